This is an optimization exercise on Yosys and OpenROAD, whose aim is a short achievable clock period and few clock cycles, not a production implementation.
At most, simulation tests tie the RTL to the original design; equivalence was not proved.
The runs stand in the order in which they began. Some may have run side by side, so a run need not build on the results above it, and the first need not be the original design.
Not every run is shown, and edits may drop behaviour that the tests do not exercise.
For runs 2 to 8, 11, 12, 14 and 16, only the layout was checked, not whether the RTL still works.
Power and IR drop assume default switching activity.

[flow/design.v]
`timescale 1ns / 1ps
module MultiCPU(
    input clk,
    input reset,
    input [31:0] Data_in,
    output mem_w,
    output [2:0] RAMCtrl,
    output [31:0] Data_out,
    output [31:0] Addr_out
    );
    localparam NL = 128;
    integer i;
    reg  [31:0] pcF;
    reg  [10:0] fa;                  
    reg         vD;
    reg  [31:0] irD, pcD, pnD;
    reg  [1:0]  ctrD;
    reg         vE;
    reg  [4:0]  rdE;
    reg  [31:0] opA, opB, immE, tgtE, dataE, pnE, fallE;
    reg         fA, fB;
    reg         oAdd, oSub, oAnd, oOr, oXor, oNor, oSlt, oSltu, oSll, oSr, oImm, sraE;
    reg         ldE, stE;
    reg  [2:0]  ctlE;
    reg         bEq, bNe, bGez, bAlw, bJr;
    reg  [6:0]  pidxE;
    reg  [1:0]  ctrE;
    reg  [4:0]  rdW;
    reg  [31:0] resW;
    reg  [32*32-1:0] rf;             
    reg  [NL-1:0]    cval;
    reg  [32*NL-1:0] cdat;
    reg  [4*NL-1:0]  ctag;
    reg  [NL-1:0]    cctl;           
    reg  [2*NL-1:0]  cctr;           
    reg  [11*NL-1:0] ctgt;           
    wire [6:0]  ix    = pcF[7:1];
    wire        hitC  = cval[ix] && (ctag[ix*4 +: 4] == pcF[11:8]);
    wire        memE  = ldE | stE;
    wire        byp   = !memE && (fa == pcF[11:1]);
    wire        avail = hitC | byp;
    wire [31:0] instF = hitC ? cdat[ix*32 +: 32] : Data_in;
    wire        ptF   = hitC & cctl[ix] & cctr[ix*2+1];
    wire [31:0] pc2F  = pcF + 32'd2;
    wire [31:0] pnF   = ptF ? {pcF[31:12], ctgt[ix*11 +: 11], 1'b0} : pc2F;
    wire [6:0]  fix   = fa[6:0];
    wire        fpres = cval[fix] && (ctag[fix*4 +: 4] == fa[10:7]);
    wire        fillEn = !memE && !fpres;
    wire [5:0]  dop   = Data_in[31:26];
    wire        dBr   = (dop == 6'h04) | (dop == 6'h05) | (dop == 6'h01);
    wire        dJ    = (dop == 6'h02) | (dop == 6'h03);
    wire        dJr   = (dop == 6'h00) && (Data_in[5:1] == 5'b00100);
    wire        pdCtl = dBr | dJ | dJr;
    wire [1:0]  pdCtr = dJ ? 2'b11 : dBr ? (Data_in[15] ? 2'b10 : 2'b01) : 2'b00;
    wire [10:0] pdTgt = dJ ? Data_in[10:0] : (fa + 11'd1 + Data_in[10:0]);
    wire [5:0]  op  = irD[31:26];
    wire [5:0]  fn  = irD[5:0];
    wire [4:0]  rs  = irD[25:21];
    wire [4:0]  rt  = irD[20:16];
    wire [4:0]  rd  = irD[15:11];
    wire [4:0]  sa  = irD[10:6];
    wire [15:0] imm = irD[15:0];
    wire [31:0] simm = {{16{imm[15]}}, imm};
    wire isR    = (op == 6'h00);
    wire isJr   = isR && (fn[5:1] == 5'b00100);      
    wire isJalr = isR && (fn == 6'h09);
    wire isSh   = isR && ((fn == 6'h00) || (fn == 6'h02) || (fn == 6'h03));
    wire isRalu = isR && !isJr;
    wire isIalu = (op == 6'h08) || (op == 6'h0A) || (op == 6'h0B) ||
                  (op == 6'h0C) || (op == 6'h0D) || (op == 6'h0E);
    wire isLui  = (op == 6'h0F);
    wire isLd   = (op[5:3] == 3'b100);
    wire isSt   = (op[5:3] == 3'b101);
    wire isBeq  = (op == 6'h04);
    wire isBne  = (op == 6'h05);
    wire isBgez = (op == 6'h01);
    wire isJ    = (op == 6'h02);
    wire isJal  = (op == 6'h03);
    wire isBr   = isBeq | isBne | isBgez;
    wire [4:0] dst = isRalu ? rd :
                     (isIalu | isLui | isLd) ? rt :
                     (isJal | isJalr | isBgez) ? 5'd31 : 5'd0;
    wire [31:0] rfA = rf[rs*32 +: 32];
    wire [31:0] rfB = rf[rt*32 +: 32];
    wire [31:0] rsV = (rdW != 5'd0 && rdW == rs) ? resW : rfA;
    wire [31:0] rtV = (rdW != 5'd0 && rdW == rt) ? resW : rfB;
    wire hitEs = (rdE != 5'd0) && (rdE == rs);
    wire hitEt = (rdE != 5'd0) && (rdE == rt);
    wire stall = vD && (isLd | isSt | isJr) && (hitEs || (isJr && hitEt));
    wire [31:0] agu  = rsV + (isJr ? rtV : simm);
    wire [31:0] pc2D = pcD + 32'd2;
    wire [31:0] btgt = {pcD[31:1], 1'b1} + {simm[30:0], 1'b1};
    wire [31:0] jtgt = {pc2D[31:27], irD[25:0], 1'b0};
    wire [31:0] tgtD = (isJ | isJal) ? jtgt : isBr ? btgt : agu;
    reg  [2:0] ctlD;
    always @(*) begin
        case (op[2:0])
            3'b011: ctlD = 3'b000;       
            3'b010: ctlD = 3'b001;       
            3'b001: ctlD = 3'b111;       
            3'b000: ctlD = 3'b110;       
            3'b101: ctlD = 3'b101;       
            3'b100: ctlD = 3'b100;       
            default: ctlD = 3'b000;
        endcase
    end
    reg dAdd, dSub, dAnd, dOr, dXor, dNor, dSlt, dSltu, dSll, dSr, dSra;
    always @(*) begin
        {dAdd, dSub, dAnd, dOr, dXor, dNor, dSlt, dSltu, dSll, dSr, dSra} = 11'b0;
        if (isRalu) begin
            case (fn)
                6'h22: dSub = 1'b1;
                6'h24: dAnd = 1'b1;
                6'h25: dOr  = 1'b1;
                6'h26: dXor = 1'b1;
                6'h27: dNor = 1'b1;
                6'h2A: dSlt = 1'b1;
                6'h2B: dSltu = 1'b1;
                6'h04, 6'h00: dSll = 1'b1;
                6'h06, 6'h02: dSr = 1'b1;
                6'h07, 6'h03: begin dSr = 1'b1; dSra = 1'b1; end
                default: dAdd = 1'b1;
            endcase
        end else if (isIalu) begin
            case (op)
                6'h0A: dSlt = 1'b1;
                6'h0B: dSltu = 1'b1;
                6'h0C: dAnd = 1'b1;
                6'h0D: dOr  = 1'b1;
                6'h0E: dXor = 1'b1;
                default: dAdd = 1'b1;
            endcase
        end
    end
    wire [31:0] A = fA ? resW : opA;
    wire [31:0] B = fB ? resW : opB;
    wire [31:0] sumAB = A + B;
    wire [32:0] difAB = {1'b0, A} - {1'b0, B};
    wire        ltu   = difAB[32];
    wire        lts   = (A[31] ^ B[31]) ? A[31] : difAB[31];
    wire        big   = |B[31:5];
    wire [31:0] shl   = big ? 32'd0 : (A << B[4:0]);
    wire        fill  = sraE & A[31];
    wire [63:0] srw   = {{32{fill}}, A} >> B[4:0];
    wire [31:0] shr   = big ? {32{fill}} : srw[31:0];
    wire [31:0] aluR  = ({32{oAdd}} & sumAB) | ({32{oSub}} & difAB[31:0]) |
                        ({32{oAnd}} & (A & B)) | ({32{oOr}} & (A | B)) |
                        ({32{oXor}} & (A ^ B)) | ({32{oNor}} & ~(A | B)) |
                        {31'd0, (oSlt & lts) | (oSltu & ltu)} |
                        ({32{oSll}} & shl) | ({32{oSr}} & shr) |
                        ({32{oImm}} & immE);
    wire [31:0] resE  = ldE ? Data_in : aluR;
    wire        eqAB  = (A == B);
    wire        taken = bAlw | (bEq & eqAB) | (bNe & ~eqAB) | (bGez & ~A[31]);
    wire        eqT   = (tgtE == pnE);
    wire        eqF   = (fallE == pnE);
    wire        misp  = vE & (taken ? ~eqT : ~eqF);
    wire [31:0] redir = taken ? tgtE : fallE;
    wire        updEn = bEq | bNe | bGez | bJr;
    wire [1:0]  updCtr = bJr ? 2'b11 :
                         taken ? ((ctrE == 2'b11) ? 2'b11 : ctrE + 2'd1) :
                                 ((ctrE == 2'b00) ? 2'b00 : ctrE - 2'd1);
    assign Addr_out = memE ? tgtE : {20'd0, fa, 1'b0};
    assign RAMCtrl  = memE ? ctlE : 3'b000;
    assign mem_w    = stE;
    assign Data_out = dataE;
    wire goE = vD && !stall && !misp;
    always @(posedge clk or posedge reset) begin
        if (reset) begin
            pcF <= 32'd0;
            fa  <= 11'd0;
            vD  <= 1'b0;
            vE  <= 1'b0;
            rdE <= 5'd0;
            ldE <= 1'b0;
            stE <= 1'b0;
            bEq <= 1'b0; bNe <= 1'b0; bGez <= 1'b0; bAlw <= 1'b0; bJr <= 1'b0;
            rdW <= 5'd0;
            cval <= {NL{1'b0}};
            rf  <= {32*32{1'b0}};
        end else begin
            if (misp) begin
                vD  <= 1'b0;
                pcF <= redir;
            end else if (!stall) begin
                vD  <= avail;
                if (avail) pcF <= pnF;
            end
            if (misp)
                fa <= redir[11:1];
            else if (!hitC && !byp)
                fa <= pcF[11:1];
            else if (!memE && ((fa - pcF[11:1]) < 11'd64))
                fa <= fa + 11'd1;
            if (fillEn) cval[fix] <= 1'b1;
            vE  <= goE;
            rdE <= goE ? dst : 5'd0;
            ldE <= goE & isLd;
            stE <= goE & isSt;
            bEq <= goE & isBeq;
            bNe <= goE & isBne;
            bGez <= goE & isBgez;
            bAlw <= goE & (isJ | isJal | isJr);
            bJr <= goE & isJr;
            rdW <= rdE;
            for (i = 1; i < 32; i = i + 1)
                if (rdW == i) rf[i*32 +: 32] <= resW;
        end
    end
    always @(posedge clk) begin
        if (!stall) begin
            irD  <= instF;
            pcD  <= pcF;
            pnD  <= pnF;
            ctrD <= hitC ? cctr[ix*2 +: 2] : pdCtr;
        end
        opA   <= rsV;
        opB   <= isSh ? {27'd0, sa} : isIalu ? simm : rtV;
        fA    <= hitEs;
        fB    <= hitEt && !(isSh | isIalu);
        immE  <= isLui ? {imm, 16'd0} : pc2D;
        oImm  <= isLui | isJal | isJalr | isBgez;
        oAdd  <= dAdd; oSub <= dSub; oAnd <= dAnd; oOr <= dOr; oXor <= dXor; oNor <= dNor;
        oSlt  <= dSlt; oSltu <= dSltu; oSll <= dSll; oSr <= dSr; sraE <= dSra;
        tgtE  <= tgtD;
        dataE <= hitEt ? resE : rtV;
        ctlE  <= ctlD;
        pnE   <= pnD;
        fallE <= pc2D;
        pidxE <= pcD[7:1];
        ctrE  <= ctrD;
        resW  <= resE;
        for (i = 0; i < NL; i = i + 1) begin
            if (fillEn && fix == i) begin
                cdat[i*32 +: 32] <= Data_in;
                ctag[i*4 +: 4]   <= fa[10:7];
                cctl[i]          <= pdCtl;
                cctr[i*2 +: 2]   <= pdCtr;
                ctgt[i*11 +: 11] <= pdTgt;
            end else if (updEn && pidxE == i) begin
                cctr[i*2 +: 2]   <= updCtr;
                if (bJr) ctgt[i*11 +: 11] <= tgtE[11:1];
            end
        end
    end
endmodule
[flow/run.sh]
#!/bin/bash
# synth_recipe.tcl (not shown) runs the flow's synth.tcl, then flattens the netlist and writes it again
# the make line also repeats each setting of config.mk as NAME=value (left out here)
make -C /OpenROAD-flow-scripts/flow DESIGN_CONFIG=/design/flow/config.mk WORK_HOME=/design/flow/orfs CLKGATE_MAP_FILE= SYNTH_SCRIPT=/design/flow/synth_recipe.tcl finish
[flow/config.mk]
export PLATFORM = sky130hd
export DESIGN_NAME = MultiCPU
export DESIGN_NICKNAME = MultiCPU
export VERILOG_FILES = /design/flow/design.v
export SDC_FILE = /design/flow/constraint.sdc
export NUM_CORES = 8
export LEC_CHECK = 0
export CAP_MARGIN = 30
export CORE_MARGIN = 2
export CORE_UTILIZATION = 40
export SLEW_MARGIN = 30
[flow/constraint.sdc]
create_clock -name core_clock -period 13.0 [get_ports {clk}]
set_input_delay 2.6000 -clock core_clock [delete_from_list [all_inputs] [get_ports {clk}]]
set_output_delay 2.6000 -clock core_clock [all_outputs]
set_load 0.01 [all_outputs]
==> results of run 1 <==
## stage by stage
step                util (%)  TNS (ns)
floorplan                  -  -7002.13
global placement        41.8         0
detailed placement      41.9         0
CTS                     44.8         0
global route            44.9         0
finish                  44.9         0
## layer usage
layer  share of wire [%]  vias to the layer above
li1                    -                    80497
met1                  39                   110185
met2                  47                    10465
met3                 9.5                     2125
met4                 4.2                       42
met5               0.049                        -
## kinds of logic (layout without fill, tap and decap cells)
kind of cell | Yosys count | count (layout) | synth area share (%)
flops | 7973 | 7973 | 63.9
mux | 6025 | 6025 | 27.1
buf+inv | 2082 | 2651 | 2.38
compound gates | 1724 | 1724 | 3.05
simple gates | 1691 | 1691 | 2.22
xor+xnor | 266 | 266 | 0.646
fa+ha+maj | 202 | 202 | 0.711
other cells | 0 | 46 | 0
## registers in the layout, summed over array words and instances, names as in the netlist, 32 cells and up, named ones only
signal,cells
cctl,128
cctr,256
cdat,4096
ctag,512
ctgt,1408
cval,128
dataE,32
fallE,32
immE,32
irD,32
opA,32
opB,32
pcD,32
pcF,32
pnD,32
pnE,32
resW,32
rf,992
tgtE,32
## power by group
group	leakage [µW]	switching, µW	total, µW	internal [µW]
registers	0.0774	1630	31900	30300
logic	0.0514	20000	32800	12800
clock network	0.0130	10200	23600	13500
total	0.142	31800	88400	56600
## worst max-delay path: stages, from the launching register on
cell,delay [ns]
dfrtp_4,0.92
buf_12,0.66
mux4_2,0.61
mux4_2,0.51
nand2_1,0.11
a21oi_1,0.08
a31oi_1,0.54
o221ai_1,0.30
xor2_1,0.21
a211oi_2,0.08
buf_4,0.19
nand2b_1,0.17
buf_4,0.32
nor3_4,0.73
nand2_1,0.69
inv_2,0.69
buf_4,0.64
## worst max-delay path by stage
stage / slack (ns) / cells after the start / end / from
2_1_floorplan: -5.92 / 1 / bAlw / reset
5_1_grt: 4.54 / 16 / cdat[1434] / fa[0]
4_1_cts: 4.56 / 15 / cdat[430] / fa[0]
6_report: 4.82 / 16 / cdat[1434] / fa[0]
3_5_place_dp: 4.73 / 15 / cdat[445] / fa[0]
3_3_place_gp: 4.67 / 15 / cdat[458] / fa[0]
## synthesized netlist by cell type (all sizes together), types with 70 or more instances
cell / number
nor3: 70
inv: 310
a21oi: 436
nand3: 164
ha: 194
clkbuf: 1183
nor2: 493
dfxtp: 293
mux2: 2560
xnor2: 161
xor2: 105
nor2b: 75
a22oi: 104
mux4: 2741
edfxtp: 6498
dfrtp: 1182
o21ai: 448
a22o: 91
a21o: 181
mux2i: 724
nand2: 541
buf: 585
## cell type report
type / count / area share [%]
Inverter: 314 / 0.328
Tap cell: 11900 / 3.69
Multi-Input combinational cell: 9908 / 30.4
Antenna cell: 46 / 0.0285
Sequential cell: 7973 / 57.2
Timing Repair Buffer: 832 / 1.82
Clock inverter: 419 / 0.894
Clock buffer: 1086 / 5.65
==> flow_metrics.py, run 1 <==
metrics = {
    "status": {
        "status": "complete, no violations",
    },
    "logic_synthesis": {
        "syn_avg_cell_area_um2": 18.1,
        "ys_types": 95,
        "yosysWarnings": 1,
        "ys_async_sr_fraction_pct": 14.8,
        "netlist.area_leader.share_pct": 54.1,
        "synthCells": 19963,
        "syn_area_mm2": 0.361,
        "synth-seq-cells": 7973,
        "post_synth_main_area_contributors": "edfxtp_1, mux4_2, dfrtp_1, mux2_2, mux2i_1",
        "synth_top_area_cell": "edfxtp_1",
        "ys_seq_area_share_pct": 63.9,
        "synth_flop_cell": "edfxtp_1",
        "synth_edf_count": 6498,
    },
    "worst_setup_path": {
        "reg2reg_to": "cdat[1434]",
        "cp.arrival_ns": 8.82,
        "start_kind": "flop",
        "cp-end-kind": "flop",
        "worstPathRequired_ns": 13.64,
        "cp_max_fo": 95,
        "timing.rr.start": "fa[0]",
        "critical_path_class": "flop to flop",
        "r2r_slack_ns": 4.82,
        "worst_r2r_path_depth": 16,
    },
    "timing": {
        "relSlewSlack_pct": 21.2,
        "finalClockSkew_ns": 0.211,
        "timing.hold.ws_ns": 0.339,
        "timing.final.ws_setup_ns": 4.82,
        "final_max_slew_viol_count": 0,
        "finalHoldViolations": 0,
        "setup_violations": 0,
        "tightest_slew_ns": 1.18,
        "finalCritPeriodShare_pct": 63.0,
        "grt_setup_unrepaired": "no",
        "period_needed_ns": 8.18,
        "fmax_mhz": 122,
    },
    "grt": {
        "grt_usage_pct": 25.7,
        "grt_pass1_wl_mm": 1650,
        "grt_pass1_vias": 201895,
        "overflow": 0,
        "use_met2_pct": 41.0,
        "grt_max_degree": 159,
        "busiest_layer": "met2",
        "antenna_found_initial": 103,
        "met3_usage_pct": 5.75,
        "use_met1_pct": 34.7,
    },
    "finish": {
        "finalNetCount": 20111,
        "final_cell_mix": "edfxtp_1, mux4_2, mux2_2, dfrtp_1, clkbuf_16",
        "multi_input_area_mm2": 0.123,
        "fill_cells": 76970,
        "final_area_mm2": 0.403,
        "seq_area_mm2": 0.231,
        "fin_cells": 32478,
        "drive_gt1_share_pct": 36.8,
        "syn_to_final_growth_pct": 11.8,
        "final_common_cell": "edfxtp_1",
    },
    "pwr": {
        "total_power_uw": 88400,
        "cellLeakagePower_uw": 0.142,
        "power.density_mw_per_mm2": 219,
        "ir_drop_mv": 0.454,
    },
    "floorplanning": {
        "core.rowCount": 348,
        "initial_core_util_pct": 40.2,
        "io_pins": 102,
        "dieHeight_um": 954,
        "die-area_mm2": 0.910,
        "die_width_um": 954,
        "core_area_mm2": 0.899,
    },
    "run": {
        "cap_violations": 0,
    },
    "drt": {
        "vias": 203314,
        "via_per_inst": 6.26,
        "antenna_left": 0,
        "avgRoutedWirePerCell_um": 36.8,
        "firstDrtPassIters": 8,
        "drtIter0Drc": 27993,
        "wirelength_mm": 1190,
        "drc": 0,
    },
    "placement": {
        "placed_area_mm2": 0.377,
        "preCtsSetupSlack_ns": 4.73,
        "placed_cells": 30914,
        "portBuffers": 101,
        "hpwl_mm": 738,
        "globalplace.congestion": 0.949,
    },
    "clocking": {
        "clock-sinks": 7973,
        "clk_path_buf_depth": 5,
        "cts_buffers": 848,
        "cts_setup_buffers": 0,
        "cts_tree": "built",
        "cts_hold_buf": 0,
        "clk_latency_ns": 1.20,
        "cts_resized": 0,
        "cts.reportedPaths.clkPinSlew_ns": 0.06,
        "cts_max_level": 6,
        "cts_root_buf": "clkbuf_16",
    },
    "min_path": {
        "worstHoldStart": "pnD[2]",
        "worst_hold_path_type": "flop to flop",
        "hold_end": "pnE[2]",
        "hold_depth": 0,
    },
}
Testbench counts, summed over its fixed seeds: cycles 36,785.
==> run 2, diff against run 1 <==
--- a/flow/design.v
+++ b/flow/design.v
@@ -36,7 +36,7 @@
     reg  [11*NL-1:0] ctgt;           
     wire [6:0]  ix    = pcF[7:1];
     wire        hitC  = cval[ix] && (ctag[ix*4 +: 4] == pcF[11:8]);
-    wire        memE  = ldE | stE;
+    reg         memE;                
     wire        byp   = !memE && (fa == pcF[11:1]);
     wire        avail = hitC | byp;
     wire [31:0] instF = hitC ? cdat[ix*32 +: 32] : Data_in;
@@ -46,13 +46,20 @@
     wire [6:0]  fix   = fa[6:0];
     wire        fpres = cval[fix] && (ctag[fix*4 +: 4] == fa[10:7]);
     wire        fillEn = !memE && !fpres;
+    reg         fv;
+    reg  [10:0] fad;
+    reg  [31:0] fdat;
+    wire [5:0]  fop   = fdat[31:26];
+    wire        fBr   = (fop == 6'h04) | (fop == 6'h05) | (fop == 6'h01);
+    wire        fJ    = (fop == 6'h02) | (fop == 6'h03);
+    wire        fJr   = (fop == 6'h00) && (fdat[5:1] == 5'b00100);
+    wire        pdCtl = fBr | fJ | fJr;
+    wire [1:0]  pdCtr = fJ ? 2'b11 : fBr ? (fdat[15] ? 2'b10 : 2'b01) : 2'b00;
+    wire [10:0] pdTgt = fJ ? fdat[10:0] : (fad + 11'd1 + fdat[10:0]);
     wire [5:0]  dop   = Data_in[31:26];
     wire        dBr   = (dop == 6'h04) | (dop == 6'h05) | (dop == 6'h01);
     wire        dJ    = (dop == 6'h02) | (dop == 6'h03);
-    wire        dJr   = (dop == 6'h00) && (Data_in[5:1] == 5'b00100);
-    wire        pdCtl = dBr | dJ | dJr;
-    wire [1:0]  pdCtr = dJ ? 2'b11 : dBr ? (Data_in[15] ? 2'b10 : 2'b01) : 2'b00;
-    wire [10:0] pdTgt = dJ ? Data_in[10:0] : (fa + 11'd1 + Data_in[10:0]);
+    wire [1:0]  bpCtr = dJ ? 2'b11 : dBr ? (Data_in[15] ? 2'b10 : 2'b01) : 2'b00;
     wire [5:0]  op  = irD[31:26];
     wire [5:0]  fn  = irD[5:0];
     wire [4:0]  rs  = irD[25:21];
@@ -156,12 +163,18 @@
     wire        eqF   = (fallE == pnE);
     wire        misp  = vE & (taken ? ~eqT : ~eqF);
     wire [31:0] redir = taken ? tgtE : fallE;
+    wire        fok   = taken ? (tgtE == pcF) : (fallE == pcF);
+    wire        rdr   = misp & ~fok;
     wire        updEn = bEq | bNe | bGez | bJr;
     wire [1:0]  updCtr = bJr ? 2'b11 :
                          taken ? ((ctrE == 2'b11) ? 2'b11 : ctrE + 2'd1) :
                                  ((ctrE == 2'b00) ? 2'b00 : ctrE - 2'd1);
-    assign Addr_out = memE ? tgtE : {20'd0, fa, 1'b0};
-    assign RAMCtrl  = memE ? ctlE : 3'b000;
+    wire [10:0] fan = (!hitC && !byp) ? pcF[11:1] :
+                      (!memE && ((fa - pcF[11:1]) < 11'd64)) ? fa + 11'd1 : fa;
+    wire        selMem = vD && !stall && (isLd | isSt);
+    reg  [31:0] aout;
+    assign Addr_out = aout;
+    assign RAMCtrl  = ctlE;
     assign mem_w    = stE;
     assign Data_out = dataE;
     wire goE = vD && !stall && !misp;
@@ -169,6 +182,10 @@
         if (reset) begin
             pcF <= 32'd0;
             fa  <= 11'd0;
+            memE <= 1'b0;
+            aout <= 32'd0;
+            ctlE <= 3'b000;
+            fv  <= 1'b0;
             vD  <= 1'b0;
             vE  <= 1'b0;
             rdE <= 5'd0;
@@ -179,20 +196,19 @@
             cval <= {NL{1'b0}};
             rf  <= {32*32{1'b0}};
         end else begin
-            if (misp) begin
+            if (rdr) begin
                 vD  <= 1'b0;
                 pcF <= redir;
-            end else if (!stall) begin
+            end else if (!stall || misp) begin
                 vD  <= avail;
                 if (avail) pcF <= pnF;
             end
-            if (misp)
-                fa <= redir[11:1];
-            else if (!hitC && !byp)
-                fa <= pcF[11:1];
-            else if (!memE && ((fa - pcF[11:1]) < 11'd64))
-                fa <= fa + 11'd1;
-            if (fillEn) cval[fix] <= 1'b1;
+            fa   <= fan;
+            memE <= selMem;
+            aout <= selMem ? tgtD : {20'd0, fan, 1'b0};
+            ctlE <= selMem ? ctlD : 3'b000;
+            fv <= fillEn;
+            if (fv) cval[fad[6:0]] <= 1'b1;
             vE  <= goE;
             rdE <= goE ? dst : 5'd0;
             ldE <= goE & isLd;
@@ -208,11 +224,11 @@
         end
     end
     always @(posedge clk) begin
-        if (!stall) begin
+        if (!stall || misp) begin
             irD  <= instF;
             pcD  <= pcF;
             pnD  <= pnF;
-            ctrD <= hitC ? cctr[ix*2 +: 2] : pdCtr;
+            ctrD <= hitC ? cctr[ix*2 +: 2] : bpCtr;
         end
         opA   <= rsV;
         opB   <= isSh ? {27'd0, sa} : isIalu ? simm : rtV;
@@ -224,16 +240,17 @@
         oSlt  <= dSlt; oSltu <= dSltu; oSll <= dSll; oSr <= dSr; sraE <= dSra;
         tgtE  <= tgtD;
         dataE <= hitEt ? resE : rtV;
-        ctlE  <= ctlD;
         pnE   <= pnD;
         fallE <= pc2D;
         pidxE <= pcD[7:1];
         ctrE  <= ctrD;
         resW  <= resE;
+        fad   <= fa;
+        fdat  <= Data_in;
         for (i = 0; i < NL; i = i + 1) begin
-            if (fillEn && fix == i) begin
-                cdat[i*32 +: 32] <= Data_in;
-                ctag[i*4 +: 4]   <= fa[10:7];
+            if (fv && fad[6:0] == i) begin
+                cdat[i*32 +: 32] <= fdat;
+                ctag[i*4 +: 4]   <= fad[10:7];
                 cctl[i]          <= pdCtl;
                 cctr[i*2 +: 2]   <= pdCtr;
                 ctgt[i*11 +: 11] <= pdTgt;
==> flow/flow/run.sh (new file) <==
#!/bin/bash
set -euo pipefail
cd "$(dirname "$0")/.."
MARGIN=$(cat flow/setup_margin.txt)
bash standard.sh SETUP_SLACK_MARGIN=$MARGIN finish > flow_make.log 2>&1
==> flow/flow/setup_margin.txt (new file) <==
8.5
==> flow/standard.sh (new file) <==
#!/bin/bash
# synth_recipe.tcl (not shown) runs the flow's synth.tcl, then flattens the netlist and writes it again
# the make line also repeats each setting of config.mk as NAME=value (left out here)
make -C /OpenROAD-flow-scripts/flow DESIGN_CONFIG=/design/flow/config.mk WORK_HOME=/design/flow/orfs CLKGATE_MAP_FILE= SYNTH_SCRIPT=/design/flow/synth_recipe.tcl "${@:-finish}"
removed: flow/run.sh
==> run 2 against run 1 <==
Via count grew 8.0%. Design area grew 3.8%. Critical path depth increased by 6. Sequential power hardly changed. Cell count increased by 7.3%. Sequential share of layout area down 1.6 points. Worst hold slack worse by 0.026 ns. Clock-buffer cell count rose by 6. Synthesized area down 0.28%. Utilization rose by 1.8 points. Maximum frequency rose by 52%. Critical endpoint is now aout[31]. Largest cell class unchanged. Highest routed layer unchanged.
==> flow_metrics.py, run 2 <==
metrics = {
    "timing": {
        "setup_violations": 0,
        "final_max_slew_viol_count": 0,
        "finalClockSkew_ns": 0.125,
        "finalCritPeriodShare_pct": 41.3,
        "relSlewSlack_pct": 22.1,
        "tns_ns": 0,
        "tightest_slew_ns": 1.14,
        "fmax_mhz": 186,
        "grt_setup_unrepaired": "yes",
        "period_needed_ns": 5.37,
        "finalHoldViolations": 0,
    },
    "drt": {
        "wirelength_mm": 1250,
        "antenna_left": 0,
        "via_per_inst": 6.30,
        "firstDrtPassIters": 10,
        "drtIter0Drc": 33905,
        "drc": 0,
        "avgRoutedWirePerCell_um": 35.8,
        "vias": 219550,
    },
    "logic_synthesis": {
        "post_synth_main_area_contributors": "edfxtp_1, mux4_2, dfrtp_1, mux2_2, o21ai_0",
        "synthCells": 21791,
        "syn_area_mm2": 0.360,
        "ys_seq_area_share_pct": 64.5,
        "ys_types": 99,
        "syn_avg_cell_area_um2": 16.5,
        "yosys.cell_count.top_type": "edfxtp_1",
        "ys_async_sr_fraction_pct": 15.1,
        "ys_top_cells_by_count": "edfxtp_1, mux4_2, nand2_1",
        "synth_flop_cell": "edfxtp_1",
        "synth_edf_count": 6498,
        "synth-seq-cells": 8050,
        "yosysWarnings": 1,
        "synth_top_area_cell": "edfxtp_1",
        "netlist.area_leader.share_pct": 54.2,
    },
    "finish": {
        "largest_reg_flops": 4096,
        "regMostFlops": "cdat",
        "final_common_cell": "edfxtp_1",
        "drive_gt1_share_pct": 33.3,
        "largestRegisters": "cdat x4096, ctgt x1408, rf x992",
        "finalNetCount": 22430,
        "final_cell_mix": "edfxtp_1, mux4_2, nand2_1, o21ai_0, dfrtp_1",
        "syn_to_final_growth_pct": 16.3,
        "fin_cells": 34849,
    },
    "placement": {
        "hpwl_mm": 721,
        "placed_cells": 32623,
        "portBuffers": 101,
        "globalplace.congestion": 0.956,
    },
    "worst_setup_path": {
        "critical_path_class": "flop to flop",
        "cp.arrival_ns": 6.46,
        "worstPathRequired_ns": 14.09,
        "cp_max_fo": 7,
        "cp-end-kind": "flop",
        "start_kind": "flop",
    },
    "floorplanning": {
        "core.rowCount": 348,
        "initial_core_util_pct": 40.1,
        "die-area_mm2": 0.907,
        "die_width_um": 953,
        "core_area_mm2": 0.897,
        "io_pins": 102,
        "dieHeight_um": 953,
    },
    "pwr": {
        "power.switching_uw": 33100,
        "seq_power_share_pct": 34.4,
        "swShare_pct": 36.0,
        "cellLeakagePower_uw": 0.149,
        "power.density_mw_per_mm2": 219,
        "p_comb_share_pct": 39.6,
        "p_clk_share_pct": 26.0,
        "internal_power_uw": 58800,
        "ir_drop_mv": 0.179,
    },
    "grt": {
        "grt_usage_pct": 26.5,
        "grt_pass1_wl_mm": 1710,
        "antenna_found_initial": 100,
        "overflow": 0,
        "grt_pass1_vias": 209717,
        "grt_max_degree": 165,
    },
    "run": {
        "cap_violations": 0,
    },
    "clocking": {
        "cts.reportedPaths.clkPinSlew_ns": 0.06,
        "clk_latency_ns": 1.24,
        "cts_hold_buf": 0,
        "clock-sinks": 8050,
        "cts_max_level": 6,
        "cts_buffers": 829,
        "cts_tree": "built",
        "clk_path_buf_depth": 4,
        "cts_root_buf": "clkbuf_16",
    },
    "status": {
        "status": "complete, no violations",
    },
    "min_path": {
        "worst_hold_path_type": "flop to flop",
    },
}
run 2: cells by family after synthesis:
group / count (synthesis) / synth area share [%]
XOR/XNOR: 275 / 0.669
AND/OR/NAND/NOR: 3245 / 3.74
buffers and inverters: 2313 / 2.59
multiplexers: 4367 / 22.4
adder cells (fa/ha/maj): 203 / 0.717
flip-flops: 8050 / 64.5
AO/OA/AOI/OAI: 3338 / 5.33
run 2: layout make-up:
class                   instances  area (µm²)
diodes                         43         108
clock buffers                1092       22300
clock inverters               450        4600
fillers                     75165      479000
inverters                     325        1340
multi-input cells           11440      124000
flip-flops and latches       8050      233000
well taps                   11900       14900
repair buffers               1547       18600
repair inverters                2        13.8
run 2: critical path, cell delays in order (launching register included):
cell and delay, ns:
edfxtp_1 0.42, buf_6 0.15, buf_16 0.15, buf_16 0.14, nor2b_4 0.17, buf_12 0.18
buf_12 0.16, a22o_1 0.23, mux4_2 0.49, mux2i_4 0.29, a21oi_2 0.13, mux2_4 0.29
ha_4 0.32, nand3_4 0.10, o21ai_2 0.13, a21o_1 0.21, nand2_2 0.14, o41a_1 0.43
a211oi_4 0.38, a311o_1 0.24, xor2_1 0.15, o21ai_1 0.08, and2_1 0.19
run 2: metal layers:
metal,part of all wire [%],wire length [µm],GRT usage [%]
met1,39,484000,37.5
met2,45,562000,40.7
met3,12,143000,5.91
met5,0.041,506,0.162
met4,4.6,57100,9.44
run 2: stage by stage:
step / instance area, µm² / hold WS (ns) / util (%) / setup WS, ns / power [µW]
global placement: 375000 / 0.324 / 41.8 / 5.10 / 61800
finish: 419000 / 0.314 / 46.7 / 7.63 / 91800
global route: 419000 / 0.321 / 46.6 / 7.61 / 94400
floorplan: 360000 / 0.323 / - / -6.44 / 51000
detailed placement: 375000 / 0.327 / 41.8 / 5.31 / 62100
CTS: 415000 / 0.312 / 46.2 / 7.69 / 90300
run 2: timing repair:
| item | in CTS | in global routing |
|---|---|---|
| gates cloned | 123 | 26 |
| buffers inserted | 334 | 144 |
| gates resized for setup | 1463 | 406 |
| pin swaps | 162 | 200 |
| setup endpoints to repair | 1207 | 1345 |
run 2: path summary, 6_finish.rpt:
kind                               from        to  slack (ns)  cells after the start
worst max-delay path            irD[17]  aout[31]        7.63                     22
worst min-delay path            pnD[30]   pnE[30]        0.31                      0
worst max register to register  irD[17]  aout[31]        7.63                     22
worst min register to register  pnD[30]   pnE[30]        0.31                      0
max in group asynchronous         reset   rf[773]        8.91                      5
min in group asynchronous         reset       stE        1.75                      2
run 2: power groups by stage:
stage | logic, µW | clock network [µW] | registers [µW]
floorplan | 19800 | 0 | 31200
global placement | 29700 | 0 | 32100
detailed placement | 30000 | 0 | 32100
CTS | 34700 | 24100 | 31500
global route | 37700 | 25100 | 31700
finish | 36400 | 23900 | 31600
==> run 3, diff against run 2 <==
==> flow/design.v (replaced) <==
`timescale 1ns / 1ps
module CpuAlu(
    input  [31:0] A,
    input  [31:0] B,
    input  [31:0] imm,           
    input         oAdd, oSub, oAnd, oOr, oXor, oNor, oSlt, oSltu, oSll, oSr, oSra, oImm,
    output [31:0] res,
    output        lt             
    );
    wire [31:0] sum  = A + B;
    wire [32:0] dif  = {1'b0, A} - {1'b0, B};
    wire        ltu  = dif[32];
    wire        lts  = (A[31] ^ B[31]) ? A[31] : dif[31];
    wire        big  = |B[31:5];
    wire [31:0] shl  = big ? 32'd0 : (A << B[4:0]);
    wire        fill = oSra & A[31];
    wire [63:0] srw  = {{32{fill}}, A} >> B[4:0];
    wire [31:0] shr  = big ? {32{fill}} : srw[31:0];
    assign lt  = oSlt ? lts : ltu;
    assign res = ({32{oAdd}} & sum) | ({32{oSub}} & dif[31:0]) |
                 ({32{oAnd}} & (A & B)) | ({32{oOr}} & (A | B)) |
                 ({32{oXor}} & (A ^ B)) | ({32{oNor}} & ~(A | B)) |
                 {31'd0, (oSlt & lts) | (oSltu & ltu)} |
                 ({32{oSll}} & shl) | ({32{oSr}} & shr) |
                 ({32{oImm}} & imm);
endmodule
`timescale 1ns / 1ps
module CpuRd(
    input  [32*32-1:0] rf,       
    input  [4:0]       r,
    input  [4:0]       rdW0,
    input  [31:0]      resW0,
    input  [4:0]       rdW1,
    input  [31:0]      resW1,
    output [31:0]      v
    );
    assign v = (rdW1 != 5'd0 && rdW1 == r) ? resW1 :
               (rdW0 != 5'd0 && rdW0 == r) ? resW0 : rf[r*32 +: 32];
endmodule
`timescale 1ns / 1ps
module CpuDec(
    input  [31:0] ir,
    output [4:0]  rs,
    output [4:0]  rt,
    output [4:0]  dst,           
    output        usesRs,
    output        usesRt,
    output        isLd,
    output        isSt,
    output        isJr,          
    output        isJ,           
    output        isBeq,
    output        isBne,
    output        isBgez,
    output        isBr,          
    output        isCtl,         
    output        isSh,          
    output        isIalu,
    output        isLui,
    output        oImm,          
    output [31:0] simm,
    output [2:0]  ctl,           
    output [5:0]  fk,            
    output        oAdd, oSub, oAnd, oOr, oXor, oNor, oSlt, oSltu, oSll, oSr, oSra
    );
    wire [5:0] op = ir[31:26];
    wire [5:0] fn = ir[5:0];
    assign rs   = ir[25:21];
    assign rt   = ir[20:16];
    assign simm = {{16{ir[15]}}, ir[15:0]};
    wire isR    = (op == 6'h00);
    assign isJr   = isR && (fn[5:1] == 5'b00100);
    wire   isJalr = isR && (fn == 6'h09);
    assign isSh   = isR && ((fn == 6'h00) || (fn == 6'h02) || (fn == 6'h03));
    wire   isRalu = isR && !isJr;
    assign isIalu = (op == 6'h08) || (op == 6'h0A) || (op == 6'h0B) ||
                    (op == 6'h0C) || (op == 6'h0D) || (op == 6'h0E);
    assign isLui  = (op == 6'h0F);
    assign isLd   = (op[5:3] == 3'b100);
    assign isSt   = (op[5:3] == 3'b101);
    assign isBeq  = (op == 6'h04);
    assign isBne  = (op == 6'h05);
    assign isBgez = (op == 6'h01);
    wire   isJ0   = (op == 6'h02);
    wire   isJal  = (op == 6'h03);
    assign isJ    = isJ0 | isJal;
    assign isBr   = isBeq | isBne | isBgez;
    assign isCtl  = isBr | isJ | isJr;
    assign oImm   = isLui | isJal | isJalr | isBgez;
    assign dst = isRalu ? ir[15:11] :
                 (isIalu | isLui | isLd) ? rt :
                 (isJal | isJalr | isBgez) ? 5'd31 : 5'd0;
    assign usesRs = !(isLui | isJ);
    assign usesRt = (isRalu && !isSh) | isBeq | isBne | isSt | isJr;
    reg [2:0] c;
    always @(*) begin
        case (op[2:0])
            3'b011: c = 3'b000;      
            3'b010: c = 3'b001;      
            3'b001: c = 3'b111;      
            3'b000: c = 3'b110;      
            3'b101: c = 3'b101;      
            3'b100: c = 3'b100;      
            default: c = 3'b000;
        endcase
    end
    assign ctl = c;
    reg a, s, n, o, x, nr, lt, ltu, sl, sr, sra;
    always @(*) begin
        {a, s, n, o, x, nr, lt, ltu, sl, sr, sra} = 11'b0;
        if (isRalu) begin
            case (fn)
                6'h22: s = 1'b1;
                6'h24: n = 1'b1;
                6'h25: o = 1'b1;
                6'h26: x = 1'b1;
                6'h27: nr = 1'b1;
                6'h2A: lt = 1'b1;
                6'h2B: ltu = 1'b1;
                6'h04, 6'h00: sl = 1'b1;
                6'h06, 6'h02: sr = 1'b1;
                6'h07, 6'h03: begin sr = 1'b1; sra = 1'b1; end
                default: a = 1'b1;
            endcase
        end else if (isIalu) begin
            case (op)
                6'h0A: lt = 1'b1;
                6'h0B: ltu = 1'b1;
                6'h0C: n = 1'b1;
                6'h0D: o = 1'b1;
                6'h0E: x = 1'b1;
                default: a = 1'b1;
            endcase
        end
    end
    assign fk = {s | x, a & isIalu, n, isSh, o, lt | ltu};
    assign {oAdd, oSub, oAnd, oOr, oXor, oNor, oSlt, oSltu, oSll, oSr, oSra} =
           {a, s, n, o, x, nr, lt, ltu, sl, sr, sra};
endmodule
`timescale 1ns / 1ps
module MultiCPU(
    input clk,
    input reset,
    input [31:0] Data_in,
    output mem_w,
    output [2:0] RAMCtrl,
    output [31:0] Data_out,
    output [31:0] Addr_out
    );
    localparam LB = 5;               
    localparam NB = 1 << LB;         
    localparam TW = 10 - LB;         
    localparam LIM = 40;             
    integer i;
    reg  [31:0] pcF;
    reg  [10:0] fa;                  
    reg         memE;                
    reg  [31:0] aout;
    reg  [2:0]  ctlE;
    reg         v0, v1;
    reg  [31:0] ir0, ir1, pc0, pc1, pn0, pn1;
    reg  [1:0]  ct0, ct1;
    reg  [4:0]  rdE0, rdE1;
    reg  [31:0] opA0, opB0, imE0, opA1, opB1, imE1;
    reg         fA0w0, fA0w1, fB0w0, fB0w1, fA1w0, fA1w1, fB1w0, fB1w1;
    reg  [11:0] fnE0, fnE1;          
    reg         ldE0, ldE1, stE;
    reg  [31:0] dataE;
    reg         bEq, bNe, bGez, bAlw, bJr, cslot;
    reg  [31:0] tgtE, fallE, pnE;
    reg  [LB:0] pidxE;
    reg  [1:0]  ctrE;
    reg         fusE;
    reg  [5:0]  kE;
    reg  [31:0] kq;
    reg  [4:0]  rdW0, rdW1;
    reg  [31:0] resW0, resW1;
    reg  [32*32-1:0] rf;             
    reg  [NB-1:0]    cv0, cv1;
    reg  [TW*NB-1:0] cg0, cg1;       
    reg  [32*NB-1:0] cd0, cd1;
    reg  [NB-1:0]    ck0, ck1;       
    reg  [2*NB-1:0]  cc0, cc1;       
    reg  [11*NB-1:0] ct0b, ct1b;     
    reg         fv;
    reg  [10:0] fad;
    reg  [31:0] fdat;
    wire [10:0] iF   = pcF[11:1];
    wire [LB-1:0] x1 = iF[LB:1];
    wire [LB-1:0] x0 = iF[LB:1] + iF[0];
    wire [10:0] iF2  = pc2F[11:1];
    wire [31:0] pc2F = pcF + 32'd2;
    wire [31:0] pc4F = pcF + 32'd4;
    wire        rv0 = cv0[x0];
    wire [TW-1:0] rg0 = cg0[x0*TW +: TW];
    wire [31:0] rd0 = cd0[x0*32 +: 32];
    wire        rk0 = ck0[x0];
    wire [1:0]  rc0 = cc0[x0*2 +: 2];
    wire [10:0] rt0 = ct0b[x0*11 +: 11];
    wire        rv1 = cv1[x1];
    wire [TW-1:0] rg1 = cg1[x1*TW +: TW];
    wire [31:0] rd1 = cd1[x1*32 +: 32];
    wire        rk1 = ck1[x1];
    wire [1:0]  rc1 = cc1[x1*2 +: 2];
    wire [10:0] rt1 = ct1b[x1*11 +: 11];
    wire        sw   = iF[0];
    wire        ev0  = sw ? rv1 : rv0;
    wire [TW-1:0] eg0 = sw ? rg1 : rg0;
    wire [31:0] ed0  = sw ? rd1 : rd0;
    wire        ek0  = sw ? rk1 : rk0;
    wire [1:0]  ec0  = sw ? rc1 : rc0;
    wire [10:0] et0  = sw ? rt1 : rt0;
    wire        ev1  = sw ? rv0 : rv1;
    wire [TW-1:0] eg1 = sw ? rg0 : rg1;
    wire [31:0] ed1  = sw ? rd0 : rd1;
    wire        ek1  = sw ? rk0 : rk1;
    wire [1:0]  ec1  = sw ? rc0 : rc1;
    wire [10:0] et1  = sw ? rt0 : rt1;
    wire        hit0 = ev0 && (eg0 == iF[10:LB+1]);
    wire        hit1 = ev1 && (eg1 == iF2[10:LB+1]);
    wire        byp  = !memE && (fa == iF);
    wire        fv0  = hit0 | byp;
    wire [31:0] fi0  = hit0 ? ed0 : Data_in;
    wire        pt0  = hit0 & ek0 & ec0[1];
    wire        fv1  = fv0 & !pt0 & hit1;
    wire        pt1  = ek1 & ec1[1];
    wire [31:0] pnF0 = pt0 ? {pcF[31:12], et0, 1'b0} : pc2F;
    wire [31:0] pnF1 = pt1 ? {pc2F[31:12], et1, 1'b0} : pc4F;
    wire [5:0]  dop   = Data_in[31:26];
    wire        dBr   = (dop == 6'h04) | (dop == 6'h05) | (dop == 6'h01);
    wire        dJ    = (dop == 6'h02) | (dop == 6'h03);
    wire [1:0]  bpCtr = dJ ? 2'b11 : dBr ? (Data_in[15] ? 2'b10 : 2'b01) : 2'b00;
    wire [1:0]  fc0   = hit0 ? ec0 : bpCtr;
    wire        fpres = fa[0] ? (cv1[fa[LB:1]] && (cg1[fa[LB:1]*TW +: TW] == fa[10:LB+1]))
                              : (cv0[fa[LB:1]] && (cg0[fa[LB:1]*TW +: TW] == fa[10:LB+1]));
    wire        fillEn = !memE && !fpres;
    wire [5:0]  fop   = fdat[31:26];
    wire        fBr   = (fop == 6'h04) | (fop == 6'h05) | (fop == 6'h01);
    wire        fJ    = (fop == 6'h02) | (fop == 6'h03);
    wire        fJr   = (fop == 6'h00) && (fdat[5:1] == 5'b00100);
    wire        pdCtl = fBr | fJ | fJr;
    wire [1:0]  pdCtr = fJ ? 2'b11 : fBr ? (fdat[15] ? 2'b10 : 2'b01) : 2'b00;
    wire [10:0] pdTgt = fJ ? fdat[10:0] : (fad + 11'd1 + fdat[10:0]);
    wire [4:0]  rsa, rta, dsa, rsb, rtb, dsb;
    wire        uRsa, uRta, ldA, stA, jrA, jA, beqA, bneA, bgzA, brA, ctA, shA, iaA, luA, imA;
    wire        uRsb, uRtb, ldB, stB, jrB, jB, beqB, bneB, bgzB, brB, ctB, shB, iaB, luB, imB;
    wire [31:0] simA, simB;
    wire [2:0]  mcA, mcB;
    wire [10:0] fnA, fnB;
    wire [5:0]  fkA, fkB;
    CpuDec decA(.ir(ir0), .rs(rsa), .rt(rta), .dst(dsa), .usesRs(uRsa), .usesRt(uRta),
                .isLd(ldA), .isSt(stA), .isJr(jrA), .isJ(jA), .isBeq(beqA), .isBne(bneA),
                .isBgez(bgzA), .isBr(brA), .isCtl(ctA), .isSh(shA), .isIalu(iaA), .isLui(luA),
                .oImm(imA), .simm(simA), .ctl(mcA), .fk(fkA),
                .oAdd(fnA[10]), .oSub(fnA[9]), .oAnd(fnA[8]), .oOr(fnA[7]), .oXor(fnA[6]),
                .oNor(fnA[5]), .oSlt(fnA[4]), .oSltu(fnA[3]), .oSll(fnA[2]), .oSr(fnA[1]),
                .oSra(fnA[0]));
    CpuDec decB(.ir(ir1), .rs(rsb), .rt(rtb), .dst(dsb), .usesRs(uRsb), .usesRt(uRtb),
                .isLd(ldB), .isSt(stB), .isJr(jrB), .isJ(jB), .isBeq(beqB), .isBne(bneB),
                .isBgez(bgzB), .isBr(brB), .isCtl(ctB), .isSh(shB), .isIalu(iaB), .isLui(luB),
                .oImm(imB), .simm(simB), .ctl(mcB), .fk(fkB),
                .oAdd(fnB[10]), .oSub(fnB[9]), .oAnd(fnB[8]), .oOr(fnB[7]), .oXor(fnB[6]),
                .oNor(fnB[5]), .oSlt(fnB[4]), .oSltu(fnB[3]), .oSll(fnB[2]), .oSr(fnB[1]),
                .oSra(fnB[0]));
    wire [31:0] rsVa, rtVa, rsVb, rtVb;
    CpuRd rpa(.rf(rf), .r(rsa), .rdW0(rdW0), .resW0(resW0), .rdW1(rdW1), .resW1(resW1), .v(rsVa));
    CpuRd rpb(.rf(rf), .r(rta), .rdW0(rdW0), .resW0(resW0), .rdW1(rdW1), .resW1(resW1), .v(rtVa));
    CpuRd rpc(.rf(rf), .r(rsb), .rdW0(rdW0), .resW0(resW0), .rdW1(rdW1), .resW1(resW1), .v(rsVb));
    CpuRd rpd(.rf(rf), .r(rtb), .rdW0(rdW0), .resW0(resW0), .rdW1(rdW1), .resW1(resW1), .v(rtVb));
    wire hE0sa = (rdE0 != 5'd0) && (rdE0 == rsa);
    wire hE1sa = (rdE1 != 5'd0) && (rdE1 == rsa);
    wire hE0ta = (rdE0 != 5'd0) && (rdE0 == rta);
    wire hE1ta = (rdE1 != 5'd0) && (rdE1 == rta);
    wire hE0sb = (rdE0 != 5'd0) && (rdE0 == rsb);
    wire hE1sb = (rdE1 != 5'd0) && (rdE1 == rsb);
    wire hE0tb = (rdE0 != 5'd0) && (rdE0 == rtb);
    wire hE1tb = (rdE1 != 5'd0) && (rdE1 == rtb);
    wire agiA = (stA | ldA | jrA) && (hE0sa || hE1sa || (jrA && (hE0ta || hE1ta)));
    wire agiB = (stB | ldB | jrB) && (hE0sb || hE1sb || (jrB && (hE0tb || hE1tb)));
    wire memA = ldA | stA;
    wire memB = ldB | stB;
    wire rawBA = (dsa != 5'd0) && ((uRsb && rsb == dsa) || (uRtb && rtb == dsa));
    wire fuseB = (beqB | bneB) && (dsa != 5'd0) && (|fkA) &&
                 ((rsb == dsa && rtb == 5'd0) || (rtb == dsa && rsb == 5'd0));
    wire iss0 = v0 && !agiA;
    wire iss1 = iss0 && v1 && !agiB && (!rawBA || fuseB) && !(memA && memB) && !(ctA && ctB) && !(ctA && stB);
    wire [31:0] aguA  = rsVa + (jrA ? rtVa : simA);
    wire [31:0] aguB  = rsVb + (jrB ? rtVb : simB);
    wire [31:0] pc2a  = pc0 + 32'd2;
    wire [31:0] pc2b  = pc1 + 32'd2;
    wire [31:0] btgA  = {pc0[31:1], 1'b1} + {simA[30:0], 1'b1};
    wire [31:0] btgB  = {pc1[31:1], 1'b1} + {simB[30:0], 1'b1};
    wire [31:0] tgtA  = jA ? {pc2a[31:27], ir0[25:0], 1'b0} : brA ? btgA : aguA;
    wire [31:0] tgtB  = jB ? {pc2b[31:27], ir1[25:0], 1'b0} : brB ? btgB : aguB;
    wire [31:0] A0 = fA0w1 ? resW1 : fA0w0 ? resW0 : opA0;
    wire [31:0] B0 = fB0w1 ? resW1 : fB0w0 ? resW0 : opB0;
    wire [31:0] A1 = fA1w1 ? resW1 : fA1w0 ? resW0 : opA1;
    wire [31:0] B1 = fB1w1 ? resW1 : fB1w0 ? resW0 : opB1;
    wire [31:0] alu0, alu1;
    wire        lt0, lt1;
    CpuAlu alA(.A(A0), .B(B0), .imm(imE0),
               .oAdd(fnE0[11]), .oSub(fnE0[10]), .oAnd(fnE0[9]), .oOr(fnE0[8]), .oXor(fnE0[7]),
               .oNor(fnE0[6]), .oSlt(fnE0[5]), .oSltu(fnE0[4]), .oSll(fnE0[3]), .oSr(fnE0[2]),
               .oSra(fnE0[1]), .oImm(fnE0[0]), .res(alu0), .lt(lt0));
    CpuAlu alB(.A(A1), .B(B1), .imm(imE1),
               .oAdd(fnE1[11]), .oSub(fnE1[10]), .oAnd(fnE1[9]), .oOr(fnE1[8]), .oXor(fnE1[7]),
               .oNor(fnE1[6]), .oSlt(fnE1[5]), .oSltu(fnE1[4]), .oSll(fnE1[3]), .oSr(fnE1[2]),
               .oSra(fnE1[1]), .oImm(fnE1[0]), .res(alu1), .lt(lt1));
    wire [31:0] resE0 = ldE0 ? Data_in : alu0;
    wire [31:0] resE1 = ldE1 ? Data_in : alu1;
    wire        condF = (kE[5] & (A0 == B0)) | (kE[4] & (A0 == kq)) |
                        (kE[3] & ((A0 & B0) == 32'd0)) | (kE[2] & ((A0 & kq) == 32'd0)) |
                        (kE[1] & ((A0 | B0) == 32'd0)) | (kE[0] & ~lt0);
    wire        eqC   = fusE ? condF : cslot ? (A1 == B1) : (A0 == B0);
    wire        sgC   = cslot ? A1[31] : A0[31];
    wire        taken = bAlw | (bEq & eqC) | (bNe & ~eqC) | (bGez & ~sgC);
    wire        vC    = bEq | bNe | bGez | bAlw;
    wire        eqT   = (tgtE == pnE);
    wire        eqF   = (fallE == pnE);
    wire        misp  = vC & (taken ? ~eqT : ~eqF);
    wire [31:0] redir = taken ? tgtE : fallE;
    wire        kill1 = misp & ~cslot;
    reg         updEn, updJr;
    reg  [1:0]  updCtr;
    reg  [LB:0] updIdx;
    reg  [10:0] updTgt;
    wire keep2  = v0 && !iss0 && v1;         
    wire keepS0 = v0 && !iss0 && !v1;        
    wire shift1 = iss0 && !iss1 && v1;       
    wire r1     = keepS0 | shift1;
    wire r0     = !keep2 && !r1;
    wire take2  = r0 && fv1;                 
    wire take1  = (r0 || r1) && fv0;         
    wire [10:0] fan = (!hit0 && !byp) ? iF :
                      (!memE && ((fa - iF) < LIM)) ? fa + 11'd1 : fa;
    wire        selMem = (iss0 && memA) || (iss1 && memB);
    wire        mA     = memA;               
    wire        selCtl = (iss0 && ctA) || (iss1 && ctB);
    wire        cA     = iss0 && ctA;        
    wire        go0    = iss0 && !misp;
    wire        go1    = iss1 && !misp;
    wire        goC    = selCtl && !misp;
    wire [4:0]  sdR    = mA ? rta : rtb;
    wire [31:0] sdV    = mA ? rtVa : rtVb;
    always @(posedge clk or posedge reset) begin
        if (reset) begin
            pcF  <= 32'd0;
            fa   <= 11'd0;
            fv   <= 1'b0;
            memE <= 1'b0;
            aout <= 32'd0;
            ctlE <= 3'b000;
            v0   <= 1'b0;
            v1   <= 1'b0;
            rdE0 <= 5'd0;
            rdE1 <= 5'd0;
            ldE0 <= 1'b0;
            ldE1 <= 1'b0;
            stE  <= 1'b0;
            bEq <= 1'b0; bNe <= 1'b0; bGez <= 1'b0; bAlw <= 1'b0; bJr <= 1'b0;
            updEn <= 1'b0;
            rdW0 <= 5'd0;
            rdW1 <= 5'd0;
            cv0  <= {NB{1'b0}};
            cv1  <= {NB{1'b0}};
            rf   <= {32*32{1'b0}};
        end else begin
            if (misp) begin
                pcF <= redir;
                v0  <= 1'b0;
                v1  <= 1'b0;
            end else begin
                if (take2) pcF <= pnF1;
                else if (take1) pcF <= pnF0;
                v0 <= keep2 | r1 | fv0;
                v1 <= keep2 | (r1 ? fv0 : fv1);
            end
            fa   <= fan;
            memE <= selMem;
            aout <= selMem ? (mA ? aguA : aguB) : {20'd0, fan, 1'b0};
            ctlE <= selMem ? (mA ? mcA : mcB) : 3'b000;
            fv   <= fillEn;
            if (fv) begin
                if (fad[0]) cv1[fad[LB:1]] <= 1'b1;
                else        cv0[fad[LB:1]] <= 1'b1;
            end
            rdE0 <= go0 ? dsa : 5'd0;
            rdE1 <= go1 ? dsb : 5'd0;
            ldE0 <= go0 & ldA;
            ldE1 <= go1 & ldB;
            stE  <= (go0 & stA) | (go1 & stB);
            bEq  <= goC & (cA ? beqA : beqB);
            bNe  <= goC & (cA ? bneA : bneB);
            bGez <= goC & (cA ? bgzA : bgzB);
            bAlw <= goC & (cA ? (jA | jrA) : (jB | jrB));
            bJr  <= goC & (cA ? jrA : jrB);
            updEn <= bEq | bNe | bGez | bJr;
            rdW0 <= rdE0;
            rdW1 <= kill1 ? 5'd0 : rdE1;
            for (i = 1; i < 32; i = i + 1) begin
                if (rdW1 == i)      rf[i*32 +: 32] <= resW1;
                else if (rdW0 == i) rf[i*32 +: 32] <= resW0;
            end
        end
    end
    always @(posedge clk) begin
        if (r0) begin
            ir0 <= fi0;  pc0 <= pcF;  pn0 <= pnF0; ct0 <= fc0;
            ir1 <= ed1;  pc1 <= pc2F; pn1 <= pnF1; ct1 <= ec1;
        end else if (r1) begin
            if (shift1) begin
                ir0 <= ir1; pc0 <= pc1; pn0 <= pn1; ct0 <= ct1;
            end
            ir1 <= fi0;  pc1 <= pcF;  pn1 <= pnF0; ct1 <= fc0;
        end
        opA0 <= rsVa;
        opB0 <= shA ? {27'd0, ir0[10:6]} : iaA ? simA : rtVa;
        imE0 <= luA ? {ir0[15:0], 16'd0} : pc2a;
        fA0w1 <= hE1sa;
        fA0w0 <= hE0sa && !hE1sa;
        fB0w1 <= hE1ta && !(shA | iaA);
        fB0w0 <= hE0ta && !hE1ta && !(shA | iaA);
        fnE0 <= {fnA, imA};
        opA1 <= rsVb;
        opB1 <= shB ? {27'd0, ir1[10:6]} : iaB ? simB : rtVb;
        imE1 <= luB ? {ir1[15:0], 16'd0} : pc2b;
        fA1w1 <= hE1sb;
        fA1w0 <= hE0sb && !hE1sb;
        fB1w1 <= hE1tb && !(shB | iaB);
        fB1w0 <= hE0tb && !hE1tb && !(shB | iaB);
        fnE1 <= {fnB, imB};
        dataE <= (rdE1 != 5'd0 && rdE1 == sdR) ? resE1 :
                 (rdE0 != 5'd0 && rdE0 == sdR) ? resE0 : sdV;
        cslot <= !cA;
        fusE  <= !cA && fuseB;
        kE    <= fkA;
        kq    <= fkA[4] ? (32'd0 - simA) : fnA[2] ? (32'hFFFFFFFF >> ir0[10:6]) : (32'hFFFFFFFF << ir0[10:6]);
        tgtE  <= cA ? tgtA : tgtB;
        fallE <= cA ? pc2a : pc2b;
        pnE   <= cA ? pn0 : pn1;
        pidxE <= cA ? pc0[LB+1:1] : pc1[LB+1:1];
        ctrE  <= cA ? ct0 : ct1;
        resW0 <= resE0;
        resW1 <= resE1;
        updJr  <= bJr;
        updCtr <= bJr ? 2'b11 :
                  taken ? ((ctrE == 2'b11) ? 2'b11 : ctrE + 2'd1) :
                          ((ctrE == 2'b00) ? 2'b00 : ctrE - 2'd1);
        updIdx <= pidxE;
        updTgt <= tgtE[11:1];
        fad  <= fa;
        fdat <= Data_in;
        for (i = 0; i < NB; i = i + 1) begin
            if (fv && fad[0] == 1'b0 && fad[LB:1] == i) begin
                cd0[i*32 +: 32] <= fdat;
                cg0[i*TW +: TW] <= fad[10:LB+1];
                ck0[i]          <= pdCtl;
                cc0[i*2 +: 2]   <= pdCtr;
                ct0b[i*11 +: 11] <= pdTgt;
            end else if (updEn && updIdx[0] == 1'b0 && updIdx[LB:1] == i) begin
                cc0[i*2 +: 2]   <= updCtr;
                if (updJr) ct0b[i*11 +: 11] <= updTgt;
            end
            if (fv && fad[0] == 1'b1 && fad[LB:1] == i) begin
                cd1[i*32 +: 32] <= fdat;
                cg1[i*TW +: TW] <= fad[10:LB+1];
                ck1[i]          <= pdCtl;
                cc1[i*2 +: 2]   <= pdCtr;
                ct1b[i*11 +: 11] <= pdTgt;
            end else if (updEn && updIdx[0] == 1'b1 && updIdx[LB:1] == i) begin
                cc1[i*2 +: 2]   <= updCtr;
                if (updJr) ct1b[i*11 +: 11] <= updTgt;
            end
        end
    end
    assign Addr_out = aout;
    assign RAMCtrl  = ctlE;
    assign mem_w    = stE;
    assign Data_out = dataE;
endmodule
==> run 3 against run 2 <==
Register-to-register slack got worse by 0.75 ns. Design area decreased by 18%. Critical path depth increased by 9. Total power decreased by 10%. Sequential share of layout area decreased by 13 points. Synthesized area decreased by 21%. Sequential power decreased by 32%. Via count increased by 2.3%. Clock-buffer cell count decreased by 319. Global-route usage increased by 8.2 points. First-iteration DRC count increased by 7.4%. Highest routed layer unchanged.
==> flow_metrics.py, run 3 <==
metrics = {
    "clocking": {
        "cts_root_buf": "clkbuf_16",
        "cts_max_level": 6,
        "clk_path_buf_depth": 4,
        "cts_tree": "built",
        "cts_buffers": 586,
        "cts.reportedPaths.clkPinSlew_ns": 0.06,
        "clk_latency_ns": 1.23,
        "clock-sinks": 5174,
    },
    "logic_synthesis": {
        "syn_avg_cell_area_um2": 12.1,
        "synth_top_area_cell": "edfxtp_1",
        "synthSimpleGateAreaFrac_pct": 8.36,
        "synth_top_family_by_area": "multiplexers",
        "synth_flop_cell": "edfxtp_1",
        "synthMuxAreaShare_pct": 24.0,
        "netlist.area_leader.share_pct": 36.4,
        "ys_types": 112,
        "ys_async_sr_fraction_pct": 22.6,
        "ys_top_cells_by_count": "edfxtp_1, nand2_1, o21ai_0",
        "post_synth_main_area_contributors": "edfxtp_1, mux4_2, dfrtp_1, mux2i_1, nand2_1",
        "synth_compound_area_share_pct": 10.3,
        "synth_xor_area_share_pct": 1.53,
        "ys_seq_area_share_pct": 50.5,
        "yosysWarnings": 2,
        "syn_area_mm2": 0.285,
        "synth_edf_count": 3460,
        "yosys.cell_count.top_type": "edfxtp_1",
        "synthCells": 23491,
        "synth-seq-cells": 5174,
        "synth_fa_ha_area_share_pct": 1.77,
    },
    "pwr": {
        "total_power_uw": 82200,
        "cellLeakagePower_uw": 0.129,
        "ir_drop_mv": 0.230,
        "power.density_mw_per_mm2": 240,
    },
    "worst_setup_path": {
        "cp_max_fo": 7,
        "crit_path_frequent_cell": "a21oi_2",
        "cp-end-kind": "flop",
        "critical_path_class": "flop to flop",
        "path_buf_inv": 8,
        "cp.arrival_ns": 7.24,
        "start_kind": "flop",
        "r2r_slack_ns": 6.87,
        "critPathMaxStageDelay_ns": 0.37,
        "cp_slowest_cell": "dfxtp_4",
        "crit_family": "compound AO/OA/AOI/OAI gates",
        "worstPathRequired_ns": 14.11,
    },
    "grt": {
        "grt_pass1_wl_mm": 1740,
        "antenna_found_initial": 133,
        "grt_pass1_vias": 209103,
        "grt_max_degree": 134,
        "grt_usage_pct": 34.7,
        "overflow": 0,
    },
    "finish": {
        "largestRegisters": "cd0 x1024, cd1 x1024, rf x992",
        "finalNetCount": 24295,
        "final_common_cell": "edfxtp_1",
        "syn_to_final_growth_pct": 19.9,
        "final_area_mm2": 0.342,
        "drive_gt1_share_pct": 27.9,
        "final_cell_mix": "edfxtp_1, nand2_1, mux4_2, o21ai_0, mux2i_1",
    },
    "min_path": {
        "worst_hold_path_type": "flop to flop",
    },
    "drt": {
        "via_per_inst": 6.62,
        "wirelength_mm": 1300,
        "avgRoutedWirePerCell_um": 38.4,
        "firstDrtPassIters": 9,
        "antenna_left": 0,
        "drtIter0Drc": 36419,
        "vias": 224497,
        "drc": 0,
    },
    "timing": {
        "grt_setup_unrepaired": "yes",
        "timing.final.ws_setup_ns": 6.87,
        "finalClockSkew_ns": 0.229,
        "setup_violations": 0,
        "relSlewSlack_pct": 11.7,
        "fmax_mhz": 163,
        "finalCritPeriodShare_pct": 47.1,
        "tightest_slew_ns": 1.32,
        "finalHoldViolations": 0,
        "period_needed_ns": 6.13,
        "final_max_slew_viol_count": 0,
    },
    "status": {
        "status": "complete, no violations",
    },
    "run": {
        "cap_violations": 0,
    },
    "placement": {
        "portBuffers": 101,
        "placed_area_mm2": 0.298,
        "globalplace.congestion": 1.07,
        "hpwl_mm": 802,
        "preCtsSetupSlack_ns": 4.02,
    },
    "floorplanning": {
        "dieHeight_um": 848,
        "io_pins": 102,
        "die-area_mm2": 0.720,
        "initial_core_util_pct": 40.1,
        "die_width_um": 848,
        "core.rowCount": 310,
        "core_area_mm2": 0.712,
    },
}
-- run 3: final timing paths --
kind,startpoint,endpoint,cells after the start
max,fA0w0,pcF[2],31
min,pidxE[1],updIdx[1],0
max reg2reg,fA0w0,pcF[2],31
min reg2reg,pidxE[1],updIdx[1],0
max in group asynchronous,reset,rf[771],4
min in group asynchronous,reset,rf[98],2
-- run 3: kinds of logic (layout without fill, tap and decap cells) --
logic type / count (synthesis) / count (layout)
compound gates: 5022 / 5022
simple gates: 5716 / 5726
mux: 4076 / 4076
buf+inv: 2609 / 3437
other cells: 0 / 89
flops: 5174 / 5174
xor+xnor: 497 / 497
fa+ha+maj: 397 / 397
-- run 3: per-stage QoR --
step | setup TNS [ns] | utilization (%) | hold slack, ns | instances
CTS | 0 | 46.9 | 0.332 | 33494
global placement | 0 | 41.8 | 0.315 | 31762
detailed placement | 0 | 41.9 | 0.312 | 31778
global route | 0 | 48.0 | 0.346 | 33856
finish | 0 | 48.0 | 0.331 | 33934
floorplan | -6668.41 | - | 0.310 | 23491
-- run 3: layout make-up --
cell class	count	area (µm²)
multi-input combinational	15718	141000
fill	62191	370000
clock buffer	773	16100
tap	9516	11900
timing repair inverter	1	8.76
timing repair buffer	1968	23600
clock inverter	279	2860
sequential	5174	144000
inverter	416	1680
antenna	89	223
-- run 3: layer usage --
metal	vias to the layer above	GRT usage (%)	wire length [µm]
met3	4215	12.1	175000
met5	-	0.126	643
met1	113577	44.5	470000
met2	16999	49.5	543000
li1	89640	-	-
met4	66	23.4	112000
-- run 3: report_power, final --
group          internal [µW]  switching (µW)
clock network           9550            7230
registers              19900            1480
logic                  16900           27200
total                  46300           35900
-- run 3: what timing repair did --
item	in CTS	in global routing
setup endpoints to repair	945	648
cloned	131	35
hold buffers	0	0
buffers inserted	533	310
pin swaps	277	501
resized for setup	1911	1004
endpoints found under the hold margin	0	0
==> run 4, diff against run 3 <==
--- a/flow/design.v
+++ b/flow/design.v
@@ -1,4 +1,36 @@
 `timescale 1ns / 1ps
+module CpuAdd #(parameter W = 32) (
+    input  [W-1:0] a,
+    input  [W-1:0] b,
+    input          cin,
+    output [W-1:0] s,
+    output         cout
+    );
+    localparam L = $clog2(W);
+    wire [W-1:0] p0 = a ^ b;
+    wire [W-1:0] g0 = a & b;
+    wire [(L+1)*W-1:0] G, P;
+    assign G[W-1:0] = {g0[W-1:1], g0[0] | (p0[0] & cin)};
+    assign P[W-1:0] = p0;
+    genvar k, i;
+    generate
+        for (k = 0; k < L; k = k + 1) begin : lvl
+            for (i = 0; i < W; i = i + 1) begin : bt
+                if (i >= (1 << k)) begin : comb
+                    assign G[(k+1)*W + i] = G[k*W + i] | (P[k*W + i] & G[k*W + i - (1 << k)]);
+                    assign P[(k+1)*W + i] = P[k*W + i] & P[k*W + i - (1 << k)];
+                end else begin : ps
+                    assign G[(k+1)*W + i] = G[k*W + i];
+                    assign P[(k+1)*W + i] = P[k*W + i];
+                end
+            end
+        end
+    endgenerate
+    wire [W-1:0] c = {G[L*W +: W-1], cin};      
+    assign s    = p0 ^ c;
+    assign cout = G[L*W + W-1];
+endmodule
+`timescale 1ns / 1ps
 module CpuAlu(
     input  [31:0] A,
     input  [31:0] B,
@@ -7,9 +39,11 @@
     output [31:0] res,
     output        lt             
     );
-    wire [31:0] sum  = A + B;
-    wire [32:0] dif  = {1'b0, A} - {1'b0, B};
-    wire        ltu  = dif[32];
+    wire [31:0] sum, dif;
+    wire        cs, cd;
+    CpuAdd #(32) addS(.a(A), .b(B),  .cin(1'b0), .s(sum), .cout(cs));
+    CpuAdd #(32) addD(.a(A), .b(~B), .cin(1'b1), .s(dif), .cout(cd));
+    wire        ltu  = ~cd;
     wire        lts  = (A[31] ^ B[31]) ? A[31] : dif[31];
     wire        big  = |B[31:5];
     wire [31:0] shl  = big ? 32'd0 : (A << B[4:0]);
@@ -17,7 +51,7 @@
     wire [63:0] srw  = {{32{fill}}, A} >> B[4:0];
     wire [31:0] shr  = big ? {32{fill}} : srw[31:0];
     assign lt  = oSlt ? lts : ltu;
-    assign res = ({32{oAdd}} & sum) | ({32{oSub}} & dif[31:0]) |
+    assign res = ({32{oAdd}} & sum) | ({32{oSub}} & dif) |
                  ({32{oAnd}} & (A & B)) | ({32{oOr}} & (A | B)) |
                  ({32{oXor}} & (A ^ B)) | ({32{oNor}} & ~(A | B)) |
                  {31'd0, (oSlt & lts) | (oSltu & ltu)} |
@@ -189,8 +223,10 @@
     wire [LB-1:0] x1 = iF[LB:1];
     wire [LB-1:0] x0 = iF[LB:1] + iF[0];
     wire [10:0] iF2  = pc2F[11:1];
-    wire [31:0] pc2F = pcF + 32'd2;
-    wire [31:0] pc4F = pcF + 32'd4;
+    wire [31:0] pc2F, pc4F;
+    wire        cF2, cF4;
+    CpuAdd #(32) incF2(.a(pcF), .b(32'd2), .cin(1'b0), .s(pc2F), .cout(cF2));
+    CpuAdd #(32) incF4(.a(pcF), .b(32'd4), .cin(1'b0), .s(pc4F), .cout(cF4));
     wire        rv0 = cv0[x0];
     wire [TW-1:0] rg0 = cg0[x0*TW +: TW];
     wire [31:0] rd0 = cd0[x0*32 +: 32];
@@ -284,12 +320,14 @@
                  ((rsb == dsa && rtb == 5'd0) || (rtb == dsa && rsb == 5'd0));
     wire iss0 = v0 && !agiA;
     wire iss1 = iss0 && v1 && !agiB && (!rawBA || fuseB) && !(memA && memB) && !(ctA && ctB) && !(ctA && stB);
-    wire [31:0] aguA  = rsVa + (jrA ? rtVa : simA);
-    wire [31:0] aguB  = rsVb + (jrB ? rtVb : simB);
-    wire [31:0] pc2a  = pc0 + 32'd2;
-    wire [31:0] pc2b  = pc1 + 32'd2;
-    wire [31:0] btgA  = {pc0[31:1], 1'b1} + {simA[30:0], 1'b1};
-    wire [31:0] btgB  = {pc1[31:1], 1'b1} + {simB[30:0], 1'b1};
+    wire [31:0] aguA, aguB, pc2a, pc2b, btgA, btgB;
+    wire        c1, c2, c3, c4, c5, c6;
+    CpuAdd #(32) agA(.a(rsVa), .b(jrA ? rtVa : simA), .cin(1'b0), .s(aguA), .cout(c1));
+    CpuAdd #(32) agB(.a(rsVb), .b(jrB ? rtVb : simB), .cin(1'b0), .s(aguB), .cout(c2));
+    CpuAdd #(32) inA(.a(pc0), .b(32'd2), .cin(1'b0), .s(pc2a), .cout(c3));
+    CpuAdd #(32) inB(.a(pc1), .b(32'd2), .cin(1'b0), .s(pc2b), .cout(c4));
+    CpuAdd #(32) btA(.a({pc0[31:1], 1'b1}), .b({simA[30:0], 1'b1}), .cin(1'b0), .s(btgA), .cout(c5));
+    CpuAdd #(32) btB(.a({pc1[31:1], 1'b1}), .b({simB[30:0], 1'b1}), .cin(1'b0), .s(btgB), .cout(c6));
     wire [31:0] tgtA  = jA ? {pc2a[31:27], ir0[25:0], 1'b0} : brA ? btgA : aguA;
     wire [31:0] tgtB  = jB ? {pc2b[31:27], ir1[25:0], 1'b0} : brB ? btgB : aguB;
     wire [31:0] A0 = fA0w1 ? resW1 : fA0w0 ? resW0 : opA0;
--- a/flow/config.mk
+++ b/flow/config.mk
@@ -7,5 +7,6 @@
 export LEC_CHECK = 0
 export CAP_MARGIN = 30
 export CORE_MARGIN = 2
-export CORE_UTILIZATION = 40
+export CORE_UTILIZATION = 55
+export PLACE_DENSITY = 0.65
 export SLEW_MARGIN = 30
==> run 4 against run 3 <==
Highest routed layer unchanged. Clock power barely moved. Clock-buffer cell count fell by 20. Largest cell class unchanged. Worst hold slack got worse by 0.00052 ns. Via count rose by 1.1%. Critical path depth rose by 2.
==> flow_metrics.py, run 4 <==
metrics = {
    "floorplanning": {
        "dieHeight_um": 723,
        "core_area_mm2": 0.516,
        "die-area_mm2": 0.523,
        "io_pins": 102,
        "die_width_um": 723,
        "initial_core_util_pct": 55.1,
        "core.rowCount": 264,
    },
    "drt": {
        "drc": 0,
        "drtIter0Drc": 38866,
        "firstDrtPassIters": 11,
        "avgRoutedWirePerCell_um": 43.1,
        "wirelength_mm": 1320,
        "vias": 227051,
        "antenna_left": 0,
        "via_per_inst": 7.40,
    },
    "timing": {
        "timing.hold.ws_ns": 0.330,
        "tightest_slew_ns": 1.22,
        "finalClockSkew_ns": 0.126,
        "period_needed_ns": 6.58,
        "finalHoldViolations": 0,
        "setup_violations": 0,
        "grt_setup_unrepaired": "yes",
        "final_max_slew_viol_count": 0,
        "fmax_mhz": 152,
        "relSlewSlack_pct": 16.6,
        "finalCritPeriodShare_pct": 50.6,
    },
    "pwr": {
        "p_clk_share_pct": 21.0,
        "p_comb_share_pct": 51.3,
        "internal_power_uw": 45100,
        "power.switching_uw": 33100,
        "ir_drop_mv": 0.286,
        "swShare_pct": 42.3,
        "power.density_mw_per_mm2": 233,
        "cellLeakagePower_uw": 0.130,
        "total_power_uw": 78300,
        "seq_power_share_pct": 27.7,
    },
    "logic_synthesis": {
        "synth_top_area_cell": "edfxtp_1",
        "yosys.cell_count.top_type": "edfxtp_1",
        "synth_flop_cell": "edfxtp_1",
        "synth_edf_count": 3460,
        "ys_types": 103,
        "ys_top_cells_by_count": "edfxtp_1, nand2_1, mux4_2",
        "yosysWarnings": 2,
        "synth-seq-cells": 5174,
        "syn_avg_cell_area_um2": 12.4,
        "post_synth_main_area_contributors": "edfxtp_1, mux4_2, dfrtp_1, mux2i_1, dfxtp_1",
        "ys_seq_area_share_pct": 50.6,
        "netlist.area_leader.share_pct": 36.5,
        "syn_area_mm2": 0.284,
        "ys_async_sr_fraction_pct": 22.6,
        "synthCells": 22937,
    },
    "placement": {
        "globalplace.congestion": 1.06,
        "placed_cells": 28552,
        "hpwl_mm": 772,
        "placed_area_mm2": 0.294,
        "portBuffers": 101,
    },
    "clocking": {
        "clk_latency_ns": 1.17,
        "cts_tree": "built",
        "cts_max_level": 6,
        "cts_buffers": 565,
        "clk_path_buf_depth": 4,
        "cts.reportedPaths.clkPinSlew_ns": 0.07,
        "clock-sinks": 5174,
        "cts_root_buf": "clkbuf_16",
    },
    "worst_setup_path": {
        "critPathMaxStageDelay_ns": 0.47,
        "cp.arrival_ns": 7.62,
        "start_kind": "flop",
        "cp-end-kind": "flop",
        "cp_slowest_cell": "o31ai_4",
        "critical_path_class": "flop to flop",
        "worstPathRequired_ns": 14.04,
        "cp_max_fo": 7,
    },
    "status": {
        "status": "complete, no violations",
    },
    "finish": {
        "finalNetCount": 23616,
        "drive_gt1_share_pct": 28.4,
        "final_area_mm2": 0.337,
        "final_cell_mix": "edfxtp_1, nand2_1, mux4_2, o21ai_0, mux2i_1",
        "seq_area_mm2": 0.144,
        "syn_to_final_growth_pct": 18.3,
        "final_common_cell": "edfxtp_1",
        "fill_cells": 37823,
        "fin_cells": 30689,
        "largestRegisters": "cd0 x1024, cd1 x1024, rf x992",
        "utilization_pct": 65.3,
        "multi_input_area_mm2": 0.140,
    },
    "grt": {
        "grt_usage_pct": 49.8,
        "grt_pass1_wl_mm": 1790,
        "antenna_found_initial": 136,
        "overflow": 0,
        "grt_max_degree": 153,
        "grt_pass1_vias": 212571,
    },
    "run": {
        "cap_violations": 0,
    },
    "min_path": {
        "worst_hold_path_type": "flop to flop",
    },
}
## run 4: layout make-up
cell class / count / area share (%)
Sequential cell: 5174 / 42.9
Multi-Input combinational cell: 15195 / 41.4
Timing Repair Buffer: 1831 / 6.97
Clock buffer: 753 / 4.63
Tap cell: 6916 / 2.57
Clock inverter: 273 / 0.911
Inverter: 416 / 0.497
Antenna cell: 129 / 0.0959
Timing Repair inverter: 2 / 0.00409
## run 4: worst paths after layout
check	startpoint	end	slack (ns)	cells after the start
hold / removal	pidxE[0]	updIdx[0]	0.33	0
hold reg to reg	pidxE[0]	updIdx[0]	0.33	0
setup / recovery	fA0w0	pcF[8]	6.42	33
setup reg to reg	fA0w0	pcF[8]	6.42	33
max in group asynchronous	reset	rf[443]	8.84	5
min in group asynchronous	reset	rf[803]	1.98	3
## run 4: per-layer routing
layer	routed length, µm	part of all wire (%)	vias to the layer above	GRT usage [%]
met3	196000	15	5835	19.9
met1	432000	33	113232	60.3
met2	550000	42	20220	70.2
li1	-	-	87679	-
met5	2030	0.15	-	1.47
met4	143000	11	85	40.9
## run 4: power by group through the flow
stage	combinational, µW	clock, µW	sequential, µW
2_1_floorplan	19700	0	20900
3_3_place_gp	30100	0	21900
3_5_place_dp	30500	0	22000
4_1_cts	37400	16400	21500
5_1_grt	40800	17100	21700
6_report	40200	16500	21700
## run 4: what timing repair did
action	4_1_cts	5_1_grt
gates resized for setup	2043	600
gates cloned	191	16
hold buffers	0	0
pin swaps	377	271
hold endpoints to repair	0	0
endpoints found under the setup margin	853	760
buffers inserted	614	154
## run 4: cells by family (layout without fill, tap and decap cells)
kind of cell / after synthesis / after routing / synth area share [%]
buffers and inverters: 2577 / 3275 / 3.50
AO/OA/AOI/OAI: 4803 / 4804 / 9.83
other: 0 / 129 / 0
adder cells (fa/ha/maj): 397 / 397 / 1.77
multiplexers: 4226 / 4226 / 25.0
XOR/XNOR: 513 / 513 / 1.58
AND/OR/NAND/NOR: 5247 / 5255 / 7.69
flip-flops: 5174 / 5174 / 50.6
## run 4: worst max-delay path: cells and delay by family (launching register included)
| family | cells | cell delay [ns] |
|---|---|---|
| compound gates | 12 | 2.46 |
| simple gates | 6 | 0.88 |
| mux | 2 | 0.32 |
| fa+ha+maj | 2 | 0.64 |
| buf+inv | 11 | 1.84 |
| flops | 1 | 0.38 |
## run 4: through the flow
step	setup WS [ns]	TNS [ns]
4_1_cts	6.72	0
3_5_place_dp	3.91	0
5_1_grt	6.38	0
2_1_floorplan	-5.71	-6668.41
6_report	6.42	0
3_3_place_gp	3.65	0
==> run 5, diff against run 4 <==
==> flow/design.v (replaced) <==
`timescale 1ns / 1ps
module CpuAdd #(parameter W = 32) (
    input  [W-1:0] a,
    input  [W-1:0] b,
    input          cin,
    output [W-1:0] s,
    output         cout
    );
    localparam L = $clog2(W);
    wire [W-1:0] p0 = a ^ b;
    wire [W-1:0] g0 = a & b;
    wire [(L+1)*W-1:0] G, P;
    assign G[W-1:0] = {g0[W-1:1], g0[0] | (p0[0] & cin)};
    assign P[W-1:0] = p0;
    genvar k, i;
    generate
        for (k = 0; k < L; k = k + 1) begin : lvl
            for (i = 0; i < W; i = i + 1) begin : bt
                if (i >= (1 << k)) begin : comb
                    assign G[(k+1)*W + i] = G[k*W + i] | (P[k*W + i] & G[k*W + i - (1 << k)]);
                    assign P[(k+1)*W + i] = P[k*W + i] & P[k*W + i - (1 << k)];
                end else begin : ps
                    assign G[(k+1)*W + i] = G[k*W + i];
                    assign P[(k+1)*W + i] = P[k*W + i];
                end
            end
        end
    endgenerate
    wire [W-1:0] c = {G[L*W +: W-1], cin};      
    assign s    = p0 ^ c;
    assign cout = G[L*W + W-1];
endmodule
`timescale 1ns / 1ps
module CpuAlu(
    input  [31:0] A,
    input  [31:0] B,
    input  [31:0] imm,           
    input  [4:0]  sh,            
    input         big,           
    input         oAdd, oSub, oAnd, oOr, oXor, oNor, oSlt, oSltu, oSll, oSr, oSra, oImm,
    output [31:0] res,
    output [31:0] sum
    );
    wire [31:0] dif;
    wire        cs, cd;
    CpuAdd #(32) addS(.a(A), .b(B),  .cin(1'b0), .s(sum), .cout(cs));
    CpuAdd #(32) addD(.a(A), .b(~B), .cin(1'b1), .s(dif), .cout(cd));
    wire        ltu  = ~cd;
    wire        lts  = (A[31] ^ B[31]) ? A[31] : dif[31];
    wire [31:0] shl  = big ? 32'd0 : (A << sh);
    wire        fill = oSra & A[31];
    wire [63:0] srw  = {{32{fill}}, A} >> sh;
    wire [31:0] shr  = big ? {32{fill}} : srw[31:0];
    assign res = ({32{oAdd}} & sum) | ({32{oSub}} & dif) |
                 ({32{oAnd}} & (A & B)) | ({32{oOr}} & (A | B)) |
                 ({32{oXor}} & (A ^ B)) | ({32{oNor}} & ~(A | B)) |
                 {31'd0, (oSlt & lts) | (oSltu & ltu)} |
                 ({32{oSll}} & shl) | ({32{oSr}} & shr) |
                 ({32{oImm}} & imm);
endmodule
`timescale 1ns / 1ps
module CpuRd(
    input  [32*32-1:0] rf,       
    input  [4:0]       r,
    input  [31:1]      oh,       
    input  [4:0]       rdW0,
    input  [31:0]      resW0,
    input  [4:0]       rdW1,
    input  [31:0]      resW1,
    output [31:0]      v
    );
    reg [31:0] acc;
    integer k;
    always @(*) begin
        acc = 32'd0;
        for (k = 1; k < 32; k = k + 1)
            acc = acc | ({32{oh[k]}} & rf[k*32 +: 32]);
    end
    wire w1 = (rdW1 != 5'd0) && (rdW1 == r);
    wire w0 = (rdW0 != 5'd0) && (rdW0 == r) && !w1;
    assign v = ({32{w1}} & resW1) | ({32{w0}} & resW0) | ({32{!w1 && !w0}} & acc);
endmodule
`timescale 1ns / 1ps
module CpuDec(
    input  [31:0] ir,
    output [4:0]  rs,
    output [4:0]  rt,
    output [4:0]  dst,           
    output        usesRs,
    output        usesRt,
    output        isLd,
    output        isSt,
    output        isJr,          
    output        isJ,           
    output        isBeq,
    output        isBne,
    output        isBgez,
    output        isBr,          
    output        isCtl,         
    output        isSh,          
    output        isIalu,
    output        isLui,
    output        oImm,          
    output [31:0] simm,
    output [2:0]  ctl,           
    output [5:0]  fk,            
    output        oAdd, oSub, oAnd, oOr, oXor, oNor, oSlt, oSltu, oSll, oSr, oSra
    );
    wire [5:0] op = ir[31:26];
    wire [5:0] fn = ir[5:0];
    assign rs   = ir[25:21];
    assign rt   = ir[20:16];
    assign simm = {{16{ir[15]}}, ir[15:0]};
    wire isR    = (op == 6'h00);
    assign isJr   = isR && (fn[5:1] == 5'b00100);
    wire   isJalr = isR && (fn == 6'h09);
    assign isSh   = isR && ((fn == 6'h00) || (fn == 6'h02) || (fn == 6'h03));
    wire   isRalu = isR && !isJr;
    assign isIalu = (op == 6'h08) || (op == 6'h0A) || (op == 6'h0B) ||
                    (op == 6'h0C) || (op == 6'h0D) || (op == 6'h0E);
    assign isLui  = (op == 6'h0F);
    assign isLd   = (op[5:3] == 3'b100);
    assign isSt   = (op[5:3] == 3'b101);
    assign isBeq  = (op == 6'h04);
    assign isBne  = (op == 6'h05);
    assign isBgez = (op == 6'h01);
    wire   isJ0   = (op == 6'h02);
    wire   isJal  = (op == 6'h03);
    assign isJ    = isJ0 | isJal;
    assign isBr   = isBeq | isBne | isBgez;
    assign isCtl  = isBr | isJ | isJr;
    assign oImm   = isLui | isJal | isJalr | isBgez;
    assign dst = isRalu ? ir[15:11] :
                 (isIalu | isLui | isLd) ? rt :
                 (isJal | isJalr | isBgez) ? 5'd31 : 5'd0;
    assign usesRs = !(isLui | isJ);
    assign usesRt = (isRalu && !isSh) | isBeq | isBne | isSt | isJr;
    reg [2:0] c;
    always @(*) begin
        case (op[2:0])
            3'b011: c = 3'b000;      
            3'b010: c = 3'b001;      
            3'b001: c = 3'b111;      
            3'b000: c = 3'b110;      
            3'b101: c = 3'b101;      
            3'b100: c = 3'b100;      
            default: c = 3'b000;
        endcase
    end
    assign ctl = c;
    reg a, s, n, o, x, nr, lt, ltu, sl, sr, sra;
    always @(*) begin
        {a, s, n, o, x, nr, lt, ltu, sl, sr, sra} = 11'b0;
        if (isRalu) begin
            case (fn)
                6'h22: s = 1'b1;
                6'h24: n = 1'b1;
                6'h25: o = 1'b1;
                6'h26: x = 1'b1;
                6'h27: nr = 1'b1;
                6'h2A: lt = 1'b1;
                6'h2B: ltu = 1'b1;
                6'h04, 6'h00: sl = 1'b1;
                6'h06, 6'h02: sr = 1'b1;
                6'h07, 6'h03: begin sr = 1'b1; sra = 1'b1; end
                default: a = 1'b1;
            endcase
        end else if (isIalu) begin
            case (op)
                6'h0A: lt = 1'b1;
                6'h0B: ltu = 1'b1;
                6'h0C: n = 1'b1;
                6'h0D: o = 1'b1;
                6'h0E: x = 1'b1;
                default: a = 1'b1;
            endcase
        end
    end
    assign fk = {s | x, a & isIalu, n, isSh, o, 1'b0};
    assign {oAdd, oSub, oAnd, oOr, oXor, oNor, oSlt, oSltu, oSll, oSr, oSra} =
           {a, s, n, o, x, nr, lt, ltu, sl, sr, sra};
endmodule
`timescale 1ns / 1ps
module MultiCPU(
    input clk,
    input reset,
    input [31:0] Data_in,
    output mem_w,
    output [2:0] RAMCtrl,
    output [31:0] Data_out,
    output [31:0] Addr_out
    );
    localparam LB = 5;               
    localparam NB = 1 << LB;         
    localparam TW = 10 - LB;         
    localparam LIM = 40;             
    integer i, e;
    reg  [31:0] pcF;
    reg  [10:0] fa;                  
    reg         mpend;
    reg  [31:0] mpc;
    reg         memE;                
    reg  [31:0] aout;
    reg  [2:0]  ctlE;
    reg         v0, v1;
    reg  [31:0] ir0, ir1, pc0, pc1, pn0, pn1;
    reg  [31:1] os0, ot0, os1, ot1;   
    reg  [4:0]  rdE0, rdE1;
    reg  [31:0] opA0, opB0, imE0, opA1, opB1, imE1;
    reg         fA0w0, fA0w1, fB0w0, fB0w1, fA1w0, fA1w1, fB1w0, fB1w1;
    reg         fA0r, fB0r, fA1r, fB1r;   
    reg  [4:0]  shE0, shE1;          
    reg         bgE0, bgE1;
    reg         fS0w0, fS0w1, fS1w0, fS1w1;
    reg  [11:0] fnE0, fnE1;          
    reg         ldE0, ldE1, stE0, stE1;
    reg  [31:0] opD0, opD1;          
    reg         fD0w0, fD0w1, fD1w0, fD1w1;
    reg  [2:0]  ctlS;                
    reg         stW;                 
    reg  [31:0] dataW;
    reg         jrw;
    reg  [31:0] jrX, jrY;
    reg         bEq, bNe, bGez, bAlw, bJr, cslot;
    reg         bSh;                 
    reg         bNv;                 
    reg         vE1;                 
    reg         nc;                  
    reg  [31:0] tgtE, fallE, pnE;
    reg  [10:0] pidxE;               
    reg         fusE;
    reg  [5:0]  kE;
    reg  [31:0] kq;
    reg  [4:0]  rdW0, rdW1;
    reg  [31:0] resW0, resW1;
    reg  [32*32-1:0] rf;             
    reg         rstq;
    reg  [NB-1:0]    cv0, cv1;
    reg  [TW*NB-1:0] cg0, cg1;       
    reg  [32*NB-1:0] cd0, cd1;
    localparam NE = 8;
    reg  [NE-1:0]    bv;
    reg  [11*NE-1:0] bpc, btg;
    reg  [11*NE-1:0] bpm;            
    reg  [2*NE-1:0]  bct;
    reg  [2:0]       brr;            
    reg         fv;
    reg  [10:0] fad;
    reg  [31:0] fdat;
    wire [10:0] iF   = pcF[11:1];
    wire [LB-1:0] x1 = iF[LB:1];
    wire [LB-1:0] x0 = iF[LB:1] + iF[0];
    wire [31:0] pc2F = pcF + 32'd2;
    wire [31:0] pc4F = pcF + 32'd4;
    wire [TW-1:0] tg2 = iF[10:LB+1] + {{(TW-1){1'b0}}, &iF[LB:0]};   
    wire        rv0 = cv0[x0];
    wire [TW-1:0] rg0 = cg0[x0*TW +: TW];
    wire [31:0] rd0 = cd0[x0*32 +: 32];
    wire        rv1 = cv1[x1];
    wire [TW-1:0] rg1 = cg1[x1*TW +: TW];
    wire [31:0] rd1 = cd1[x1*32 +: 32];
    wire        sw   = iF[0];
    wire        ev0  = sw ? rv1 : rv0;
    wire [TW-1:0] eg0 = sw ? rg1 : rg0;
    wire [31:0] ed0  = sw ? rd1 : rd0;
    wire        ev1  = sw ? rv0 : rv1;
    wire [TW-1:0] eg1 = sw ? rg0 : rg1;
    wire [31:0] ed1  = sw ? rd0 : rd1;
    wire        hit0 = ev0 && (eg0 == iF[10:LB+1]);
    wire        hit1 = ev1 && (eg1 == tg2);
    wire        byp  = !memE && (fa == iF);
    wire        fv0  = (hit0 | byp) & !mpend;
    wire [31:0] fi0  = byp ? Data_in : ed0;
    reg  [31:1] ofs0, oft0, ofs1, oft1;
    always @(*) begin
        for (e = 1; e < 32; e = e + 1) begin
            ofs0[e] = (fi0[25:21] == e);
            oft0[e] = (fi0[20:16] == e);
            ofs1[e] = (ed1[25:21] == e);
            oft1[e] = (ed1[20:16] == e);
        end
    end
    reg         pt0, pt1;
    reg  [10:0] et0, et1;
    always @(*) begin
        pt0 = 1'b0; pt1 = 1'b0; et0 = 11'd0; et1 = 11'd0;
        for (e = 0; e < NE; e = e + 1) begin
            if (bv[e] && bpc[e*11 +: 11] == iF) begin
                pt0 = pt0 | bct[e*2+1];
                et0 = et0 | btg[e*11 +: 11];
            end
            if (bv[e] && bpm[e*11 +: 11] == iF) begin
                pt1 = pt1 | bct[e*2+1];
                et1 = et1 | btg[e*11 +: 11];
            end
        end
    end
    wire        fv1  = fv0 & !pt0 & hit1 & !byp;
    wire [31:0] pnF0 = pt0 ? {pcF[31:12], et0, 1'b0} : pc2F;
    wire [31:0] pnF1 = pt1 ? {pc2F[31:12], et1, 1'b0} : pc4F;
    wire        fpres = fa[0] ? (cv1[fa[LB:1]] && (cg1[fa[LB:1]*TW +: TW] == fa[10:LB+1]))
                              : (cv0[fa[LB:1]] && (cg0[fa[LB:1]*TW +: TW] == fa[10:LB+1]));
    wire        fillEn = !memE && !fpres;
    wire [4:0]  rsa, rta, dsa, rsb, rtb, dsb;
    wire        uRsa, uRta, ldA, stA, jrA, jA, beqA, bneA, bgzA, brA, ctA, shA, iaA, luA, imA;
    wire        uRsb, uRtb, ldB, stB, jrB, jB, beqB, bneB, bgzB, brB, ctB, shB, iaB, luB, imB;
    wire [31:0] simA, simB;
    wire [2:0]  mcA, mcB;
    wire [10:0] fnA, fnB;
    wire [5:0]  fkA, fkB;
    CpuDec decA(.ir(ir0), .rs(rsa), .rt(rta), .dst(dsa), .usesRs(uRsa), .usesRt(uRta),
                .isLd(ldA), .isSt(stA), .isJr(jrA), .isJ(jA), .isBeq(beqA), .isBne(bneA),
                .isBgez(bgzA), .isBr(brA), .isCtl(ctA), .isSh(shA), .isIalu(iaA), .isLui(luA),
                .oImm(imA), .simm(simA), .ctl(mcA), .fk(fkA),
                .oAdd(fnA[10]), .oSub(fnA[9]), .oAnd(fnA[8]), .oOr(fnA[7]), .oXor(fnA[6]),
                .oNor(fnA[5]), .oSlt(fnA[4]), .oSltu(fnA[3]), .oSll(fnA[2]), .oSr(fnA[1]),
                .oSra(fnA[0]));
    CpuDec decB(.ir(ir1), .rs(rsb), .rt(rtb), .dst(dsb), .usesRs(uRsb), .usesRt(uRtb),
                .isLd(ldB), .isSt(stB), .isJr(jrB), .isJ(jB), .isBeq(beqB), .isBne(bneB),
                .isBgez(bgzB), .isBr(brB), .isCtl(ctB), .isSh(shB), .isIalu(iaB), .isLui(luB),
                .oImm(imB), .simm(simB), .ctl(mcB), .fk(fkB),
                .oAdd(fnB[10]), .oSub(fnB[9]), .oAnd(fnB[8]), .oOr(fnB[7]), .oXor(fnB[6]),
                .oNor(fnB[5]), .oSlt(fnB[4]), .oSltu(fnB[3]), .oSll(fnB[2]), .oSr(fnB[1]),
                .oSra(fnB[0]));
    wire [31:0] rsVa, rtVa, rsVb, rtVb;
    CpuRd rpa(.rf(rf), .r(rsa), .oh(os0), .rdW0(rdW0), .resW0(resW0), .rdW1(rdW1), .resW1(resW1), .v(rsVa));
    CpuRd rpb(.rf(rf), .r(rta), .oh(ot0), .rdW0(rdW0), .resW0(resW0), .rdW1(rdW1), .resW1(resW1), .v(rtVa));
    CpuRd rpc(.rf(rf), .r(rsb), .oh(os1), .rdW0(rdW0), .resW0(resW0), .rdW1(rdW1), .resW1(resW1), .v(rsVb));
    CpuRd rpd(.rf(rf), .r(rtb), .oh(ot1), .rdW0(rdW0), .resW0(resW0), .rdW1(rdW1), .resW1(resW1), .v(rtVb));
    wire hE0sa = (rdE0 != 5'd0) && (rdE0 == rsa);
    wire hE1sa = (rdE1 != 5'd0) && (rdE1 == rsa);
    wire hE0ta = (rdE0 != 5'd0) && (rdE0 == rta);
    wire hE1ta = (rdE1 != 5'd0) && (rdE1 == rta);
    wire hE0sb = (rdE0 != 5'd0) && (rdE0 == rsb);
    wire hE1sb = (rdE1 != 5'd0) && (rdE1 == rsb);
    wire hE0tb = (rdE0 != 5'd0) && (rdE0 == rtb);
    wire hE1tb = (rdE1 != 5'd0) && (rdE1 == rtb);
    wire stInE = stE0 | stE1;
    wire agiA = ((ldA | jrA) && (hE0sa || hE1sa || (jrA && (hE0ta || hE1ta)))) || (ldA && stInE);
    wire agiB = ((ldB | jrB) && (hE0sb || hE1sb || (jrB && (hE0tb || hE1tb)))) || (ldB && stInE);
    wire slowA = jrA && (rta != 5'd0);       
    wire slowB = jrB && (rtb != 5'd0);
    wire memA = ldA | stA;
    wire memB = ldB | stB;
    wire vsA = (fnA[2] | fnA[1]) & !shA;     
    wire vsB = (fnB[2] | fnB[1]) & !shB;
    wire rawBA = (dsa != 5'd0) && ((uRsb && rsb == dsa) || (uRtb && rtb == dsa));
    wire fuseB = (beqB | bneB) && (dsa != 5'd0) && (|fkA) &&
                 ((rsb == dsa && rtb == 5'd0) || (rtb == dsa && rsb == 5'd0));
    wire iss0 = v0 && !agiA && !(slowA && !jrw);
    wire iss1 = iss0 && v1 && !agiB && !slowB && (!rawBA || fuseB) &&
                !(memA && memB && !(ldA && stB)) && !(ctA && ctB);
    wire [31:0] pc2a, pc2b, btgA, btgB, jrS;
    wire [11:0] ldAdA, ldAdB;
    wire        c1, c2, c3, c4, c5, c6, c7;
    CpuAdd #(12) agA(.a(rsVa[11:0]), .b(simA[11:0]), .cin(1'b0), .s(ldAdA), .cout(c1));
    CpuAdd #(12) agB(.a(rsVb[11:0]), .b(simB[11:0]), .cin(1'b0), .s(ldAdB), .cout(c2));
    CpuAdd #(32) agJ(.a(jrX), .b(jrY), .cin(1'b0), .s(jrS), .cout(c7));
    CpuAdd #(32) inA(.a(pc0), .b(32'd2), .cin(1'b0), .s(pc2a), .cout(c3));
    CpuAdd #(32) inB(.a(pc1), .b(32'd2), .cin(1'b0), .s(pc2b), .cout(c4));
    CpuAdd #(32) btA(.a({pc0[31:1], 1'b1}), .b({simA[30:0], 1'b1}), .cin(1'b0), .s(btgA), .cout(c5));
    CpuAdd #(32) btB(.a({pc1[31:1], 1'b1}), .b({simB[30:0], 1'b1}), .cin(1'b0), .s(btgB), .cout(c6));
    wire [31:0] tgtA  = jA ? {pc2a[31:27], ir0[25:0], 1'b0} : brA ? btgA : jrw ? jrS : rsVa;
    wire [31:0] tgtB  = jB ? {pc2b[31:27], ir1[25:0], 1'b0} : brB ? btgB : rsVb;
    wire [31:0] A0 = ({32{fA0w1}} & resW1) | ({32{fA0w0}} & resW0) | ({32{fA0r}} & opA0);
    wire [31:0] B0 = ({32{fB0w1}} & resW1) | ({32{fB0w0}} & resW0) | ({32{fB0r}} & opB0);
    wire [31:0] A1 = ({32{fA1w1}} & resW1) | ({32{fA1w0}} & resW0) | ({32{fA1r}} & opA1);
    wire [31:0] B1 = ({32{fB1w1}} & resW1) | ({32{fB1w0}} & resW0) | ({32{fB1r}} & opB1);
    wire [31:0] alu0, alu1, sum0, sum1;
    wire [4:0]  sh0 = fS0w1 ? resW1[4:0] : fS0w0 ? resW0[4:0] : shE0;
    wire [4:0]  sh1 = fS1w1 ? resW1[4:0] : fS1w0 ? resW0[4:0] : shE1;
    wire        bg0 = fS0w1 ? |resW1[31:5] : fS0w0 ? |resW0[31:5] : bgE0;
    wire        bg1 = fS1w1 ? |resW1[31:5] : fS1w0 ? |resW0[31:5] : bgE1;
    CpuAlu alA(.A(A0), .B(B0), .imm(imE0), .sh(sh0), .big(bg0),
               .oAdd(fnE0[11]), .oSub(fnE0[10]), .oAnd(fnE0[9]), .oOr(fnE0[8]), .oXor(fnE0[7]),
               .oNor(fnE0[6]), .oSlt(fnE0[5]), .oSltu(fnE0[4]), .oSll(fnE0[3]), .oSr(fnE0[2]),
               .oSra(fnE0[1]), .oImm(fnE0[0]), .res(alu0), .sum(sum0));
    CpuAlu alB(.A(A1), .B(B1), .imm(imE1), .sh(sh1), .big(bg1),
               .oAdd(fnE1[11]), .oSub(fnE1[10]), .oAnd(fnE1[9]), .oOr(fnE1[8]), .oXor(fnE1[7]),
               .oNor(fnE1[6]), .oSlt(fnE1[5]), .oSltu(fnE1[4]), .oSll(fnE1[3]), .oSr(fnE1[2]),
               .oSra(fnE1[1]), .oImm(fnE1[0]), .res(alu1), .sum(sum1));
    wire [31:0] resE0 = ldE0 ? Data_in : alu0;
    wire [31:0] resE1 = ldE1 ? Data_in : alu1;
    wire [31:0] D0    = fD0w1 ? resW1 : fD0w0 ? resW0 : opD0;
    wire [31:0] D1    = fD1w1 ? resW1 : fD1w0 ? resW0 : opD1;
    wire        condF = (kE[5] & (A0 == B0)) | (kE[4] & (A0 == kq)) |
                        (kE[3] & ((A0 & B0) == 32'd0)) | (kE[2] & ((A0 & kq) == 32'd0)) |
                        (kE[1] & ((A0 | B0) == 32'd0));
    wire        eqC   = fusE ? condF : cslot ? (A1 == B1) : (A0 == B0);
    wire        sgC   = cslot ? A1[31] : A0[31];
    wire        taken = bAlw | (bEq & eqC) | (bNe & ~eqC) | (bGez & ~sgC);
    wire        vC    = bEq | bNe | bGez | bAlw | bNv;
    wire        eqT   = (tgtE == pnE);
    wire        eqF   = (fallE == pnE);
    wire        shAct = bSh & eqF & (cslot | ~vE1);
    wire        misp  = vC & (taken ? (~eqT & ~shAct) : ~eqF);
    wire        shTk  = shAct & taken;
    wire        null0 = shTk | nc;                    
    wire [31:0] redir = taken ? tgtE : fallE;
    wire        kill1 = misp & ~cslot;
    reg         updEn, updAlw, updTk;
    reg  [10:0] updIdx, updTgt;
    reg  [NE-1:0] um;
    reg  [1:0]  uct;
    always @(*) begin
        uct = 2'b00;
        for (e = 0; e < NE; e = e + 1) begin
            um[e] = bv[e] && (bpc[e*11 +: 11] == updIdx);
            if (um[e]) uct = uct | bct[e*2 +: 2];
        end
    end
    wire        uhit = |um;
    wire [1:0]  unew = updAlw ? 2'b11 :
                       updTk ? ((uct == 2'b11) ? 2'b11 : uct + 2'd1) :
                               ((uct == 2'b00) ? 2'b00 : uct - 2'd1);
    wire keep2  = v0 && !iss0 && v1;         
    wire keepS0 = v0 && !iss0 && !v1;        
    wire shift1 = iss0 && !iss1 && v1;       
    wire r1     = keepS0 | shift1;
    wire r0     = !keep2 && !r1;
    wire e0     = r0 || r1;
    wire e1     = r0 && !byp && !pt0;
    wire [31:0] pcSpec = e1 ? pnF1 : e0 ? pnF0 : pcF;
    wire mev    = !mpend && ((e0 && !(hit0 | byp)) || (e1 && !hit1));
    wire [31:0] pcFix  = (hit0 | byp) ? pc2F : pcF;
    wire [10:0] fan = mpend ? fa :
                      (!hit0 && !byp) ? iF :
                      (e1 && !hit1) ? pc2F[11:1] :
                      (!memE && ((fa - iF) < LIM)) ? fa + 11'd1 : fa;
    wire        selLd  = (iss0 && ldA) || (iss1 && ldB);
    wire        selCtl = (iss0 && ctA) || (iss1 && ctB);
    wire        cA     = iss0 && ctA;        
    wire        go0    = iss0 && !misp && !null0;
    wire        go1    = iss1 && !misp;
    wire        goC    = selCtl && !misp && !(cA && null0);
    always @(posedge clk or posedge reset) begin
        if (reset) begin
            pcF  <= 32'd0;
            fa   <= 11'd0;
            fv   <= 1'b0;
            mpend <= 1'b0;
            mpc  <= 32'd0;
            memE <= 1'b0;
            aout <= 32'd0;
            ctlE <= 3'b000;
            stW  <= 1'b0;
            jrw  <= 1'b0;
            v0   <= 1'b0;
            v1   <= 1'b0;
            rdE0 <= 5'd0;
            rdE1 <= 5'd0;
            ldE0 <= 1'b0;
            ldE1 <= 1'b0;
            stE0 <= 1'b0;
            stE1 <= 1'b0;
            bEq <= 1'b0; bNe <= 1'b0; bGez <= 1'b0; bAlw <= 1'b0; bJr <= 1'b0;
            bNv <= 1'b0; vE1 <= 1'b0; nc <= 1'b0;
            updEn <= 1'b0;
            bv    <= {NE{1'b0}};
            brr   <= 3'd0;
            rdW0 <= 5'd0;
            rdW1 <= 5'd0;
            cv0  <= {NB{1'b0}};
            cv1  <= {NB{1'b0}};
        end else begin
            if (misp) begin
                pcF <= redir;
                v0  <= 1'b0;
                v1  <= 1'b0;
            end else begin
                pcF <= mpend ? mpc : pcSpec;
                v0 <= keep2 | r1 | fv0;
                v1 <= keep2 | (r1 ? fv0 : fv1);
            end
            mpend <= !misp && mev;
            mpc   <= pcFix;
            fa   <= fan;
            memE <= stInE | selLd;
            aout <= stE0 ? sum0 : stE1 ? sum1 :
                    selLd ? {20'd0, (iss0 && ldA) ? ldAdA : ldAdB} : {20'd0, fan, 1'b0};
            ctlE <= stInE ? ctlS : selLd ? ((iss0 && ldA) ? mcA : mcB) : 3'b000;
            stW  <= stE0 | (stE1 & ~kill1);
            jrw  <= !misp && v0 && slowA && !agiA && !jrw;
            fv   <= fillEn;
            if (fv) begin
                if (fad[0]) cv1[fad[LB:1]] <= 1'b1;
                else        cv0[fad[LB:1]] <= 1'b1;
            end
            rdE0 <= go0 ? dsa : 5'd0;
            rdE1 <= go1 ? dsb : 5'd0;
            ldE0 <= go0 & ldA;
            ldE1 <= go1 & ldB;
            stE0 <= go0 & stA;
            stE1 <= go1 & stB;
            bEq  <= goC & (cA ? beqA : beqB);
            bNe  <= goC & (cA ? bneA : bneB);
            bGez <= goC & (cA ? bgzA : bgzB);
            bAlw <= goC & (cA ? (jA | jrA) : (jB | jrB));
            bJr  <= goC & (cA ? jrA : jrB);
            bNv  <= iss0 && !misp && cA && null0;
            vE1  <= go1;
            nc   <= !misp && null0 && !iss0;
            updEn <= (bEq | bNe | bGez | bAlw) & ~shAct;
            if (updEn && !uhit && updTk) begin
                bv[brr] <= 1'b1;
                brr <= brr + 3'd1;
            end
            rdW0 <= rdE0;
            rdW1 <= kill1 ? 5'd0 : rdE1;
        end
    end
    always @(posedge clk) begin
        rstq <= reset;
        if (rstq)
            rf <= {32*32{1'b0}};
        else
            for (i = 1; i < 32; i = i + 1) begin
                if (rdW1 == i)      rf[i*32 +: 32] <= resW1;
                else if (rdW0 == i) rf[i*32 +: 32] <= resW0;
            end
    end
    always @(posedge clk) begin
        if (r0) begin
            ir0 <= fi0;  pc0 <= pcF;  pn0 <= pnF0; os0 <= ofs0; ot0 <= oft0;
            ir1 <= ed1;  pc1 <= pc2F; pn1 <= pnF1; os1 <= ofs1; ot1 <= oft1;
        end else if (r1) begin
            if (shift1) begin
                ir0 <= ir1; pc0 <= pc1; pn0 <= pn1; os0 <= os1; ot0 <= ot1;
            end
            ir1 <= fi0;  pc1 <= pcF;  pn1 <= pnF0; os1 <= ofs0; ot1 <= oft0;
        end
        opA0 <= rsVa;
        opB0 <= shA ? {27'd0, ir0[10:6]} : (iaA | stA) ? simA : rtVa;
        opD0 <= rtVa;
        fD0w1 <= hE1ta;
        fD0w0 <= hE0ta && !hE1ta;
        imE0 <= luA ? {ir0[15:0], 16'd0} : pc2a;
        fA0w1 <= hE1sa;
        fA0w0 <= hE0sa && !hE1sa;
        fA0r  <= !hE0sa && !hE1sa;
        fB0w1 <= hE1ta && !(shA | iaA | stA);
        fB0w0 <= hE0ta && !hE1ta && !(shA | iaA | stA);
        fB0r  <= !(hE0ta || hE1ta) || (shA | iaA | stA);
        shE0  <= shA ? ir0[10:6] : rtVa[4:0];
        bgE0  <= !shA && (|rtVa[31:5]);
        fS0w1 <= hE1ta && vsA;
        fS0w0 <= hE0ta && !hE1ta && vsA;
        fnE0 <= {fnA, imA};
        opA1 <= rsVb;
        opB1 <= shB ? {27'd0, ir1[10:6]} : (iaB | stB) ? simB : rtVb;
        opD1 <= rtVb;
        fD1w1 <= hE1tb;
        fD1w0 <= hE0tb && !hE1tb;
        ctlS <= (iss0 && stA) ? mcA : mcB;
        if (v0 && slowA && !jrw) begin
            jrX <= rsVa;
            jrY <= rtVa;
        end
        imE1 <= luB ? {ir1[15:0], 16'd0} : pc2b;
        fA1w1 <= hE1sb;
        fA1w0 <= hE0sb && !hE1sb;
        fA1r  <= !hE0sb && !hE1sb;
        fB1w1 <= hE1tb && !(shB | iaB | stB);
        fB1w0 <= hE0tb && !hE1tb && !(shB | iaB | stB);
        fB1r  <= !(hE0tb || hE1tb) || (shB | iaB | stB);
        shE1  <= shB ? ir1[10:6] : rtVb[4:0];
        bgE1  <= !shB && (|rtVb[31:5]);
        fS1w1 <= hE1tb && vsB;
        fS1w0 <= hE0tb && !hE1tb && vsB;
        fnE1 <= {fnB, imB};
        dataW <= stE0 ? D0 : D1;
        cslot <= !cA;
        fusE  <= !cA && fuseB && !null0;
        bSh   <= cA ? (brA && ir0[15:0] == 16'd1) : (brB && ir1[15:0] == 16'd1);
        kE    <= fkA;
        kq    <= fkA[4] ? (32'd0 - simA) : fnA[2] ? (32'hFFFFFFFF >> ir0[10:6]) : (32'hFFFFFFFF << ir0[10:6]);
        tgtE  <= cA ? tgtA : tgtB;
        fallE <= cA ? pc2a : pc2b;
        pnE   <= cA ? pn0 : pn1;
        pidxE <= cA ? pc0[11:1] : pc1[11:1];
        resW0 <= resE0;
        resW1 <= resE1;
        for (i = 0; i < NE; i = i + 1) begin
            if (updEn && uhit && um[i]) begin
                bct[i*2 +: 2] <= unew;
                if (updTk) btg[i*11 +: 11] <= updTgt;
            end else if (updEn && !uhit && updTk && brr == i) begin
                bpc[i*11 +: 11] <= updIdx;
                bpm[i*11 +: 11] <= updIdx - 11'd1;
                btg[i*11 +: 11] <= updTgt;
                bct[i*2 +: 2]   <= updAlw ? 2'b11 : 2'b10;
            end
        end
        updAlw <= bAlw;
        updTk  <= taken;
        updIdx <= pidxE;
        updTgt <= tgtE[11:1];
        fad  <= fa;
        fdat <= Data_in;
        for (i = 0; i < NB; i = i + 1) begin
            if (fv && fad[0] == 1'b0 && fad[LB:1] == i) begin
                cd0[i*32 +: 32] <= fdat;
                cg0[i*TW +: TW] <= fad[10:LB+1];
            end
            if (fv && fad[0] == 1'b1 && fad[LB:1] == i) begin
                cd1[i*32 +: 32] <= fdat;
                cg1[i*TW +: TW] <= fad[10:LB+1];
            end
        end
    end
    assign Addr_out = aout;
    assign RAMCtrl  = ctlE;
    assign mem_w    = stW;
    assign Data_out = dataW;
endmodule
==> flow/flow/setup_margin.txt (replaced) <==
8.0
--- a/flow/config.mk
+++ b/flow/config.mk
@@ -6,7 +6,10 @@
 export NUM_CORES = 8
 export LEC_CHECK = 0
 export CAP_MARGIN = 30
+export CELL_PAD_IN_SITES_DETAIL_PLACEMENT = 1
+export CELL_PAD_IN_SITES_GLOBAL_PLACEMENT = 1
 export CORE_MARGIN = 2
-export CORE_UTILIZATION = 55
-export PLACE_DENSITY = 0.65
+export CORE_UTILIZATION = 40
 export SLEW_MARGIN = 30
+export SYNTH_HIERARCHICAL = 1
+export SYNTH_MINIMUM_KEEP_SIZE = 0
==> run 5 against run 4 <==
Still clean on timing, DRC and antenna. Utilization fell by 19 points. Synthesized cell count rose by 0.15%. Sequential cell count fell by 304. Combinational power fell by 21%. Worst hold slack got worse by 0.0077 ns. Routed wire length rose by 5.5%. Design area fell by 10%. Clock skew fell by 0.047 ns. First-iteration DRC count fell by 0.29%. Via count rose by 0.23%. Critical path depth fell by 18. Worst setup slack improved by 1.1 ns. Highest routed layer unchanged.
==> flow_metrics.py, run 5 <==
metrics = {
    "pwr": {
        "cellLeakagePower_uw": 0.110,
        "seq_power_share_pct": 29.9,
        "swShare_pct": 44.9,
        "internal_power_uw": 37800,
        "p_comb_share_pct": 46.3,
        "power.switching_uw": 30800,
        "p_clk_share_pct": 23.8,
        "ir_drop_mv": 0.241,
        "total_power_uw": 68500,
        "power.density_mw_per_mm2": 227,
    },
    "drt": {
        "antenna_left": 0,
        "vias": 227580,
        "firstDrtPassIters": 17,
        "drtIter0Drc": 38752,
        "drc": 0,
        "wirelength_mm": 1400,
        "avgRoutedWirePerCell_um": 43.4,
        "via_per_inst": 7.07,
    },
    "worst_setup_path": {
        "worstPathRequired_ns": 14.01,
        "cp.arrival_ns": 6.45,
        "cp_slowest_cell": "nand4_1",
        "cp_max_fo": 32,
        "start_kind": "flop",
        "crit_path_frequent_cell": "a222oi_1",
        "path_cells": "buf_6 -> a222oi_1 -> nand4_1 -> nor4_4 -> o31ai_1 -> buf_4 -> ha_4 -> nand2_1 -> nand4b_1 -> o21ai_0 -> a211oi_1 -> o311ai_2 -> a222oi_1 -> nor2_1 -> a221o_1",
        "cp-end-kind": "flop",
        "critical_path_class": "flop to flop",
        "critPathMaxStageDelay_ns": 0.82,
        "path_buf_inv": 2,
        "crit_family": "compound AO/OA/AOI/OAI gates",
    },
    "finish": {
        "final_common_cell": "edfxtp_1",
        "syn_to_final_growth_pct": 15.3,
        "fill_cells": 67480,
        "drive_gt1_share_pct": 17.9,
        "largestRegisters": "cd0 x1024, cd1 x1024, rf x992",
        "final_cell_mix": "edfxtp_1, nor2_1, nand2_1, dfxtp_1, mux2i_1",
        "final_area_mm2": 0.301,
        "finalNetCount": 23578,
    },
    "logic_synthesis": {
        "yosysWarnings": 9,
        "syn_avg_cell_area_um2": 11.4,
        "synthCells": 22972,
        "syn_area_mm2": 0.261,
    },
    "placement": {
        "globalplace.congestion": 1.03,
        "portBuffers": 101,
        "hpwl_mm": 908,
        "placed_area_mm2": 0.274,
    },
    "floorplanning": {
        "core.rowCount": 296,
        "dieHeight_um": 812,
        "core_area_mm2": 0.650,
        "io_pins": 102,
        "die-area_mm2": 0.660,
        "initial_core_util_pct": 40.2,
        "die_width_um": 812,
    },
    "timing": {
        "period_needed_ns": 5.45,
        "setup_violations": 0,
        "final_max_slew_viol_count": 0,
        "finalCritPeriodShare_pct": 41.9,
        "finalClockSkew_ns": 0.0784,
        "finalHoldViolations": 0,
        "tightest_slew_ns": 1.27,
        "tns_ns": 0,
        "grt_setup_unrepaired": "yes",
        "relSlewSlack_pct": 14.8,
        "fmax_mhz": 184,
    },
    "grt": {
        "grt_max_degree": 192,
        "antenna_found_initial": 165,
        "grt_usage_pct": 40.6,
        "grt_pass1_vias": 216875,
        "overflow": 0,
        "grt_pass1_wl_mm": 1870,
    },
    "clocking": {
        "cts_max_level": 6,
        "clk_latency_ns": 1.16,
        "cts.reportedPaths.clkPinSlew_ns": 0.06,
        "cts_root_buf": "clkbuf_16",
        "cts_buffers": 564,
        "clk_path_buf_depth": 4,
        "clock-sinks": 4870,
        "cts_tree": "built",
    },
    "min_path": {
        "worst_hold_path_type": "flop to flop",
    },
    "status": {
        "status": "complete, no violations",
    },
    "run": {
        "cap_violations": 0,
    },
}
==> run 5: layout make-up <==
class	count	area, µm²	area share, %
Clock buffer	760	15600	5.17
Timing Repair Buffer	1406	13700	4.55
Tap cell	8642	10800	3.59
Antenna cell	126	315	0.105
Clock inverter	250	2880	0.955
Inverter	416	1670	0.554
Multi-Input combinational cell	15704	127000	42.2
Sequential cell	4870	129000	42.9
Timing Repair inverter	1	5.00	0.00166
==> run 5: final timing paths <==
check | start | endpoint | slack, ns | cells after the start
min | pidxE[6] | updIdx[6] | 0.32 | 0
min reg2reg | pidxE[6] | updIdx[6] | 0.32 | 0
max reg2reg | os0[25] | aout[9] | 7.55 | 15
min in group asynchronous | reset | aout[27] | 1.88 | 2
max in group asynchronous | reset | pcF[2] | 8.71 | 5
max | os0[25] | aout[9] | 7.55 | 15
==> run 5: layer usage <==
layer	track usage, %	up-vias	share of wire [%]
met3	14.1	4217	12
met4	25.8	85	7.9
met5	0.920	-	0.10
met2	56.7	16075	41
li1	-	89726	-
met1	53.4	117477	39
==> run 5: stage by stage <==
stage	std cells	setup slack, ns	util, %	hold WS, ns
final	32175	7.55	46.3	0.323
after global routing	32067	7.73	46.3	0.328
after CTS	31874	7.87	45.7	0.318
after detailed placement	30666	5.75	42.2	0.314
after global placement	30646	5.89	42.1	0.311
after floorplan	23047	7.48	-	0.310
==> run 5: power by group through the flow <==
stage / combinational, µW / sequential, µW / clock (µW)
floorplan: 16700 / 19600 / 0
global placement: 27900 / 20800 / 0
detailed placement: 28200 / 20800 / 0
CTS: 29700 / 20400 / 16400
global route: 32200 / 20500 / 16900
finish: 31700 / 20500 / 16300
==> run 5: timing repair <==
| item | 4_1_cts | 5_1_grt |
|---|---|---|
| setup buffers | 173 | 153 |
| hold buffers | 0 | 0 |
| setup endpoints to repair | 600 | 296 |
| gates cloned | 25 | 10 |
| resized for setup | 526 | 418 |
| pin swaps | 170 | 198 |
==> run 6, diff against run 5 <==
--- a/flow/design.v
+++ b/flow/design.v
@@ -1,68 +1,69 @@
 `timescale 1ns / 1ps
-module CpuAdd #(parameter W = 32) (
-    input  [W-1:0] a,
-    input  [W-1:0] b,
-    input          cin,
-    output [W-1:0] s,
-    output         cout
+module CpuInc(
+    input  [31:0] pc,
+    output [31:0] p2,
+    output [31:0] p4
     );
-    localparam L = $clog2(W);
-    wire [W-1:0] p0 = a ^ b;
-    wire [W-1:0] g0 = a & b;
-    wire [(L+1)*W-1:0] G, P;
-    assign G[W-1:0] = {g0[W-1:1], g0[0] | (p0[0] & cin)};
-    assign P[W-1:0] = p0;
-    genvar k, i;
-    generate
-        for (k = 0; k < L; k = k + 1) begin : lvl
-            for (i = 0; i < W; i = i + 1) begin : bt
-                if (i >= (1 << k)) begin : comb
-                    assign G[(k+1)*W + i] = G[k*W + i] | (P[k*W + i] & G[k*W + i - (1 << k)]);
-                    assign P[(k+1)*W + i] = P[k*W + i] & P[k*W + i - (1 << k)];
-                end else begin : ps
-                    assign G[(k+1)*W + i] = G[k*W + i];
-                    assign P[(k+1)*W + i] = P[k*W + i];
-                end
-            end
-        end
-    endgenerate
-    wire [W-1:0] c = {G[L*W +: W-1], cin};      
-    assign s    = p0 ^ c;
-    assign cout = G[L*W + W-1];
+    assign p2 = pc + 32'd2;
+    assign p4 = pc + 32'd4;
 endmodule
 `timescale 1ns / 1ps
-module CpuAlu(
-    input  [31:0] A,
-    input  [31:0] B,
+module CpuExe(
+    input  [31:0] opA,           
+    input  [31:0] opB,
+    input  [31:0] resW0,         
+    input  [31:0] resW1,
+    input         fAw1, fAw0, fAr,   
+    input         fBw1, fBw0, fBr,
+    input  [4:0]  shE,           
+    input         bgE,
+    input         fSw1, fSw0,    
     input  [31:0] imm,           
-    input  [4:0]  sh,            
-    input         big,           
     input         oAdd, oSub, oAnd, oOr, oXor, oNor, oSlt, oSltu, oSll, oSr, oSra, oImm,
+    input         ld,            
+    input  [31:0] Data_in,
+    input  [5:0]  k,             
+    input  [31:0] kq,
     output [31:0] res,
-    output [31:0] sum
+    output [31:0] resR,          
+    output [31:0] resS,
+    output [31:0] sum,           
+    output        eq,            
+    output        sgn,           
+    output        condF          
     );
-    wire [31:0] dif;
-    wire        cs, cd;
-    CpuAdd #(32) addS(.a(A), .b(B),  .cin(1'b0), .s(sum), .cout(cs));
-    CpuAdd #(32) addD(.a(A), .b(~B), .cin(1'b1), .s(dif), .cout(cd));
-    wire        ltu  = ~cd;
+    wire [31:0] A = fAw1 ? resW1 : fAw0 ? resW0 : opA;
+    wire [31:0] B = fBw1 ? resW1 : fBw0 ? resW0 : opB;
+    wire [4:0]  sh  = fSw1 ? resW1[4:0] : fSw0 ? resW0[4:0] : shE;
+    wire        big = fSw1 ? |resW1[31:5] : fSw0 ? |resW0[31:5] : bgE;
+    assign sum = A + B;
+    wire [32:0] dif = {1'b0, A} - {1'b0, B};
+    wire        ltu  = dif[32];
     wire        lts  = (A[31] ^ B[31]) ? A[31] : dif[31];
     wire [31:0] shl  = big ? 32'd0 : (A << sh);
     wire        fill = oSra & A[31];
     wire [63:0] srw  = {{32{fill}}, A} >> sh;
     wire [31:0] shr  = big ? {32{fill}} : srw[31:0];
-    assign res = ({32{oAdd}} & sum) | ({32{oSub}} & dif) |
-                 ({32{oAnd}} & (A & B)) | ({32{oOr}} & (A | B)) |
-                 ({32{oXor}} & (A ^ B)) | ({32{oNor}} & ~(A | B)) |
-                 {31'd0, (oSlt & lts) | (oSltu & ltu)} |
-                 ({32{oSll}} & shl) | ({32{oSr}} & shr) |
-                 ({32{oImm}} & imm);
+    wire [31:0] alu = ({32{oAdd}} & sum) | ({32{oSub}} & dif[31:0]) |
+                      ({32{oAnd}} & (A & B)) | ({32{oOr}} & (A | B)) |
+                      ({32{oXor}} & (A ^ B)) | ({32{oNor}} & ~(A | B)) |
+                      {31'd0, (oSlt & lts) | (oSltu & ltu)} |
+                      ({32{oSll}} & shl) | ({32{oSr}} & shr) |
+                      ({32{oImm}} & imm);
+    assign res  = alu | ({32{ld}} & Data_in);
+    assign resR = alu | ({32{ld}} & Data_in);
+    assign resS = alu | ({32{ld}} & Data_in);
+    assign eq    = (A == B);
+    assign sgn   = A[31];
+    assign condF = (k[5] & (A == B)) | (k[4] & (A == kq)) |
+                   (k[3] & ((A & B) == 32'd0)) | (k[2] & ((A & kq) == 32'd0)) |
+                   (k[1] & ((A | B) == 32'd0));
 endmodule
 `timescale 1ns / 1ps
 module CpuRd(
     input  [32*32-1:0] rf,       
     input  [4:0]       r,
-    input  [31:1]      oh,       
+    input  [31:1]      oh,
     input  [4:0]       rdW0,
     input  [31:0]      resW0,
     input  [4:0]       rdW1,
@@ -78,7 +79,34 @@
     end
     wire w1 = (rdW1 != 5'd0) && (rdW1 == r);
     wire w0 = (rdW0 != 5'd0) && (rdW0 == r) && !w1;
-    assign v = ({32{w1}} & resW1) | ({32{w0}} & resW0) | ({32{!w1 && !w0}} & acc);
+    assign v = w1 ? resW1 : w0 ? resW0 : acc;
+endmodule
+module CpuAgu(
+    input  [32*32-1:0] rf,
+    input  [4:0]       r,
+    input  [31:1]      oh,
+    input  [4:0]       rdW0,
+    input  [31:0]      resW0,
+    input  [4:0]       rdW1,
+    input  [31:0]      resW1,
+    input  [11:0]      off,
+    output [31:0]      v,
+    output [11:0]      ad
+    );
+    reg [31:0] acc;
+    integer k;
+    always @(*) begin
+        acc = 32'd0;
+        for (k = 1; k < 32; k = k + 1)
+            acc = acc | ({32{oh[k]}} & rf[k*32 +: 32]);
+    end
+    wire w1 = (rdW1 != 5'd0) && (rdW1 == r);
+    wire w0 = (rdW0 != 5'd0) && (rdW0 == r) && !w1;
+    assign v  = w1 ? resW1 : w0 ? resW0 : acc;
+    wire [11:0] ad1 = resW1[11:0] + off;
+    wire [11:0] ad0 = resW0[11:0] + off;
+    wire [11:0] adr = acc[11:0] + off;
+    assign ad = w1 ? ad1 : w0 ? ad0 : adr;
 endmodule
 `timescale 1ns / 1ps
 module CpuDec(
@@ -222,9 +250,9 @@
     reg         jrw;
     reg  [31:0] jrX, jrY;
     reg         bEq, bNe, bGez, bAlw, bJr, cslot;
-    reg         bSh;                 
     reg         bNv;                 
     reg         vE1;                 
+    reg         tZ, tN, mZ, mN, sZ, sN, skE;
     reg         nc;                  
     reg  [31:0] tgtE, fallE, pnE;
     reg  [10:0] pidxE;               
@@ -233,7 +261,11 @@
     reg  [31:0] kq;
     reg  [4:0]  rdW0, rdW1;
     reg  [31:0] resW0, resW1;
+    reg  [4:0]  rdR0, rdR1, rdS0, rdS1;
+    reg  [31:0] resR0, resR1, resS0, resS1;
+    wire [31:0] resER0, resER1, resES0, resES1;
     reg  [32*32-1:0] rf;             
+    reg  [32*32-1:0] rg;
     reg         rstq;
     reg  [NB-1:0]    cv0, cv1;
     reg  [TW*NB-1:0] cg0, cg1;       
@@ -250,8 +282,8 @@
     wire [10:0] iF   = pcF[11:1];
     wire [LB-1:0] x1 = iF[LB:1];
     wire [LB-1:0] x0 = iF[LB:1] + iF[0];
-    wire [31:0] pc2F = pcF + 32'd2;
-    wire [31:0] pc4F = pcF + 32'd4;
+    wire [31:0] pc2F, pc4F;
+    CpuInc incF(.pc(pcF), .p2(pc2F), .p4(pc4F));
     wire [TW-1:0] tg2 = iF[10:LB+1] + {{(TW-1){1'b0}}, &iF[LB:0]};   
     wire        rv0 = cv0[x0];
     wire [TW-1:0] rg0 = cg0[x0*TW +: TW];
@@ -323,10 +355,13 @@
                 .oNor(fnB[5]), .oSlt(fnB[4]), .oSltu(fnB[3]), .oSll(fnB[2]), .oSr(fnB[1]),
                 .oSra(fnB[0]));
     wire [31:0] rsVa, rtVa, rsVb, rtVb;
-    CpuRd rpa(.rf(rf), .r(rsa), .oh(os0), .rdW0(rdW0), .resW0(resW0), .rdW1(rdW1), .resW1(resW1), .v(rsVa));
+    wire [11:0] ldAdA, ldAdB;
+    CpuAgu rpa(.rf(rf), .r(rsa), .oh(os0), .rdW0(rdW0), .resW0(resW0), .rdW1(rdW1), .resW1(resW1),
+               .off(simA[11:0]), .v(rsVa), .ad(ldAdA));
     CpuRd rpb(.rf(rf), .r(rta), .oh(ot0), .rdW0(rdW0), .resW0(resW0), .rdW1(rdW1), .resW1(resW1), .v(rtVa));
-    CpuRd rpc(.rf(rf), .r(rsb), .oh(os1), .rdW0(rdW0), .resW0(resW0), .rdW1(rdW1), .resW1(resW1), .v(rsVb));
-    CpuRd rpd(.rf(rf), .r(rtb), .oh(ot1), .rdW0(rdW0), .resW0(resW0), .rdW1(rdW1), .resW1(resW1), .v(rtVb));
+    CpuAgu rpc(.rf(rg), .r(rsb), .oh(os1), .rdW0(rdW0), .resW0(resW0), .rdW1(rdW1), .resW1(resW1),
+               .off(simB[11:0]), .v(rsVb), .ad(ldAdB));
+    CpuRd rpd(.rf(rg), .r(rtb), .oh(ot1), .rdW0(rdW0), .resW0(resW0), .rdW1(rdW1), .resW1(resW1), .v(rtVb));
     wire hE0sa = (rdE0 != 5'd0) && (rdE0 == rsa);
     wire hE1sa = (rdE1 != 5'd0) && (rdE1 == rsa);
     wire hE0ta = (rdE0 != 5'd0) && (rdE0 == rta);
@@ -350,51 +385,38 @@
     wire iss0 = v0 && !agiA && !(slowA && !jrw);
     wire iss1 = iss0 && v1 && !agiB && !slowB && (!rawBA || fuseB) &&
                 !(memA && memB && !(ldA && stB)) && !(ctA && ctB);
-    wire [31:0] pc2a, pc2b, btgA, btgB, jrS;
-    wire [11:0] ldAdA, ldAdB;
-    wire        c1, c2, c3, c4, c5, c6, c7;
-    CpuAdd #(12) agA(.a(rsVa[11:0]), .b(simA[11:0]), .cin(1'b0), .s(ldAdA), .cout(c1));
-    CpuAdd #(12) agB(.a(rsVb[11:0]), .b(simB[11:0]), .cin(1'b0), .s(ldAdB), .cout(c2));
-    CpuAdd #(32) agJ(.a(jrX), .b(jrY), .cin(1'b0), .s(jrS), .cout(c7));
-    CpuAdd #(32) inA(.a(pc0), .b(32'd2), .cin(1'b0), .s(pc2a), .cout(c3));
-    CpuAdd #(32) inB(.a(pc1), .b(32'd2), .cin(1'b0), .s(pc2b), .cout(c4));
-    CpuAdd #(32) btA(.a({pc0[31:1], 1'b1}), .b({simA[30:0], 1'b1}), .cin(1'b0), .s(btgA), .cout(c5));
-    CpuAdd #(32) btB(.a({pc1[31:1], 1'b1}), .b({simB[30:0], 1'b1}), .cin(1'b0), .s(btgB), .cout(c6));
+    wire [31:0] jrS  = jrX + jrY;
+    wire [31:0] pc2a = pc0 + 32'd2;
+    wire [31:0] pc2b = pc1 + 32'd2;
+    wire [31:0] btgA = {pc0[31:1], 1'b1} + {simA[30:0], 1'b1};    
+    wire [31:0] btgB = {pc1[31:1], 1'b1} + {simB[30:0], 1'b1};
     wire [31:0] tgtA  = jA ? {pc2a[31:27], ir0[25:0], 1'b0} : brA ? btgA : jrw ? jrS : rsVa;
     wire [31:0] tgtB  = jB ? {pc2b[31:27], ir1[25:0], 1'b0} : brB ? btgB : rsVb;
-    wire [31:0] A0 = ({32{fA0w1}} & resW1) | ({32{fA0w0}} & resW0) | ({32{fA0r}} & opA0);
-    wire [31:0] B0 = ({32{fB0w1}} & resW1) | ({32{fB0w0}} & resW0) | ({32{fB0r}} & opB0);
-    wire [31:0] A1 = ({32{fA1w1}} & resW1) | ({32{fA1w0}} & resW0) | ({32{fA1r}} & opA1);
-    wire [31:0] B1 = ({32{fB1w1}} & resW1) | ({32{fB1w0}} & resW0) | ({32{fB1r}} & opB1);
-    wire [31:0] alu0, alu1, sum0, sum1;
-    wire [4:0]  sh0 = fS0w1 ? resW1[4:0] : fS0w0 ? resW0[4:0] : shE0;
-    wire [4:0]  sh1 = fS1w1 ? resW1[4:0] : fS1w0 ? resW0[4:0] : shE1;
-    wire        bg0 = fS0w1 ? |resW1[31:5] : fS0w0 ? |resW0[31:5] : bgE0;
-    wire        bg1 = fS1w1 ? |resW1[31:5] : fS1w0 ? |resW0[31:5] : bgE1;
-    CpuAlu alA(.A(A0), .B(B0), .imm(imE0), .sh(sh0), .big(bg0),
+    wire [31:0] resE0, resE1, sum0, sum1;
+    wire        eq0, eq1, sg0, sg1, condF, cf1;
+    CpuExe ex0(.opA(opA0), .opB(opB0), .resW0(resW0), .resW1(resW1),
+               .fAw1(fA0w1), .fAw0(fA0w0), .fAr(fA0r), .fBw1(fB0w1), .fBw0(fB0w0), .fBr(fB0r),
+               .shE(shE0), .bgE(bgE0), .fSw1(fS0w1), .fSw0(fS0w0), .imm(imE0),
                .oAdd(fnE0[11]), .oSub(fnE0[10]), .oAnd(fnE0[9]), .oOr(fnE0[8]), .oXor(fnE0[7]),
                .oNor(fnE0[6]), .oSlt(fnE0[5]), .oSltu(fnE0[4]), .oSll(fnE0[3]), .oSr(fnE0[2]),
-               .oSra(fnE0[1]), .oImm(fnE0[0]), .res(alu0), .sum(sum0));
-    CpuAlu alB(.A(A1), .B(B1), .imm(imE1), .sh(sh1), .big(bg1),
+               .oSra(fnE0[1]), .oImm(fnE0[0]), .ld(ldE0), .Data_in(Data_in), .k(kE), .kq(kq),
+               .res(resE0), .resR(resER0), .resS(resES0), .sum(sum0), .eq(eq0), .sgn(sg0), .condF(condF));
+    CpuExe ex1(.opA(opA1), .opB(opB1), .resW0(resW0), .resW1(resW1),
+               .fAw1(fA1w1), .fAw0(fA1w0), .fAr(fA1r), .fBw1(fB1w1), .fBw0(fB1w0), .fBr(fB1r),
+               .shE(shE1), .bgE(bgE1), .fSw1(fS1w1), .fSw0(fS1w0), .imm(imE1),
                .oAdd(fnE1[11]), .oSub(fnE1[10]), .oAnd(fnE1[9]), .oOr(fnE1[8]), .oXor(fnE1[7]),
                .oNor(fnE1[6]), .oSlt(fnE1[5]), .oSltu(fnE1[4]), .oSll(fnE1[3]), .oSr(fnE1[2]),
-               .oSra(fnE1[1]), .oImm(fnE1[0]), .res(alu1), .sum(sum1));
-    wire [31:0] resE0 = ldE0 ? Data_in : alu0;
-    wire [31:0] resE1 = ldE1 ? Data_in : alu1;
+               .oSra(fnE1[1]), .oImm(fnE1[0]), .ld(ldE1), .Data_in(Data_in), .k(6'd0), .kq(32'd0),
+               .res(resE1), .resR(resER1), .resS(resES1), .sum(sum1), .eq(eq1), .sgn(sg1), .condF(cf1));
     wire [31:0] D0    = fD0w1 ? resW1 : fD0w0 ? resW0 : opD0;
     wire [31:0] D1    = fD1w1 ? resW1 : fD1w0 ? resW0 : opD1;
-    wire        condF = (kE[5] & (A0 == B0)) | (kE[4] & (A0 == kq)) |
-                        (kE[3] & ((A0 & B0) == 32'd0)) | (kE[2] & ((A0 & kq) == 32'd0)) |
-                        (kE[1] & ((A0 | B0) == 32'd0));
-    wire        eqC   = fusE ? condF : cslot ? (A1 == B1) : (A0 == B0);
-    wire        sgC   = cslot ? A1[31] : A0[31];
-    wire        taken = bAlw | (bEq & eqC) | (bNe & ~eqC) | (bGez & ~sgC);
-    wire        vC    = bEq | bNe | bGez | bAlw | bNv;
-    wire        eqT   = (tgtE == pnE);
-    wire        eqF   = (fallE == pnE);
-    wire        shAct = bSh & eqF & (cslot | ~vE1);
-    wire        misp  = vC & (taken ? (~eqT & ~shAct) : ~eqF);
-    wire        shTk  = shAct & taken;
+    wire        eqC   = fusE ? condF : cslot ? eq1 : eq0;
+    wire        sgC   = cslot ? sg1 : sg0;
+    wire        cnd   = bGez ? ~sgC : eqC;
+    wire        taken = cnd ? tZ : tN;
+    wire        misp  = bJr ? (tgtE != pnE) : cnd ? mZ : mN;
+    wire        shTk  = cnd ? sZ : sN;
+    wire        shAct = skE;
     wire        null0 = shTk | nc;                    
     wire [31:0] redir = taken ? tgtE : fallE;
     wire        kill1 = misp & ~cslot;
@@ -413,6 +435,18 @@
     wire [1:0]  unew = updAlw ? 2'b11 :
                        updTk ? ((uct == 2'b11) ? 2'b11 : uct + 2'd1) :
                                ((uct == 2'b00) ? 2'b00 : uct - 2'd1);
+    wire [31:0] tgtD  = cA ? tgtA : tgtB;
+    wire [31:0] pnD   = cA ? pn0 : pn1;
+    wire [31:0] fallD = cA ? pc2a : pc2b;
+    wire [31:0] tgtDn = cA ? (jA ? {pc2a[31:27], ir0[25:0], 1'b0} : btgA) :
+                             (jB ? {pc2b[31:27], ir1[25:0], 1'b0} : btgB);
+    wire        eqTd  = (tgtDn == pnD);
+    wire        eqFd  = (fallD == pnD);
+    wire        tZd   = cA ? (jA | jrA | beqA | bgzA) : (jB | jrB | beqB | bgzB);
+    wire        tNd   = cA ? (jA | jrA | bneA) : (jB | jrB | bneB);
+    wire        bShD  = cA ? (brA && ir0[15:0] == 16'd1) : (brB && ir1[15:0] == 16'd1);
+    wire        shD   = bShD & eqFd & (!cA | !iss1);
+    wire        bnvD  = iss0 && !misp && cA && null0;
     wire keep2  = v0 && !iss0 && v1;         
     wire keepS0 = v0 && !iss0 && !v1;        
     wire shift1 = iss0 && !iss1 && v1;       
@@ -428,6 +462,7 @@
                       (e1 && !hit1) ? pc2F[11:1] :
                       (!memE && ((fa - iF) < LIM)) ? fa + 11'd1 : fa;
     wire        selLd  = (iss0 && ldA) || (iss1 && ldB);
+    wire        ldSp   = ((v0 && ldA) || (v1 && ldB)) && !stInE;
     wire        selCtl = (iss0 && ctA) || (iss1 && ctB);
     wire        cA     = iss0 && ctA;        
     wire        go0    = iss0 && !misp && !null0;
@@ -460,6 +495,10 @@
             brr   <= 3'd0;
             rdW0 <= 5'd0;
             rdW1 <= 5'd0;
+            rdR0 <= 5'd0;
+            rdR1 <= 5'd0;
+            rdS0 <= 5'd0;
+            rdS1 <= 5'd0;
             cv0  <= {NB{1'b0}};
             cv1  <= {NB{1'b0}};
         end else begin
@@ -475,10 +514,10 @@
             mpend <= !misp && mev;
             mpc   <= pcFix;
             fa   <= fan;
-            memE <= stInE | selLd;
-            aout <= stE0 ? sum0 : stE1 ? sum1 :
-                    selLd ? {20'd0, (iss0 && ldA) ? ldAdA : ldAdB} : {20'd0, fan, 1'b0};
-            ctlE <= stInE ? ctlS : selLd ? ((iss0 && ldA) ? mcA : mcB) : 3'b000;
+            memE <= stInE | ldSp;
+            aout <= ldSp ? {20'd0, (v0 && ldA) ? ldAdA : ldAdB} :
+                    stE0 ? sum0 : stE1 ? sum1 : {20'd0, fan, 1'b0};
+            ctlE <= ldSp ? ((v0 && ldA) ? mcA : mcB) : stInE ? ctlS : 3'b000;
             stW  <= stE0 | (stE1 & ~kill1);
             jrw  <= !misp && v0 && slowA && !agiA && !jrw;
             fv   <= fillEn;
@@ -507,16 +546,23 @@
             end
             rdW0 <= rdE0;
             rdW1 <= kill1 ? 5'd0 : rdE1;
+            rdR0 <= rdE0;
+            rdR1 <= kill1 ? 5'd0 : rdE1;
+            rdS0 <= rdE0;
+            rdS1 <= kill1 ? 5'd0 : rdE1;
         end
     end
     always @(posedge clk) begin
         rstq <= reset;
-        if (rstq)
+        if (rstq) begin
             rf <= {32*32{1'b0}};
-        else
+            rg <= {32*32{1'b0}};
+        end else
             for (i = 1; i < 32; i = i + 1) begin
-                if (rdW1 == i)      rf[i*32 +: 32] <= resW1;
-                else if (rdW0 == i) rf[i*32 +: 32] <= resW0;
+                if (rdR1 == i)      rf[i*32 +: 32] <= resR1;
+                else if (rdR0 == i) rf[i*32 +: 32] <= resR0;
+                if (rdS1 == i)      rg[i*32 +: 32] <= resS1;
+                else if (rdS0 == i) rg[i*32 +: 32] <= resS0;
             end
     end
     always @(posedge clk) begin
@@ -571,7 +617,13 @@
         dataW <= stE0 ? D0 : D1;
         cslot <= !cA;
         fusE  <= !cA && fuseB && !null0;
-        bSh   <= cA ? (brA && ir0[15:0] == 16'd1) : (brB && ir1[15:0] == 16'd1);
+        tZ <= goC & (cA ? (jA | jrA | beqA | bgzA) : (jB | jrB | beqB | bgzB));
+        tN <= goC & (cA ? (jA | jrA | bneA) : (jB | jrB | bneB));
+        mZ <= bnvD ? ~eqFd : goC & (tZd ? ~eqTd & ~shD : ~eqFd);
+        mN <= bnvD ? ~eqFd : goC & (tNd ? ~eqTd & ~shD : ~eqFd);
+        sZ <= goC & shD & tZd;
+        sN <= goC & shD & tNd;
+        skE <= goC & shD;
         kE    <= fkA;
         kq    <= fkA[4] ? (32'd0 - simA) : fnA[2] ? (32'hFFFFFFFF >> ir0[10:6]) : (32'hFFFFFFFF << ir0[10:6]);
         tgtE  <= cA ? tgtA : tgtB;
@@ -580,6 +632,10 @@
         pidxE <= cA ? pc0[11:1] : pc1[11:1];
         resW0 <= resE0;
         resW1 <= resE1;
+        resR0 <= resER0;
+        resR1 <= resER1;
+        resS0 <= resES0;
+        resS1 <= resES1;
         for (i = 0; i < NE; i = i + 1) begin
             if (updEn && uhit && um[i]) begin
                 bct[i*2 +: 2] <= unew;
==> flow/flow/setup_margin.txt (replaced) <==
8.3
--- a/flow/config.mk
+++ b/flow/config.mk
@@ -10,6 +10,7 @@
 export CELL_PAD_IN_SITES_GLOBAL_PLACEMENT = 1
 export CORE_MARGIN = 2
 export CORE_UTILIZATION = 40
+export PLACE_DENSITY = 0.55
 export SLEW_MARGIN = 30
 export SYNTH_HIERARCHICAL = 1
 export SYNTH_MINIMUM_KEEP_SIZE = 0
==> run 6 against run 5 <==
Register-to-register slack better by 0.36 ns. Utilization rose by 0.50 points. Critical path type unchanged. Non-clock buffer count grew 502. Sequential cell count up 1121. Sequential share of layout area shrank 0.47 points. Synthesized cell count is 22% higher.
==> flow_metrics.py, run 6 <==
metrics = {
    "timing": {
        "tightest_slew_ns": 1.32,
        "finalHoldViolations": 0,
        "grt_setup_unrepaired": "yes",
        "finalClockSkew_ns": 0.100,
        "final_max_slew_viol_count": 0,
        "finalCritPeriodShare_pct": 39.2,
        "tns_ns": 0,
        "period_needed_ns": 5.09,
        "timing.hold.ws_ns": 0.327,
        "relSlewSlack_pct": 11.7,
        "fmax_mhz": 196,
        "setup_violations": 0,
    },
    "pwr": {
        "seq_power_share_pct": 29.7,
        "ir_drop_mv": 0.175,
        "swShare_pct": 44.3,
        "power.density_mw_per_mm2": 229,
        "p_comb_share_pct": 45.8,
        "cellLeakagePower_uw": 0.132,
        "internal_power_uw": 45600,
        "p_clk_share_pct": 24.5,
        "total_power_uw": 81800,
        "power.switching_uw": 36300,
    },
    "placement": {
        "portBuffers": 101,
        "placed_area_mm2": 0.321,
        "globalplace.congestion": 1.03,
        "hpwl_mm": 1170,
    },
    "logic_synthesis": {
        "yosysWarnings": 10,
        "synthCells": 27957,
        "syn_area_mm2": 0.306,
        "syn_avg_cell_area_um2": 11.0,
    },
    "floorplanning": {
        "die_width_um": 879,
        "die-area_mm2": 0.773,
        "initial_core_util_pct": 40.1,
        "core.rowCount": 321,
        "dieHeight_um": 879,
        "io_pins": 102,
        "core_area_mm2": 0.764,
    },
    "worst_setup_path": {
        "cp.arrival_ns": 6.18,
        "critPathLaunch": "fB0w0",
        "critical_path_class": "flop to flop",
        "critPathMaxStageDelay_ns": 0.64,
        "cp_max_fo": 8,
        "worst_r2r_path_depth": 20,
        "timing.rr.start": "fB0w0",
        "reg2reg_to": "pcF[20]",
        "r2r_slack_ns": 7.91,
        "start_kind": "flop",
        "path_cells": "buf_12 -> buf_12 -> mux2i_1 -> o21a_1 -> ha_4 -> nand4_1 -> or4_4 -> nor4_4 -> a41oi_2 -> nand3_2 -> a21oi_4 -> o21ai_4 -> mux2i_2 -> a21oi_4 -> buf_12 -> nor3_4 -> buf_6 -> buf_12 -> a31oi_1 -> a22o_1",
        "cp_slowest_cell": "or4_4",
        "worstPathRequired_ns": 14.09,
        "crit_path_frequent_cell": "buf_12",
        "cp-end-kind": "flop",
    },
    "finish": {
        "fill_cells": 79628,
        "utilization_pct": 46.9,
        "finalNetCount": 28159,
        "syn_to_final_growth_pct": 16.8,
        "final_area_mm2": 0.358,
        "largestRegisters": "cd0 x1024, cd1 x1024",
        "final_cell_mix": "edfxtp_1, nor2_1, mux2i_1, dfxtp_1, a211oi_1",
        "drive_gt1_share_pct": 17.9,
        "final_common_cell": "edfxtp_1",
    },
    "drt": {
        "antenna_left": 0,
        "avgRoutedWirePerCell_um": 47.7,
        "drtIter0Drc": 40289,
        "via_per_inst": 7.05,
        "drc": 0,
        "firstDrtPassIters": 13,
        "vias": 275008,
        "wirelength_mm": 1860,
    },
    "clocking": {
        "cts_root_buf": "clkbuf_16",
        "cts_hold_buf": 0,
        "cts.reportedPaths.clkPinSlew_ns": 0.06,
        "cts_tree": "built",
        "clk_path_buf_depth": 4,
        "clk_latency_ns": 1.25,
        "cts_buffers": 688,
        "cts_max_level": 6,
        "clock-sinks": 5991,
    },
    "grt": {
        "grt_usage_pct": 46.1,
        "grt_pass1_vias": 262118,
        "overflow": 0,
        "grt_pass1_wl_mm": 2440,
        "grt_max_degree": 186,
        "antenna_found_initial": 264,
    },
    "min_path": {
        "worst_hold_path_type": "flop to flop",
        "hold_depth": 0,
        "worstHoldStart": "pidxE[8]",
        "hold_end": "updIdx[8]",
    },
    "run": {
        "cap_violations": 0,
    },
    "status": {
        "status": "complete, no violations",
    },
}
[run 6: timing repair]
action	in CTS	in global routing
cloned	55	26
buffers inserted	372	142
resized for setup	1136	330
setup endpoints to repair	832	510
pin swaps	175	135
[run 6: metrics by stage]
step                setup WS [ns]  instances
finish                       7.91      39001
global route                 7.94      38808
CTS                          8.05      38308
detailed placement           5.61      36617
global placement             5.65      36589
floorplan                    7.49      27957
[run 6: metal layers]
metal  part of all wire, %  global-route usage (%)  wire, µm  up-vias
li1                      -                       -         -   107000
met1                    36                    55.0    677000   142125
met2                    43                    67.7    797000    19119
met3                   9.9                    12.6    185000     6682
met4                    11                    42.0    202000       82
met5                 0.038                   0.418       706        -
[run 6: worst max path at each step]
stage | endpoint | cells after the start
after floorplan | aout[0] | 1
after global placement | os0[18] | 13
after detailed placement | os0[29] | 13
after CTS | resS1[31] | 19
after global routing | resW0[31] | 22
final | pcF[20] | 20
[run 6: final cells by class]
class,count,area [µm²],area share (%)
Antenna cell,515,1290,0.360
Clock buffer,968,19500,5.46
Clock inverter,296,3100,0.866
Inverter,441,1740,0.487
Multi-Input combinational cell,18708,148000,41.4
Sequential cell,5991,152000,42.4
Tap cell,10174,12700,3.56
Timing Repair Buffer,1908,19700,5.51
[run 6: worst max-delay path, delay by kind of cell, from the launching register on]
family / cells / cell delay [ns]
AOI/OAI and AO/OA: 7 / 1.44
adders and majority gates: 1 / 0.22
buffers and inverters: 5 / 0.84
DFF: 1 / 0.44
muxes: 2 / 0.48
and+or+nand+nor: 5 / 1.49
[run 6: power groups by stage]
| stage | registers, µW | clock network [µW] | logic, µW |
|---|---|---|---|
| 2_1_floorplan | 23200 | 0 | 17200 |
| 3_3_place_gp | 24800 | 0 | 30800 |
| 3_5_place_dp | 24800 | 0 | 31100 |
| 4_1_cts | 24200 | 20100 | 34600 |
| 5_1_grt | 24300 | 20800 | 37600 |
| 6_report | 24300 | 20100 | 37400 |
==> run 7, diff against run 6 <==
--- a/flow/config.mk
+++ b/flow/config.mk
@@ -10,7 +10,7 @@
 export CELL_PAD_IN_SITES_GLOBAL_PLACEMENT = 1
 export CORE_MARGIN = 2
 export CORE_UTILIZATION = 40
-export PLACE_DENSITY = 0.55
+export MIN_ROUTING_LAYER = met2
 export SLEW_MARGIN = 30
 export SYNTH_HIERARCHICAL = 1
 export SYNTH_MINIMUM_KEEP_SIZE = 0
==> run 7 against run 6 <==
Synthesized cell count did not move. The flow now stops in global routing. Synthesized area did not move.
==> flow_metrics.py, run 7 <==
metrics = {
    "floorplanning": {
        "io_pins": 102,
        "dieHeight_um": 879,
        "die_width_um": 879,
        "core.rowCount": 321,
        "initial_core_util_pct": 40.1,
    },
    "clocking": {
        "clk_path_buf_depth": 4,
        "cts_max_level": 6,
        "cts_buffers": 681,
        "cts_root_buf": "clkbuf_16",
        "cts_hold_buf": 0,
    },
    "status": {
        "lastStage": "global routing",
        "error_line": "[ERROR GRT-0116] Global routing finished with congestion. Check the congestion regions in the DRC Viewer.",
        "status": "aborted with a tool error",
    },
    "grt": {
        "grt_pass1_vias": 405476,
        "grt_pass1_wl_mm": 2650,
        "overflow": 58,
        "grt_usage_pct": 73.8,
        "grt_max_degree": 180,
    },
    "logic_synthesis": {
        "syn_area_mm2": 0.306,
        "yosysWarnings": 10,
        "synthCells": 27957,
        "syn_avg_cell_area_um2": 11.0,
    },
    "placement": {
        "globalplace.congestion": 1.17,
        "hpwl_mm": 1220,
        "portBuffers": 101,
    },
}
==> run 7: power by group through the flow <==
| stage | clock, µW | combinational (µW) | sequential [µW] |
|---|---|---|---|
| CTS | 20100 | 35600 | 24300 |
| detailed placement | 0 | 31700 | 24900 |
| global placement | 0 | 31400 | 24900 |
| floorplan | 0 | 17200 | 23200 |
==> run 7: stage by stage <==
stage          instances  area, µm²  util [%]  hold slack, ns  worst slack [ns]
2_1_floorplan      27957     306000         -           0.310              7.49
3_3_place_gp       36641     320000      41.9           0.314              5.42
3_5_place_dp       36676     321000      42.1           0.315              5.45
4_1_cts            38325     354000      46.4           0.311              7.96
==> run 7: what timing repair did <==
item | 4_1_cts
buffers inserted | 324
gates cloned | 72
endpoints found under the setup margin | 844
pin swaps | 183
gates resized for setup | 1216
==> run 7: worst max-delay path by stage <==
stage | start | endpoint | depth (start not counted)
3_5_place_dp | pcF[2] | os1[27] | 14
4_1_cts | fA0w0 | pcF[22] | 24
2_1_floorplan | reset | aout[0] | 1
3_3_place_gp | pcF[2] | os0[23] | 15
==> run 7: metal layers <==
layer	global-route usage (%)	GRT overflow
met5	57.4	4
met4	55.9	27
met3	81.2	25
met2	78.3	2
met1	-	-
==> run 8, diff against run 7 <==
--- a/flow/design.v
+++ b/flow/design.v
@@ -7,12 +7,45 @@
     assign p2 = pc + 32'd2;
     assign p4 = pc + 32'd4;
 endmodule
+module CpuAdd #(parameter W = 32) (
+    input  [W-1:0] a,
+    input  [W-1:0] b,
+    input          cin,
+    output [W-1:0] s,
+    output         cout
+    );
+    localparam L = $clog2(W);
+    wire [W-1:0] p0 = a ^ b;
+    wire [W-1:0] g0 = a & b;
+    wire [(L+1)*W-1:0] G, P;
+    assign G[W-1:0] = {g0[W-1:1], g0[0] | (p0[0] & cin)};
+    assign P[W-1:0] = p0;
+    genvar k, i;
+    generate
+        for (k = 0; k < L; k = k + 1) begin : lvl
+            for (i = 0; i < W; i = i + 1) begin : bt
+                if (i >= (1 << k)) begin : comb
+                    assign G[(k+1)*W + i] = G[k*W + i] | (P[k*W + i] & G[k*W + i - (1 << k)]);
+                    assign P[(k+1)*W + i] = P[k*W + i] & P[k*W + i - (1 << k)];
+                end else begin : ps
+                    assign G[(k+1)*W + i] = G[k*W + i];
+                    assign P[(k+1)*W + i] = P[k*W + i];
+                end
+            end
+        end
+    endgenerate
+    wire [W-1:0] c = {G[L*W +: W-1], cin};      
+    assign s    = p0 ^ c;
+    assign cout = G[L*W + W-1];
+endmodule
 `timescale 1ns / 1ps
 module CpuExe(
     input  [31:0] opA,           
     input  [31:0] opB,
     input  [31:0] resW0,         
     input  [31:0] resW1,
+    input  [31:0] cW0,           
+    input  [31:0] cW1,
     input         fAw1, fAw0, fAr,   
     input         fBw1, fBw0, fBr,
     input  [4:0]  shE,           
@@ -36,15 +69,17 @@
     wire [31:0] B = fBw1 ? resW1 : fBw0 ? resW0 : opB;
     wire [4:0]  sh  = fSw1 ? resW1[4:0] : fSw0 ? resW0[4:0] : shE;
     wire        big = fSw1 ? |resW1[31:5] : fSw0 ? |resW0[31:5] : bgE;
-    assign sum = A + B;
-    wire [32:0] dif = {1'b0, A} - {1'b0, B};
-    wire        ltu  = dif[32];
+    wire [31:0] dif;
+    wire        cs, cd;
+    CpuAdd #(32) adS(.a(A), .b(B),  .cin(1'b0), .s(sum), .cout(cs));
+    CpuAdd #(32) adD(.a(A), .b(~B), .cin(1'b1), .s(dif), .cout(cd));
+    wire        ltu  = ~cd;
     wire        lts  = (A[31] ^ B[31]) ? A[31] : dif[31];
     wire [31:0] shl  = big ? 32'd0 : (A << sh);
     wire        fill = oSra & A[31];
     wire [63:0] srw  = {{32{fill}}, A} >> sh;
     wire [31:0] shr  = big ? {32{fill}} : srw[31:0];
-    wire [31:0] alu = ({32{oAdd}} & sum) | ({32{oSub}} & dif[31:0]) |
+    wire [31:0] alu = ({32{oAdd}} & sum) | ({32{oSub}} & dif) |
                       ({32{oAnd}} & (A & B)) | ({32{oOr}} & (A | B)) |
                       ({32{oXor}} & (A ^ B)) | ({32{oNor}} & ~(A | B)) |
                       {31'd0, (oSlt & lts) | (oSltu & ltu)} |
@@ -53,11 +88,22 @@
     assign res  = alu | ({32{ld}} & Data_in);
     assign resR = alu | ({32{ld}} & Data_in);
     assign resS = alu | ({32{ld}} & Data_in);
-    assign eq    = (A == B);
-    assign sgn   = A[31];
-    assign condF = (k[5] & (A == B)) | (k[4] & (A == kq)) |
-                   (k[3] & ((A & B) == 32'd0)) | (k[2] & ((A & kq) == 32'd0)) |
-                   (k[1] & ((A | B) == 32'd0));
+    wire e_rr = (opA == opB), e_r0 = (opA == cW0), e_r1 = (opA == cW1);
+    wire e_0r = (cW0 == opB), e_1r = (cW1 == opB), e_01 = (cW0 == cW1);
+    assign eq = (fAr  & ((fBr & e_rr) | (fBw0 & e_r0) | (fBw1 & e_r1))) |
+                (fAw0 & ((fBr & e_0r) | fBw0 | (fBw1 & e_01))) |
+                (fAw1 & ((fBr & e_1r) | (fBw0 & e_01) | fBw1));
+    assign sgn = A[31];
+    wire kq_r = (opA == kq), kq_0 = (cW0 == kq), kq_1 = (cW1 == kq);
+    wire eqK  = (fAr & kq_r) | (fAw0 & kq_0) | (fAw1 & kq_1);
+    wire an_r = ((opA & opB) == 32'd0), an_0 = ((cW0 & opB) == 32'd0), an_1 = ((cW1 & opB) == 32'd0);
+    wire zAB  = (fAr & an_r) | (fAw0 & an_0) | (fAw1 & an_1);
+    wire ak_r = ((opA & kq) == 32'd0), ak_0 = ((cW0 & kq) == 32'd0), ak_1 = ((cW1 & kq) == 32'd0);
+    wire zAK  = (fAr & ak_r) | (fAw0 & ak_0) | (fAw1 & ak_1);
+    wire z_r  = (opA == 32'd0), z_0 = (cW0 == 32'd0), z_1 = (cW1 == 32'd0), zb_r = (opB == 32'd0);
+    wire zA   = (fAr & z_r) | (fAw0 & z_0) | (fAw1 & z_1);
+    wire zB   = (fBr & zb_r) | (fBw0 & z_0) | (fBw1 & z_1);
+    assign condF = (k[5] & eq) | (k[4] & eqK) | (k[3] & zAB) | (k[2] & zAK) | (k[1] & zA & zB);
 endmodule
 `timescale 1ns / 1ps
 module CpuRd(
@@ -103,9 +149,11 @@
     wire w1 = (rdW1 != 5'd0) && (rdW1 == r);
     wire w0 = (rdW0 != 5'd0) && (rdW0 == r) && !w1;
     assign v  = w1 ? resW1 : w0 ? resW0 : acc;
-    wire [11:0] ad1 = resW1[11:0] + off;
-    wire [11:0] ad0 = resW0[11:0] + off;
-    wire [11:0] adr = acc[11:0] + off;
+    wire [11:0] ad1, ad0, adr;
+    wire        c1, c0, cr;
+    CpuAdd #(12) a1(.a(resW1[11:0]), .b(off), .cin(1'b0), .s(ad1), .cout(c1));
+    CpuAdd #(12) a0(.a(resW0[11:0]), .b(off), .cin(1'b0), .s(ad0), .cout(c0));
+    CpuAdd #(12) ar(.a(acc[11:0]),   .b(off), .cin(1'b0), .s(adr), .cout(cr));
     assign ad = w1 ? ad1 : w0 ? ad0 : adr;
 endmodule
 `timescale 1ns / 1ps
@@ -204,7 +252,7 @@
             endcase
         end
     end
-    assign fk = {s | x, a & isIalu, n, isSh, o, 1'b0};
+    assign fk = {s | x, a & isIalu, n & isIalu, isSh, o, 1'b0};
     assign {oAdd, oSub, oAnd, oOr, oXor, oNor, oSlt, oSltu, oSll, oSr, oSra} =
            {a, s, n, o, x, nr, lt, ltu, sl, sr, sra};
 endmodule
@@ -394,14 +442,14 @@
     wire [31:0] tgtB  = jB ? {pc2b[31:27], ir1[25:0], 1'b0} : brB ? btgB : rsVb;
     wire [31:0] resE0, resE1, sum0, sum1;
     wire        eq0, eq1, sg0, sg1, condF, cf1;
-    CpuExe ex0(.opA(opA0), .opB(opB0), .resW0(resW0), .resW1(resW1),
+    CpuExe ex0(.opA(opA0), .opB(opB0), .resW0(resW0), .resW1(resW1), .cW0(resS0), .cW1(resS1),
                .fAw1(fA0w1), .fAw0(fA0w0), .fAr(fA0r), .fBw1(fB0w1), .fBw0(fB0w0), .fBr(fB0r),
                .shE(shE0), .bgE(bgE0), .fSw1(fS0w1), .fSw0(fS0w0), .imm(imE0),
                .oAdd(fnE0[11]), .oSub(fnE0[10]), .oAnd(fnE0[9]), .oOr(fnE0[8]), .oXor(fnE0[7]),
                .oNor(fnE0[6]), .oSlt(fnE0[5]), .oSltu(fnE0[4]), .oSll(fnE0[3]), .oSr(fnE0[2]),
                .oSra(fnE0[1]), .oImm(fnE0[0]), .ld(ldE0), .Data_in(Data_in), .k(kE), .kq(kq),
                .res(resE0), .resR(resER0), .resS(resES0), .sum(sum0), .eq(eq0), .sgn(sg0), .condF(condF));
-    CpuExe ex1(.opA(opA1), .opB(opB1), .resW0(resW0), .resW1(resW1),
+    CpuExe ex1(.opA(opA1), .opB(opB1), .resW0(resW0), .resW1(resW1), .cW0(resR0), .cW1(resR1),
                .fAw1(fA1w1), .fAw0(fA1w0), .fAr(fA1r), .fBw1(fB1w1), .fBw0(fB1w0), .fBr(fB1r),
                .shE(shE1), .bgE(bgE1), .fSw1(fS1w1), .fSw0(fS1w0), .imm(imE1),
                .oAdd(fnE1[11]), .oSub(fnE1[10]), .oAnd(fnE1[9]), .oOr(fnE1[8]), .oXor(fnE1[7]),
--- a/flow/config.mk
+++ b/flow/config.mk
@@ -10,7 +10,7 @@
 export CELL_PAD_IN_SITES_GLOBAL_PLACEMENT = 1
 export CORE_MARGIN = 2
 export CORE_UTILIZATION = 40
-export MIN_ROUTING_LAYER = met2
+export PLACE_DENSITY = 0.55
 export SLEW_MARGIN = 30
 export SYNTH_HIERARCHICAL = 1
 export SYNTH_MINIMUM_KEEP_SIZE = 0
==> run 8 against run 7 <==
Now clean on timing, DRC and antenna. Synthesized cell count increased by 4.1%. Synthesized area up 3.8%.
==> flow_metrics.py, run 8 <==
metrics = {
    "finish": {
        "largestRegisters": "cd0 x1024, cd1 x1024",
        "final_common_cell": "edfxtp_1",
        "final_cell_mix": "edfxtp_1, mux2i_1, nor2_1, dfxtp_1, a211oi_1",
        "finalNetCount": 29859,
        "drive_gt1_share_pct": 19.1,
        "syn_to_final_growth_pct": 18.1,
        "utilization_pct": 47.4,
    },
    "grt": {
        "grt_usage_pct": 46.5,
        "antenna_found_initial": 288,
        "grt_max_degree": 207,
        "overflow": 0,
        "grt_pass1_wl_mm": 2550,
        "grt_pass1_vias": 274710,
    },
    "status": {
        "status": "complete, no violations",
    },
    "timing": {
        "fmax_mhz": 198,
        "setup_violations": 0,
        "period_needed_ns": 5.04,
        "final_max_slew_viol_count": 0,
        "finalCritPeriodShare_pct": 38.8,
        "relSlewSlack_pct": 11.0,
        "finalClockSkew_ns": 0.125,
        "finalHoldViolations": 0,
        "tightest_slew_ns": 1.34,
        "tns_ns": 0,
        "timing.final.ws_setup_ns": 7.96,
        "grt_setup_unrepaired": "yes",
    },
    "min_path": {
        "hold_depth": 0,
        "worst_hold_path_type": "flop to flop",
        "worstHoldStart": "pidxE[9]",
        "hold_end": "updIdx[9]",
    },
    "logic_synthesis": {
        "syn_avg_cell_area_um2": 10.9,
        "yosysWarnings": 10,
        "syn_area_mm2": 0.318,
        "synthCells": 29100,
    },
    "floorplanning": {
        "die_width_um": 895,
        "initial_core_util_pct": 40.1,
        "core_area_mm2": 0.793,
        "core.rowCount": 327,
        "die-area_mm2": 0.802,
        "io_pins": 102,
        "dieHeight_um": 895,
    },
    "clocking": {
        "clock-sinks": 5995,
        "cts.reportedPaths.clkPinSlew_ns": 0.07,
        "clk_latency_ns": 1.23,
        "clk_path_buf_depth": 4,
        "cts_root_buf": "clkbuf_16",
        "cts_max_level": 6,
        "cts_tree": "built",
        "cts_buffers": 695,
        "cts_hold_buf": 0,
    },
    "worst_setup_path": {
        "cp_max_fo": 34,
        "timing.rr.start": "resR1[20]",
        "cp.arrival_ns": 6.02,
        "worstPathRequired_ns": 13.98,
        "critical_path_class": "flop to flop",
        "reg2reg_to": "pcF[19]",
        "r2r_slack_ns": 7.96,
        "cp-end-kind": "flop",
        "worst_r2r_path_depth": 18,
        "critPathLaunch": "resR1[20]",
        "start_kind": "flop",
    },
    "pwr": {
        "power.density_mw_per_mm2": 229,
        "total_power_uw": 85900,
        "ir_drop_mv": 0.197,
        "cellLeakagePower_uw": 0.142,
    },
    "drt": {
        "vias": 288863,
        "wirelength_mm": 1950,
        "drc": 0,
        "firstDrtPassIters": 10,
        "drtIter0Drc": 41546,
        "avgRoutedWirePerCell_um": 48.1,
        "via_per_inst": 7.13,
        "antenna_left": 0,
    },
    "placement": {
        "preCtsSetupSlack_ns": 5.63,
        "portBuffers": 101,
        "globalplace.congestion": 1.07,
        "hpwl_mm": 1260,
    },
    "run": {
        "cap_violations": 0,
    },
}
-- run 8: worst max-delay path by stage --
| stage | end | depth (start not counted) | slack [ns] |
|---|---|---|---|
| floorplan | aout[0] | 1 | 7.49 |
| global placement | aout[9] | 15 | 5.20 |
| detailed placement | pcF[25] | 15 | 5.63 |
| CTS | resS0[27] | 19 | 8.09 |
| global route | resR0[20] | 20 | 8.05 |
| finish | pcF[19] | 18 | 7.96 |
-- run 8: metrics by stage --
step / hold slack [ns] / area [µm²] / cells
floorplan: 0.310 / 319000 / 29104
global placement: 0.313 / 333000 / 38199
detailed placement: 0.313 / 334000 / 38233
CTS: 0.307 / 368000 / 39883
global route: 0.323 / 375000 / 40307
finish: 0.312 / 375000 / 40523
-- run 8: layout make-up --
| cell class | count | area, µm² |
|---|---|---|
| fillers | 82239 | 417000 |
| multi-input cells | 19968 | 162000 |
| flip-flops and latches | 5995 | 152000 |
| repair buffers | 2056 | 21800 |
| clock buffers | 936 | 19400 |
| well taps | 10528 | 13200 |
| clock inverters | 333 | 4380 |
| inverters | 350 | 1430 |
| diodes | 356 | 891 |
| repair inverters | 1 | 8.76 |
-- run 8: routing by layer --
layer / vias to the layer above / wire [µm] / global-route usage (%)
li1: 112012 / - / -
met1: 148517 / 710000 / 55.7
met2: 20974 / 820000 / 67.6
met3: 7262 / 211000 / 14.1
met4: 98 / 209000 / 41.0
met5: - / 1150 / 0
-- run 8: repair_timing --
action,4_1_cts,5_1_grt
setup endpoints to repair,891,530
gates cloned,51,35
setup buffers,330,228
pin swaps,187,262
resized for setup,1346,704
-- run 8: critical path: stages (launching register included) --
cell and delay (ns):
dfxtp_1 0.45, buf_6 0.38, xor2_1 0.16, nor4_1 0.20, nand4_1 0.19, nor2_2 0.21, a221oi_2 0.10, o211ai_1 0.90
mux2i_1 0.18, nor2_1 0.23, a21oi_4 0.10, o21ai_4 0.30, buf_6 0.14, buf_6 0.11, mux2i_4 0.24, buf_12 0.18
buf_12 0.20, mux2i_1 0.43, a221oi_2 0.13
-- run 8: power breakdown --
part | leakage [µW] | internal (µW) | switching (µW) | total (µW)
clock | 0.0115 | 11800 | 9010 | 20800
combinational | 0.0769 | 13000 | 27000 | 40000
sequential | 0.0531 | 22300 | 2750 | 25000
total | 0.142 | 47100 | 38700 | 85900
==> run 9, diff against run 8 <==
--- a/flow/design.v
+++ b/flow/design.v
@@ -14,7 +14,7 @@
     output [W-1:0] s,
     output         cout
     );
-    localparam L = $clog2(W);
+    localparam L = (W <= 2) ? 1 : (W <= 4) ? 2 : (W <= 8) ? 3 : (W <= 16) ? 4 : (W <= 32) ? 5 : 6;
     wire [W-1:0] p0 = a ^ b;
     wire [W-1:0] g0 = a & b;
     wire [(L+1)*W-1:0] G, P;
@@ -38,6 +38,23 @@
     assign s    = p0 ^ c;
     assign cout = G[L*W + W-1];
 endmodule
+module CpuAddN(
+    input  [31:0] a,
+    input  [31:0] b,
+    output [31:0] s
+    );
+    assign s = a + b;
+endmodule
+module CpuSubN(
+    input  [31:0] a,
+    input  [31:0] b,
+    output [31:0] d,
+    output        lo
+    );
+    wire [32:0] t = {1'b0, a} - {1'b0, b};
+    assign d  = t[31:0];
+    assign lo = t[32];
+endmodule
 `timescale 1ns / 1ps
 module CpuExe(
     input  [31:0] opA,           
@@ -69,25 +86,19 @@
     wire [31:0] B = fBw1 ? resW1 : fBw0 ? resW0 : opB;
     wire [4:0]  sh  = fSw1 ? resW1[4:0] : fSw0 ? resW0[4:0] : shE;
     wire        big = fSw1 ? |resW1[31:5] : fSw0 ? |resW0[31:5] : bgE;
-    wire [31:0] dif;
-    wire        cs, cd;
-    CpuAdd #(32) adS(.a(A), .b(B),  .cin(1'b0), .s(sum), .cout(cs));
-    CpuAdd #(32) adD(.a(A), .b(~B), .cin(1'b1), .s(dif), .cout(cd));
-    wire        ltu  = ~cd;
+    wire [31:0] dif, rest;
+    wire        ltu;
+    CpuAddN adS(.a(A), .b(B), .s(sum));
+    CpuSubN adD(.a(A), .b(B), .d(dif), .lo(ltu));
+    CpuAluR alr(.A(A), .B(B), .sh(sh), .big(big), .imm(imm),
+                .oAnd(oAnd), .oOr(oOr), .oXor(oXor), .oNor(oNor), .oSll(oSll), .oSr(oSr),
+                .oSra(oSra), .oImm(oImm), .ld(ld), .Data_in(Data_in), .rest(rest));
     wire        lts  = (A[31] ^ B[31]) ? A[31] : dif[31];
-    wire [31:0] shl  = big ? 32'd0 : (A << sh);
-    wire        fill = oSra & A[31];
-    wire [63:0] srw  = {{32{fill}}, A} >> sh;
-    wire [31:0] shr  = big ? {32{fill}} : srw[31:0];
-    wire [31:0] alu = ({32{oAdd}} & sum) | ({32{oSub}} & dif) |
-                      ({32{oAnd}} & (A & B)) | ({32{oOr}} & (A | B)) |
-                      ({32{oXor}} & (A ^ B)) | ({32{oNor}} & ~(A | B)) |
-                      {31'd0, (oSlt & lts) | (oSltu & ltu)} |
-                      ({32{oSll}} & shl) | ({32{oSr}} & shr) |
-                      ({32{oImm}} & imm);
-    assign res  = alu | ({32{ld}} & Data_in);
-    assign resR = alu | ({32{ld}} & Data_in);
-    assign resS = alu | ({32{ld}} & Data_in);
+    wire [31:0] alu  = ({32{oAdd}} & sum) | ({32{oSub}} & dif) |
+                       {31'd0, (oSlt & lts) | (oSltu & ltu)} | rest;
+    assign res  = alu;
+    assign resR = alu;
+    assign resS = alu;
     wire e_rr = (opA == opB), e_r0 = (opA == cW0), e_r1 = (opA == cW1);
     wire e_0r = (cW0 == opB), e_1r = (cW1 == opB), e_01 = (cW0 == cW1);
     assign eq = (fAr  & ((fBr & e_rr) | (fBw0 & e_r0) | (fBw1 & e_r1))) |
@@ -105,6 +116,26 @@
     wire zB   = (fBr & zb_r) | (fBw0 & z_0) | (fBw1 & z_1);
     assign condF = (k[5] & eq) | (k[4] & eqK) | (k[3] & zAB) | (k[2] & zAK) | (k[1] & zA & zB);
 endmodule
+module CpuAluR(
+    input  [31:0] A,
+    input  [31:0] B,
+    input  [4:0]  sh,
+    input         big,
+    input  [31:0] imm,
+    input         oAnd, oOr, oXor, oNor, oSll, oSr, oSra, oImm,
+    input         ld,
+    input  [31:0] Data_in,
+    output [31:0] rest
+    );
+    wire [31:0] shl  = big ? 32'd0 : (A << sh);
+    wire        fill = oSra & A[31];
+    wire [63:0] srw  = {{32{fill}}, A} >> sh;
+    wire [31:0] shr  = big ? {32{fill}} : srw[31:0];
+    assign rest = ({32{oAnd}} & (A & B)) | ({32{oOr}} & (A | B)) |
+                  ({32{oXor}} & (A ^ B)) | ({32{oNor}} & ~(A | B)) |
+                  ({32{oSll}} & shl) | ({32{oSr}} & shr) |
+                  ({32{oImm}} & imm) | ({32{ld}} & Data_in);
+endmodule
 `timescale 1ns / 1ps
 module CpuRd(
     input  [32*32-1:0] rf,       
==> run 9 against run 8 <==
Combinational power is 1% lower. Design area decreased by 1.0%. Utilization fell by 0.49 points. First-iteration DRC count increased by 10%. Via count grew 0.71%. Routed wire length up 1.3%. Maximum frequency up 0.45%. Total power fell by 1.3%. Global-route usage up 0.58 points. Largest power group unchanged. Highest routed layer unchanged.
==> flow_metrics.py, run 9 <==
metrics = {
    "timing": {
        "finalClockSkew_ns": 0.137,
        "finalHoldViolations": 0,
        "relSlewSlack_pct": 18.7,
        "fmax_mhz": 199,
        "grt_setup_unrepaired": "yes",
        "tightest_slew_ns": 1.22,
        "finalCritPeriodShare_pct": 38.6,
        "setup_violations": 0,
        "final_max_slew_viol_count": 0,
        "period_needed_ns": 5.02,
        "tns_ns": 0,
    },
    "drt": {
        "avgRoutedWirePerCell_um": 49.0,
        "antenna_left": 0,
        "drc": 0,
        "wirelength_mm": 1980,
        "via_per_inst": 7.21,
        "drtIter0Drc": 45848,
        "vias": 290902,
        "firstDrtPassIters": 10,
    },
    "grt": {
        "grt_pass1_wl_mm": 2570,
        "grt_max_degree": 184,
        "grt_usage_pct": 47.1,
        "overflow": 0,
        "antenna_found_initial": 317,
        "grt_pass1_vias": 273522,
    },
    "logic_synthesis": {
        "syn_area_mm2": 0.318,
        "syn_avg_cell_area_um2": 10.9,
        "synthCells": 29030,
        "yosysWarnings": 10,
    },
    "floorplanning": {
        "initial_core_util_pct": 40.1,
        "die-area_mm2": 0.802,
        "io_pins": 102,
        "dieHeight_um": 895,
        "core_area_mm2": 0.793,
        "core.rowCount": 327,
        "die_width_um": 895,
    },
    "placement": {
        "hpwl_mm": 1250,
        "placed_cells": 38172,
        "globalplace.congestion": 1.02,
        "portBuffers": 101,
        "placed_area_mm2": 0.334,
    },
    "finish": {
        "largestRegisters": "cd0 x1024, cd1 x1024",
        "fin_cells": 40351,
        "drive_gt1_share_pct": 18.0,
        "final_area_mm2": 0.371,
        "finalNetCount": 29639,
        "syn_to_final_growth_pct": 16.9,
        "final_common_cell": "edfxtp_1",
        "final_cell_mix": "edfxtp_1, nor2_1, mux2i_1, dfxtp_1, a211oi_1",
    },
    "worst_setup_path": {
        "cp-end-kind": "flop",
        "critical_path_depth": 12,
        "path_buf_inv": 2,
        "cp.arrival_ns": 6.08,
        "crit_family": "compound AO/OA/AOI/OAI gates",
        "worst_r2r_path_depth": 12,
        "critical_path_class": "flop to flop",
        "worstPathRequired_ns": 14.05,
        "start_kind": "flop",
        "critPathMaxStageDelay_ns": 0.91,
        "cp_max_fo": 11,
        "cp_slowest_cell": "xnor2_1",
        "path_cells": "buf_6 -> mux2i_1 -> o21ai_0 -> buf_4 -> ha_1 -> a21oi_1 -> or2_2 -> nand2_1 -> a311oi_4 -> a31o_2 -> xnor2_1 -> a221o_4",
    },
    "clocking": {
        "clk_path_buf_depth": 4,
        "cts_root_buf": "clkbuf_16",
        "cts.reportedPaths.clkPinSlew_ns": 0.06,
        "cts_tree": "built",
        "cts_max_level": 6,
        "clock-sinks": 5995,
        "cts_hold_buf": 0,
        "clk_latency_ns": 1.25,
        "cts_buffers": 698,
    },
    "min_path": {
        "hold_depth": 0,
        "worst_hold_path_type": "flop to flop",
    },
    "pwr": {
        "swShare_pct": 45.2,
        "seq_power_share_pct": 29.2,
        "ir_drop_mv": 0.230,
        "cellLeakagePower_uw": 0.138,
        "p_comb_share_pct": 46.7,
        "p_clk_share_pct": 24.1,
        "internal_power_uw": 46400,
        "power.density_mw_per_mm2": 228,
        "power.switching_uw": 38300,
    },
    "run": {
        "cap_violations": 0,
    },
    "status": {
        "status": "complete, no violations",
    },
}
==> run 9: power groups by stage <==
stage | registers (µW) | clock network [µW] | logic, µW
floorplan | 23800 | 0 | 18700
global placement | 25100 | 0 | 33500
detailed placement | 25200 | 0 | 33800
CTS | 24500 | 20500 | 36900
global route | 24700 | 21200 | 39900
finish | 24700 | 20500 | 39600
==> run 9: area by class of cell <==
| cell class | count | area (µm²) |
|---|---|---|
| clock buffer | 943 | 19400 |
| multi-input combinational | 19795 | 160000 |
| tap | 10528 | 13200 |
| fill | 82471 | 421000 |
| sequential | 5995 | 152000 |
| clock inverter | 345 | 3920 |
| inverter | 443 | 1720 |
| timing repair inverter | 1 | 8.76 |
| antenna | 387 | 968 |
| timing repair buffer | 1914 | 20800 |
==> run 9: repair_timing <==
item | in CTS | in global routing
buffers inserted | 227 | 159
cloned | 48 | 45
resized for setup | 1120 | 462
hold endpoints to repair | 0 | 0
endpoints found under the setup margin | 746 | 619
pin swaps | 63 | 112
==> run 9: metrics by stage <==
stage	total power, µW	setup slack, ns	hold slack, ns	utilization, %
after floorplan	42500	7.40	0.310	-
after global placement	58600	5.48	0.313	42.0
after detailed placement	59000	5.63	0.314	42.1
after CTS	81900	8.22	0.329	46.1
after global routing	85800	8.15	0.340	46.8
final	84700	7.98	0.327	46.9
==> run 9: final timing paths <==
| check | start | end | slack [ns] |
|---|---|---|---|
| max | resW0[6] | resS0[21] | 7.98 |
| min | pidxE[7] | updIdx[7] | 0.33 |
| max reg2reg | resW0[6] | resS0[21] | 7.98 |
| min reg2reg | pidxE[7] | updIdx[7] | 0.33 |
| max in group asynchronous | reset | pcF[11] | 8.52 |
| min in group asynchronous | reset | cv0[9] | 2.61 |
==> run 9: worst register-to-register path: stages, from the launching register on <==
cell	delay (ns)
dfxtp_1	0.41
buf_6	0.24
mux2i_1	0.84
o21ai_0	0.18
buf_4	0.21
ha_1	0.40
a21oi_1	0.10
or2_2	0.35
nand2_1	0.16
a311oi_4	0.18
a31o_2	0.33
xnor2_1	0.91
a221o_4	0.56
==> run 9: per-layer routing <==
metal | vias up | GRT usage [%] | share of wire, %
li1 | 111440 | - | -
met1 | 150023 | 57.1 | 37
met2 | 22135 | 67.4 | 42
met3 | 7192 | 16.0 | 12
met4 | 112 | 39.2 | 10
met5 | - | 0.286 | 0.061
Testbench counts for the RTL of run 9, summed over its fixed seeds: cycles 26,377.
==> run 10, diff against run 9 <==
==> flow/flow/setup_margin.txt (replaced) <==
8.5
==> run 10 against run 9 <==
Clock power barely moved. Sequential power barely moved. Worst hold slack improved by 0.00084 ns. Register-to-register slack improved by 0.19 ns. Critical path depth rose by 8. Global-route usage rose by 0.19 points. Critical endpoint is now aout[7].
==> flow_metrics.py, run 10 <==
metrics = {
    "worst_setup_path": {
        "crit_path_frequent_cell": "buf_4",
        "cp.arrival_ns": 5.95,
        "crit_family": "compound AO/OA/AOI/OAI gates",
        "r2r_slack_ns": 8.17,
        "critical_path_class": "flop to flop",
        "reg2reg_to": "aout[7]",
        "worstPathRequired_ns": 14.12,
        "worst_r2r_path_depth": 20,
        "critPathMaxStageDelay_ns": 0.43,
        "timing.rr.start": "os0[23]",
        "path_buf_inv": 3,
        "cp_max_fo": 12,
        "cp-end-kind": "flop",
        "path_cells": "buf_4 -> buf_4 -> a22oi_1 -> nand4_1 -> nor2_4 -> nand2_2 -> ha_4 -> and4_1 -> a21o_1 -> o21a_1 -> nor2_1 -> xnor2_1 -> mux2i_1 -> o21ai_2 -> mux2i_4 -> a21oi_2 -> a21oi_2 -> o21ai_1 -> buf_4 -> o221a_2",
        "cp_slowest_cell": "buf_4",
        "start_kind": "flop",
    },
    "logic_synthesis": {
        "yosysWarnings": 10,
        "synthCells": 29030,
        "syn_area_mm2": 0.318,
        "syn_avg_cell_area_um2": 10.9,
    },
    "floorplanning": {
        "die-area_mm2": 0.802,
        "core.rowCount": 327,
        "die_width_um": 895,
        "dieHeight_um": 895,
        "io_pins": 102,
        "initial_core_util_pct": 40.1,
        "core_area_mm2": 0.793,
    },
    "pwr": {
        "power.density_mw_per_mm2": 230,
        "cellLeakagePower_uw": 0.141,
        "total_power_uw": 86800,
        "ir_drop_mv": 0.187,
    },
    "finish": {
        "final_common_cell": "edfxtp_1",
        "largestRegisters": "cd0 x1024, cd1 x1024",
        "syn_to_final_growth_pct": 18.5,
        "drive_gt1_share_pct": 19.4,
        "final_cell_mix": "edfxtp_1, nor2_1, mux2i_1, dfxtp_1, a211oi_1",
        "utilization_pct": 47.5,
        "fin_cells": 40589,
        "finalNetCount": 29904,
        "fill_cells": 82159,
    },
    "drt": {
        "firstDrtPassIters": 9,
        "antenna_left": 0,
        "via_per_inst": 7.19,
        "drtIter0Drc": 42769,
        "drc": 0,
        "vias": 291673,
        "avgRoutedWirePerCell_um": 48.9,
        "wirelength_mm": 1990,
    },
    "clocking": {
        "cts_tree": "built",
        "clk_latency_ns": 1.29,
        "cts_max_level": 6,
        "cts_hold_buf": 0,
        "clk_path_buf_depth": 4,
        "cts.reportedPaths.clkPinSlew_ns": 0.06,
        "cts_root_buf": "clkbuf_16",
        "clock-sinks": 5995,
        "cts_buffers": 694,
    },
    "placement": {
        "portBuffers": 101,
        "globalplace.congestion": 1.06,
        "hpwl_mm": 1260,
        "placed_cells": 38201,
    },
    "grt": {
        "grt_pass1_vias": 277213,
        "grt_pass1_wl_mm": 2580,
        "antenna_found_initial": 266,
        "grt_max_degree": 197,
        "overflow": 0,
        "grt_usage_pct": 47.3,
    },
    "min_path": {
        "worst_hold_path_type": "flop to flop",
        "worstHoldStart": "pidxE[7]",
        "hold_end": "updIdx[7]",
        "hold_depth": 0,
    },
    "status": {
        "status": "complete, no violations",
    },
    "timing": {
        "grt_setup_unrepaired": "yes",
        "finalHoldViolations": 0,
        "final_max_slew_viol_count": 0,
        "finalCritPeriodShare_pct": 37.1,
        "tightest_slew_ns": 1.29,
        "setup_violations": 0,
        "timing.hold.ws_ns": 0.328,
        "period_needed_ns": 4.83,
        "relSlewSlack_pct": 14.3,
        "fmax_mhz": 207,
        "tns_ns": 0,
        "finalClockSkew_ns": 0.137,
    },
    "run": {
        "cap_violations": 0,
    },
}
[run 10: worst max path at each step]
stage                   start        to  slack [ns]  cells past startpoint
floorplan              pcF[2]    fa[10]        7.41                     23
global placement    resS0[22]   pcF[23]        5.37                     16
detailed placement     pcF[1]     fa[0]        5.70                     14
CTS                    os1[4]   aout[7]        8.28                     22
global route          os1[12]  aout[10]        8.23                     20
finish                os0[23]   aout[7]        8.17                     20
[run 10: layer usage]
metal | wire (µm) | track usage [%] | share of wire (%) | vias to the layer above
li1 | - | - | - | 111975
met1 | 711000 | 55.8 | 36 | 149893
met2 | 834000 | 68.6 | 42 | 21944
met3 | 221000 | 15.2 | 11 | 7763
met4 | 219000 | 42.6 | 11 | 98
met5 | 911 | 0.137 | 0.046 | -
[run 10: timing repair]
action,CTS,global route
hold endpoints to repair,0,0
pin swaps,182,161
cloned,70,50
setup buffers,422,192
endpoints found under the setup margin,1017,555
gates resized for setup,1567,580
[run 10: report_power, final]
part | switching, µW | internal, µW
Combinational | 27700 | 13800
Sequential | 2410 | 22200
Clock | 9030 | 11600
[run 10: cell type report]
cell class	instances	area, µm²	share of cell area [%]
inverter	443	1730	0.459
antenna	365	913	0.242
clock buffer	923	19100	5.06
timing repair inverter	2	16.3	0.00432
clock inverter	356	4520	1.20
multi-input combinational	19793	161000	42.7
tap	10528	13200	3.50
sequential	5995	152000	40.3
timing repair buffer	2184	24300	6.45
[run 10: stage by stage]
stage	setup slack [ns]	instance area, µm²
after floorplan	7.41	318000
after CTS	8.28	370000
after global placement	5.37	333000
after global routing	8.23	376000
after detailed placement	5.70	334000
final	8.17	377000
==> run 11, diff against run 10 <==
--- a/flow/design.v
+++ b/flow/design.v
@@ -77,6 +77,7 @@
     output [31:0] res,
     output [31:0] resR,          
     output [31:0] resS,
+    output [31:0] resC,          
     output [31:0] sum,           
     output        eq,            
     output        sgn,           
@@ -99,6 +100,7 @@
     assign res  = alu;
     assign resR = alu;
     assign resS = alu;
+    assign resC = alu;
     wire e_rr = (opA == opB), e_r0 = (opA == cW0), e_r1 = (opA == cW1);
     wire e_0r = (cW0 == opB), e_1r = (cW1 == opB), e_01 = (cW0 == cW1);
     assign eq = (fAr  & ((fBr & e_rr) | (fBw0 & e_r0) | (fBw1 & e_r1))) |
@@ -334,6 +336,7 @@
     reg         tZ, tN, mZ, mN, sZ, sN, skE;
     reg         nc;                  
     reg  [31:0] tgtE, fallE, pnE;
+    reg  [31:0] tgtJ;                
     reg  [10:0] pidxE;               
     reg         fusE;
     reg  [5:0]  kE;
@@ -343,6 +346,8 @@
     reg  [4:0]  rdR0, rdR1, rdS0, rdS1;
     reg  [31:0] resR0, resR1, resS0, resS1;
     wire [31:0] resER0, resER1, resES0, resES1;
+    reg  [31:0] resC0, resC1;        
+    wire [31:0] resEC0, resEC1;
     reg  [32*32-1:0] rf;             
     reg  [32*32-1:0] rg;
     reg         rstq;
@@ -469,31 +474,31 @@
     wire [31:0] pc2b = pc1 + 32'd2;
     wire [31:0] btgA = {pc0[31:1], 1'b1} + {simA[30:0], 1'b1};    
     wire [31:0] btgB = {pc1[31:1], 1'b1} + {simB[30:0], 1'b1};
-    wire [31:0] tgtA  = jA ? {pc2a[31:27], ir0[25:0], 1'b0} : brA ? btgA : jrw ? jrS : rsVa;
-    wire [31:0] tgtB  = jB ? {pc2b[31:27], ir1[25:0], 1'b0} : brB ? btgB : rsVb;
+    wire [31:0] tgtA  = jA ? {pc2a[31:27], ir0[25:0], 1'b0} : btgA;
+    wire [31:0] tgtB  = jB ? {pc2b[31:27], ir1[25:0], 1'b0} : btgB;
     wire [31:0] resE0, resE1, sum0, sum1;
     wire        eq0, eq1, sg0, sg1, condF, cf1;
-    CpuExe ex0(.opA(opA0), .opB(opB0), .resW0(resW0), .resW1(resW1), .cW0(resS0), .cW1(resS1),
+    CpuExe ex0(.opA(opA0), .opB(opB0), .resW0(resW0), .resW1(resW1), .cW0(resC0), .cW1(resC1),
                .fAw1(fA0w1), .fAw0(fA0w0), .fAr(fA0r), .fBw1(fB0w1), .fBw0(fB0w0), .fBr(fB0r),
                .shE(shE0), .bgE(bgE0), .fSw1(fS0w1), .fSw0(fS0w0), .imm(imE0),
                .oAdd(fnE0[11]), .oSub(fnE0[10]), .oAnd(fnE0[9]), .oOr(fnE0[8]), .oXor(fnE0[7]),
                .oNor(fnE0[6]), .oSlt(fnE0[5]), .oSltu(fnE0[4]), .oSll(fnE0[3]), .oSr(fnE0[2]),
                .oSra(fnE0[1]), .oImm(fnE0[0]), .ld(ldE0), .Data_in(Data_in), .k(kE), .kq(kq),
-               .res(resE0), .resR(resER0), .resS(resES0), .sum(sum0), .eq(eq0), .sgn(sg0), .condF(condF));
-    CpuExe ex1(.opA(opA1), .opB(opB1), .resW0(resW0), .resW1(resW1), .cW0(resR0), .cW1(resR1),
+               .res(resE0), .resR(resER0), .resS(resES0), .resC(resEC0), .sum(sum0), .eq(eq0), .sgn(sg0), .condF(condF));
+    CpuExe ex1(.opA(opA1), .opB(opB1), .resW0(resW0), .resW1(resW1), .cW0(resC0), .cW1(resC1),
                .fAw1(fA1w1), .fAw0(fA1w0), .fAr(fA1r), .fBw1(fB1w1), .fBw0(fB1w0), .fBr(fB1r),
                .shE(shE1), .bgE(bgE1), .fSw1(fS1w1), .fSw0(fS1w0), .imm(imE1),
                .oAdd(fnE1[11]), .oSub(fnE1[10]), .oAnd(fnE1[9]), .oOr(fnE1[8]), .oXor(fnE1[7]),
                .oNor(fnE1[6]), .oSlt(fnE1[5]), .oSltu(fnE1[4]), .oSll(fnE1[3]), .oSr(fnE1[2]),
                .oSra(fnE1[1]), .oImm(fnE1[0]), .ld(ldE1), .Data_in(Data_in), .k(6'd0), .kq(32'd0),
-               .res(resE1), .resR(resER1), .resS(resES1), .sum(sum1), .eq(eq1), .sgn(sg1), .condF(cf1));
+               .res(resE1), .resR(resER1), .resS(resES1), .resC(resEC1), .sum(sum1), .eq(eq1), .sgn(sg1), .condF(cf1));
     wire [31:0] D0    = fD0w1 ? resW1 : fD0w0 ? resW0 : opD0;
     wire [31:0] D1    = fD1w1 ? resW1 : fD1w0 ? resW0 : opD1;
     wire        eqC   = fusE ? condF : cslot ? eq1 : eq0;
     wire        sgC   = cslot ? sg1 : sg0;
     wire        cnd   = bGez ? ~sgC : eqC;
     wire        taken = cnd ? tZ : tN;
-    wire        misp  = bJr ? (tgtE != pnE) : cnd ? mZ : mN;
+    wire        misp  = bJr ? (tgtJ != pnE) : cnd ? mZ : mN;
     wire        shTk  = cnd ? sZ : sN;
     wire        shAct = skE;
     wire        null0 = shTk | nc;                    
@@ -534,6 +539,10 @@
     wire e0     = r0 || r1;
     wire e1     = r0 && !byp && !pt0;
     wire [31:0] pcSpec = e1 ? pnF1 : e0 ? pnF0 : pcF;
+    wire        jrM   = bJr & (tgtJ != pnE);
+    wire [31:0] pcNx  = mpend ? mpc : pcSpec;
+    wire [31:0] pcZ   = (!bJr & mZ) ? (tZ ? tgtE : fallE) : pcNx;
+    wire [31:0] pcN   = (!bJr & mN) ? (tN ? tgtE : fallE) : pcNx;
     wire mev    = !mpend && ((e0 && !(hit0 | byp)) || (e1 && !hit1));
     wire [31:0] pcFix  = (hit0 | byp) ? pc2F : pcF;
     wire [10:0] fan = mpend ? fa :
@@ -581,12 +590,11 @@
             cv0  <= {NB{1'b0}};
             cv1  <= {NB{1'b0}};
         end else begin
+            pcF <= jrM ? tgtJ : cnd ? pcZ : pcN;
             if (misp) begin
-                pcF <= redir;
                 v0  <= 1'b0;
                 v1  <= 1'b0;
             end else begin
-                pcF <= mpend ? mpc : pcSpec;
                 v0 <= keep2 | r1 | fv0;
                 v1 <= keep2 | (r1 ? fv0 : fv1);
             end
@@ -706,6 +714,7 @@
         kE    <= fkA;
         kq    <= fkA[4] ? (32'd0 - simA) : fnA[2] ? (32'hFFFFFFFF >> ir0[10:6]) : (32'hFFFFFFFF << ir0[10:6]);
         tgtE  <= cA ? tgtA : tgtB;
+        tgtJ  <= cA ? (jrw ? jrS : rsVa) : rsVb;
         fallE <= cA ? pc2a : pc2b;
         pnE   <= cA ? pn0 : pn1;
         pidxE <= cA ? pc0[11:1] : pc1[11:1];
@@ -715,6 +724,8 @@
         resR1 <= resER1;
         resS0 <= resES0;
         resS1 <= resES1;
+        resC0 <= resEC0;
+        resC1 <= resEC1;
         for (i = 0; i < NE; i = i + 1) begin
             if (updEn && uhit && um[i]) begin
                 bct[i*2 +: 2] <= unew;
@@ -729,7 +740,7 @@
         updAlw <= bAlw;
         updTk  <= taken;
         updIdx <= pidxE;
-        updTgt <= tgtE[11:1];
+        updTgt <= bJr ? tgtJ[11:1] : tgtE[11:1];
         fad  <= fa;
         fdat <= Data_in;
         for (i = 0; i < NB; i = i + 1) begin
==> run 11 against run 10 <==
The layout now fails its checks (antenna violations). First-iteration DRC count rose by 4.6%. Worst setup slack got worse by 0.065 ns. Utilization is 1.1 points lower. Design area is 1.3% lower. Maximum frequency is 1.3% lower. Worst hold slack better by 0.0034 ns. Clock-buffer cell count up 53. Synthesized cell count rose by 1.0%. Non-clock buffer count shrank 335. Clock skew shrank 0.026 ns. Clock power hardly changed. Die area rose by 1.0%. Critical endpoint is now aout[11]. Largest cell class unchanged.
==> flow_metrics.py, run 11 <==
metrics = {
    "status": {
        "status": "finished with violations",
        "failed_checks": "antenna violations",
    },
    "grt": {
        "grt_pass1_vias": 270910,
        "grt_pass1_wl_mm": 2480,
        "grt_max_degree": 195,
        "grt_usage_pct": 44.4,
        "overflow": 0,
        "antenna_found_initial": 227,
    },
    "pwr": {
        "cellLeakagePower_uw": 0.138,
        "power.density_mw_per_mm2": 233,
        "ir_drop_mv": 0.204,
    },
    "finish": {
        "utilization_pct": 46.4,
        "final_area_mm2": 0.372,
        "syn_to_final_growth_pct": 15.8,
        "final_common_cell": "edfxtp_1",
        "largestRegisters": "cd0 x1024, cd1 x1024",
        "fin_cells": 40474,
        "finalNetCount": 29794,
        "final_cell_mix": "edfxtp_1, nor2_1, mux2i_1, dfxtp_1, a211oi_1",
        "drive_gt1_share_pct": 18.0,
    },
    "clocking": {
        "clk_path_buf_depth": 4,
        "cts.reportedPaths.clkPinSlew_ns": 0.07,
        "cts_tree": "built",
        "cts_max_level": 6,
        "cts_buffers": 701,
        "clock-sinks": 6090,
        "clk_latency_ns": 1.21,
        "cts_hold_buf": 0,
        "cts_root_buf": "clkbuf_16",
    },
    "floorplanning": {
        "core_area_mm2": 0.801,
        "io_pins": 102,
        "dieHeight_um": 900,
        "initial_core_util_pct": 40.1,
        "die-area_mm2": 0.810,
        "core.rowCount": 329,
        "die_width_um": 900,
    },
    "timing": {
        "finalClockSkew_ns": 0.111,
        "timing.hold.ws_ns": 0.332,
        "setup_violations": 0,
        "finalCritPeriodShare_pct": 37.6,
        "relSlewSlack_pct": 18.3,
        "period_needed_ns": 4.89,
        "grt_setup_unrepaired": "yes",
        "finalHoldViolations": 0,
        "fmax_mhz": 204,
        "tns_ns": 0,
        "final_max_slew_viol_count": 0,
        "tightest_slew_ns": 1.21,
    },
    "drt": {
        "via_per_inst": 7.07,
        "drtIter0Drc": 44724,
        "antenna_left": 1,
        "wirelength_mm": 1880,
        "vias": 286132,
        "firstDrtPassIters": 25,
        "avgRoutedWirePerCell_um": 46.5,
        "drc": 0,
    },
    "placement": {
        "placed_area_mm2": 0.337,
        "portBuffers": 101,
        "globalplace.congestion": 1.00,
        "placed_cells": 38398,
        "hpwl_mm": 1220,
    },
    "worst_setup_path": {
        "worstPathRequired_ns": 14.06,
        "critical_path_class": "flop to flop",
        "cp_max_fo": 21,
        "start_kind": "flop",
        "cp.arrival_ns": 5.95,
        "cp-end-kind": "flop",
    },
    "logic_synthesis": {
        "syn_area_mm2": 0.321,
        "synthCells": 29327,
        "yosysWarnings": 10,
        "syn_avg_cell_area_um2": 11.0,
    },
    "run": {
        "cap_violations": 0,
    },
    "min_path": {
        "worst_hold_path_type": "flop to flop",
    },
}
-- run 11: per-stage QoR --
stage,worst slack (ns),power [µW]
floorplan,7.14,43900
global placement,5.48,59900
detailed placement,5.89,60400
CTS,8.45,83800
global route,8.07,88100
finish,8.11,86700
-- run 11: path summary, 6_finish.rpt --
path / slack, ns / start / cells after the start / endpoint
max: 8.11 / os0[19] / 18 / aout[11]
min: 0.33 / pidxE[6] / 0 / updIdx[6]
max reg2reg: 8.11 / os0[19] / 18 / aout[11]
min reg2reg: 0.33 / pidxE[6] / 0 / updIdx[6]
max in group asynchronous: 9.24 / reset / 5 / fa[1]
min in group asynchronous: 1.74 / reset / 2 / ctlE[1]
-- run 11: cell type report --
class | count | area, µm²
Fill cell | 83726 | 429000
Multi-Input combinational cell | 19930 | 160000
Sequential cell | 6090 | 154000
Clock buffer | 976 | 19800
Timing Repair Buffer | 1849 | 18400
Tap cell | 10592 | 13300
Clock inverter | 328 | 3590
Inverter | 428 | 1650
Antenna cell | 278 | 696
Timing Repair inverter | 3 | 26.3
-- run 11: layer usage --
metal / part of all wire [%] / track usage, %
met1: 40 / 59.5
met3: 12 / 13.6
met5: 0.042 / 0.117
met4: 7.6 / 28.2
met2: 41 / 62.2
-- run 11: timing repair --
item	4_1_cts	5_1_grt
setup endpoints to repair	924	529
gates resized for setup	1183	320
gates cloned	39	21
pin swaps	109	117
setup buffers	286	133
-- run 11: power by group --
| group | switching (µW) | leakage, µW | internal (µW) |
|---|---|---|---|
| Sequential | 3160 | 0.0540 | 22600 |
| Combinational | 26700 | 0.0727 | 13600 |
| Clock | 9040 | 0.0114 | 11500 |
| Total | 38900 | 0.138 | 47700 |
-- run 11: worst max-delay path: stages (launching register included) --
cell      delay [ns]
edfxtp_1        0.38
buf_4           0.32
buf_6           0.38
a22oi_1         0.28
nand4_1         0.17
nor2_4          0.45
nand2_1         0.13
ha_1            0.40
and4_1          0.21
a21o_1          0.20
nor2_2          0.25
nand4b_1        0.15
o311ai_2        0.12
mux2i_1         0.20
o21ai_2         0.32
nand2_1         0.16
a31oi_4         0.26
o21ai_0         0.13
o21ai_1         0.17
==> run 12, diff against run 11 <==
--- a/flow/design.v
+++ b/flow/design.v
@@ -289,6 +289,25 @@
     assign {oAdd, oSub, oAnd, oOr, oXor, oNor, oSlt, oSltu, oSll, oSr, oSra} =
            {a, s, n, o, x, nr, lt, ltu, sl, sr, sra};
 endmodule
+module CpuPre(
+    input  [31:0] ir,
+    output [12:0] pd
+    );
+    wire [4:0] rs, rt, dst;
+    wire uRs, uRt, ld, st, jr, j, beq, bne, bgz, br, ctl, sh, ia, lu, im;
+    wire [31:0] sim;
+    wire [2:0] c;
+    wire [5:0] fk;
+    wire [10:0] fn;
+    CpuDec d(.ir(ir), .rs(rs), .rt(rt), .dst(dst), .usesRs(uRs), .usesRt(uRt),
+             .isLd(ld), .isSt(st), .isJr(jr), .isJ(j), .isBeq(beq), .isBne(bne),
+             .isBgez(bgz), .isBr(br), .isCtl(ctl), .isSh(sh), .isIalu(ia), .isLui(lu),
+             .oImm(im), .simm(sim), .ctl(c), .fk(fk),
+             .oAdd(fn[10]), .oSub(fn[9]), .oAnd(fn[8]), .oOr(fn[7]), .oXor(fn[6]),
+             .oNor(fn[5]), .oSlt(fn[4]), .oSltu(fn[3]), .oSll(fn[2]), .oSr(fn[1]),
+             .oSra(fn[0]));
+    assign pd = {dst, uRs, uRt, ld, st, jr, ctl, beq | bne, |fk};
+endmodule
 `timescale 1ns / 1ps
 module MultiCPU(
     input clk,
@@ -314,6 +333,7 @@
     reg         v0, v1;
     reg  [31:0] ir0, ir1, pc0, pc1, pn0, pn1;
     reg  [31:1] os0, ot0, os1, ot1;   
+    reg  [12:0] pd0, pd1;             
     reg  [4:0]  rdE0, rdE1;
     reg  [31:0] opA0, opB0, imE0, opA1, opB1, imE1;
     reg         fA0w0, fA0w1, fB0w0, fB0w1, fA1w0, fA1w1, fB1w0, fB1w1;
@@ -354,6 +374,8 @@
     reg  [NB-1:0]    cv0, cv1;
     reg  [TW*NB-1:0] cg0, cg1;       
     reg  [32*NB-1:0] cd0, cd1;
+    localparam PW = 13;
+    reg  [PW*NB-1:0] cp0, cp1;
     localparam NE = 8;
     reg  [NE-1:0]    bv;
     reg  [11*NE-1:0] bpc, btg;
@@ -375,6 +397,8 @@
     wire        rv1 = cv1[x1];
     wire [TW-1:0] rg1 = cg1[x1*TW +: TW];
     wire [31:0] rd1 = cd1[x1*32 +: 32];
+    wire [PW-1:0] rp0 = cp0[x0*PW +: PW];
+    wire [PW-1:0] rp1 = cp1[x1*PW +: PW];
     wire        sw   = iF[0];
     wire        ev0  = sw ? rv1 : rv0;
     wire [TW-1:0] eg0 = sw ? rg1 : rg0;
@@ -382,11 +406,17 @@
     wire        ev1  = sw ? rv0 : rv1;
     wire [TW-1:0] eg1 = sw ? rg0 : rg1;
     wire [31:0] ed1  = sw ? rd0 : rd1;
+    wire [PW-1:0] ep0 = sw ? rp1 : rp0;
+    wire [PW-1:0] ep1 = sw ? rp0 : rp1;
     wire        hit0 = ev0 && (eg0 == iF[10:LB+1]);
     wire        hit1 = ev1 && (eg1 == tg2);
     wire        byp  = !memE && (fa == iF);
     wire        fv0  = (hit0 | byp) & !mpend;
     wire [31:0] fi0  = byp ? Data_in : ed0;
+    wire [PW-1:0] pdI, pdF;              
+    CpuPre preI(.ir(Data_in), .pd(pdI));
+    CpuPre preF(.ir(fdat), .pd(pdF));
+    wire [PW-1:0] fp0 = byp ? pdI : ep0;
     reg  [31:1] ofs0, oft0, ofs1, oft1;
     always @(*) begin
         for (e = 1; e < 32; e = e + 1) begin
@@ -455,20 +485,25 @@
     wire hE0tb = (rdE0 != 5'd0) && (rdE0 == rtb);
     wire hE1tb = (rdE1 != 5'd0) && (rdE1 == rtb);
     wire stInE = stE0 | stE1;
-    wire agiA = ((ldA | jrA) && (hE0sa || hE1sa || (jrA && (hE0ta || hE1ta)))) || (ldA && stInE);
-    wire agiB = ((ldB | jrB) && (hE0sb || hE1sb || (jrB && (hE0tb || hE1tb)))) || (ldB && stInE);
-    wire slowA = jrA && (rta != 5'd0);       
-    wire slowB = jrB && (rtb != 5'd0);
-    wire memA = ldA | stA;
-    wire memB = ldB | stB;
+    wire [4:0] dsaP = pd0[12:8];
+    wire uRsaP = pd0[7], uRtaP = pd0[6], ldAP = pd0[5], stAP = pd0[4], jrAP = pd0[3];
+    wire ctAP = pd0[2], beqneAP = pd0[1], fkAP = pd0[0];
+    wire uRsbP = pd1[7], uRtbP = pd1[6], ldBP = pd1[5], stBP = pd1[4], jrBP = pd1[3];
+    wire ctBP = pd1[2], beqneBP = pd1[1];
+    wire agiA = ((ldAP | jrAP) && (hE0sa || hE1sa || (jrAP && (hE0ta || hE1ta)))) || (ldAP && stInE);
+    wire agiB = ((ldBP | jrBP) && (hE0sb || hE1sb || (jrBP && (hE0tb || hE1tb)))) || (ldBP && stInE);
+    wire slowA = jrAP && (rta != 5'd0);      
+    wire slowB = jrBP && (rtb != 5'd0);
+    wire memA = ldAP | stAP;
+    wire memB = ldBP | stBP;
     wire vsA = (fnA[2] | fnA[1]) & !shA;     
     wire vsB = (fnB[2] | fnB[1]) & !shB;
-    wire rawBA = (dsa != 5'd0) && ((uRsb && rsb == dsa) || (uRtb && rtb == dsa));
-    wire fuseB = (beqB | bneB) && (dsa != 5'd0) && (|fkA) &&
-                 ((rsb == dsa && rtb == 5'd0) || (rtb == dsa && rsb == 5'd0));
+    wire rawBA = (dsaP != 5'd0) && ((uRsbP && rsb == dsaP) || (uRtbP && rtb == dsaP));
+    wire fuseB = beqneBP && (dsaP != 5'd0) && fkAP &&
+                 ((rsb == dsaP && rtb == 5'd0) || (rtb == dsaP && rsb == 5'd0));
     wire iss0 = v0 && !agiA && !(slowA && !jrw);
     wire iss1 = iss0 && v1 && !agiB && !slowB && (!rawBA || fuseB) &&
-                !(memA && memB && !(ldA && stB)) && !(ctA && ctB);
+                !(memA && memB && !(ldAP && stBP)) && !(ctAP && ctBP);
     wire [31:0] jrS  = jrX + jrY;
     wire [31:0] pc2a = pc0 + 32'd2;
     wire [31:0] pc2b = pc1 + 32'd2;
@@ -550,9 +585,9 @@
                       (e1 && !hit1) ? pc2F[11:1] :
                       (!memE && ((fa - iF) < LIM)) ? fa + 11'd1 : fa;
     wire        selLd  = (iss0 && ldA) || (iss1 && ldB);
-    wire        ldSp   = ((v0 && ldA) || (v1 && ldB)) && !stInE;
-    wire        selCtl = (iss0 && ctA) || (iss1 && ctB);
-    wire        cA     = iss0 && ctA;        
+    wire        ldSp   = ((v0 && ldAP) || (v1 && ldBP)) && !stInE;
+    wire        selCtl = (iss0 && ctAP) || (iss1 && ctBP);
+    wire        cA     = iss0 && ctAP;       
     wire        go0    = iss0 && !misp && !null0;
     wire        go1    = iss1 && !misp;
     wire        goC    = selCtl && !misp && !(cA && null0);
@@ -654,13 +689,13 @@
     end
     always @(posedge clk) begin
         if (r0) begin
-            ir0 <= fi0;  pc0 <= pcF;  pn0 <= pnF0; os0 <= ofs0; ot0 <= oft0;
-            ir1 <= ed1;  pc1 <= pc2F; pn1 <= pnF1; os1 <= ofs1; ot1 <= oft1;
+            ir0 <= fi0;  pc0 <= pcF;  pn0 <= pnF0; os0 <= ofs0; ot0 <= oft0; pd0 <= fp0;
+            ir1 <= ed1;  pc1 <= pc2F; pn1 <= pnF1; os1 <= ofs1; ot1 <= oft1; pd1 <= ep1;
         end else if (r1) begin
             if (shift1) begin
-                ir0 <= ir1; pc0 <= pc1; pn0 <= pn1; os0 <= os1; ot0 <= ot1;
+                ir0 <= ir1; pc0 <= pc1; pn0 <= pn1; os0 <= os1; ot0 <= ot1; pd0 <= pd1;
             end
-            ir1 <= fi0;  pc1 <= pcF;  pn1 <= pnF0; os1 <= ofs0; ot1 <= oft0;
+            ir1 <= fi0;  pc1 <= pcF;  pn1 <= pnF0; os1 <= ofs0; ot1 <= oft0; pd1 <= fp0;
         end
         opA0 <= rsVa;
         opB0 <= shA ? {27'd0, ir0[10:6]} : (iaA | stA) ? simA : rtVa;
@@ -746,10 +781,12 @@
         for (i = 0; i < NB; i = i + 1) begin
             if (fv && fad[0] == 1'b0 && fad[LB:1] == i) begin
                 cd0[i*32 +: 32] <= fdat;
+                cp0[i*PW +: PW] <= pdF;
                 cg0[i*TW +: TW] <= fad[10:LB+1];
             end
             if (fv && fad[0] == 1'b1 && fad[LB:1] == i) begin
                 cd1[i*32 +: 32] <= fdat;
+                cp1[i*PW +: PW] <= pdF;
                 cg1[i*TW +: TW] <= fad[10:LB+1];
             end
         end
==> run 12 against run 11 <==
The run now finishes clean. Clock skew up 0.010 ns. Total power increased by 3.9%. Sequential cell count up 855. Non-clock buffer count is 10 lower. Worst setup slack worse by 0.044 ns. Combinational power is 4% lower. Worst hold slack worse by 0.00085 ns. Synthesized cell count up 5.1%. Cell count grew 6.8%. Synthesized area grew 10%. Routed wire length is 7.5% higher. Highest routed layer unchanged.
==> flow_metrics.py, run 12 <==
metrics = {
    "timing": {
        "period_needed_ns": 4.94,
        "fmax_mhz": 203,
        "finalClockSkew_ns": 0.121,
        "tightest_slew_ns": 1.23,
        "tns_ns": 0,
        "setup_violations": 0,
        "relSlewSlack_pct": 17.8,
        "finalCritPeriodShare_pct": 38.0,
        "timing.final.ws_setup_ns": 8.06,
        "final_max_slew_viol_count": 0,
        "finalHoldViolations": 0,
        "grt_setup_unrepaired": "yes",
    },
    "worst_setup_path": {
        "start_kind": "flop",
        "cp_max_fo": 16,
        "worstPathRequired_ns": 14.01,
        "critical_path_class": "flop to flop",
        "cp-end-kind": "flop",
        "cp.arrival_ns": 5.95,
    },
    "clocking": {
        "clk_path_buf_depth": 5,
        "cts_max_level": 6,
        "cts_root_buf": "clkbuf_16",
        "clock-sinks": 6945,
        "cts.reportedPaths.clkPinSlew_ns": 0.06,
        "cts_buffers": 811,
        "clk_latency_ns": 1.20,
        "cts_tree": "built",
    },
    "placement": {
        "preCtsSetupSlack_ns": 5.58,
        "globalplace.congestion": 0.994,
        "portBuffers": 101,
        "hpwl_mm": 1280,
    },
    "drt": {
        "avgRoutedWirePerCell_um": 46.8,
        "drtIter0Drc": 46458,
        "firstDrtPassIters": 10,
        "wirelength_mm": 2020,
        "via_per_inst": 7.06,
        "vias": 305126,
        "antenna_left": 0,
        "drc": 0,
    },
    "floorplanning": {
        "die_width_um": 945,
        "io_pins": 102,
        "core_area_mm2": 0.882,
        "dieHeight_um": 945,
        "initial_core_util_pct": 40.1,
        "core.rowCount": 345,
        "die-area_mm2": 0.892,
    },
    "grt": {
        "grt_max_degree": 161,
        "grt_pass1_wl_mm": 2670,
        "overflow": 0,
        "antenna_found_initial": 243,
        "grt_pass1_vias": 289408,
        "grt_usage_pct": 43.7,
    },
    "finish": {
        "syn_to_final_growth_pct": 15.2,
        "drive_gt1_share_pct": 17.8,
        "fill_cells": 90947,
        "final_cell_mix": "edfxtp_1, nor2_1, mux2i_1, dfxtp_1, a211oi_1",
        "finalNetCount": 31284,
        "largestRegisters": "cd0 x1024, cd1 x1024",
        "final_common_cell": "edfxtp_1",
    },
    "logic_synthesis": {
        "yosysWarnings": 10,
        "syn_avg_cell_area_um2": 11.5,
        "synthCells": 30830,
        "syn_area_mm2": 0.354,
    },
    "pwr": {
        "total_power_uw": 90100,
        "power.density_mw_per_mm2": 221,
        "cellLeakagePower_uw": 0.149,
        "ir_drop_mv": 0.186,
    },
    "run": {
        "cap_violations": 0,
    },
    "min_path": {
        "worst_hold_path_type": "flop to flop",
    },
    "status": {
        "status": "complete, no violations",
    },
}
## run 12: power by group
part	internal (µW)	switching, µW	total, µW
registers	25500	2540	28000
logic	13300	25400	38700
clock network	13400	9960	23300
## run 12: per-stage QoR
| step | hold slack [ns] | area, µm² | utilization, % | std cells |
|---|---|---|---|---|
| floorplan | 0.310 | 354000 | - | 30834 |
| global placement | 0.316 | 370000 | 41.9 | 41085 |
| detailed placement | 0.313 | 371000 | 42.0 | 41119 |
| CTS | 0.337 | 404000 | 45.8 | 42822 |
| global route | 0.335 | 407000 | 46.2 | 43024 |
| finish | 0.331 | 408000 | 46.2 | 43217 |
## run 12: layout make-up
class | count | area [µm²] | share of cell area, %
Tap cell | 11798 | 14800 | 3.62
Antenna cell | 280 | 701 | 0.172
Clock buffer | 1097 | 22600 | 5.55
Timing Repair Buffer | 1839 | 18500 | 4.53
Inverter | 427 | 1650 | 0.404
Clock inverter | 361 | 3590 | 0.881
Sequential cell | 6945 | 179000 | 44.0
Multi-Input combinational cell | 20470 | 166000 | 40.8
## run 12: final timing paths
path                          start         to  slack [ns]  cells past startpoint
hold reg to reg            pidxE[2]  updIdx[2]        0.33                      0
hold / removal             pidxE[2]  updIdx[2]        0.33                      0
min in group asynchronous     reset        stW        2.00                      2
max in group asynchronous     reset      fa[2]        8.85                      4
setup / recovery            os0[13]   aout[11]        8.06                     15
setup reg to reg            os0[13]   aout[11]        8.06                     15
## run 12: critical path, cell delays in order (launching register included)
cell and delay [ns]:
edfxtp_1 0.57, buf_4 0.38, a22oi_1 0.30, nand4_1 0.19
nor2_4 0.40, nand2_1 0.30, ha_1 0.48, nand4_1 0.23
nand4b_1 0.18, o2111a_1 0.20, o311ai_1 0.16, mux2i_1 0.26
o21ai_2 0.14, mux2i_1 0.28, o21ai_1 0.22, a221o_1 0.34
## run 12: timing repair
action                      CTS  global route
setup endpoints to repair  1005           400
gates resized for setup    1007           440
setup buffers               195            92
hold buffers                  0             0
gates cloned                 50            12
pin swaps                    75            70
## run 12: metal layers
layer | GRT usage [%] | vias up | share of wire, %
li1 | - | 118326 | -
met1 | 55.8 | 158799 | 38
met2 | 63.2 | 21667 | 42
met3 | 11.9 | 6227 | 11
met4 | 33.3 | 107 | 9.0
met5 | 0.148 | - | 0.047
==> run 13, diff against run 12 <==
--- a/flow/design.v
+++ b/flow/design.v
@@ -289,25 +289,6 @@
     assign {oAdd, oSub, oAnd, oOr, oXor, oNor, oSlt, oSltu, oSll, oSr, oSra} =
            {a, s, n, o, x, nr, lt, ltu, sl, sr, sra};
 endmodule
-module CpuPre(
-    input  [31:0] ir,
-    output [12:0] pd
-    );
-    wire [4:0] rs, rt, dst;
-    wire uRs, uRt, ld, st, jr, j, beq, bne, bgz, br, ctl, sh, ia, lu, im;
-    wire [31:0] sim;
-    wire [2:0] c;
-    wire [5:0] fk;
-    wire [10:0] fn;
-    CpuDec d(.ir(ir), .rs(rs), .rt(rt), .dst(dst), .usesRs(uRs), .usesRt(uRt),
-             .isLd(ld), .isSt(st), .isJr(jr), .isJ(j), .isBeq(beq), .isBne(bne),
-             .isBgez(bgz), .isBr(br), .isCtl(ctl), .isSh(sh), .isIalu(ia), .isLui(lu),
-             .oImm(im), .simm(sim), .ctl(c), .fk(fk),
-             .oAdd(fn[10]), .oSub(fn[9]), .oAnd(fn[8]), .oOr(fn[7]), .oXor(fn[6]),
-             .oNor(fn[5]), .oSlt(fn[4]), .oSltu(fn[3]), .oSll(fn[2]), .oSr(fn[1]),
-             .oSra(fn[0]));
-    assign pd = {dst, uRs, uRt, ld, st, jr, ctl, beq | bne, |fk};
-endmodule
 `timescale 1ns / 1ps
 module MultiCPU(
     input clk,
@@ -333,7 +314,6 @@
     reg         v0, v1;
     reg  [31:0] ir0, ir1, pc0, pc1, pn0, pn1;
     reg  [31:1] os0, ot0, os1, ot1;   
-    reg  [12:0] pd0, pd1;             
     reg  [4:0]  rdE0, rdE1;
     reg  [31:0] opA0, opB0, imE0, opA1, opB1, imE1;
     reg         fA0w0, fA0w1, fB0w0, fB0w1, fA1w0, fA1w1, fB1w0, fB1w1;
@@ -356,7 +336,6 @@
     reg         tZ, tN, mZ, mN, sZ, sN, skE;
     reg         nc;                  
     reg  [31:0] tgtE, fallE, pnE;
-    reg  [31:0] tgtJ;                
     reg  [10:0] pidxE;               
     reg         fusE;
     reg  [5:0]  kE;
@@ -374,8 +353,6 @@
     reg  [NB-1:0]    cv0, cv1;
     reg  [TW*NB-1:0] cg0, cg1;       
     reg  [32*NB-1:0] cd0, cd1;
-    localparam PW = 13;
-    reg  [PW*NB-1:0] cp0, cp1;
     localparam NE = 8;
     reg  [NE-1:0]    bv;
     reg  [11*NE-1:0] bpc, btg;
@@ -397,8 +374,6 @@
     wire        rv1 = cv1[x1];
     wire [TW-1:0] rg1 = cg1[x1*TW +: TW];
     wire [31:0] rd1 = cd1[x1*32 +: 32];
-    wire [PW-1:0] rp0 = cp0[x0*PW +: PW];
-    wire [PW-1:0] rp1 = cp1[x1*PW +: PW];
     wire        sw   = iF[0];
     wire        ev0  = sw ? rv1 : rv0;
     wire [TW-1:0] eg0 = sw ? rg1 : rg0;
@@ -406,17 +381,11 @@
     wire        ev1  = sw ? rv0 : rv1;
     wire [TW-1:0] eg1 = sw ? rg0 : rg1;
     wire [31:0] ed1  = sw ? rd0 : rd1;
-    wire [PW-1:0] ep0 = sw ? rp1 : rp0;
-    wire [PW-1:0] ep1 = sw ? rp0 : rp1;
     wire        hit0 = ev0 && (eg0 == iF[10:LB+1]);
     wire        hit1 = ev1 && (eg1 == tg2);
     wire        byp  = !memE && (fa == iF);
     wire        fv0  = (hit0 | byp) & !mpend;
     wire [31:0] fi0  = byp ? Data_in : ed0;
-    wire [PW-1:0] pdI, pdF;              
-    CpuPre preI(.ir(Data_in), .pd(pdI));
-    CpuPre preF(.ir(fdat), .pd(pdF));
-    wire [PW-1:0] fp0 = byp ? pdI : ep0;
     reg  [31:1] ofs0, oft0, ofs1, oft1;
     always @(*) begin
         for (e = 1; e < 32; e = e + 1) begin
@@ -485,32 +454,27 @@
     wire hE0tb = (rdE0 != 5'd0) && (rdE0 == rtb);
     wire hE1tb = (rdE1 != 5'd0) && (rdE1 == rtb);
     wire stInE = stE0 | stE1;
-    wire [4:0] dsaP = pd0[12:8];
-    wire uRsaP = pd0[7], uRtaP = pd0[6], ldAP = pd0[5], stAP = pd0[4], jrAP = pd0[3];
-    wire ctAP = pd0[2], beqneAP = pd0[1], fkAP = pd0[0];
-    wire uRsbP = pd1[7], uRtbP = pd1[6], ldBP = pd1[5], stBP = pd1[4], jrBP = pd1[3];
-    wire ctBP = pd1[2], beqneBP = pd1[1];
-    wire agiA = ((ldAP | jrAP) && (hE0sa || hE1sa || (jrAP && (hE0ta || hE1ta)))) || (ldAP && stInE);
-    wire agiB = ((ldBP | jrBP) && (hE0sb || hE1sb || (jrBP && (hE0tb || hE1tb)))) || (ldBP && stInE);
-    wire slowA = jrAP && (rta != 5'd0);      
-    wire slowB = jrBP && (rtb != 5'd0);
-    wire memA = ldAP | stAP;
-    wire memB = ldBP | stBP;
+    wire agiA = ((ldA | jrA) && (hE0sa || hE1sa || (jrA && (hE0ta || hE1ta)))) || (ldA && stInE);
+    wire agiB = ((ldB | jrB) && (hE0sb || hE1sb || (jrB && (hE0tb || hE1tb)))) || (ldB && stInE);
+    wire slowA = jrA && (rta != 5'd0);       
+    wire slowB = jrB && (rtb != 5'd0);
+    wire memA = ldA | stA;
+    wire memB = ldB | stB;
     wire vsA = (fnA[2] | fnA[1]) & !shA;     
     wire vsB = (fnB[2] | fnB[1]) & !shB;
-    wire rawBA = (dsaP != 5'd0) && ((uRsbP && rsb == dsaP) || (uRtbP && rtb == dsaP));
-    wire fuseB = beqneBP && (dsaP != 5'd0) && fkAP &&
-                 ((rsb == dsaP && rtb == 5'd0) || (rtb == dsaP && rsb == 5'd0));
+    wire rawBA = (dsa != 5'd0) && ((uRsb && rsb == dsa) || (uRtb && rtb == dsa));
+    wire fuseB = (beqB | bneB) && (dsa != 5'd0) && (|fkA) &&
+                 ((rsb == dsa && rtb == 5'd0) || (rtb == dsa && rsb == 5'd0));
     wire iss0 = v0 && !agiA && !(slowA && !jrw);
     wire iss1 = iss0 && v1 && !agiB && !slowB && (!rawBA || fuseB) &&
-                !(memA && memB && !(ldAP && stBP)) && !(ctAP && ctBP);
+                !(memA && memB && !(ldA && stB)) && !(ctA && ctB);
     wire [31:0] jrS  = jrX + jrY;
     wire [31:0] pc2a = pc0 + 32'd2;
     wire [31:0] pc2b = pc1 + 32'd2;
     wire [31:0] btgA = {pc0[31:1], 1'b1} + {simA[30:0], 1'b1};    
     wire [31:0] btgB = {pc1[31:1], 1'b1} + {simB[30:0], 1'b1};
-    wire [31:0] tgtA  = jA ? {pc2a[31:27], ir0[25:0], 1'b0} : btgA;
-    wire [31:0] tgtB  = jB ? {pc2b[31:27], ir1[25:0], 1'b0} : btgB;
+    wire [31:0] tgtA  = jA ? {pc2a[31:27], ir0[25:0], 1'b0} : brA ? btgA : jrw ? jrS : rsVa;
+    wire [31:0] tgtB  = jB ? {pc2b[31:27], ir1[25:0], 1'b0} : brB ? btgB : rsVb;
     wire [31:0] resE0, resE1, sum0, sum1;
     wire        eq0, eq1, sg0, sg1, condF, cf1;
     CpuExe ex0(.opA(opA0), .opB(opB0), .resW0(resW0), .resW1(resW1), .cW0(resC0), .cW1(resC1),
@@ -533,7 +497,7 @@
     wire        sgC   = cslot ? sg1 : sg0;
     wire        cnd   = bGez ? ~sgC : eqC;
     wire        taken = cnd ? tZ : tN;
-    wire        misp  = bJr ? (tgtJ != pnE) : cnd ? mZ : mN;
+    wire        misp  = bJr ? (tgtE != pnE) : cnd ? mZ : mN;
     wire        shTk  = cnd ? sZ : sN;
     wire        shAct = skE;
     wire        null0 = shTk | nc;                    
@@ -574,7 +538,7 @@
     wire e0     = r0 || r1;
     wire e1     = r0 && !byp && !pt0;
     wire [31:0] pcSpec = e1 ? pnF1 : e0 ? pnF0 : pcF;
-    wire        jrM   = bJr & (tgtJ != pnE);
+    wire        jrM   = bJr & (tgtE != pnE);
     wire [31:0] pcNx  = mpend ? mpc : pcSpec;
     wire [31:0] pcZ   = (!bJr & mZ) ? (tZ ? tgtE : fallE) : pcNx;
     wire [31:0] pcN   = (!bJr & mN) ? (tN ? tgtE : fallE) : pcNx;
@@ -585,9 +549,9 @@
                       (e1 && !hit1) ? pc2F[11:1] :
                       (!memE && ((fa - iF) < LIM)) ? fa + 11'd1 : fa;
     wire        selLd  = (iss0 && ldA) || (iss1 && ldB);
-    wire        ldSp   = ((v0 && ldAP) || (v1 && ldBP)) && !stInE;
-    wire        selCtl = (iss0 && ctAP) || (iss1 && ctBP);
-    wire        cA     = iss0 && ctAP;       
+    wire        ldSp   = ((v0 && ldA) || (v1 && ldB)) && !stInE;
+    wire        selCtl = (iss0 && ctA) || (iss1 && ctB);
+    wire        cA     = iss0 && ctA;        
     wire        go0    = iss0 && !misp && !null0;
     wire        go1    = iss1 && !misp;
     wire        goC    = selCtl && !misp && !(cA && null0);
@@ -625,7 +589,7 @@
             cv0  <= {NB{1'b0}};
             cv1  <= {NB{1'b0}};
         end else begin
-            pcF <= jrM ? tgtJ : cnd ? pcZ : pcN;
+            pcF <= jrM ? tgtE : cnd ? pcZ : pcN;
             if (misp) begin
                 v0  <= 1'b0;
                 v1  <= 1'b0;
@@ -689,13 +653,13 @@
     end
     always @(posedge clk) begin
         if (r0) begin
-            ir0 <= fi0;  pc0 <= pcF;  pn0 <= pnF0; os0 <= ofs0; ot0 <= oft0; pd0 <= fp0;
-            ir1 <= ed1;  pc1 <= pc2F; pn1 <= pnF1; os1 <= ofs1; ot1 <= oft1; pd1 <= ep1;
+            ir0 <= fi0;  pc0 <= pcF;  pn0 <= pnF0; os0 <= ofs0; ot0 <= oft0;
+            ir1 <= ed1;  pc1 <= pc2F; pn1 <= pnF1; os1 <= ofs1; ot1 <= oft1;
         end else if (r1) begin
             if (shift1) begin
-                ir0 <= ir1; pc0 <= pc1; pn0 <= pn1; os0 <= os1; ot0 <= ot1; pd0 <= pd1;
+                ir0 <= ir1; pc0 <= pc1; pn0 <= pn1; os0 <= os1; ot0 <= ot1;
             end
-            ir1 <= fi0;  pc1 <= pcF;  pn1 <= pnF0; os1 <= ofs0; ot1 <= oft0; pd1 <= fp0;
+            ir1 <= fi0;  pc1 <= pcF;  pn1 <= pnF0; os1 <= ofs0; ot1 <= oft0;
         end
         opA0 <= rsVa;
         opB0 <= shA ? {27'd0, ir0[10:6]} : (iaA | stA) ? simA : rtVa;
@@ -749,7 +713,6 @@
         kE    <= fkA;
         kq    <= fkA[4] ? (32'd0 - simA) : fnA[2] ? (32'hFFFFFFFF >> ir0[10:6]) : (32'hFFFFFFFF << ir0[10:6]);
         tgtE  <= cA ? tgtA : tgtB;
-        tgtJ  <= cA ? (jrw ? jrS : rsVa) : rsVb;
         fallE <= cA ? pc2a : pc2b;
         pnE   <= cA ? pn0 : pn1;
         pidxE <= cA ? pc0[11:1] : pc1[11:1];
@@ -775,18 +738,16 @@
         updAlw <= bAlw;
         updTk  <= taken;
         updIdx <= pidxE;
-        updTgt <= bJr ? tgtJ[11:1] : tgtE[11:1];
+        updTgt <= tgtE[11:1];
         fad  <= fa;
         fdat <= Data_in;
         for (i = 0; i < NB; i = i + 1) begin
             if (fv && fad[0] == 1'b0 && fad[LB:1] == i) begin
                 cd0[i*32 +: 32] <= fdat;
-                cp0[i*PW +: PW] <= pdF;
                 cg0[i*TW +: TW] <= fad[10:LB+1];
             end
             if (fv && fad[0] == 1'b1 && fad[LB:1] == i) begin
                 cd1[i*32 +: 32] <= fdat;
-                cp1[i*PW +: PW] <= pdF;
                 cg1[i*TW +: TW] <= fad[10:LB+1];
             end
         end
==> run 13 against run 12 <==
Still clean. Clock power shrank 12%. Clock-buffer cell count shrank 170. Non-clock buffer count grew 81. Total power shrank 4.0%. Routed wire length shrank 4.9%. Design area shrank 8.0%. Critical endpoint is now bgE1. Largest cell class is now multi-input combinational cells.
==> flow_metrics.py, run 13 <==
metrics = {
    "status": {
        "status": "complete, no violations",
    },
    "finish": {
        "final_cell_mix": "edfxtp_1, nor2_1, mux2i_1, dfxtp_1, a211oi_1",
        "final_area_mm2": 0.375,
        "final_common_cell": "edfxtp_1",
        "largestRegisters": "cd0 x1024, cd1 x1024",
        "finalNetCount": 29861,
        "syn_to_final_growth_pct": 16.9,
        "fill_cells": 83130,
        "drive_gt1_share_pct": 18.2,
        "fin_cells": 40615,
    },
    "timing": {
        "relSlewSlack_pct": 19.0,
        "finalClockSkew_ns": 0.131,
        "grt_setup_unrepaired": "yes",
        "finalHoldViolations": 0,
        "fmax_mhz": 208,
        "final_max_slew_viol_count": 0,
        "tns_ns": 0,
        "period_needed_ns": 4.80,
        "setup_violations": 0,
        "tightest_slew_ns": 1.21,
        "finalCritPeriodShare_pct": 36.9,
    },
    "placement": {
        "hpwl_mm": 1240,
        "placed_area_mm2": 0.336,
        "globalplace.congestion": 1.03,
        "placed_cells": 38397,
        "portBuffers": 101,
    },
    "clocking": {
        "cts_root_buf": "clkbuf_16",
        "cts_max_level": 6,
        "cts.reportedPaths.clkPinSlew_ns": 0.06,
        "clk_path_buf_depth": 4,
        "cts_tree": "built",
        "clock-sinks": 6059,
        "cts_buffers": 692,
        "clk_latency_ns": 1.27,
        "cts_hold_buf": 0,
    },
    "floorplanning": {
        "dieHeight_um": 900,
        "die_width_um": 900,
        "core.rowCount": 328,
        "core_area_mm2": 0.799,
        "die-area_mm2": 0.809,
        "initial_core_util_pct": 40.2,
        "io_pins": 102,
    },
    "drt": {
        "wirelength_mm": 1930,
        "antenna_left": 0,
        "drtIter0Drc": 40315,
        "drc": 0,
        "vias": 288133,
        "via_per_inst": 7.09,
        "avgRoutedWirePerCell_um": 47.4,
        "firstDrtPassIters": 10,
    },
    "min_path": {
        "worst_hold_path_type": "flop to flop",
    },
    "worst_setup_path": {
        "worstPathRequired_ns": 13.93,
        "critPathMaxStageDelay_ns": 0.90,
        "cp.arrival_ns": 5.73,
        "cp_max_fo": 29,
        "cp-end-kind": "flop",
        "crit_family": "simple AND/OR/NAND/NOR gates",
        "start_kind": "flop",
        "critical_path_class": "flop to flop",
        "cp_slowest_cell": "nor4_1",
        "path_cells": "buf_12 -> a22o_1 -> a221oi_1 -> nand4_1 -> nor4_1 -> o31ai_1 -> nor4_2 -> and4_1 -> a41oi_1",
        "path_buf_inv": 1,
    },
    "pwr": {
        "p_clk_share_pct": 23.7,
        "power.density_mw_per_mm2": 231,
        "ir_drop_mv": 0.196,
        "cellLeakagePower_uw": 0.139,
        "power.switching_uw": 38900,
        "seq_power_share_pct": 29.7,
        "p_comb_share_pct": 46.7,
        "internal_power_uw": 47600,
        "swShare_pct": 44.9,
    },
    "logic_synthesis": {
        "synthCells": 29345,
        "yosysWarnings": 10,
        "syn_avg_cell_area_um2": 10.9,
        "syn_area_mm2": 0.321,
    },
    "grt": {
        "antenna_found_initial": 196,
        "grt_usage_pct": 45.4,
        "overflow": 0,
        "grt_max_degree": 196,
        "grt_pass1_wl_mm": 2530,
        "grt_pass1_vias": 275833,
    },
    "run": {
        "cap_violations": 0,
    },
}
-- run 13: stage by stage --
| stage | hold slack [ns] | utilization [%] | total power (µW) | worst slack, ns |
|---|---|---|---|---|
| 2_1_floorplan | 0.310 | - | 42800 | 7.49 |
| 3_3_place_gp | 0.312 | 41.9 | 58600 | 5.02 |
| 3_5_place_dp | 0.314 | 42.1 | 58900 | 5.64 |
| 4_1_cts | 0.329 | 46.1 | 82900 | 8.32 |
| 5_1_grt | 0.336 | 46.9 | 87700 | 8.27 |
| 6_report | 0.328 | 47.0 | 86500 | 8.20 |
-- run 13: layer usage --
layer,track usage (%),routed length [µm],up-vias
met5,0.147,859,-
met4,37.9,194000,66
met3,11.5,192000,6302
met2,67.8,831000,19813
met1,55.3,708000,149504
li1,-,-,112448
-- run 13: area by class of cell --
class	instances	area (µm²)	area share, %
multi-input combinational	19967	162000	43.2
clock inverter	345	4070	1.09
timing repair inverter	1	7.51	0.00200
antenna	408	1020	0.272
inverter	428	1660	0.444
tap	10560	13200	3.52
sequential	6059	153000	40.8
clock buffer	927	19200	5.11
timing repair buffer	1920	20800	5.55
-- run 13: repair_timing --
action	in CTS	in global routing
endpoints found under the hold margin	0	0
setup endpoints to repair	1065	616
gates cloned	58	34
buffers inserted	272	160
pin swaps	132	192
gates resized for setup	1257	661
-- run 13: worst paths after layout --
path / startpoint / to / slack [ns] / cells past startpoint
min in group asynchronous: reset / aout[26] / 2.10 / 3
worst min register to register: pidxE[5] / updIdx[5] / 0.33 / 0
worst max register to register: ot1[7] / bgE1 / 8.20 / 9
worst min-delay path: pidxE[5] / updIdx[5] / 0.33 / 0
worst max-delay path: ot1[7] / bgE1 / 8.20 / 9
max in group asynchronous: reset / cv0[7] / 8.77 / 6
-- run 13: power by group through the flow --
stage          clock (µW)  combinational [µW]  sequential, µW
2_1_floorplan           0               18800           23900
3_3_place_gp            0               32500           26100
3_5_place_dp            0               32800           26100
4_1_cts             20600               36900           25500
5_1_grt             21300               40800           25600
6_report            20500               40400           25700
Testbench counts for the RTL of run 13, summed over its fixed seeds: cycles 26,377.
==> run 14, diff against run 13 <==
--- a/flow/design.v
+++ b/flow/design.v
@@ -164,6 +164,7 @@
     input  [32*32-1:0] rf,
     input  [4:0]       r,
     input  [31:1]      oh,
+    input  [31:1]      ohL,      
     input  [4:0]       rdW0,
     input  [31:0]      resW0,
     input  [4:0]       rdW1,
@@ -182,13 +183,36 @@
     wire w1 = (rdW1 != 5'd0) && (rdW1 == r);
     wire w0 = (rdW0 != 5'd0) && (rdW0 == r) && !w1;
     assign v  = w1 ? resW1 : w0 ? resW0 : acc;
+    reg [11:0] accL;
+    always @(*) begin
+        accL = 12'd0;
+        for (k = 1; k < 32; k = k + 1)
+            accL = accL | ({12{ohL[k]}} & rf[k*32 +: 12]);
+    end
     wire [11:0] ad1, ad0, adr;
-    wire        c1, c0, cr;
-    CpuAdd #(12) a1(.a(resW1[11:0]), .b(off), .cin(1'b0), .s(ad1), .cout(c1));
-    CpuAdd #(12) a0(.a(resW0[11:0]), .b(off), .cin(1'b0), .s(ad0), .cout(c0));
-    CpuAdd #(12) ar(.a(acc[11:0]),   .b(off), .cin(1'b0), .s(adr), .cout(cr));
+    CpuAdd12 a1(.a(resW1[11:0]), .b(off), .s(ad1));
+    CpuAdd12 a0(.a(resW0[11:0]), .b(off), .s(ad0));
+    CpuAdd12 ar(.a(accL),        .b(off), .s(adr));
     assign ad = w1 ? ad1 : w0 ? ad0 : adr;
 endmodule
+module CpuAdd12(
+    input  [11:0] a,
+    input  [11:0] b,
+    output [11:0] s
+    );
+    assign s = a + b;
+endmodule
+module CpuOh(
+    input  [4:0]  r,
+    output [31:1] oh
+    );
+    genvar k;
+    generate
+        for (k = 1; k < 32; k = k + 1) begin : d
+            assign oh[k] = (r == k);
+        end
+    endgenerate
+endmodule
 `timescale 1ns / 1ps
 module CpuDec(
     input  [31:0] ir,
@@ -314,6 +338,7 @@
     reg         v0, v1;
     reg  [31:0] ir0, ir1, pc0, pc1, pn0, pn1;
     reg  [31:1] os0, ot0, os1, ot1;   
+    reg  [31:1] ol0, ol1;             
     reg  [4:0]  rdE0, rdE1;
     reg  [31:0] opA0, opB0, imE0, opA1, opB1, imE1;
     reg         fA0w0, fA0w1, fB0w0, fB0w1, fA1w0, fA1w1, fB1w0, fB1w1;
@@ -387,6 +412,9 @@
     wire        fv0  = (hit0 | byp) & !mpend;
     wire [31:0] fi0  = byp ? Data_in : ed0;
     reg  [31:1] ofs0, oft0, ofs1, oft1;
+    wire [31:1] ofl0, ofl1;
+    CpuOh ohl0(.r(fi0[25:21]), .oh(ofl0));
+    CpuOh ohl1(.r(ed1[25:21]), .oh(ofl1));
     always @(*) begin
         for (e = 1; e < 32; e = e + 1) begin
             ofs0[e] = (fi0[25:21] == e);
@@ -439,10 +467,10 @@
                 .oSra(fnB[0]));
     wire [31:0] rsVa, rtVa, rsVb, rtVb;
     wire [11:0] ldAdA, ldAdB;
-    CpuAgu rpa(.rf(rf), .r(rsa), .oh(os0), .rdW0(rdW0), .resW0(resW0), .rdW1(rdW1), .resW1(resW1),
+    CpuAgu rpa(.rf(rf), .r(rsa), .oh(os0), .ohL(ol0), .rdW0(rdW0), .resW0(resW0), .rdW1(rdW1), .resW1(resW1),
                .off(simA[11:0]), .v(rsVa), .ad(ldAdA));
     CpuRd rpb(.rf(rf), .r(rta), .oh(ot0), .rdW0(rdW0), .resW0(resW0), .rdW1(rdW1), .resW1(resW1), .v(rtVa));
-    CpuAgu rpc(.rf(rg), .r(rsb), .oh(os1), .rdW0(rdW0), .resW0(resW0), .rdW1(rdW1), .resW1(resW1),
+    CpuAgu rpc(.rf(rg), .r(rsb), .oh(os1), .ohL(ol1), .rdW0(rdW0), .resW0(resW0), .rdW1(rdW1), .resW1(resW1),
                .off(simB[11:0]), .v(rsVb), .ad(ldAdB));
     CpuRd rpd(.rf(rg), .r(rtb), .oh(ot1), .rdW0(rdW0), .resW0(resW0), .rdW1(rdW1), .resW1(resW1), .v(rtVb));
     wire hE0sa = (rdE0 != 5'd0) && (rdE0 == rsa);
@@ -653,13 +681,13 @@
     end
     always @(posedge clk) begin
         if (r0) begin
-            ir0 <= fi0;  pc0 <= pcF;  pn0 <= pnF0; os0 <= ofs0; ot0 <= oft0;
-            ir1 <= ed1;  pc1 <= pc2F; pn1 <= pnF1; os1 <= ofs1; ot1 <= oft1;
+            ir0 <= fi0;  pc0 <= pcF;  pn0 <= pnF0; os0 <= ofs0; ot0 <= oft0; ol0 <= ofl0;
+            ir1 <= ed1;  pc1 <= pc2F; pn1 <= pnF1; os1 <= ofs1; ot1 <= oft1; ol1 <= ofl1;
         end else if (r1) begin
             if (shift1) begin
-                ir0 <= ir1; pc0 <= pc1; pn0 <= pn1; os0 <= os1; ot0 <= ot1;
+                ir0 <= ir1; pc0 <= pc1; pn0 <= pn1; os0 <= os1; ot0 <= ot1; ol0 <= ol1;
             end
-            ir1 <= fi0;  pc1 <= pcF;  pn1 <= pnF0; os1 <= ofs0; ot1 <= oft0;
+            ir1 <= fi0;  pc1 <= pcF;  pn1 <= pnF0; os1 <= ofs0; ot1 <= oft0; ol1 <= ofl0;
         end
         opA0 <= rsVa;
         opB0 <= shA ? {27'd0, ir0[10:6]} : (iaA | stA) ? simA : rtVa;
==> run 14 against run 13 <==
Design area increased by 1.8%. Global-route usage grew 0.35 points. Via count grew 2.9%. Highest routed layer unchanged. First-iteration DRC count rose by 11%. Critical path depth grew 10. Sequential share of layout area is 0.25 points lower.
==> flow_metrics.py, run 14 <==
metrics = {
    "pwr": {
        "power.density_mw_per_mm2": 232,
        "ir_drop_mv": 0.186,
        "swShare_pct": 45.0,
        "p_clk_share_pct": 23.3,
        "internal_power_uw": 48700,
        "seq_power_share_pct": 29.3,
        "p_comb_share_pct": 47.5,
        "total_power_uw": 88700,
        "power.switching_uw": 39900,
        "cellLeakagePower_uw": 0.143,
    },
    "floorplanning": {
        "initial_core_util_pct": 40.1,
        "core_area_mm2": 0.811,
        "core.rowCount": 331,
        "dieHeight_um": 905,
        "die_width_um": 905,
        "die-area_mm2": 0.820,
        "io_pins": 102,
    },
    "drt": {
        "avgRoutedWirePerCell_um": 47.2,
        "dr.max_layer_used": "met5",
        "wl_met2_mm": 824,
        "met3_wirelength_mm": 220,
        "antenna_left": 0,
        "wl_met1_mm": 729,
        "via_per_inst": 7.13,
        "drc": 0,
        "wirelength_mm": 1960,
        "firstDrtPassIters": 13,
        "vias": 296437,
        "drtIter0Drc": 44613,
    },
    "finish": {
        "final_cell_mix": "edfxtp_1, nor2_1, mux2i_1, dfxtp_1, a211oi_1",
        "syn_to_final_growth_pct": 17.5,
        "fill_cells": 84927,
        "finalNetCount": 30523,
        "final_common_cell": "edfxtp_1",
        "largestRegisters": "cd0 x1024, cd1 x1024",
        "drive_gt1_share_pct": 18.8,
    },
    "clocking": {
        "cts_max_level": 6,
        "cts_buffers": 707,
        "cts_tree": "built",
        "cts_hold_buf": 0,
        "clk_latency_ns": 1.25,
        "clock-sinks": 6121,
        "cts.reportedPaths.clkPinSlew_ns": 0.06,
        "cts_root_buf": "clkbuf_16",
        "clk_path_buf_depth": 4,
    },
    "min_path": {
        "hold_depth": 0,
        "worst_hold_path_type": "flop to flop",
    },
    "worst_setup_path": {
        "crit_path_frequent_cell": "buf_4",
        "critical_path_depth": 19,
        "cp.arrival_ns": 6.02,
        "worstPathRequired_ns": 14.06,
        "cp-end-kind": "flop",
        "path_buf_inv": 3,
        "crit_family": "simple AND/OR/NAND/NOR gates",
        "path_cells": "buf_12 -> buf_4 -> a22oi_1 -> nand4_1 -> or4_4 -> ha_4 -> fa_2 -> a211oi_4 -> nor3_1 -> nand3b_1 -> a21oi_2 -> xnor2_1 -> mux2i_4 -> o21ai_1 -> nand2_1 -> nand2_4 -> a222oi_1 -> buf_4 -> nand2_2",
        "critPathMaxStageDelay_ns": 0.60,
        "cp_slowest_cell": "or4_4",
        "worst_r2r_path_depth": 19,
        "critical_path_class": "flop to flop",
        "start_kind": "flop",
        "cp_max_fo": 4,
    },
    "grt": {
        "overflow": 0,
        "antenna_found_initial": 344,
        "grt_usage_pct": 45.8,
        "grt_max_degree": 183,
        "grt_pass1_vias": 281327,
        "grt_pass1_wl_mm": 2580,
    },
    "placement": {
        "globalplace.congestion": 1.03,
        "portBuffers": 101,
        "preCtsSetupSlack_ns": 5.66,
        "hpwl_mm": 1260,
    },
    "timing": {
        "finalHoldViolations": 0,
        "tightest_slew_ns": 1.31,
        "fmax_mhz": 202,
        "tns_ns": 0,
        "timing.final.ws_setup_ns": 8.04,
        "finalClockSkew_ns": 0.130,
        "relSlewSlack_pct": 12.4,
        "period_needed_ns": 4.96,
        "finalCritPeriodShare_pct": 38.2,
        "grt_setup_unrepaired": "yes",
        "final_max_slew_viol_count": 0,
        "setup_violations": 0,
    },
    "logic_synthesis": {
        "syn_area_mm2": 0.325,
        "synthCells": 29863,
        "yosysWarnings": 10,
        "syn_avg_cell_area_um2": 10.9,
    },
    "status": {
        "status": "complete, no violations",
    },
    "run": {
        "cap_violations": 0,
    },
}
[run 14: routing by layer]
metal / global-route usage (%) / up-vias
met4: 37.3 / 119
met5: 0.885 / -
met1: 56.2 / 152447
met2: 65.4 / 21690
met3: 15.2 / 7025
li1: - / 115156
[run 14: power by group through the flow]
| stage | Combinational (µW) | Sequential (µW) | Clock [µW] |
|---|---|---|---|
| after floorplan | 19100 | 24400 | 0 |
| after global placement | 33000 | 26300 | 0 |
| after detailed placement | 33300 | 26300 | 0 |
| after CTS | 38200 | 25700 | 20700 |
| after global routing | 42600 | 25900 | 21400 |
| final | 42100 | 25900 | 20600 |
[run 14: what timing repair did]
| item | CTS | global route |
|---|---|---|
| gates resized for setup | 1434 | 712 |
| pin swaps | 270 | 231 |
| endpoints found under the setup margin | 1202 | 679 |
| gates cloned | 98 | 24 |
| setup buffers | 356 | 123 |
[run 14: path summary, 6_finish.rpt]
check / from / endpoint / slack, ns
min in group asynchronous: reset / aout[0] / 1.90
setup reg to reg: ol1[14] / aout[10] / 8.04
max in group asynchronous: reset / pcF[3] / 9.01
setup / recovery: ol1[14] / aout[10] / 8.04
hold / removal: pidxE[0] / updIdx[0] / 0.30
hold reg to reg: pidxE[0] / updIdx[0] / 0.30
[run 14: layout make-up]
cell class	instances	area [µm²]	share of cell area, %
Multi-Input combinational cell	20384	165000	43.2
Sequential cell	6121	155000	40.6
Timing Repair Buffer	2095	22300	5.83
Clock buffer	968	19600	5.12
Tap cell	10822	13500	3.55
Clock inverter	325	3800	0.994
Inverter	427	1690	0.443
Antenna cell	455	1140	0.298
Timing Repair inverter	2	13.8	0.00360
[run 14: metrics by stage]
stage / area [µm²] / instances / utilization (%) / hold slack [ns]
2_1_floorplan: 325000 / 29863 / - / 0.310
3_3_place_gp: 340000 / 39207 / 41.9 / 0.319
3_5_place_dp: 341000 / 39232 / 42.1 / 0.313
4_1_cts: 376000 / 40979 / 46.3 / 0.291
5_1_grt: 381000 / 41344 / 47.0 / 0.291
6_report: 382000 / 41599 / 47.1 / 0.297
==> run 15, diff against run 14 <==
==> flow/design.v: back to that of run 13 <==
--- a/flow/config.mk
+++ b/flow/config.mk
@@ -10,7 +10,7 @@
 export CELL_PAD_IN_SITES_GLOBAL_PLACEMENT = 1
 export CORE_MARGIN = 2
 export CORE_UTILIZATION = 40
-export PLACE_DENSITY = 0.55
+export PLACE_DENSITY = 0.45
 export SLEW_MARGIN = 30
 export SYNTH_HIERARCHICAL = 1
 export SYNTH_MINIMUM_KEEP_SIZE = 0
==> run 15 against run 14 <==
Clock-buffer cell count rose by 16. Register-to-register slack gained 0.19 ns. Total power down 3.6%. Global-route usage down 0.53 points. Combinational power shrank 5.9%. Largest cell class unchanged. Critical endpoint is now resS1[7].
==> flow_metrics.py, run 15 <==
metrics = {
    "finish": {
        "syn_to_final_growth_pct": 16.4,
        "finalNetCount": 29895,
        "final_area_mm2": 0.373,
        "final_cell_mix": "edfxtp_1, nor2_1, mux2i_1, dfxtp_1, a211oi_1",
        "final_common_cell": "edfxtp_1",
        "drive_gt1_share_pct": 17.8,
        "fill_cells": 83438,
        "largestRegisters": "cd0 x1024, cd1 x1024",
    },
    "worst_setup_path": {
        "r2r_slack_ns": 8.22,
        "worst_r2r_path_depth": 13,
        "cp_max_fo": 13,
        "critical_path_class": "flop to flop",
        "cp.arrival_ns": 5.80,
        "reg2reg_to": "resS1[7]",
        "cp_slowest_cell": "nor4_4",
        "start_kind": "flop",
        "crit_path_frequent_cell": "buf_4",
        "cp-end-kind": "flop",
        "critPathMaxStageDelay_ns": 0.51,
        "worstPathRequired_ns": 14.03,
        "path_cells": "buf_4 -> nor4_4 -> nand4_1 -> o22a_1 -> buf_4 -> nor3b_1 -> buf_4 -> nand2_1 -> o21ai_2 -> nor2_1 -> a31oi_1 -> a221o_1 -> buf_4",
        "timing.rr.start": "resW1[5]",
    },
    "timing": {
        "tns_ns": 0,
        "tightest_slew_ns": 1.20,
        "timing.hold.ws_ns": 0.328,
        "period_needed_ns": 4.78,
        "fmax_mhz": 209,
        "grt_setup_unrepaired": "yes",
        "finalCritPeriodShare_pct": 36.7,
        "timing.final.ws_setup_ns": 8.22,
        "final_max_slew_viol_count": 0,
        "finalClockSkew_ns": 0.0946,
        "finalHoldViolations": 0,
        "setup_violations": 0,
        "relSlewSlack_pct": 19.6,
    },
    "drt": {
        "wl_met2_mm": 826,
        "avgRoutedWirePerCell_um": 47.0,
        "drc": 0,
        "vias": 286936,
        "met3_wirelength_mm": 195,
        "wirelength_mm": 1910,
        "drtIter0Drc": 41896,
        "firstDrtPassIters": 7,
        "dr.max_layer_used": "met5",
        "antenna_left": 0,
        "via_per_inst": 7.05,
        "wl_met1_mm": 701,
    },
    "pwr": {
        "cellLeakagePower_uw": 0.139,
        "total_power_uw": 85500,
        "ir_drop_mv": 0.173,
        "power.density_mw_per_mm2": 229,
    },
    "min_path": {
        "hold_end": "updIdx[8]",
        "worst_hold_path_type": "flop to flop",
        "worstHoldStart": "pidxE[8]",
        "hold_depth": 0,
    },
    "status": {
        "status": "complete, no violations",
    },
    "grt": {
        "antenna_found_initial": 253,
        "overflow": 0,
        "grt_usage_pct": 45.3,
        "grt_pass1_vias": 273753,
        "grt_pass1_wl_mm": 2520,
        "grt_max_degree": 181,
    },
    "clocking": {
        "cts_hold_buf": 0,
        "clock-sinks": 6059,
        "clk_path_buf_depth": 4,
        "cts_root_buf": "clkbuf_16",
        "cts_max_level": 6,
        "cts_buffers": 698,
        "cts.reportedPaths.clkPinSlew_ns": 0.07,
        "cts_tree": "built",
        "clk_latency_ns": 1.23,
    },
    "logic_synthesis": {
        "yosysWarnings": 10,
        "syn_avg_cell_area_um2": 10.9,
        "synthCells": 29345,
        "syn_area_mm2": 0.321,
    },
    "placement": {
        "placed_area_mm2": 0.336,
        "portBuffers": 101,
        "globalplace.congestion": 1.05,
        "preCtsSetupSlack_ns": 5.62,
        "hpwl_mm": 1230,
    },
    "floorplanning": {
        "core.rowCount": 328,
        "io_pins": 102,
        "die_width_um": 900,
        "core_area_mm2": 0.799,
        "dieHeight_um": 900,
        "die-area_mm2": 0.809,
        "initial_core_util_pct": 40.2,
    },
    "run": {
        "cap_violations": 0,
    },
}
[run 15: metrics by stage]
stage          util (%)  cells
2_1_floorplan         -  29349
3_3_place_gp       42.0  38425
3_5_place_dp       42.1  38459
4_1_cts            46.1  40051
5_1_grt            46.7  40552
6_report           46.8  40709
[run 15: worst max-delay path, delay by kind of cell (launching register included)]
kind                   cells  cell delay [ns]
buffers and inverters      4             1.09
AOI/OAI and AO/OA          4             1.49
and+or+nand+nor            5             1.61
DFF                        1             0.31
[run 15: worst max path at each step]
| stage | start | slack, ns | cells past startpoint | to |
|---|---|---|---|---|
| 5_1_grt | ir0[30] | 8.29 | 23 | pcF[20] |
| 2_1_floorplan | reset | 7.49 | 1 | aout[0] |
| 4_1_cts | aout[2] | 8.35 | 1 | Addr_out[2] |
| 3_5_place_dp | pcF[2] | 5.62 | 15 | os1[11] |
| 6_report | resW1[5] | 8.22 | 13 | resS1[7] |
| 3_3_place_gp | pcF[2] | 4.93 | 13 | os0[11] |
[run 15: final cells by class]
cell class	count	area (µm²)	share of cell area, %
well taps	10560	13200	3.54
repair inverters	2	13.8	0.00369
flip-flops and latches	6059	153000	41.0
clock buffers	984	19900	5.32
inverters	428	1680	0.449
multi-input cells	19965	161000	43.1
diodes	457	1140	0.306
clock inverters	305	3580	0.958
repair buffers	1949	19800	5.31
[run 15: routing by layer]
layer / global-route usage [%] / vias up
li1: - / 112456
met1: 54.7 / 148289
met2: 67.4 / 19814
met3: 12.5 / 6298
met4: 37.5 / 79
met5: 0.0294 / -
[run 15: timing repair]
| item | in CTS | in global routing |
|---|---|---|
| pin swaps | 126 | 172 |
| setup buffers | 261 | 171 |
| endpoints found under the setup margin | 1036 | 630 |
| gates cloned | 42 | 17 |
| resized for setup | 1190 | 472 |
[run 15: power breakdown]
group | switching [µW] | internal [µW]
Sequential | 3030 | 22300
Clock | 8990 | 11600
Combinational | 26100 | 13500
Total | 38100 | 47400
Testbench counts for the RTL of run 15, summed over its fixed seeds: cycles 26,377.
==> run 16, diff against run 15 <==
==> flow/design.v: back to that of run 12 <==
--- a/flow/config.mk
+++ b/flow/config.mk
@@ -10,7 +10,7 @@
 export CELL_PAD_IN_SITES_GLOBAL_PLACEMENT = 1
 export CORE_MARGIN = 2
 export CORE_UTILIZATION = 40
-export PLACE_DENSITY = 0.45
+export PLACE_DENSITY = 0.5
 export SLEW_MARGIN = 30
 export SYNTH_HIERARCHICAL = 1
 export SYNTH_MINIMUM_KEEP_SIZE = 0
==> run 16 against run 15 <==
Still clean on timing, DRC and antenna. Via count up 5.9%. Synthesized cell count up 5.1%. Synthesized area up 10%. Critical path depth is 4 higher. Clock-buffer cell count increased by 104. Sequential power up 11%. Worst setup slack worse by 0.15 ns. Sequential cell count increased by 886. Worst hold slack worse by 0.0056 ns. Design area up 10%. Utilization decreased by 0.12 points. Sequential share of layout area increased by 2.6 points. Largest cell class is now flip-flops and latches.
==> flow_metrics.py, run 16 <==
metrics = {
    "status": {
        "status": "complete, no violations",
    },
    "timing": {
        "setup_violations": 0,
        "finalCritPeriodShare_pct": 37.9,
        "fmax_mhz": 203,
        "timing.hold.ws_ns": 0.322,
        "relSlewSlack_pct": 12.8,
        "grt_setup_unrepaired": "yes",
        "period_needed_ns": 4.92,
        "finalClockSkew_ns": 0.131,
        "finalHoldViolations": 0,
        "tns_ns": 0,
        "final_max_slew_viol_count": 0,
        "tightest_slew_ns": 1.31,
    },
    "clocking": {
        "cts_max_level": 6,
        "cts_root_buf": "clkbuf_16",
        "clock-sinks": 6945,
        "cts_buffers": 821,
        "cts_tree": "built",
        "clk_latency_ns": 1.20,
        "cts.reportedPaths.clkPinSlew_ns": 0.06,
        "clk_path_buf_depth": 5,
    },
    "min_path": {
        "worst_hold_path_type": "flop to flop",
        "worstHoldStart": "pidxE[0]",
    },
    "drt": {
        "drtIter0Drc": 44435,
        "firstDrtPassIters": 10,
        "avgRoutedWirePerCell_um": 47.0,
        "via_per_inst": 7.01,
        "drc": 0,
        "vias": 303918,
        "wirelength_mm": 2040,
        "antenna_left": 0,
    },
    "finish": {
        "final_area_mm2": 0.411,
        "final_common_cell": "edfxtp_1",
        "fin_cells": 43371,
        "largestRegisters": "cd0 x1024, cd1 x1024",
        "finalNetCount": 31456,
        "drive_gt1_share_pct": 18.7,
        "syn_to_final_growth_pct": 16.3,
        "final_cell_mix": "edfxtp_1, nor2_1, mux2i_1, dfxtp_1, a211oi_1",
    },
    "run": {
        "cap_violations": 0,
    },
    "worst_setup_path": {
        "timing.rr.start": "os0[21]",
        "start_kind": "flop",
        "cp-end-kind": "flop",
        "critical_path_class": "flop to flop",
        "cp_max_fo": 19,
        "critPathLaunch": "os0[21]",
        "worstPathRequired_ns": 14.05,
        "cp.arrival_ns": 5.97,
    },
    "grt": {
        "grt_usage_pct": 44.0,
        "antenna_found_initial": 229,
        "overflow": 0,
        "grt_pass1_vias": 288241,
        "grt_max_degree": 159,
        "grt_pass1_wl_mm": 2680,
    },
    "logic_synthesis": {
        "syn_avg_cell_area_um2": 11.5,
        "syn_area_mm2": 0.354,
        "yosysWarnings": 10,
        "synthCells": 30830,
    },
    "floorplanning": {
        "dieHeight_um": 945,
        "io_pins": 102,
        "core_area_mm2": 0.882,
        "core.rowCount": 345,
        "initial_core_util_pct": 40.1,
        "die-area_mm2": 0.892,
        "die_width_um": 945,
    },
    "placement": {
        "portBuffers": 101,
        "placed_cells": 41141,
        "hpwl_mm": 1310,
        "placed_area_mm2": 0.371,
        "globalplace.congestion": 1.00,
    },
    "pwr": {
        "ir_drop_mv": 0.268,
        "power.density_mw_per_mm2": 227,
        "total_power_uw": 93600,
        "cellLeakagePower_uw": 0.151,
    },
}
run 16: repair_timing:
action	CTS	global route
pin swaps	118	132
endpoints found under the setup margin	1073	481
resized for setup	1194	501
hold buffers	0	0
setup buffers	276	146
cloned	53	16
run 16: final timing paths:
kind	end	slack, ns	depth (start not counted)
worst max register to register	aout[11]	8.08	17
worst min register to register	updIdx[0]	0.32	0
worst max-delay path	aout[11]	8.08	17
worst min-delay path	updIdx[0]	0.32	0
max in group asynchronous	pcF[5]	8.61	5
min in group asynchronous	jrw	2.13	2
run 16: routing by layer:
layer / wire (µm) / GRT usage, % / part of all wire, %
met1: 787000 / 56.4 / 39
met2: 867000 / 64.2 / 42
met3: 209000 / 11.6 / 10
met4: 177000 / 32.4 / 8.7
met5: 653 / 0.0794 / 0.032
run 16: critical path: stages, from the launching register on:
cell and delay, ns:
edfxtp_1 0.38, buf_4 0.29, buf_4 0.43, a22oi_1 0.23, nand4_1 0.19, nor2_4 0.44
nand2_1 0.28, ha_1 0.48, nand2_1 0.07, o21ba_2 0.23, nand4b_1 0.09, o2111a_1 0.20
o311ai_2 0.13, mux2i_2 0.28, o21ai_2 0.16, mux2i_4 0.30, o21ai_4 0.15, a221o_1 0.31
run 16: metrics by stage:
step	utilization [%]	worst slack [ns]
5_1_grt	46.6	8.22
3_5_place_dp	42.1	5.55
2_1_floorplan	-	7.49
3_3_place_gp	41.9	5.50
4_1_cts	46.1	8.33
6_report	46.6	8.08
run 16: final cells by class:
type                    count  area, µm²
multi-input cells       20475     168000
fillers                 90932     471000
repair buffers           1996      20300
diodes                    252        631
inverters                 427       1680
well taps               11798      14800
clock buffers            1088      22900
flip-flops and latches   6945     180000
clock inverters           390       4110
run 16: where the power goes:
| part | internal, µW | switching (µW) | total, µW |
|---|---|---|---|
| combinational | 14700 | 26900 | 41600 |
| sequential | 25600 | 2460 | 28100 |
| clock | 13900 | 10000 | 23900 |
| total | 54200 | 39400 | 93600 |
==> run 17, diff against run 16 <==
==> flow/design.v: back to that of run 13 <==
==> run 17 against run 16 <==
Still clean. Critical path depth down 4. Worst hold slack better by 0.0056 ns. Maximum frequency up 3.1%. Clock-buffer cell count down 104. Via count down 5.6%. Sequential power down 9.6%. Clock skew down 0.036 ns. Critical endpoint is now resS1[7].
==> flow_metrics.py, run 17 <==
metrics = {
    "worst_setup_path": {
        "crit_path_frequent_cell": "buf_4",
        "cp_max_fo": 13,
        "critPathMaxStageDelay_ns": 0.51,
        "critPathLaunch": "resW1[5]",
        "cp.arrival_ns": 5.80,
        "cp_slowest_cell": "nor4_4",
        "timing.rr.start": "resW1[5]",
        "cp-end-kind": "flop",
        "path_buf_inv": 4,
        "path_cells": "buf_4 -> nor4_4 -> nand4_1 -> o22a_1 -> buf_4 -> nor3b_1 -> buf_4 -> nand2_1 -> o21ai_2 -> nor2_1 -> a31oi_1 -> a221o_1 -> buf_4",
        "r2r_slack_ns": 8.22,
        "worst_r2r_path_depth": 13,
        "crit_family": "simple AND/OR/NAND/NOR gates",
        "reg2reg_to": "resS1[7]",
        "critical_path_depth": 13,
        "critical_path_class": "flop to flop",
        "start_kind": "flop",
        "worstPathRequired_ns": 14.03,
    },
    "floorplanning": {
        "core_area_mm2": 0.799,
        "die_width_um": 900,
        "die-area_mm2": 0.809,
        "io_pins": 102,
        "core.rowCount": 328,
        "dieHeight_um": 900,
        "initial_core_util_pct": 40.2,
    },
    "drt": {
        "antenna_left": 0,
        "via_per_inst": 7.05,
        "firstDrtPassIters": 7,
        "vias": 286936,
        "drtIter0Drc": 41896,
        "drc": 0,
        "wirelength_mm": 1910,
        "avgRoutedWirePerCell_um": 47.0,
    },
    "timing": {
        "finalCritPeriodShare_pct": 36.7,
        "tns_ns": 0,
        "grt_setup_unrepaired": "yes",
        "relSlewSlack_pct": 19.6,
        "final_max_slew_viol_count": 0,
        "fmax_mhz": 209,
        "timing.final.ws_setup_ns": 8.22,
        "finalHoldViolations": 0,
        "period_needed_ns": 4.78,
        "tightest_slew_ns": 1.20,
        "finalClockSkew_ns": 0.0946,
        "setup_violations": 0,
    },
    "clocking": {
        "cts_tree": "built",
        "cts_max_level": 6,
        "cts_hold_buf": 0,
        "cts.reportedPaths.clkPinSlew_ns": 0.07,
        "clk_path_buf_depth": 4,
        "clock-sinks": 6059,
        "cts_buffers": 698,
        "clk_latency_ns": 1.23,
        "cts_root_buf": "clkbuf_16",
    },
    "finish": {
        "drive_gt1_share_pct": 17.8,
        "final_cell_mix": "edfxtp_1, nor2_1, mux2i_1, dfxtp_1, a211oi_1",
        "fin_cells": 40709,
        "fill_cells": 83438,
        "finalNetCount": 29895,
        "syn_to_final_growth_pct": 16.4,
        "largestRegisters": "cd0 x1024, cd1 x1024",
        "final_common_cell": "edfxtp_1",
    },
    "pwr": {
        "p_comb_share_pct": 46.3,
        "ir_drop_mv": 0.173,
        "power.density_mw_per_mm2": 229,
        "p_clk_share_pct": 24.1,
        "power.switching_uw": 38100,
        "total_power_uw": 85500,
        "cellLeakagePower_uw": 0.139,
        "internal_power_uw": 47400,
        "seq_power_share_pct": 29.7,
        "swShare_pct": 44.6,
    },
    "placement": {
        "portBuffers": 101,
        "globalplace.congestion": 1.05,
        "hpwl_mm": 1230,
        "placed_cells": 38459,
        "preCtsSetupSlack_ns": 5.62,
    },
    "grt": {
        "grt_usage_pct": 45.3,
        "grt_pass1_vias": 273753,
        "grt_max_degree": 181,
        "overflow": 0,
        "grt_pass1_wl_mm": 2520,
        "antenna_found_initial": 253,
    },
    "logic_synthesis": {
        "yosysWarnings": 10,
        "syn_area_mm2": 0.321,
        "synthCells": 29345,
        "syn_avg_cell_area_um2": 10.9,
    },
    "run": {
        "cap_violations": 0,
    },
    "min_path": {
        "worst_hold_path_type": "flop to flop",
        "hold_end": "updIdx[8]",
        "hold_depth": 0,
        "worstHoldStart": "pidxE[8]",
    },
    "status": {
        "status": "complete, no violations",
    },
}
## run 17: changes by cell type in the layout (fill, tap and decap cells not counted), sizes merged, moves of 48 or more
cell / change
a211oi: +48
nand2: -54
a21oi: -55
buf: -53
mux4: -200
edfxtp: -855
diode: +205
clkbuf: -100
and2: -58
a311oi: -56
## run 17: per-layer routing
layer,track usage (%),up-vias,wire length (µm)
met1,54.7,148289,701000
met4,37.5,79,189000
li1,-,112456,-
met3,12.5,6298,195000
met2,67.4,19814,826000
met5,0.0294,-,783
## run 17: worst max path at each step
stage / endpoint / slack, ns
3_5_place_dp: os1[11] / 5.62
2_1_floorplan: aout[0] / 7.49
5_1_grt: pcF[20] / 8.29
3_3_place_gp: os0[11] / 4.93
6_report: resS1[7] / 8.22
4_1_cts: Addr_out[2] / 8.35
## run 17: layout make-up
cell class                 count  area (µm²)  area share [%]
sequential                  6059      153000            41.0
antenna                      457        1140           0.306
tap                        10560       13200            3.54
clock inverter               305        3580           0.958
inverter                     428        1680           0.449
timing repair buffer        1949       19800            5.31
multi-input combinational  19965      161000            43.1
timing repair inverter         2        13.8         0.00369
clock buffer                 984       19900            5.32
## run 17: stage by stage
step	hold WS (ns)	area, µm²	util, %
3_3_place_gp	0.314	335000	42.0
6_report	0.328	373000	46.8
4_1_cts	0.328	368000	46.1
3_5_place_dp	0.318	336000	42.1
2_1_floorplan	0.310	321000	-
5_1_grt	0.337	373000	46.7
## run 17: power groups by stage
stage | Combinational (µW) | Sequential [µW] | Clock, µW
final | 39600 | 25400 | 20600
after detailed placement | 33200 | 25800 | 0
after global routing | 40200 | 25300 | 21400
after global placement | 32800 | 25800 | 0
after CTS | 36800 | 25200 | 20600
after floorplan | 18800 | 23900 | 0
## run 17: what timing repair did
action,in CTS,in global routing
pin swaps,126,172
cloned,42,17
setup buffers,261,171
resized for setup,1190,472
endpoints found under the setup margin,1036,630
Testbench counts for the RTL of run 17, summed over its fixed seeds: cycles 26,377.

==> re-timing with driven ports <==
The results above use ideal ports. As a check the final layouts listed here were re-extracted and re-timed, cells and wires unchanged. Step 1: set_driving_cell puts a clkbuf_16 on clk and a buf_2 on each other input, an assumption about the parent block. Step 2 adds t to the input delays and takes it off the output delays; t is the mean of the earliest and latest rising clock arrival at the registers after step 1. Input paths then give back, and output paths get back, about the clock's delay inside the block. Three values: ideal, step 1, step 2; two values: the first two.
run | t, ns | setup WS [ns] | cell pins on the clock port's net
run 1 | 1.248 | 4.815 / 4.815 / 4.815 | 1
run 2 | 1.322 | 7.629 / 7.629 / 7.494 | 1
run 3 | 1.256 | 6.874 / 6.874 / 6.874 | 1
run 4 | 1.252 | 6.421 / 6.421 / 6.421 | 1
run 5 | 1.254 | 7.554 / 7.554 / 7.554 | 1
run 6 | 1.366 | 7.910 / 7.910 / 7.068 | 1
run 8 | 1.339 | 7.955 / 7.955 / 7.277 | 1
run 9 | 1.350 | 7.978 / 7.978 / 7.070 | 1
run 10 | 1.373 | 8.171 / 8.171 / 7.127 | 1
run 11 | 1.310 | 8.106 / 8.106 / 7.284 | 1
run 12 | 1.304 | 8.062 / 8.062 / 7.390 | 1
run 13 | 1.383 | 8.203 / 8.203 / 7.094 | 1
run 14 | 1.353 | 8.040 / 8.040 / 7.071 | 1
run 15 | 1.356 | 8.225 / 8.225 / 7.225 | 1
run 16 | 1.310 | 8.076 / 8.076 / 7.154 | 1
run 17 | 1.356 | 8.225 / 8.225 / 7.225 | 1
For run 13, which loses most, drivers alone change the setup slack by 0.000 ns; drivers and shift together by -1.109 ns.
